Source: an optimization exercise on an open RTL-to-GDS flow (aim: small area, a short achievable clock period and few clock cycles per item). Production flows keep margins and buffers that such runs may drop. In this exercise RTL edits were held to simulation tests only and were not proved equivalent to the original. The runs stand in the order in which they began. Some may have run side by side, so a run need not build on the results above it, and the first need not be the original design. Some runs may be left out. An edit can pass the tests and still lose a function that they never use.

===== flow/config.mk =====
export PLATFORM = sky130hd
export DESIGN_NAME = cpu
export DESIGN_NICKNAME = cpu
export VERILOG_FILES = /design/flow/design.v
export SDC_FILE = /design/flow/constraint.sdc
export NUM_CORES = 4
export LEC_CHECK = 0
export CAP_MARGIN = 20
export CORE_MARGIN = 2
export CORE_UTILIZATION = 40
export SLEW_MARGIN = 20

===== flow/constraint.sdc =====
create_clock -name core_clock -period 18.0 [get_ports {clk}]
set_input_delay 3.6000 -clock core_clock [delete_from_list [all_inputs] [get_ports {clk}]]
set_output_delay 3.6000 -clock core_clock [all_outputs]
set_load 0.01 [all_outputs]

===== flow/design.v =====
module addr_gen(
    input addr_gen_sel,
    input [31:0] pc,
    input [31:0] reg1,
    input [31:0] imm,
    output [31:0] next_pc
);
assign next_pc = (addr_gen_sel) ? (reg1 + imm) : (pc + imm);
endmodule
module alu(
    input [3:0] alu_op,
    input [31:0] operand1,
    input [31:0] operand2,
    output reg [31:0] result
);
wire [63:0] mult_output;
reg [63:0] mult_operand1;
reg [63:0] mult_operand2;
reg [31:0] selected_mult_output;
always@(*) begin
    case(alu_op)
        4'b0000:
            result = (operand1 + operand2);
        4'b0001:
            result = (operand1 - operand2);
        4'b0010:
            result = operand1 << (operand2[4:0]);
        4'b0011:
            result = (($signed(operand1)) < ($signed(operand2)));
        4'b0100:
            result = (operand1 < operand2);
        4'b0101:
            result = (operand1 ^ operand2);
        4'b0110:
            result = operand1 >> (operand2[4:0]);
        4'b0111:
            result = $signed(operand1) >>> (operand2[4:0]);
        4'b1000:
            result = (operand1 | operand2);
        4'b1001:
            result = (operand1 & operand2);
        4'b1010,
        4'b1011,
        4'b1100,
        4'b1101:
            result = selected_mult_output;
        default:
            result = 32'd0;
    endcase
end
always@(*) begin
    mult_operand1[31:0] = operand1;
    mult_operand2[31:0] = operand2;
    case(alu_op)
        4'b1010,
        4'b1011: begin
            mult_operand1[63:32] = {32{operand1[31]}};
            mult_operand2[63:32] = {32{operand2[31]}};
        end
        4'b1100: begin
            mult_operand1[63:32] = {32{operand1[31]}};
            mult_operand2[63:32] = {32'd0};
        end
        4'b1101: begin
            mult_operand1[63:32] = {32'd0};
            mult_operand2[63:32] = {32'd0};
        end
        default: begin
            mult_operand1[63:32] = {32{operand1[31]}};
            mult_operand2[63:32] = {32{operand2[31]}};
        end
    endcase
end
assign mult_output = mult_operand1 * mult_operand2;
always@(*) begin
    case(alu_op)
        4'b1010:
            selected_mult_output = mult_output[31:0];
        4'b1011,
        4'b1100,
        4'b1101:
            selected_mult_output = mult_output[63:32];
        default:
            selected_mult_output = mult_output[31:0];
    endcase
end
endmodule
module branch_comparator(
    input is_branch,
    input [2:0] branch_type,
    input [31:0] operand1,
    input [31:0] operand2,
    output branch_take
);
reg compare_result;
always@(*) begin
    case(branch_type)
        3'b000:
            compare_result = (operand1 == operand2);
        3'b001:
            compare_result = (operand1 != operand2);
        3'b100:
            compare_result = (($signed(operand1)) < ($signed(operand2)));
        3'b101:
            compare_result = (($signed(operand1)) >= ($signed(operand2)));
        3'b110:
            compare_result = (operand1 < operand2);
        3'b111:
            compare_result = (operand1 >= operand2);
        default:
            compare_result = 1'b0;
    endcase
end
assign branch_take = is_branch & compare_result;
endmodule
module csr_alu(
    input [31:0] operand1,
    input [31:0] operand2,
    input [31:0] csr_in,
    input [2:0] csr_calc_op,
    output reg [31:0] csr_result
);
reg [31:0] selected_operand;
always@(*) begin
    selected_operand = (csr_calc_op[2] == 1'b1) ? operand2 : operand1;
    case(csr_calc_op[1:0])
        2'b00:
            csr_result = selected_operand;
        2'b01:
            csr_result = csr_in | selected_operand;
        2'b10:
            csr_result = csr_in & (~selected_operand);
        default:
            csr_result = selected_operand;
    endcase
end
endmodule
module csr_reg_bank(
    input clk,
    input nrst,
    input [11:0] raddr,
    output [31:0] rdata,
    input wen,
    input [11:0] waddr,
    input [31:0] wdata,
    input wb_is_a_inst
);
reg [31:0] registers[0:3];
reg [1:0] decoded_waddr;
reg [1:0] decoded_raddr;
always@(*) begin
    case(waddr)
        12'b1100_0000_0000:
            decoded_waddr = 2'd0;
        12'b1100_1000_0000:
            decoded_waddr = 2'd1;
        12'b1100_0000_0010:
            decoded_waddr = 2'd2;
        12'b1100_1000_0010:
            decoded_waddr = 2'd3;
        default:
            decoded_waddr = 2'd0;
    endcase
end
always@(posedge clk) begin
    if(~nrst) begin
        for(int i = 0; i < 4; i++)
            registers[i] <= 32'd0;
    end
    else begin
        if(wen)
            registers[decoded_waddr] <= wdata;
        else begin
            registers[0] <= registers[0] + 32'd1;
            if(registers[0] == 32'hFFFFFFFF)
                registers[1] <= registers[1] + 32'h1;
            if(wb_is_a_inst == 1'b1) begin
                registers[2] <= registers[2] + 32'h1;
            end
            if(wb_is_a_inst == 1'b1) begin
                if(registers[2] == 32'hFFFFFFFF)
                    registers[3] <= registers[3] + 32'h1;
            end
        end
    end
end
always@(*) begin
    case(raddr)
        12'b1100_0000_0000:
            decoded_raddr = 2'd0;
        12'b1100_1000_0000:
            decoded_raddr = 2'd1;
        12'b1100_0000_0010:
            decoded_raddr = 2'd2;
        12'b1100_1000_0010:
            decoded_raddr = 2'd3;
        default:
            decoded_raddr = 2'd0;
    endcase
end
assign rdata = registers[decoded_raddr];
endmodule
module d_e_ppreg(
    input clk,
    input nrst,
    input stall,
    input flush,
    input is_a_inst,
    input [31:0] pc,
    input [4:0] mem_op,
    input [3:0] alu_op,
    input [31:0] operand1,
    input [31:0] operand2,
    input [4:0] rd,
    input [2:0] wb_src,
    input [15:0] csr_op,
    input [31:0] reg2,
    output reg is_a_inst_out,
    output reg [4:0] rd_out,
    output reg [31:0] pc_out,
    output reg [31:0] operand1_out,
    output reg [31:0] operand2_out,
    output reg [4:0] mem_op_out,
    output reg [3:0] alu_op_out,
    output reg [2:0] wb_src_out,
    output reg [15:0] csr_op_out,
    output reg [31:0] reg2_out
);
always@(posedge clk) begin
    if(~nrst) begin
        is_a_inst_out <= 1'd0;
        rd_out <= 5'd0;
        pc_out <= 32'd0;
        operand1_out <= 32'd0;
        operand2_out <= 32'd0;
        mem_op_out <= 5'd0;
        alu_op_out <= 4'd0;
        wb_src_out <= 3'd0;
        csr_op_out <= 16'd0;
        reg2_out <= 32'd0;
    end
    else begin
        priority if(stall) begin
            is_a_inst_out <= is_a_inst_out;
            rd_out <= rd_out;
            pc_out <= pc_out;
            operand1_out <= operand1_out;
            operand2_out <= operand2_out;
            mem_op_out <= mem_op_out;
            alu_op_out <= alu_op_out;
            wb_src_out <= wb_src_out;
            csr_op_out <= csr_op_out;
            reg2_out <= reg2_out;
        end
        else if(flush) begin
            is_a_inst_out <= 1'd0;
            rd_out <= 5'd0;
            pc_out <= 32'd0;
            operand1_out <= 32'd0;
            operand2_out <= 32'd0;
            mem_op_out <= 5'd0;
            alu_op_out <= 4'd0;
            wb_src_out <= 3'd0;
            csr_op_out <= 16'd0;
            reg2_out <= 32'd0;
        end
        else begin
            is_a_inst_out <= is_a_inst;
            rd_out <= rd;
            pc_out <= pc;
            operand1_out <= operand1;
            operand2_out <= operand2;
            mem_op_out <= mem_op;
            alu_op_out <= alu_op;
            wb_src_out <= wb_src;
            csr_op_out <= csr_op;
            reg2_out <= reg2;
        end
    end
end
endmodule
module decoder(
    input f2_d_ppreg_is_a_inst,
    input [31:0] inst,
    output is_jump,
    output is_branch,
    output reg is_csr_op,
    output reg is_a_inst,
    output [4:0] rd,
    output [4:0] rs1,
    output [4:0] rs2,
    output reg [31:0] imm,
    output reg [1:0] operand1_sel,
    output reg [1:0] operand2_sel,
    output reg addr_gen_sel,
    output reg [2:0] wb_src,
    output reg [3:0] alu_op,
    output reg [4:0] mem_op,
    output reg [15:0] csr_op
);
assign is_jump = (inst[6:0] == 7'b1101111) | (inst[6:0] == 7'b1100111);
assign is_branch = (inst[6:0] == 7'b1100011);
assign rd = inst[11:7];
assign rs1 = inst[19:15];
assign rs2 = inst[24:20];
always@(*) begin
    if(f2_d_ppreg_is_a_inst == 1'b1) begin
        case(inst[6:0])
            7'b0110111,
            7'b0010111,
            7'b1101111,
            7'b1100111,
            7'b1100011,
            7'b0000011,
            7'b0100011,
            7'b0010011,
            7'b0110011,
            7'b1110011:
                is_a_inst = 1'b1;
            default:
                is_a_inst = 1'b0;
        endcase
    end
    else begin
        is_a_inst = 1'b0;
    end
end
always@(*) begin
    if(inst[6:0] == 7'b1110011) begin
        case(inst[14:12])
            3'b001,
            3'b010,
            3'b011,
            3'b101,
            3'b110,
            3'b111:
                is_csr_op = 1'b1;
            default:
                is_csr_op = 1'b0;
        endcase
    end
    else
        is_csr_op = 1'b0;
end
always@(*) begin
    case(inst[6:0])
        7'b0010011: begin
            if((inst[14:12] == 3'b001) | (inst[14:12] == 3'b101))  
                imm = { 27'd0 ,inst[24:20] };
            else
                imm = { {20{inst[31]}}, inst[31:20] };
        end
        7'b0000011,
        7'b1100111: begin
            imm = { {20{inst[31]}}, inst[31:20]};
        end
        7'b0100011: begin
            imm = { {20{inst[31]}}, inst[31:25], inst[11:7] };
        end
        7'b1100011: begin
            imm = { {20{inst[31]}}, inst[7], inst[30:25], inst[11:8], 1'b0 };
        end
        7'b0110111,
        7'b0010111: begin
            imm = { inst[31:12], 12'd0 };
        end
        7'b1101111: begin
            imm = { {12{inst[31]}}, inst[19:12], inst[20], inst[30:25], inst[24:21], 1'b0 };
        end
        7'b1110011: begin
            imm = { 27'd0, inst[19:15] };
        end
        default: begin
            imm = 32'd0;
        end
    endcase
end
always@(*) begin
    case(inst[6:0])
        7'b0000011,
        7'b0100011,
        7'b0010011,
        7'b0110011,
        7'b1110011:
            operand1_sel = 2'd0;
        7'b0010111,
        7'b1101111,
        7'b1100111:
            operand1_sel = 2'd1;
        7'b0110111:
            operand1_sel = 2'd2;
        default:
            operand1_sel = 2'd0;
    endcase
end
always@(*) begin
    case(inst[6:0])
        7'b0110011:
            operand2_sel = 2'd0;
       7'b0110111,
       7'b0010111,
       7'b0000011,
       7'b0100011,
       7'b0010011,
       7'b1110011:
            operand2_sel = 2'd1;
        7'b1101111,
        7'b1100111:
            operand2_sel = 2'd2;
        default:
            operand2_sel = 2'd0;
    endcase
end
always@(*) begin
    case(inst[6:0])
        7'b1101111,
        7'b1100011: begin
            addr_gen_sel = 1'b0;
        end
        7'b1100111: begin
            addr_gen_sel = 1'b1;
        end
        default: begin
            addr_gen_sel = 1'b0;
        end
    endcase
end
always@(*) begin
    case(inst[6:0])
        7'b0110111,
        7'b0010111,
        7'b1101111,
        7'b1100111,
        7'b0010011,
        7'b0110011: begin
            wb_src[2] = 1'b1;
            wb_src[1:0] = 2'd1;
        end
        7'b0000011: begin
            wb_src[2] = 1'b1;
            wb_src[1:0] = 2'd0;
        end
        7'b1110011: begin
            wb_src[2] = 1'b1;
            wb_src[1:0] = 2'd2;
        end
        default: begin
            wb_src[2] = 1'b0;
            wb_src[1:0] = 2'b0;
        end
    endcase
end
always@(*) begin
    case(inst[6:0])
        7'b0110111,
        7'b0010111,
        7'b1101111,
        7'b1100111,
        7'b0000011,
        7'b0100011:
            alu_op = 4'b0000;
        7'b0010011: begin
            unique case(inst[14:12])
                3'b000:
                    alu_op = 4'b0000;
                3'b010:
                    alu_op = 4'b0011;
                3'b011:
                    alu_op = 4'b0100;
                3'b100:
                    alu_op = 4'b0101;
                3'b110:
                    alu_op = 4'b1000;
                3'b111:
                    alu_op = 4'b1001;
                3'b001: begin
                    unique if(inst[31:25] == 7'b0000000)
                        alu_op = 4'b0010;
                    else
                        alu_op = 4'b0000;
                end
                3'b101: begin
                    unique if(inst[31:25] == 7'b0000000)
                        alu_op = 4'b0110;
                    else if(inst[31:25] == 7'b0100000)
                        alu_op = 4'b0111;
                    else
                        alu_op = 4'b0000;
                end
                default:
                    alu_op = 4'b0000;
            endcase
        end
        7'b0110011: begin
            unique case(inst[14:12])
                3'b000: begin
                    unique if(inst[31:25] == 7'b0000000)
                        alu_op = 4'b0000;
                    else if(inst[31:25] == 7'b0100000)
                        alu_op = 4'b0001;
                    else if(inst[31:25] == 7'b0000001)
                        alu_op = 4'b1010;
                    else
                        alu_op = 4'b0000;
                end
                3'b001: begin
                    unique if(inst[31:25] == 7'b0000000)
                        alu_op = 4'b0010;
                    else if(inst[31:25] == 7'b0000001)
                        alu_op = 4'b1011;
                    else
                        alu_op = 4'b0000;
                end
                3'b010: begin
                    unique if(inst[31:25] == 7'b0000000)
                        alu_op = 4'b0011;
                    else if(inst[31:25] == 7'b0000001)
                        alu_op = 4'b1100;
                    else
                        alu_op = 4'b0000;
                end
                3'b011: begin
                    unique if(inst[31:25] == 7'b0000000)
                        alu_op = 4'b0100;
                    else if(inst[31:25] == 7'b0000001)
                        alu_op = 4'b1101;
                    else
                        alu_op = 4'b0000;
                end
                3'b100:
                    alu_op = 4'b0101;
                3'b101: begin
                    unique if(inst[31:25] == 7'b0000000)
                        alu_op = 4'b0110;
                    else if(inst[31:25] == 7'b0100000)
                        alu_op = 4'b0111;
                    else
                        alu_op = 4'b0000;
                end
                3'b110:
                    alu_op = 4'b1000;
                3'b111:
                    alu_op = 4'b1001;
                default:
                    alu_op = 4'b0000;
            endcase
        end
        default:
            alu_op = 4'b0000;
    endcase
end
always@(*) begin
    unique if(inst[6:0] == 7'b0000011) begin
        case(inst[14:12])
            3'b000: begin
                mem_op[4:3] = 2'b10;
                mem_op[2] = 1'b1;
                mem_op[1:0] = 2'b00;
            end
            3'b001: begin
                mem_op[4:3] = 2'b10;
                mem_op[2] = 1'b1;
                mem_op[1:0] = 2'b01;
            end
            3'b010: begin
                mem_op[4:3] = 2'b10;
                mem_op[2] = 1'b1;
                mem_op[1:0] = 2'b10;
            end
            3'b100: begin
                mem_op[4:3] = 2'b10;
                mem_op[2] = 1'b0;
                mem_op[1:0] = 2'b00;
            end
            3'b101: begin
                mem_op[4:3] = 2'b10;
                mem_op[2] = 1'b0;
                mem_op[1:0] = 2'b01;
            end
            default: begin
                mem_op[4:3] = 2'b00;
                mem_op[2] = 1'b0;
                mem_op[1:0] = 2'b10;
            end
        endcase
    end
    else if(inst[6:0] == 7'b0100011) begin
        case(inst[14:12])
            3'b000: begin
                mem_op[4:3] = 2'b11;
                mem_op[2] = 1'b0;
                mem_op[1:0] = 2'b00;
            end
            3'b001: begin
                mem_op[4:3] = 2'b11;
                mem_op[2] = 1'b0;
                mem_op[1:0] = 2'b01;
            end
            3'b010: begin
                mem_op[4:3] = 2'b11;
                mem_op[2] = 1'b0;
                mem_op[1:0] = 2'b10;
            end
            default: begin
                mem_op[4:3] = 2'b00;
                mem_op[2] = 1'b0;
                mem_op[1:0] = 2'b10;
            end
        endcase
    end
    else begin
        mem_op[4:3] = 2'b00;
        mem_op[2] = 1'b0;
        mem_op[1:0] = 2'b10;
    end
end
always@(*) begin
    csr_op[11:0] = inst[31:20];
    if(inst[6:0] == 7'b1110011) begin
        case(inst[14:12])
            3'b001: begin
                csr_op[15] = (inst[11:7] == 5'd0) ? 1'b0 : 1'b1;
                csr_op[14] = 1'b0;
                csr_op[13:12] = 2'b00;
            end
            3'b101: begin
                csr_op[15] = (inst[11:7] == 5'd0) ? 1'b0 : 1'b1;
                csr_op[14] = 1'b1;
                csr_op[13:12] = 2'b00;
            end
            3'b010: begin
                csr_op[15] = (inst[11:7] == 5'd0) ? 1'b0 : 1'b1;
                csr_op[14] = 1'b0;
                csr_op[13:12] = 2'b01;
            end
            3'b110: begin
                csr_op[15] = (inst[11:7] == 5'd0) ? 1'b0 : 1'b1;
                csr_op[14] = 1'b1;
                csr_op[13:12] = 2'b01;
            end
            3'b011: begin
                csr_op[15] = (inst[11:7] == 5'd0) ? 1'b0 : 1'b1;
                csr_op[14] = 1'b0;
                csr_op[13:12] = 2'b10;
            end
            3'b111: begin
                csr_op[15] = (inst[11:7] == 5'd0) ? 1'b0 : 1'b1;
                csr_op[14] = 1'b1;
                csr_op[13:12] = 2'b10;
            end
            default: begin
                csr_op[15] = 1'b0;
                csr_op[14] = 1'b0;
                csr_op[13:12] = 2'b00;
            end
        endcase
    end
    else begin
        csr_op[15] = 1'b0;
        csr_op[14] = 1'b0;
        csr_op[13:12] = 2'b00;
    end
end
endmodule
module e_m1_ppreg(
    input clk,
    input nrst,
    input flush,
    input is_a_inst,
    input [31:0] pc,
    input [4:0] rd,
    input [4:0] mem_op,
    input [31:0] result,
    input [2:0] wb_src,
    input [15:0] csr_op,
    input [31:0] csr_dataout,
    input [31:0] csr_result,
    input [31:0] operand2,
    output reg is_a_inst_out,
    output reg [31:0] pc_out,
    output reg [4:0] rd_out,
    output reg [4:0] mem_op_out,
    output reg [31:0] result_out,
    output reg [2:0] wb_src_out,
    output reg [15:0] csr_op_out,
    output reg [31:0] csr_dataout_out,
    output reg [31:0] csr_result_out,
    output reg [31:0] operand2_out
);
always@(posedge clk) begin
    if(~nrst) begin
        is_a_inst_out <= 1'd0;
        pc_out <= 32'd0;
        rd_out <= 5'd0;
        mem_op_out <= 5'd0;
        result_out <= 32'd0;
        wb_src_out <= 3'd0;
        csr_op_out <= 16'd0;
        csr_dataout_out <= 32'd0;
        csr_result_out <= 32'd0;
        operand2_out <= 32'd0;
    end
    else begin
        priority if(flush) begin
            is_a_inst_out <= 1'd0;
            pc_out <= 32'd0;
            rd_out <= 5'd0;
            mem_op_out <= 5'd0;
            result_out <= 32'd0;
            wb_src_out <= 3'd0;
            csr_op_out <= 16'd0;
            csr_dataout_out <= 32'd0;
            csr_result_out <= 32'd0;
            operand2_out <= 32'd0;
        end
        else begin
            is_a_inst_out <= is_a_inst;
            pc_out <= pc;
            rd_out <= rd;
            mem_op_out <= mem_op;
            result_out <= result;
            wb_src_out <= wb_src;
            csr_op_out <= csr_op;
            csr_dataout_out <= csr_dataout;
            csr_result_out <= csr_result;
            operand2_out <= operand2;
        end
    end
end
endmodule
module f1_f2_ppreg(
    input clk,
    input nrst,
    input stall,
    input flush,
    input [31:0] pc,
    output reg is_a_inst_out,
    output reg flushed_out,
    output reg [31:0] pc_out
);
always@(posedge clk) begin
    if(~nrst) begin
        is_a_inst_out <= 1'b0;
        flushed_out <= 1'b1;
        pc_out <= 32'd0;
    end
    else begin
        priority if(stall) begin
            is_a_inst_out <= is_a_inst_out;
            flushed_out <= flushed_out;
            pc_out <= pc_out;
        end
        else if(flush) begin
            is_a_inst_out <= 1'b0;
            flushed_out <= 1'b1;
            pc_out <= 32'd0;
        end
        else begin
            is_a_inst_out <= 1'b1;
            flushed_out <= 1'b0;
            pc_out <= pc;
        end
    end
end
endmodule
module f2_d_ppreg(
    input clk,
    input nrst,
    input stall,
    input flush,
    input is_a_inst,
    input [31:0] inst,
    input [31:0] pc,
    output reg is_a_inst_out,
    output reg [31:0] inst_out,
    output reg [31:0] pc_out
);
always@(posedge clk) begin
    if(~nrst) begin
        is_a_inst_out <= 1'b0;
        inst_out <= 32'd0;
        pc_out <= 32'd0;
    end
    else begin
        priority if(stall) begin
            is_a_inst_out <= is_a_inst_out;
            inst_out <= inst_out;
            pc_out <= pc_out;
        end
        else if(flush) begin
            is_a_inst_out <= 1'b0;
            inst_out <= 32'h00000013;
            pc_out <= 32'd0;
        end
        else begin
            is_a_inst_out <= is_a_inst;
            inst_out <= inst;
            pc_out <= pc;
        end
    end
end
endmodule
module forwarding_unit(
    input [4:0] decoded_rs1,
    input [4:0] decoded_rs2,
    input [4:0] ex_rd,
    input [31:0] ex_result,
    input [31:0] ex_csr_dataout,
    input [2:0] ex_wb_src,
    input [4:0] ex_mem_op,
    input [4:0] m1_rd,
    input [31:0] m1_result,
    input [31:0] m1_csr_dataout,
    input [4:0] m1_mem_op,
    input [2:0] m1_wb_src,
    input [4:0] m2_rd,
    input [31:0] m2_result,
    input [31:0] m2_csr_dataout,
    input [31:0] m2_dmem_dataout,
    input [2:0] m2_wb_src,
    input [4:0] wb_rd,
    input [31:0] wb_result,
    input [31:0] wb_dmem_dataout,
    input [31:0] wb_csr_dataout,
    input [2:0] wb_wb_src,
    output reg de_operand1_sel,
    output reg de_operand2_sel,
    output reg [31:0] to_de_operand1,
    output reg [31:0] to_de_operand2
);
always@(*) begin
    priority if((ex_wb_src[2] == 1'b1) && (decoded_rs1 == ex_rd) && (decoded_rs1 != 5'd0)) begin
        if(ex_mem_op[4:3] == 2'b10) begin
            de_operand1_sel = 1'b0;
            to_de_operand1 = 32'd0;
        end
        else begin
            de_operand1_sel = 1'b1;
            case(ex_wb_src[1:0])
                2'd0:
                    to_de_operand1 = 32'd0;
                2'd1:
                    to_de_operand1 = ex_result;
                2'd2:
                    to_de_operand1 = ex_csr_dataout;
                default:
                    to_de_operand1 = 32'd0;
            endcase
        end
    end
    else if((m1_wb_src[2] == 1'b1) && (decoded_rs1 == m1_rd) && (decoded_rs1 != 5'd0)) begin
        if(m1_mem_op[4:3] == 2'b10) begin
            de_operand1_sel = 1'b0;
            to_de_operand1 = 32'd0;
        end
        else begin
            de_operand1_sel = 1'b1;
            case(m1_wb_src[1:0])
                2'd0:
                    to_de_operand1 = 32'd0;
                2'd1:
                    to_de_operand1 = m1_result;
                2'd2:
                    to_de_operand1 = m1_csr_dataout;
                default:
                    to_de_operand1 = 32'd0;
            endcase
        end
    end
    else if((m2_wb_src[2] == 1'b1) && (decoded_rs1 == m2_rd) && (decoded_rs1 != 5'd0)) begin
        de_operand1_sel = 1'b1;
        case(m2_wb_src[1:0])
            2'd0:
                to_de_operand1 = m2_dmem_dataout;
            2'd1:
                to_de_operand1 = m2_result;
            2'd2:
                to_de_operand1 = m2_csr_dataout;
            default:
                to_de_operand1 = 32'd0;
        endcase
    end
    else if((wb_wb_src[2] == 1'b1) && (decoded_rs1 == wb_rd) && (decoded_rs1 != 5'd0)) begin
        de_operand1_sel = 1'b1;
        case(wb_wb_src[1:0])
            2'd0:
                to_de_operand1 = wb_dmem_dataout;
            2'd1:
                to_de_operand1 = wb_result;
            2'd2:
                to_de_operand1 = wb_csr_dataout;
            default:
                to_de_operand1 = 32'd0;
        endcase
    end
    else begin
        de_operand1_sel = 1'b0;
        to_de_operand1 = 32'd0;
    end
end
always@(*) begin
    priority if((ex_wb_src[2] == 1'b1) && (decoded_rs2 == ex_rd) && (decoded_rs2 != 5'd0)) begin
        if(ex_mem_op[4:3] == 2'b10) begin
            de_operand2_sel = 1'b0;
            to_de_operand2 = 32'd0;
        end
        else begin
            de_operand2_sel = 1'b1;
            case(ex_wb_src[1:0])
                2'd0:
                    to_de_operand2 = 32'd0;
                2'd1:
                    to_de_operand2 = ex_result;
                2'd2:
                    to_de_operand2 = ex_csr_dataout;
                default:
                    to_de_operand2 = 32'd0;
            endcase
        end
    end
    else if((m1_wb_src[2] == 1'b1) && (decoded_rs2 == m1_rd) && (decoded_rs2 != 5'd0)) begin
        if(m1_mem_op[4:3] == 2'b10) begin
            de_operand2_sel = 1'b0;
            to_de_operand2 = 32'd0;
        end
        else begin
            de_operand2_sel = 1'b1;
            case(m1_wb_src[1:0])
                2'd0:
                    to_de_operand2 = 32'd0;
                2'd1:
                    to_de_operand2 = m1_result;
                2'd2:
                    to_de_operand2 = m1_csr_dataout;
                default:
                    to_de_operand2 = 32'd0;
            endcase
        end
    end
    else if((m2_wb_src[2] == 1'b1) && (decoded_rs2 == m2_rd) && (decoded_rs2 != 5'd0)) begin
        de_operand2_sel = 1'b1;
        case(m2_wb_src[1:0])
            2'd0:
                to_de_operand2 = m2_dmem_dataout;
            2'd1:
                to_de_operand2 = m2_result;
            2'd2:
                to_de_operand2 = m2_csr_dataout;
            default:
                to_de_operand2 = 32'd0;
        endcase
    end
    else if((wb_wb_src[2] == 1'b1) && (decoded_rs2 == wb_rd) && (decoded_rs2 != 5'd0)) begin
        de_operand2_sel = 1'b1;
        case(wb_wb_src[1:0])
            2'd0:
                to_de_operand2 = wb_dmem_dataout;
            2'd1:
                to_de_operand2 = wb_result;
            2'd2:
                to_de_operand2 = wb_csr_dataout;
            default:
                to_de_operand2 = 32'd0;
        endcase
    end
    else begin
        de_operand2_sel = 1'b0;
        to_de_operand2 = 32'd0;
    end
end
endmodule
module hazard_eliminator(
    input de_is_csr_op,
    input [4:0] decoded_rs1,
    input [4:0] decoded_rs2,
    input ex_is_a_inst,
    input [4:0] ex_rd,
    input [4:0] ex_mem_op,
    input m1_is_a_inst,
    input [4:0] m1_rd,
    input [4:0] m1_mem_op,
    input m2_is_a_inst,
    input wb_is_a_inst,
    output reg stall_pc,
    output reg stall_f2,
    output reg stall_de,
    output reg stall_ex,
    output reg flush_ex,
    output reg flush_m1
);
reg load_use_in_de;
always@(*) begin
    if((decoded_rs1 == ex_rd) && (ex_mem_op[4:3] == 2'b10))
        load_use_in_de = 1'b1;
    else if((decoded_rs2 == ex_rd) && (ex_mem_op[4:3] == 2'b10))
        load_use_in_de = 1'b1;
    else if((decoded_rs1 == m1_rd) && (m1_mem_op[4:3] == 2'b10))
        load_use_in_de = 1'b1;
    else if((decoded_rs2 == m1_rd) && (m1_mem_op[4:3] == 2'b10))
        load_use_in_de = 1'b1;
    else
        load_use_in_de = 1'b0;
end
always@(*) begin
    priority if((load_use_in_de == 1'b1) && ((ex_is_a_inst == 1'b1) || (m1_is_a_inst == 1'b1))) begin
        stall_pc = 1'b1;
        stall_f2 = 1'b1;
        stall_de = 1'b1;
        stall_ex = 1'b0;
        flush_ex = 1'b1;
        flush_m1 = 1'b0;
    end
    else if((de_is_csr_op == 1'b1) && ((ex_is_a_inst == 1'b1) || (m1_is_a_inst == 1'b1) || (m2_is_a_inst == 1'b1) || (wb_is_a_inst == 1'b1))) begin
        stall_pc = 1'b1;
        stall_f2 = 1'b1;
        stall_de = 1'b1;
        stall_ex = 1'b0;
        flush_ex = 1'b1;
        flush_m1 = 1'b0;
    end
    else begin
        stall_pc = 1'b0;
        stall_f2 = 1'b0;
        stall_de = 1'b0;
        stall_ex = 1'b0;
        flush_ex = 1'b0;
        flush_m1 = 1'b0;
    end
end
endmodule
module m1_m2_ppreg(
    input clk,
    input nrst,
    input is_a_inst,
    input [31:0] result,
    input [4:0] rd,
    input [2:0] wb_src,
    input [31:0] pc,
    input [4:0] mem_op,
    input [15:0] csr_op,
    input [31:0] csr_dataout,
    input [31:0] csr_result,
    output reg is_a_inst_out,
    output reg [31:0] result_out,
    output reg [4:0] rd_out,
    output reg [2:0] wb_src_out,
    output reg [31:0] pc_out,
    output reg [4:0] mem_op_out,
    output reg [15:0] csr_op_out,
    output reg [31:0] csr_dataout_out,
    output reg [31:0] csr_result_out
);
always@(posedge clk) begin
    if(~nrst) begin
        is_a_inst_out <= 1'd0;
        result_out <= 32'd0;
        rd_out <= 5'd0;
        wb_src_out <= 3'd0;
        pc_out <= 32'd0;
        mem_op_out <= 5'd0;
        csr_op_out <= 16'd0;
        csr_dataout_out <= 32'd0;
        csr_result_out <= 32'd0;
    end 
    else begin
        is_a_inst_out <= is_a_inst;
        result_out <= result;
        rd_out <= rd;
        wb_src_out <= wb_src;
        pc_out <= pc;
        mem_op_out <= mem_op;
        csr_op_out <= csr_op;
        csr_dataout_out <= csr_dataout;
        csr_result_out <= csr_result;
    end
end
endmodule
module m2_wb_ppreg(
    input clk,
    input nrst,
    input is_a_inst,
    input [31:0] dmem_dataout,
    input [31:0] result,
    input [4:0] rd,
    input [2:0] wb_src,
    input [31:0] pc,
    input [15:0] csr_op,
    input [31:0] csr_dataout,
    input [31:0] csr_result,
    output reg is_a_inst_out,
    output reg [31:0] dmem_dataout_out,
    output reg [31:0] result_out,
    output reg [4:0] rd_out,
    output reg [2:0] wb_src_out,
    output reg [31:0] pc_out,
    output reg [15:0] csr_op_out,
    output reg [31:0] csr_dataout_out,
    output reg [31:0] csr_result_out
);
always@(posedge clk) begin
    if(~nrst) begin
        is_a_inst_out <= 1'd0;
        dmem_dataout_out <= 32'd0;
        result_out <= 32'd0;
        rd_out <= 5'd0;
        wb_src_out <= 3'd0;
        pc_out <= 32'd0;
        csr_op_out <= 16'd0;
        csr_dataout_out <= 32'd0;
        csr_result_out <= 32'd0;
    end
    else begin
        is_a_inst_out <= is_a_inst;
        dmem_dataout_out <= dmem_dataout;
        result_out <= result;
        rd_out <= rd;
        wb_src_out <= wb_src;
        pc_out <= pc;
        csr_op_out <= csr_op;
        csr_dataout_out <= csr_dataout;
        csr_result_out <= csr_result;
    end
end
endmodule
module mmu(
    input [4:0] mem_op,
    input [31:0] store_data,
    input [31:0] addr,
    output [15:0] addrin,
    output [31:0] datain,
    output reg [3:0] wen
);
reg [31:0] store_aligned;
assign addrin = addr[15:0];
assign datain = store_aligned;
always@(*) begin
    if(mem_op[4:3] == 2'b11) begin
        unique case(mem_op[1:0])
            2'b00: begin
                unique case(addr[1:0])
                    2'b00:
                        wen = 4'b1110;
                    2'b01:
                        wen = 4'b1101;
                    2'b10:
                        wen = 4'b1011;
                    2'b11:
                        wen = 4'b0111;
                endcase
            end
            2'b01: begin
                unique case(addr[1:0])
                    2'b00:
                        wen = 4'b1100;
                    2'b01:
                        wen = 4'b1001;
                    2'b10:
                        wen = 4'b0011;
                    default:
                        wen = 4'b1111;
                endcase
            end
            2'b10:
                wen = 4'b0000;
            default:
                wen = 4'b1111;
        endcase
    end
    else
        wen = 4'b1111;
end
always@(*) begin
    unique case(mem_op[1:0])
        2'b00: begin
            unique case(addr[1:0])
                2'b00:
                    store_aligned = { 24'd0, store_data[7:0] };
                2'b01:
                    store_aligned = { 16'd0, store_data[7:0], 8'd0 };
                2'b10:
                    store_aligned = { 8'd0, store_data[7:0], 16'd0 };
                2'b11:
                    store_aligned = { store_data[7:0], 24'd0 };
            endcase
        end
        2'b01: begin
            unique case(addr[1:0])
                2'b00:
                    store_aligned = { 16'd0, store_data[15:0] };
                2'b01:
                    store_aligned = { 8'd0, store_data[15:0], 8'd0 };
                2'b10:
                    store_aligned = { store_data[15:0], 16'd0 };
                default:
                    store_aligned = 32'd0;
            endcase
        end
        2'b10: begin
            store_aligned = store_data;
        end
        default:
            store_aligned = 32'd0;
    endcase
end
endmodule
module pc(
    input clk,
    input nrst,
    input stall,
    input is_branch,
    input is_jump,
    input [31:0] new_pc,
    output reg [31:0] pc_out
);
always@(posedge clk) begin
    if(~nrst)
        pc_out <= 32'd0;
    else begin
        if(stall)
            pc_out <= pc_out;
        else if(is_branch | is_jump)
            pc_out <= new_pc;
        else
            pc_out <= pc_out + 32'd4;
    end
end
endmodule
module read_aligner(
    input [4:0] mem_op,
    input [31:0] dataout,
    input [31:0] addr,
    output reg [31:0] aligned_dataout
);
reg [7:0] read_part_byte;
reg [15:0] read_part_half;
always@(*) begin
    unique case(addr[1:0])
        2'b00:
            read_part_byte = dataout[7:0];
        2'b01:
            read_part_byte = dataout[15:8];
        2'b10:
            read_part_byte = dataout[23:16];
        2'b11:
            read_part_byte = dataout[31:24];
        default:
            read_part_byte = 8'd0;
    endcase
end
always@(*) begin
    unique case(addr[1:0])
        2'b00:
            read_part_half= dataout[15:0];
        2'b01:
            read_part_half = dataout[23:8];
        2'b10:
            read_part_half = dataout[31:16];
        default:
            read_part_half = 16'd0;
    endcase
end
always@(*) begin
    case(mem_op[1:0])
        2'b00:
            aligned_dataout = (mem_op[2] == 1'b1) ? { {24{read_part_byte[7]}}, read_part_byte[7:0] } : { 24'd0, read_part_byte[7:0] };
        2'b01:
            aligned_dataout = (mem_op[2] == 1'b1) ? { {16{read_part_half[15]}}, read_part_half[15:0] } : { 16'd0, read_part_half[15:0] };
        2'b10:
            aligned_dataout = dataout;
        default:
            aligned_dataout = 32'd0;
    endcase
end
endmodule
module regfile(
    input clk,
    input nrst,
    input [4:0] raddr1,
    input [4:0] raddr2,
    output [31:0] rdata1,
    output [31:0] rdata2,
    input wen,
    input [4:0] waddr,
    input [31:0] wdata
);
reg [31:0] register_bank [0:31];
always@(posedge clk) begin
    if(~nrst) begin
        for(int i = 1; i < 32; i++) begin
            register_bank[i] <= 32'd0;
        end
    end
    else begin
        if(wen) begin
            register_bank[waddr] <= wdata;
        end
    end
end
assign rdata1 = (raddr1 == 5'd0) ? 32'd0 : register_bank[raddr1];
assign rdata2 = (raddr2 == 5'd0) ? 32'd0 : register_bank[raddr2];
endmodule
module wb_unit(
    input [2:0] wb_src,
    input [4:0] rd,
    input [31:0] dmem_dataout,
    input [31:0] result,
    input [31:0] csr_dataout,
    output wen,
    output [4:0] waddr,
    output reg [31:0] wdata
);
assign waddr = rd;
assign wen = wb_src[2];
always@(*) begin
    case(wb_src[1:0])
        2'd0: begin
            wdata = dmem_dataout;
        end
        2'd1: begin
            wdata = result;
        end
        2'd2: begin
            wdata = csr_dataout;
        end
        default: begin
            wdata = result;
        end
    endcase
end
endmodule
module cpu(
    input clk,
    input nrst,
    input [31:0] isram_dataout,
    output isram_cs,
    output [15:0] isram_addr,
    input [31:0] dsram_dataout,
    output [3:0] dsram_wen,
    output [15:0] dsram_addr,
    output [31:0] dsram_datain
);
wire [31:0] _from_pc_pc_out;
wire _from_f1_f2_ppreg_is_a_inst_out;
wire _from_f1_f2_ppreg_flushed_out;
wire [31:0] _from_f1_f2_ppreg_pc_out;
wire branch_take_or_is_jump;
wire _from_f2_d_ppreg_is_a_inst_out;
wire [31:0] _from_f2_d_ppreg_inst_out;
wire [31:0] _from_f2_d_ppreg_pc_out;
wire [31:0] isram_dataout_or_nop;
wire _from_decoder_is_jump;
wire _from_decoder_is_branch;
wire _from_decoder_is_csr_op;
wire _from_decoder_is_a_inst;
wire [4:0] _from_decoder_rd;
wire [4:0] _from_decoder_rs1;
wire [4:0] _from_decoder_rs2;
wire [31:0] _from_decoder_imm;
wire [1:0] _from_decoder_operand1_sel;
wire [1:0] _from_decoder_operand2_sel;
wire _from_decoder_addr_gen_sel;
wire [2:0] _from_decoder_wb_src;
wire [3:0] _from_decoder_alu_op;
wire [4:0] _from_decoder_mem_op;
wire [15:0] _from_decoder_csr_op;
wire [31:0] _from_addr_gen_next_pc;
wire [31:0] _from_regfile_rdata1;
wire [31:0] _from_regfile_rdata2;
wire _from_branch_comparator_branch_take;
wire [31:0] de_operand1;
wire [31:0] de_operand2;
wire _from_d_e_ppreg_is_a_inst_out;
wire [4:0] _from_d_e_ppreg_rd_out;
wire [31:0] _from_d_e_ppreg_pc_out;
wire [31:0] _from_d_e_ppreg_operand1_out;
wire [31:0] _from_d_e_ppreg_operand2_out;
wire [4:0] _from_d_e_ppreg_mem_op_out;
wire [3:0] _from_d_e_ppreg_alu_op_out;
wire [2:0] _from_d_e_ppreg_wb_src_out;
wire [15:0] _from_d_e_ppreg_csr_op_out;
wire [31:0] _from_d_e_ppreg_reg2_out;
reg [31:0] d_e_ppreg_operand1;
reg [31:0] d_e_ppreg_operand2;
wire [31:0] _from_alu_result;
wire [31:0] _from_csr_alu_csr_result;
wire _from_e_m1_ppreg_is_a_inst_out;
wire [31:0] _from_e_m1_ppreg_pc_out;
wire [4:0] _from_e_m1_ppreg_rd_out;
wire [4:0] _from_e_m1_ppreg_mem_op_out;
wire [31:0] _from_e_m1_ppreg_result_out;
wire [2:0] _from_e_m1_ppreg_wb_src_out;
wire [15:0] _from_e_m1_ppreg_csr_op_out;
wire [31:0] _from_e_m1_ppreg_csr_dataout_out;
wire [31:0] _from_e_m1_ppreg_csr_result_out;
wire [31:0] _from_e_m1_ppreg_operand2_out;
wire _from_m1_m2_ppreg_is_a_inst_out;
wire [31:0] _from_m1_m2_ppreg_result_out;
wire [4:0] _from_m1_m2_ppreg_rd_out;
wire [2:0] _from_m1_m2_ppreg_wb_src_out;
wire [31:0] _from_m1_m2_ppreg_pc_out;
wire [4:0] _from_m1_m2_ppreg_mem_op_out;
wire [15:0] _from_m1_m2_ppreg_csr_op_out;
wire [31:0] _from_m1_m2_ppreg_csr_dataout_out;
wire [31:0] _from_m1_m2_ppreg_csr_result_out;
wire [31:0] _from_read_aligner_aligned_dataout;
wire _from_m2_wb_ppreg_is_a_inst_out;
wire [31:0] _from_m2_wb_ppreg_dmem_dataout_out;
wire [31:0] _from_m2_wb_ppreg_result_out;
wire [4:0] _from_m2_wb_ppreg_rd_out;
wire [2:0] _from_m2_wb_ppreg_wb_src_out;
wire [31:0] _from_m2_wb_ppreg_pc_out;
wire [15:0] _from_m2_wb_ppreg_csr_op_out;
wire [31:0] _from_m2_wb_ppreg_csr_dataout_out;
wire [31:0] _from_m2_wb_ppreg_csr_result_out;
wire _from_wb_unit_wen;
wire [4:0] _from_wb_unit_waddr;
wire [31:0] _from_wb_unit_wdata;
wire _from_forwarding_unit_de_operand1_sel;
wire _from_forwarding_unit_de_operand2_sel;
wire [31:0] _from_forwarding_unit_to_de_operand1;
wire [31:0] _from_forwarding_unit_to_de_operand2;
wire _from_hazard_eliminator_stall_pc;
wire _from_hazard_eliminator_stall_f2;
wire _from_hazard_eliminator_stall_de;
wire _from_hazard_eliminator_stall_ex;
wire _from_hazard_eliminator_flush_ex;
wire _from_hazard_eliminator_flush_m1;
wire [31:0] _from_csr_reg_bank_rdata;
assign isram_cs = ~_from_hazard_eliminator_stall_pc;
pc _pc(
    .clk(clk),
    .nrst(nrst),
    .stall(_from_hazard_eliminator_stall_pc),
    .is_branch(_from_branch_comparator_branch_take),
    .is_jump(_from_decoder_is_jump),
    .new_pc(_from_addr_gen_next_pc),
    .pc_out(_from_pc_pc_out)
);
assign isram_addr = _from_pc_pc_out[15:0];
assign branch_take_or_is_jump = _from_branch_comparator_branch_take | _from_decoder_is_jump;
f1_f2_ppreg f1_f2_ppreg(
    .clk(clk),
    .nrst(nrst),
    .stall(_from_hazard_eliminator_stall_f2),
    .flush(branch_take_or_is_jump),
    .pc(_from_pc_pc_out),
    .is_a_inst_out(_from_f1_f2_ppreg_is_a_inst_out),
    .flushed_out(_from_f1_f2_ppreg_flushed_out),
    .pc_out(_from_f1_f2_ppreg_pc_out)
);
assign isram_dataout_or_nop = (_from_f1_f2_ppreg_flushed_out == 1'b1) ? 32'h00000013 : isram_dataout;
f2_d_ppreg f2_d_ppreg(
    .clk(clk),
    .nrst(nrst),
    .stall(_from_hazard_eliminator_stall_de),
    .flush(branch_take_or_is_jump),
    .is_a_inst(_from_f1_f2_ppreg_is_a_inst_out),
    .inst(isram_dataout_or_nop),
    .pc(_from_f1_f2_ppreg_pc_out),
    .is_a_inst_out(_from_f2_d_ppreg_is_a_inst_out),
    .inst_out(_from_f2_d_ppreg_inst_out),
    .pc_out(_from_f2_d_ppreg_pc_out)
);
decoder _decoder(
    .inst(_from_f2_d_ppreg_inst_out),
    .f2_d_ppreg_is_a_inst(_from_f2_d_ppreg_is_a_inst_out),
    .is_jump(_from_decoder_is_jump),
    .is_branch(_from_decoder_is_branch),
    .is_csr_op(_from_decoder_is_csr_op),
    .is_a_inst(_from_decoder_is_a_inst),
    .rd(_from_decoder_rd),
    .rs1(_from_decoder_rs1),
    .rs2(_from_decoder_rs2),
    .imm(_from_decoder_imm),
    .operand1_sel(_from_decoder_operand1_sel),
    .operand2_sel(_from_decoder_operand2_sel),
    .addr_gen_sel(_from_decoder_addr_gen_sel),
    .wb_src(_from_decoder_wb_src),
    .alu_op(_from_decoder_alu_op),
    .mem_op(_from_decoder_mem_op),
    .csr_op(_from_decoder_csr_op)
);
addr_gen _addr_gen(
    .addr_gen_sel(_from_decoder_addr_gen_sel),
    .pc(_from_f2_d_ppreg_pc_out),
    .reg1(de_operand1),
    .imm(_from_decoder_imm),
    .next_pc(_from_addr_gen_next_pc)
);
regfile _regfile(
    .clk(clk),
    .nrst(nrst),
    .raddr1(_from_decoder_rs1),
    .raddr2(_from_decoder_rs2),
    .rdata1(_from_regfile_rdata1),
    .rdata2(_from_regfile_rdata2),
    .wen(_from_wb_unit_wen),
    .waddr(_from_wb_unit_waddr),
    .wdata(_from_wb_unit_wdata)
);
assign de_operand1 = (_from_forwarding_unit_de_operand1_sel == 1'b1) ? _from_forwarding_unit_to_de_operand1 : _from_regfile_rdata1;
assign de_operand2 = (_from_forwarding_unit_de_operand2_sel == 1'b1) ? _from_forwarding_unit_to_de_operand2 : _from_regfile_rdata2;
branch_comparator _branch_comparator(
    .is_branch(_from_decoder_is_branch),
    .branch_type(_from_f2_d_ppreg_inst_out[14:12]),
    .operand1(de_operand1),
    .operand2(de_operand2),
    .branch_take(_from_branch_comparator_branch_take)
);
always@(*) begin
    case(_from_decoder_operand1_sel)
        2'd0:
            d_e_ppreg_operand1 = de_operand1;
        2'd1:
            d_e_ppreg_operand1 = _from_f2_d_ppreg_pc_out;
        2'd2:
            d_e_ppreg_operand1 = 32'd0;
        default:
            d_e_ppreg_operand1 = 32'd0;
    endcase
end
always@(*) begin
    case(_from_decoder_operand2_sel)
        2'd0:
            d_e_ppreg_operand2 = de_operand2;
        2'd1:
            d_e_ppreg_operand2 = _from_decoder_imm;
        2'd2:
            d_e_ppreg_operand2 = 32'd4;
        default:
            d_e_ppreg_operand2 = 32'd0;
    endcase
end
d_e_ppreg d_e_ppreg(
    .clk(clk),
    .nrst(nrst),
    .stall(_from_hazard_eliminator_stall_ex),
    .flush(_from_hazard_eliminator_flush_ex),
    .is_a_inst(_from_decoder_is_a_inst),
    .pc(_from_f2_d_ppreg_pc_out),
    .mem_op(_from_decoder_mem_op),
    .alu_op(_from_decoder_alu_op),
    .operand1(d_e_ppreg_operand1),
    .operand2(d_e_ppreg_operand2),
    .rd(_from_decoder_rd),
    .wb_src(_from_decoder_wb_src),
    .csr_op(_from_decoder_csr_op),
    .reg2(de_operand2),
    .is_a_inst_out(_from_d_e_ppreg_is_a_inst_out),
    .rd_out(_from_d_e_ppreg_rd_out),
    .pc_out(_from_d_e_ppreg_pc_out),
    .operand1_out(_from_d_e_ppreg_operand1_out),
    .operand2_out(_from_d_e_ppreg_operand2_out),
    .mem_op_out(_from_d_e_ppreg_mem_op_out),
    .alu_op_out(_from_d_e_ppreg_alu_op_out),
    .wb_src_out(_from_d_e_ppreg_wb_src_out),
    .csr_op_out(_from_d_e_ppreg_csr_op_out),
    .reg2_out(_from_d_e_ppreg_reg2_out)
);
alu _alu(
    .alu_op(_from_d_e_ppreg_alu_op_out),
    .operand1(_from_d_e_ppreg_operand1_out),
    .operand2(_from_d_e_ppreg_operand2_out),
    .result(_from_alu_result)
);
csr_alu _csr_alu(
    .operand1(_from_d_e_ppreg_operand1_out),
    .operand2(_from_d_e_ppreg_operand2_out),
    .csr_in(_from_csr_reg_bank_rdata),
    .csr_calc_op(_from_d_e_ppreg_csr_op_out[14:12]),
    .csr_result(_from_csr_alu_csr_result)
);
e_m1_ppreg _e_m1_ppreg(
    .clk(clk),
    .nrst(nrst),
    .flush(_from_hazard_eliminator_flush_m1),
    .is_a_inst(_from_d_e_ppreg_is_a_inst_out),
    .pc(_from_d_e_ppreg_pc_out),
    .rd(_from_d_e_ppreg_rd_out),
    .mem_op(_from_d_e_ppreg_mem_op_out),
    .result(_from_alu_result),
    .wb_src(_from_d_e_ppreg_wb_src_out),
    .csr_op(_from_d_e_ppreg_csr_op_out),
    .csr_dataout(_from_csr_reg_bank_rdata),
    .csr_result(_from_csr_alu_csr_result),
    .operand2(_from_d_e_ppreg_reg2_out),
    .is_a_inst_out(_from_e_m1_ppreg_is_a_inst_out),
    .pc_out(_from_e_m1_ppreg_pc_out),
    .rd_out(_from_e_m1_ppreg_rd_out),
    .mem_op_out(_from_e_m1_ppreg_mem_op_out),
    .result_out(_from_e_m1_ppreg_result_out),
    .wb_src_out(_from_e_m1_ppreg_wb_src_out),
    .csr_op_out(_from_e_m1_ppreg_csr_op_out),
    .csr_dataout_out(_from_e_m1_ppreg_csr_dataout_out),
    .csr_result_out(_from_e_m1_ppreg_csr_result_out),
    .operand2_out(_from_e_m1_ppreg_operand2_out)
);
mmu _mmu(
    .mem_op(_from_e_m1_ppreg_mem_op_out),
    .store_data(_from_e_m1_ppreg_operand2_out),
    .addr(_from_e_m1_ppreg_result_out),
    .addrin(dsram_addr),
    .datain(dsram_datain),
    .wen(dsram_wen)
);
m1_m2_ppreg _m1_m2_ppreg(
    .clk(clk),
    .nrst(nrst),
    .is_a_inst(_from_e_m1_ppreg_is_a_inst_out),
    .result(_from_e_m1_ppreg_result_out),
    .rd(_from_e_m1_ppreg_rd_out),
    .wb_src(_from_e_m1_ppreg_wb_src_out),
    .pc(_from_e_m1_ppreg_pc_out),
    .mem_op(_from_e_m1_ppreg_mem_op_out),
    .csr_op(_from_e_m1_ppreg_csr_op_out),
    .csr_dataout(_from_e_m1_ppreg_csr_dataout_out),
    .csr_result(_from_e_m1_ppreg_csr_result_out),
    .is_a_inst_out(_from_m1_m2_ppreg_is_a_inst_out),
    .result_out(_from_m1_m2_ppreg_result_out),
    .rd_out(_from_m1_m2_ppreg_rd_out),
    .wb_src_out(_from_m1_m2_ppreg_wb_src_out),
    .pc_out(_from_m1_m2_ppreg_pc_out),
    .mem_op_out(_from_m1_m2_ppreg_mem_op_out),
    .csr_op_out(_from_m1_m2_ppreg_csr_op_out),
    .csr_dataout_out(_from_m1_m2_ppreg_csr_dataout_out),
    .csr_result_out(_from_m1_m2_ppreg_csr_result_out)
);
read_aligner _read_aligner(
    .mem_op(_from_m1_m2_ppreg_mem_op_out),
    .dataout(dsram_dataout),
    .addr(_from_m1_m2_ppreg_result_out),
    .aligned_dataout(_from_read_aligner_aligned_dataout)
);
m2_wb_ppreg _m2_wb_ppreg(
    .clk(clk),
    .nrst(nrst),
    .is_a_inst(_from_m1_m2_ppreg_is_a_inst_out),
    .dmem_dataout(_from_read_aligner_aligned_dataout),
    .result(_from_m1_m2_ppreg_result_out),
    .rd(_from_m1_m2_ppreg_rd_out),
    .wb_src(_from_m1_m2_ppreg_wb_src_out),
    .pc(_from_m1_m2_ppreg_pc_out),
    .csr_op(_from_m1_m2_ppreg_csr_op_out),
    .csr_dataout(_from_m1_m2_ppreg_csr_dataout_out),
    .csr_result(_from_m1_m2_ppreg_csr_result_out),
    .is_a_inst_out(_from_m2_wb_ppreg_is_a_inst_out),
    .dmem_dataout_out(_from_m2_wb_ppreg_dmem_dataout_out),
    .result_out(_from_m2_wb_ppreg_result_out),
    .rd_out(_from_m2_wb_ppreg_rd_out),
    .wb_src_out(_from_m2_wb_ppreg_wb_src_out),
    .pc_out(_from_m2_wb_ppreg_pc_out),
    .csr_op_out(_from_m2_wb_ppreg_csr_op_out),
    .csr_dataout_out(_from_m2_wb_ppreg_csr_dataout_out),
    .csr_result_out(_from_m2_wb_ppreg_csr_result_out)
);
wb_unit _wb_unit(
    .wb_src(_from_m2_wb_ppreg_wb_src_out),
    .rd(_from_m2_wb_ppreg_rd_out),
    .dmem_dataout(_from_m2_wb_ppreg_dmem_dataout_out),
    .result(_from_m2_wb_ppreg_result_out),
    .csr_dataout(_from_m2_wb_ppreg_csr_dataout_out),
    .wen(_from_wb_unit_wen),
    .waddr(_from_wb_unit_waddr),
    .wdata(_from_wb_unit_wdata)
);
forwarding_unit _forwarding_unit(
    .decoded_rs1(_from_decoder_rs1),
    .decoded_rs2(_from_decoder_rs2),
    .ex_rd(_from_d_e_ppreg_rd_out),
    .ex_result(_from_alu_result),
    .ex_csr_dataout(_from_csr_reg_bank_rdata),
    .ex_wb_src(_from_d_e_ppreg_wb_src_out),
    .ex_mem_op(_from_d_e_ppreg_mem_op_out),
    .m1_rd(_from_e_m1_ppreg_rd_out),
    .m1_result(_from_e_m1_ppreg_result_out),
    .m1_csr_dataout(_from_e_m1_ppreg_csr_dataout_out),
    .m1_mem_op(_from_e_m1_ppreg_mem_op_out),
    .m1_wb_src(_from_e_m1_ppreg_wb_src_out),
    .m2_rd(_from_m1_m2_ppreg_rd_out),
    .m2_result(_from_m1_m2_ppreg_result_out),
    .m2_csr_dataout(_from_m1_m2_ppreg_csr_dataout_out),
    .m2_dmem_dataout(_from_read_aligner_aligned_dataout),
    .m2_wb_src(_from_m1_m2_ppreg_wb_src_out),
    .wb_rd(_from_m2_wb_ppreg_rd_out),
    .wb_result(_from_m2_wb_ppreg_result_out),
    .wb_dmem_dataout(_from_m2_wb_ppreg_dmem_dataout_out),
    .wb_csr_dataout(_from_m2_wb_ppreg_csr_dataout_out),
    .wb_wb_src(_from_m2_wb_ppreg_wb_src_out),
    .de_operand1_sel(_from_forwarding_unit_de_operand1_sel),
    .de_operand2_sel(_from_forwarding_unit_de_operand2_sel),
    .to_de_operand1(_from_forwarding_unit_to_de_operand1),
    .to_de_operand2(_from_forwarding_unit_to_de_operand2)
);
hazard_eliminator _hazard_eliminator(
    .de_is_csr_op(_from_decoder_is_csr_op),
    .decoded_rs1(_from_decoder_rs1),
    .decoded_rs2(_from_decoder_rs2),
    .ex_is_a_inst(_from_d_e_ppreg_is_a_inst_out),
    .ex_rd(_from_d_e_ppreg_rd_out),
    .ex_mem_op(_from_d_e_ppreg_mem_op_out),
    .m1_is_a_inst(_from_e_m1_ppreg_is_a_inst_out),
    .m1_rd(_from_e_m1_ppreg_rd_out),
    .m1_mem_op(_from_e_m1_ppreg_mem_op_out),
    .m2_is_a_inst(_from_m1_m2_ppreg_is_a_inst_out),
    .wb_is_a_inst(_from_m2_wb_ppreg_is_a_inst_out),
    .stall_pc(_from_hazard_eliminator_stall_pc),
    .stall_f2(_from_hazard_eliminator_stall_f2),
    .stall_de(_from_hazard_eliminator_stall_de),
    .stall_ex(_from_hazard_eliminator_stall_ex),
    .flush_ex(_from_hazard_eliminator_flush_ex),
    .flush_m1(_from_hazard_eliminator_flush_m1)
);
csr_reg_bank _csr_reg_bank(
    .clk(clk),
    .nrst(nrst),
    .raddr(_from_d_e_ppreg_csr_op_out[11:0]),
    .rdata(_from_csr_reg_bank_rdata),
    .wen(_from_m2_wb_ppreg_csr_op_out[15]),
    .waddr(_from_m2_wb_ppreg_csr_op_out[11:0]),
    .wdata(_from_m2_wb_ppreg_csr_result_out),
    .wb_is_a_inst(_from_m2_wb_ppreg_is_a_inst_out)
);
endmodule

===== flow/run.sh =====
#!/bin/bash
# synth_recipe.tcl (not shown) runs the flow's synth.tcl, then flattens the netlist and writes it again
# the make line also repeats each setting of config.mk as NAME=value (left out here)
make -C /OpenROAD-flow-scripts/flow DESIGN_CONFIG=/design/flow/config.mk WORK_HOME=/design/flow/orfs CLKGATE_MAP_FILE= SYNTH_SCRIPT=/design/flow/synth_recipe.tcl finish

==> notes.md, run 1 <==
root buffer selected by CTS = sky130_fd_sc_hd__clkbuf_16
detailed placement HPWL = 450000 microns
final setup violation count = 0
starting density of the core = 40.2%
detailed router's first-iteration violation count = 15000
H-tree levels = 4
total grt overflow = 0
commonest non-fill, non-tap cell in the layout = sky130_fd_sc_hd__nor2_1
Synth Area in Compound Gates = 8.60%
Layout Utilization = 44.1%
fraction of layout instances using a drive strength above 1 = 12.2%
total nets after synthesis = 16300
number of iterations in the first detailed-routing pass = 7
share of the cycle needed by the critical path after routing = 86.7%
clock-pin slew of the registers on the worst-case setup and hold paths = 0.06 ns
distinct cell type count after synthesis = 98
Cells after Synth = 14400
top register by number of flip-flops = _regfile.register_bank
number of cells on the worst hold path = 1
sequential-to-total area share from yosys stat = 33.0%
routed via count divided by cell count = 6.05
endpoint kind of the worst setup timing path = flip-flop
global-route wire length before repair = 863000 microns
die extent in y = 611 microns
Min-Delay Endpoint = _m1_m2_ppreg.csr_op_out[1]
total of buffers placed on input and output ports = 134
highest-count cells in the layout ignoring fill and taps = 1980 x sky130_fd_sc_hd__nor2_1, 1772 x sky130_fd_sc_hd__inv_1, 1423 x sky130_fd_sc_hd__fa_1, 1301 x sky130_fd_sc_hd__nand2_1, 1152 x sky130_fd_sc_hd__edfxtp_1
core area = 366000 sq um
worst min-delay path startpoint = _e_m1_ppreg.csr_op_out[1]
count of max-cap constraint violations = 0
mux cell area share after synthesis = 12.5%
initial antenna violation count = 55
Crit path required time = 18.74 ns
full die area = 373000 sq um
post-CTS repair timing setup buffer count = 0
kind of start point of the critical path = flip-flop
Worst Hold Class = reg -> reg
status = no timing/DRC/antenna violations
maximum operating frequency = 64.0 MHz
number of standard-cell rows in the floorplan = 222
number of I/O pins = 135
largest family of logic cells by synthesized area = adder cells
longest individual stage delay on the worst path = 0.97 ns
max-slew violation count = 0
synthesized-area fraction occupied by adder cells = 23.4%
global-route total usage across every layer = 32.5%
worst clock skew = 0.141 ns
cell with the biggest individual delay on the critical path = sky130_fd_sc_hd__dfxtp_1
clock network latency to the later pin of the worst-skew pair = 0.94 ns
DRC Markers = 0
number of nets in the layout = 16100
clock sinks = 1849
register bit total from synthesis = 1849
R2R cell count = 45
filler-free cell count of the finished design = 19100
crit path kind = reg -> reg
placed standard-cell area = 155000 sq um
Syn Area/Cell = 10.3 sq um
Critical Path Fanout Max = 44
number of routed nets with antenna violations = 0
routed wire length = 610000 microns
total clock buffers created by CTS = 201
final critical-path required period = 15.61 ns
placer's final routability congestion estimate = 1.11
max FFs per register = 1024
final std cell area, no fill = 161000 sq um
number of hold violations in the final report = 0
basic-gate share of the synthesized area counting and, or, nand and nor cells = 13.2%
aggregate negative setup slack = 0 ns
Worst Tran Pin Value = 1.41 ns
die boundary width = 611 microns
area growth from synthesis to layout = 9.61%
post-synth design cell area = 147000 sq um
vias in the first global route = 115000
via total after detailed routing = 115000
yosys synthesis warning count = 19
worst slew slack as a fraction of its limit = 6.26%
FILL cells = 34800
Reg2Reg Setup Slack = 2.39 ns
Critical Path AT = 16.36 ns
Worst path most repeated cell = sky130_fd_sc_hd__fa_1
unrepaired setup endpoints after global routing = no
number of hold buffers added after cts = 0
fraction of synthesis flops using an asynchronous set or reset pin = 0%
worst r2r src = d_e_ppreg.alu_op_out[0]
flip-flop cell with the highest count after synthesis = sky130_fd_sc_hd__edfxtp_1
Post-Place Cells = 18700
TritonCTS clock tree = built
pin count of the biggest net entering global routing = 115
cts repair resizes = 0
deepest clock path buffer count = 4
EDFF count, synth = 1152
average routed wire per standard cell = 32.0 microns
Top Registers = _regfile.register_bank x1024, _csr_reg_bank.registers x128
xor-xnor portion of the synthesized cell area = 1.83%
per-stage QoR:
stage	setup slack, ns	hold WS, ns
finish	2.39	0.392
detailed placement	2.76	0.417
floorplan	5.16	0.405
global placement	2.95	0.414
CTS	2.65	0.398
global route	1.62	0.411
layout make-up:
| cell class | count | area, sq um | share of cell area [%] |
|---|---|---|---|
| Tap cell | 4816 | 6030 | 3.73 |
| Clock inverter | 100 | 965 | 0.597 |
| Multi-Input combinational cell | 9645 | 88500 | 54.8 |
| Inverter | 1803 | 6770 | 4.20 |
| Clock buffer | 267 | 5610 | 3.48 |
| Antenna cell | 23 | 57.6 | 0.0356 |
| Timing Repair Buffer | 586 | 4920 | 3.05 |
| Sequential cell | 1849 | 48600 | 30.1 |
critical path: cells and delay by family, from the launching register on:
kind / cells / cell delay [ns]
compound gates: 9 / 2.40
fa+ha+maj: 12 / 6.72
buf+inv: 11 / 2.07
simple gates: 13 / 3.20
flops: 1 / 0.97
logic make-up (layout without fill, tap and decap cells):
kind of cell | count (synthesis) | count (layout)
adder cells (fa/ha/maj) | 1905 | 1905
multiplexers | 966 | 966
flip-flops | 1849 | 1849
AO/OA/AOI/OAI | 1969 | 1969
XOR/XNOR | 307 | 307
buffers and inverters | 2868 | 2756
other | 0 | 23
AND/OR/NAND/NOR | 4498 | 4498
synthesized netlist by cell type, types with 49 or more instances:
| cell type | n | area, sq um |
|---|---|---|
| sky130_fd_sc_hd__a211oi_1 | 72 | 541 |
| sky130_fd_sc_hd__a21o_1 | 99 | 743 |
| sky130_fd_sc_hd__a21oi_1 | 533 | 2670 |
| sky130_fd_sc_hd__a22o_1 | 69 | 604 |
| sky130_fd_sc_hd__a22oi_1 | 62 | 465 |
| sky130_fd_sc_hd__and2_1 | 379 | 2370 |
| sky130_fd_sc_hd__and3_1 | 94 | 588 |
| sky130_fd_sc_hd__buf_1 | 147 | 552 |
| sky130_fd_sc_hd__buf_2 | 79 | 395 |
| sky130_fd_sc_hd__clkbuf_1 | 795 | 2980 |
| sky130_fd_sc_hd__dfxtp_1 | 697 | 14000 |
| sky130_fd_sc_hd__edfxtp_1 | 1152 | 34600 |
| sky130_fd_sc_hd__fa_1 | 1423 | 28500 |
| sky130_fd_sc_hd__ha_1 | 482 | 6030 |
| sky130_fd_sc_hd__inv_1 | 1775 | 6660 |
| sky130_fd_sc_hd__mux2i_1 | 245 | 2450 |
| sky130_fd_sc_hd__mux4_2 | 691 | 15600 |
| sky130_fd_sc_hd__nand2_1 | 1360 | 5100 |
| sky130_fd_sc_hd__nand3_1 | 213 | 1070 |
| sky130_fd_sc_hd__nand4_1 | 61 | 382 |
| sky130_fd_sc_hd__nor2_1 | 1987 | 7460 |
| sky130_fd_sc_hd__nor2b_1 | 58 | 363 |
| sky130_fd_sc_hd__nor3_1 | 143 | 716 |
| sky130_fd_sc_hd__o211ai_1 | 53 | 398 |
| sky130_fd_sc_hd__o21a_1 | 49 | 368 |
| sky130_fd_sc_hd__o21ai_0 | 497 | 2490 |
| sky130_fd_sc_hd__o22ai_1 | 85 | 532 |
| sky130_fd_sc_hd__xnor2_1 | 179 | 1570 |
| sky130_fd_sc_hd__xor2_1 | 128 | 1120 |
layer usage:
metal / GRT usage (%) / vias to the layer above / share of wire [%]
met5: 0 / - / 0.038
met4: 24.1 / 36 / 9.2
met2: 49.5 / 7086 / 44
met1: 40.0 / 58700 / 36
met3: 7.88 / 1788 / 11
li1: - / 47800 / -
how the worst max path moves through the flow:
stage                     slack [ns]             end                      start  cells after the start
final                           2.39       flip-flop    d_e_ppreg.alu_op_out[0]                     45
after global routing            1.62       flip-flop    d_e_ppreg.alu_op_out[1]                     46
after CTS                       2.65       flip-flop    d_e_ppreg.alu_op_out[1]                     46
after detailed placement        2.76       flip-flop    d_e_ppreg.alu_op_out[1]                     46
after global placement          2.95  _pc.pc_out[11]    d_e_ppreg.alu_op_out[1]                     46
after floorplan                 5.16       flip-flop  d_e_ppreg.operand2_out[1]                     49
Testbench counts, summed over its fixed seeds: cycles 85,390, instrs 61,413.
Power of run 1 is not shown: the default activity estimate is doubtful for this run.
--- run 2: outline of the changes from run 1 ---
flow/design.v: 1723 -> 2020 lines; modules unchanged: 0
  mul_tree: new, 1692 lines, shown in part
  cpu: edited, 393 -> 328 lines
  removed: addr_gen, alu, branch_comparator, csr_alu, csr_reg_bank, d_e_ppreg, decoder, e_m1_ppreg, f1_f2_ppreg, f2_d_ppreg, forwarding_unit, hazard_eliminator, m1_m2_ppreg, m2_wb_ppreg, mmu, pc, read_aligner, regfile, wb_unit
==> module mul_tree as of run 2, first 37 of 1692 lines <==
module mul_tree(
    input  [32:0] a,
    input  [32:0] b,
    output [63:0] sum,
    output [63:0] carry
);
wire neg0 = b[1];
wire one0 = b[0] ^ 1'b0;
wire two0 = (b[1] & ~b[0] & ~1'b0) | (~b[1] & b[0] & 1'b0);
wire pp0_0 = ((one0 & a[0]) | (two0 & 1'b0)) ^ neg0;
wire pp0_1 = ((one0 & a[1]) | (two0 & a[0])) ^ neg0;
wire pp0_2 = ((one0 & a[2]) | (two0 & a[1])) ^ neg0;
wire pp0_3 = ((one0 & a[3]) | (two0 & a[2])) ^ neg0;
wire pp0_4 = ((one0 & a[4]) | (two0 & a[3])) ^ neg0;
wire pp0_5 = ((one0 & a[5]) | (two0 & a[4])) ^ neg0;
wire pp0_6 = ((one0 & a[6]) | (two0 & a[5])) ^ neg0;
wire pp0_7 = ((one0 & a[7]) | (two0 & a[6])) ^ neg0;
wire pp0_8 = ((one0 & a[8]) | (two0 & a[7])) ^ neg0;
wire pp0_9 = ((one0 & a[9]) | (two0 & a[8])) ^ neg0;
wire pp0_10 = ((one0 & a[10]) | (two0 & a[9])) ^ neg0;
wire pp0_11 = ((one0 & a[11]) | (two0 & a[10])) ^ neg0;
wire pp0_12 = ((one0 & a[12]) | (two0 & a[11])) ^ neg0;
wire pp0_13 = ((one0 & a[13]) | (two0 & a[12])) ^ neg0;
wire pp0_14 = ((one0 & a[14]) | (two0 & a[13])) ^ neg0;
wire pp0_15 = ((one0 & a[15]) | (two0 & a[14])) ^ neg0;
wire pp0_16 = ((one0 & a[16]) | (two0 & a[15])) ^ neg0;
wire pp0_17 = ((one0 & a[17]) | (two0 & a[16])) ^ neg0;
wire pp0_18 = ((one0 & a[18]) | (two0 & a[17])) ^ neg0;
wire pp0_19 = ((one0 & a[19]) | (two0 & a[18])) ^ neg0;
wire pp0_20 = ((one0 & a[20]) | (two0 & a[19])) ^ neg0;
wire pp0_21 = ((one0 & a[21]) | (two0 & a[20])) ^ neg0;
wire pp0_22 = ((one0 & a[22]) | (two0 & a[21])) ^ neg0;
wire pp0_23 = ((one0 & a[23]) | (two0 & a[22])) ^ neg0;
wire pp0_24 = ((one0 & a[24]) | (two0 & a[23])) ^ neg0;
wire pp0_25 = ((one0 & a[25]) | (two0 & a[24])) ^ neg0;
wire pp0_26 = ((one0 & a[26]) | (two0 & a[25])) ^ neg0;
wire pp0_27 = ((one0 & a[27]) | (two0 & a[26])) ^ neg0;
==> module cpu as of run 2 <==
module cpu(
    input clk,
    input nrst,
    input [31:0] isram_dataout,
    output isram_cs,
    output [15:0] isram_addr,
    input [31:0] dsram_dataout,
    output [3:0] dsram_wen,
    output [15:0] dsram_addr,
    output [31:0] dsram_datain
);
localparam [6:0] OP_LUI = 7'b0110111, OP_AUIPC = 7'b0010111, OP_JAL = 7'b1101111,
                 OP_JALR = 7'b1100111, OP_BR = 7'b1100011, OP_LD = 7'b0000011,
                 OP_ST = 7'b0100011, OP_IMM = 7'b0010011, OP_OP = 7'b0110011,
                 OP_SYS = 7'b1110011;
reg  [31:0] pcF;         
reg         vF;          
reg  [15:0] seqF;        
reg         redir_q;     
reg  [31:0] redir_pc;
reg  [31:0] irD;
reg  [31:0] pcD;
reg         vD;
reg         predD;       
reg  [15:0] tgtD;        
reg         vE;
reg  [4:0]  rdE;
reg         wenE, brE, jalrE, ldE, stE, mulE, csrE, linkE, csrwE, predE;
reg  [2:0]  f3E;
reg  [2:0]  aluE;        
reg         subE, sraE;
reg  [1:0]  csrsE;       
reg  [31:0] aE, bE, cE;  
reg         fa1, fa2, fb1, fb2, fc1, fc2;
reg         vM1, wenM1, ldM1, mulM1;
reg  [4:0]  rdM1;
reg  [2:0]  f3M1;
reg  [31:0] resM1;
reg  [3:0]  wenq;
reg  [31:0] sdM1;
reg  [31:0] maM1, mbM1;  
reg  [63:0] mps, mpc;
reg         vM2, wenM2, ldM2, mulM2;
reg  [4:0]  rdM2;
reg  [2:0]  f3M2;
reg  [31:0] resM2;
reg  [31:0] instret, instreth, cycle, cycleh;
reg  [31:0] rf [1:31];
wire [31:0] iw = isram_dataout;
wire        pd_jal = (iw[6:0] == OP_JAL);
wire        pd_br  = (iw[6:0] == OP_BR);
wire        pd_take = pd_jal | (pd_br & (iw[31] | iw[12]));
wire [15:0] pd_imm = iw[2] ? {iw[15:12], iw[20], iw[30:21], 1'b0}
                           : {{4{iw[31]}}, iw[7], iw[30:25], iw[11:8], 1'b0};
wire [15:0] pd_tgt = pcF[15:0] + pd_imm;
wire [6:0] opD  = irD[6:0];
wire [4:0] rdD  = irD[11:7];
wire [2:0] f3D  = irD[14:12];
wire [4:0] rs1D = irD[19:15];
wire [4:0] rs2D = irD[24:20];
wire d_lui  = (opD == OP_LUI);
wire d_aui  = (opD == OP_AUIPC);
wire d_jal  = (opD == OP_JAL);
wire d_jalr = (opD == OP_JALR);
wire d_br   = (opD == OP_BR);
wire d_ld   = (opD == OP_LD);
wire d_st   = (opD == OP_ST);
wire d_imm  = (opD == OP_IMM);
wire d_op   = (opD == OP_OP);
wire d_sys  = (opD == OP_SYS);
wire d_mul  = d_op & irD[25];
wire d_csr  = d_sys & (f3D[1:0] != 2'b00);
wire d_known = d_lui | d_aui | d_jal | d_jalr | d_br | d_ld | d_st | d_imm | d_op | d_sys;
wire d_use1 = d_jalr | d_br | d_ld | d_st | d_imm | d_op | (d_csr & ~f3D[2]);
wire d_use2 = d_br | d_st | d_op;
wire d_wen  = (d_lui | d_aui | d_jal | d_jalr | d_ld | d_imm | d_op | d_sys) & (rdD != 5'd0);
wire [31:0] immI = {{20{irD[31]}}, irD[31:20]};
wire [31:0] immS = {{20{irD[31]}}, irD[31:25], irD[11:7]};
wire [31:0] immB = {{20{irD[31]}}, irD[7], irD[30:25], irD[11:8], 1'b0};
wire [31:0] immU = {irD[31:12], 12'd0};
wire [31:0] immJ = {{12{irD[31]}}, irD[19:12], irD[20], irD[30:21], 1'b0};
wire        wbE_ = vM2 & wenM2;
wire [31:0] wb_data;
wire [31:0] rf1 = (rs1D == 5'd0) ? 32'd0 : rf[rs1D];
wire [31:0] rf2 = (rs2D == 5'd0) ? 32'd0 : rf[rs2D];
wire [31:0] r1D = (wbE_ && rdM2 == rs1D) ? wb_data : rf1;
wire [31:0] r2D = (wbE_ && rdM2 == rs2D) ? wb_data : rf2;
wire [31:0] pc4D  = pcD + 32'd4;
wire [31:0] tgt32 = pcD + (d_jal ? immJ : immB);
wire m1E = rdE == rs1D, m2E = rdE == rs2D;
wire m1M = rdM1 == rs1D, m2M = rdM1 == rs2D;
wire hzE = vE & wenE & (ldE | mulE);
wire hzM = vM1 & wenM1 & (ldM1 | mulM1);
wire stallD_c = vD & ((d_use1 & ((hzE & m1E) | (hzM & m1M))) |
                      (d_use2 & ((hzE & m2E) | (hzM & m2M))));
reg  stallD;
wire [6:0] fop = iw[6:0];
wire f_use1 = (fop == OP_JALR) | (fop == OP_BR) | (fop == OP_LD) | (fop == OP_ST) |
              (fop == OP_IMM) | (fop == OP_OP) | ((fop == OP_SYS) & ~iw[14] & (iw[13:12] != 2'b00));
wire f_use2 = (fop == OP_BR) | (fop == OP_ST) | (fop == OP_OP);
wire hzD = vD & d_known & d_wen & (d_ld | d_mul);
wire hzE1 = vE & wenE & (ldE | mulE);
wire [4:0] frs1 = iw[19:15], frs2 = iw[24:20];
wire hzA = (f_use1 & ((hzD & rdD == frs1) | (hzE1 & rdE == frs1))) |
           (f_use2 & ((hzD & rdD == frs2) | (hzE1 & rdE == frs2)));
wire hzB = (d_use1 & hzE1 & m1E) | (d_use2 & hzE1 & m2E);
wire [31:0] resM2fwd = resM2;
wire [31:0] A = fa1 ? resM1 : fa2 ? resM2fwd : aE;
wire [31:0] B = fb1 ? resM1 : fb2 ? resM2fwd : bE;
wire [31:0] C = fc1 ? resM1 : fc2 ? resM2fwd : cE;
wire [32:0] sumx = {1'b0, A} + {1'b0, subE ? ~B : B} + {32'd0, subE};
wire [31:0] sum = sumx[31:0];
wire        eq  = (A == B);
wire        ltu = ~sumx[32];
wire        lts = (A[31] ^ B[31]) ? A[31] : sum[31];
wire        shl = (aluE == 3'b001);
wire [31:0] shin;
wire [31:0] shout;
genvar gi;
generate for (gi = 0; gi < 32; gi = gi + 1) begin : g_rev
    assign shin[gi] = shl ? A[31 - gi] : A[gi];
end endgenerate
wire [32:0] shx = {sraE & A[31], shin};
wire [32:0] shr = $signed(shx) >>> B[4:0];
wire [31:0] shres;
generate for (gi = 0; gi < 32; gi = gi + 1) begin : g_rev2
    assign shres[gi] = shl ? shr[31 - gi] : shr[gi];
end endgenerate
reg [31:0] alu;
always @(*) begin
    case (aluE)
        3'b000: alu = sum;
        3'b001: alu = shres;
        3'b010: alu = {31'd0, lts};
        3'b011: alu = {31'd0, ltu};
        3'b100: alu = A ^ B;
        3'b101: alu = shres;
        3'b110: alu = A | B;
        default: alu = A & B;
    endcase
end
wire [31:0] csr_old = csrsE[0] ? (csrsE[1] ? instreth : instret)
                               : (csrsE[1] ? cycleh : cycle);
reg  [31:0] csr_new;
always @(*) begin
    case (f3E[1:0])
        2'b01:   csr_new = A;
        2'b10:   csr_new = csr_old | A;
        default: csr_new = csr_old & ~A;
    endcase
end
wire [31:0] resE = linkE ? cE : csrE ? csr_old : alu;
reg btaken;
always @(*) begin
    case (f3E)
        3'b000: btaken = eq;
        3'b001: btaken = ~eq;
        3'b100: btaken = lts;
        3'b101: btaken = ~lts;
        3'b110: btaken = ltu;
        3'b111: btaken = ~ltu;
        default: btaken = 1'b0;
    endcase
end
wire mispE = vE & (jalrE | (brE & (btaken != predE)));
wire [1:0]  ea = sum[1:0];
reg  [3:0]  st_wen;
reg  [31:0] st_data;
always @(*) begin
    case (f3E[1:0])
        2'b00:   begin st_wen = ~(4'b0001 << ea); st_data = {4{C[7:0]}}; end
        2'b01:   begin st_wen = ea[1] ? 4'b0011 : 4'b1100; st_data = {2{C[15:0]}}; end
        default: begin st_wen = 4'b0000; st_data = C; end
    endcase
end
wire [32:0] ma = {(f3M1[1:0] != 2'b11) & maM1[31], maM1};
wire [32:0] mb = {~f3M1[1] & mbM1[31], mbM1};
wire [63:0] tsum, tcar;
mul_tree u_mul(.a(ma), .b(mb), .sum(tsum), .carry(tcar));
wire [63:0] prod = mps + mpc;
wire [31:0] mulres = (f3M2 == 3'b000) ? prod[31:0] : prod[63:32];
reg [31:0] ld_al;
always @(*) begin
    case (f3M2[1:0])
        2'b00: begin
            case (resM2[1:0])
                2'b00: ld_al = {{24{~f3M2[2] & dsram_dataout[7]}},  dsram_dataout[7:0]};
                2'b01: ld_al = {{24{~f3M2[2] & dsram_dataout[15]}}, dsram_dataout[15:8]};
                2'b10: ld_al = {{24{~f3M2[2] & dsram_dataout[23]}}, dsram_dataout[23:16]};
                default: ld_al = {{24{~f3M2[2] & dsram_dataout[31]}}, dsram_dataout[31:24]};
            endcase
        end
        2'b01: ld_al = resM2[1] ? {{16{~f3M2[2] & dsram_dataout[31]}}, dsram_dataout[31:16]}
                                : {{16{~f3M2[2] & dsram_dataout[15]}}, dsram_dataout[15:0]};
        default: ld_al = dsram_dataout;
    endcase
end
assign wb_data = ldM2 ? ld_al : mulM2 ? mulres : resM2;
assign dsram_addr   = resM1[15:0];
assign dsram_wen    = wenq;
assign dsram_datain = sdM1;
wire        pred_go = vD & predD;
assign isram_cs   = redir_q | ~stallD;
assign isram_addr = redir_q ? redir_pc[15:0] : pred_go ? tgtD : seqF;
wire [31:0] next_pc = redir_q ? redir_pc : pred_go ? tgt32 : pcF + 32'd4;
wire advD = ~stallD;
always @(posedge clk) begin
    if (~nrst) begin
        vF <= 1'b0;
        vD <= 1'b0;
        stallD <= 1'b0;
        vE <= 1'b0;
        vM1 <= 1'b0;
        vM2 <= 1'b0;
        wenq <= 4'hF;
        redir_q <= 1'b1;
        redir_pc <= 32'd0;
        pcF <= 32'd0;
        seqF <= 16'd4;
    end else begin
        redir_q <= mispE;
        redir_pc <= jalrE ? {sum[31:1], 1'b0} : C;
        if (isram_cs) begin
            pcF <= next_pc;
            seqF <= next_pc[15:0] + 16'd4;
        end
        vF <= ~mispE & (isram_cs | vF);
        stallD <= ~mispE & (stallD ? hzB : (vF & ~pred_go & hzA));
        if (mispE)
            vD <= 1'b0;
        else if (advD)
            vD <= vF & ~pred_go;
        vE <= ~mispE & advD & vD & d_known;
        vM1 <= vE;
        wenq <= (vE & stE) ? st_wen : 4'hF;
        vM2 <= vM1;
    end
end
always @(posedge clk) begin
    if (advD) begin
        irD   <= iw;
        pcD   <= pcF;
        predD <= pd_take;
        tgtD  <= pd_tgt;
    end
end
always @(posedge clk) begin
    if (advD) begin
        rdE   <= rdD;
        wenE  <= d_wen;
        brE   <= d_br;
        jalrE <= d_jalr;
        ldE   <= d_ld;
        stE   <= d_st;
        mulE  <= d_mul;
        csrE  <= d_csr;
        csrwE <= d_csr & (rdD != 5'd0);
        linkE <= d_jal | d_jalr;
        predE <= predD;
        f3E   <= f3D;
        csrsE <= {irD[27], irD[21]};
        if (d_op | d_imm) begin
            aluE <= f3D;
            subE <= (d_op & irD[30] & (f3D == 3'b000)) | (f3D[2:1] == 2'b01);
            sraE <= irD[30];
        end else begin
            aluE <= 3'b000;
            subE <= 1'b0;
            sraE <= 1'b0;
        end
        if (d_br) subE <= 1'b1;
        aE <= d_lui ? 32'd0 : (d_aui | d_jal) ? pcD : (d_csr & f3D[2]) ? {27'd0, rs1D} : r1D;
        bE <= (d_op | d_br) ? r2D :
              d_st ? immS :
              (d_lui | d_aui) ? immU :
              d_jal ? 32'd4 : immI;
        cE <= d_st ? r2D : (d_jal | d_jalr) ? pc4D : (predD ? pc4D : tgt32);
        fa1 <= d_use1 & vE & wenE & m1E;
        fa2 <= d_use1 & vM1 & wenM1 & m1M & ~(vE & wenE & m1E);
        fb1 <= (d_op | d_br) & vE & wenE & m2E;
        fb2 <= (d_op | d_br) & vM1 & wenM1 & m2M & ~(vE & wenE & m2E);
        fc1 <= d_st & vE & wenE & m2E;
        fc2 <= d_st & vM1 & wenM1 & m2M & ~(vE & wenE & m2E);
    end
end
always @(posedge clk) begin
    rdM1  <= rdE;
    wenM1 <= wenE;
    ldM1  <= ldE;
    mulM1 <= mulE;
    f3M1  <= f3E;
    resM1 <= resE;
    sdM1  <= st_data;
    maM1  <= A;
    mbM1  <= B;
end
always @(posedge clk) begin
    rdM2  <= rdM1;
    wenM2 <= wenM1;
    ldM2  <= ldM1;
    mulM2 <= mulM1;
    mps   <= tsum;
    mpc   <= tcar;
    f3M2  <= f3M1;
    resM2 <= resM1;
end
always @(posedge clk) begin
    if (wbE_)
        rf[rdM2] <= wb_data;
end
wire csr_wr = vE & csrwE;
always @(posedge clk) begin
    if (~nrst) begin
        instret  <= 32'd0;
        instreth <= 32'd0;
        cycle    <= 32'd0;
        cycleh   <= 32'd0;
    end else begin
        {cycleh, cycle} <= {cycleh, cycle} + 64'd1;
        if (csr_wr) begin
            if (csrsE == 2'b01) instret <= csr_new;
            if (csrsE == 2'b11) instreth <= csr_new;
        end else if (vE) begin
            {instreth, instret} <= {instreth, instret} + 64'd1;
        end
    end
end
endmodule
removed: flow/run.sh
==> flow/flow/run.sh (new file) <==
#!/bin/bash
set -euo pipefail
export SETUP_SLACK_MARGIN=11
bash standard.sh > standard.log 2>&1
==> flow/standard.sh (new file) <==
#!/bin/bash
# synth_recipe.tcl (not shown) runs the flow's synth.tcl, then flattens the netlist and writes it again
# the make line also repeats each setting of config.mk as NAME=value (left out here)
make -C /OpenROAD-flow-scripts/flow DESIGN_CONFIG=/design/flow/config.mk WORK_HOME=/design/flow/orfs CLKGATE_MAP_FILE= SYNTH_SCRIPT=/design/flow/synth_recipe.tcl "${@:-finish}"
==> run 2 against run 1 <==
  * Fmax increased by 130%
  * Area after synthesis decreased by 15%
  * First-iteration DRC count increased by 2.0%
  * Cell area decreased by 15%
  * Critical path type is now reg -> out
  * Largest cell class unchanged
==> notes.md, run 2 <==
full die area = 319000 sq um (was 373000 sq um)
routed via count divided by cell count = 6.43 (was 6.05)
post-synth design cell area = 126000 sq um (was 147000 sq um)
pin count of the biggest net entering global routing = 168 (was 115)
number of hold buffers added after cts = 0 (unchanged)
total grt overflow = 0 (unchanged)
cell type with the largest total area after synthesis = sky130_fd_sc_hd__edfxtp_1 (unchanged)
endpoint kind of the worst setup timing path = output pin (was flip-flop)
starting density of the core = 40.2% (about the same)
max-slew violation count = 0 (unchanged)
yosys synthesis warning count = 1 (was 19)
global-route total usage across every layer = 31.4% (was 32.5%)
Worst Setup Slack, final = 11.09 ns (was 2.39 ns)
wire length on met1 = 201000 microns (was 219000 microns)
Crit path required time = 14.40 ns (was 18.74 ns)
clock-pin slew of the registers on the worst-case setup and hold paths = 0.06 ns (about the same)
share of the cycle needed by the critical path after routing = 38.4% (was 86.7%)
initial antenna violation count = 31 (was 55)
register bit total from synthesis = 1735 (was 1849)
average routed wire per standard cell = 31.2 microns (was 32.0 microns)
area growth from synthesis to layout = 8.76% (was 9.61%)
most frequent cells after synthesis = 1289 x sky130_fd_sc_hd__nor2_1, 1199 x sky130_fd_sc_hd__edfxtp_1, 1064 x sky130_fd_sc_hd__a21oi_1, 1001 x sky130_fd_sc_hd__nand2_1, 974 x sky130_fd_sc_hd__o21ai_0 (was 1987 x sky130_fd_sc_hd__nor2_1, 1775 x sky130_fd_sc_hd__inv_1, 1423 x sky130_fd_sc_hd__fa_1, 1360 x sky130_fd_sc_hd__nand2_1, 1152 x sky130_fd_sc_hd__edfxtp_1)
fraction of layout instances using a drive strength above 1 = 12.3% (was 12.2%)
final setup violation count = 0 (unchanged)
Critical Path Fanout Max = 22 (was 44)
leading cell type by number of instances after synthesis = sky130_fd_sc_hd__nor2_1 (unchanged)
EDFF count, synth = 1199 (was 1152)
final critical-path required period = 6.91 ns (was 15.61 ns)
fraction of synthesis flops using an asynchronous set or reset pin = 0% (unchanged)
highest metal used = met5 (unchanged)
distinct cell type count after synthesis = 116 (was 98)
total of buffers placed on input and output ports = 134 (unchanged)
Top Registers = rf x992, mps x64, mpc x63 (was _regfile.register_bank x1024, _csr_reg_bank.registers x128)
number of I/O pins = 135 (unchanged)
global-route wire length before repair = 723000 microns (was 863000 microns)
via total after detailed routing = 106000 (was 115000)
number of standard-cell rows in the floorplan = 205 (was 222)
met2 wire len = 223000 microns (was 270000 microns)
post-placement setup slack = 10.14 ns (was 2.76 ns)
H-tree levels = 4 (unchanged)
vias in the first global route = 96300 (was 115000)
number of hold violations in the final report = 0 (unchanged)
worst clock skew = 0.0977 ns (was 0.141 ns)
Cells after Synth = 12700 (was 14400)
number of iterations in the first detailed-routing pass = 10 (was 7)
top register by number of flip-flops = rf (was _regfile.register_bank)
detailed router's first-iteration violation count = 15300 (was 15000)
placer's final routability congestion estimate = 1.04 (was 1.11)
max FFs per register = 992 (was 1024)
Worst Tran Pin Value = 1.35 ns (was 1.41 ns)
number of routed nets with antenna violations = 0 (unchanged)
unrepaired setup endpoints after global routing = no (unchanged)
status = no timing/DRC/antenna violations (unchanged)
Hold Slack = 0.330 ns (was 0.392 ns)
count of max-cap constraint violations = 0 (unchanged)
detailed-routed wire length on met3 = 55000 microns (was 65300 microns)
DRC Markers = 0 (unchanged)
sequential-to-total area share from yosys stat = 37.2% (was 33.0%)
clock network latency to the later pin of the worst-skew pair = 0.93 ns (was 0.94 ns)
number of nets in the layout = 12900 (was 16100)
worst slew slack as a fraction of its limit = 9.10% (was 6.26%)
FILL cells = 29600 (was 34800)
total nets after synthesis = 13500 (was 16300)
root buffer selected by CTS = sky130_fd_sc_hd__clkbuf_16 (unchanged)
Critical Path AT = 3.31 ns (was 16.36 ns)
Syn Area/Cell = 9.90 sq um (was 10.3 sq um)
crit path kind = reg -> out (was reg -> reg)
top-area cell type share of the netlist area = 28.7% (was 23.5%)
TritonCTS clock tree = built (unchanged)
die extent in y = 564 microns (was 611 microns)
dominant cells by area after synthesis = sky130_fd_sc_hd__edfxtp_1 29%, sky130_fd_sc_hd__mux4_2 11%, sky130_fd_sc_hd__dfxtp_1 8.5%, sky130_fd_sc_hd__fa_1 7.3%, sky130_fd_sc_hd__a21oi_1 4.2% (was sky130_fd_sc_hd__edfxtp_1 23%, sky130_fd_sc_hd__fa_1 19%, sky130_fd_sc_hd__mux4_2 11%, sky130_fd_sc_hd__dfxtp_1 9.5%, sky130_fd_sc_hd__nor2_1 5.1%)
maximum operating frequency = 145 MHz (was 64.0 MHz)
routed wire length = 513000 microns (was 610000 microns)
total clock buffers created by CTS = 196 (was 201)
Worst Hold Class = reg -> reg (unchanged)
clock sinks = 1735 (was 1849)
detailed placement HPWL = 356000 microns (was 450000 microns)
commonest non-fill, non-tap cell in the layout = sky130_fd_sc_hd__nor2_1 (unchanged)
deepest clock path buffer count = 4 (unchanged)
die boundary width = 564 microns (was 611 microns)
aggregate negative setup slack = 0 ns (unchanged)
highest-count cells in the layout ignoring fill and taps = 1247 x sky130_fd_sc_hd__nor2_1, 1199 x sky130_fd_sc_hd__edfxtp_1, 1061 x sky130_fd_sc_hd__a21oi_1, 1000 x sky130_fd_sc_hd__nand2_1, 962 x sky130_fd_sc_hd__o21ai_0 (was 1980 x sky130_fd_sc_hd__nor2_1, 1772 x sky130_fd_sc_hd__inv_1, 1423 x sky130_fd_sc_hd__fa_1, 1301 x sky130_fd_sc_hd__nand2_1, 1152 x sky130_fd_sc_hd__edfxtp_1)
core area = 312000 sq um (was 366000 sq um)
kind of start point of the critical path = flip-flop (unchanged)
flip-flop cell with the highest count after synthesis = sky130_fd_sc_hd__edfxtp_1 (unchanged)
Reg2Reg Setup Slack = 11.86 ns (was 2.39 ns)
[run 2: per-layer routing]
layer / track usage [%] / vias up
met3: 6.50 / 1209
met1: 42.4 / 52200
met2: 46.9 / 6488
met4: 17.5 / 28
li1: - / 45700
met5: 0 / -
[run 2: cell type report]
class	instances	area [sq um]	area share, %
Multi-Input combinational cell	9077	72000	52.7
Sequential cell	1735	46900	34.3
Clock buffer	251	5310	3.89
Tap cell	4140	5180	3.79
Timing Repair Buffer	455	3820	2.79
Inverter	654	2470	1.81
Clock inverter	100	918	0.672
Timing Repair inverter	3	17.5	0.0128
Antenna cell	4	10.0	0.00733
[run 2: worst max-delay path: stages (launching register included)]
cell	delay, ns
sky130_fd_sc_hd__edfxtp_1	0.44
sky130_fd_sc_hd__and2_2	0.49
sky130_fd_sc_hd__buf_4	0.41
sky130_fd_sc_hd__mux2i_1	0.11
sky130_fd_sc_hd__o21ai_0	0.34
sky130_fd_sc_hd__clkdlybuf4s50_1	0.61
[run 2: final timing paths]
| check | from | to | cells past startpoint |
|---|---|---|---|
| hold reg to reg | mulM1 | mulM2 | 0 |
| setup reg to reg | irD[5] | cE[29] | 20 |
| hold / removal | mulM1 | mulM2 | 0 |
| setup / recovery | predD | isram_addr[8] | 5 |
[run 2: cell families after synthesis]
group           Yosys count  synth area share, %
mux                    1034                 14.4
compound gates         3628                 17.9
buf+inv                1877                 5.83
fa+ha+maj               868                 11.1
flops                  1735                 37.2
xor+xnor                345                 2.41
simple gates           3202                 11.2
[run 2: through the flow]
stage	instances	utilization [%]	instance area (sq um)
after floorplan	12700	-	126000
after global placement	16100	41.8	130000
after detailed placement	16100	41.8	130000
after CTS	16400	43.8	137000
after global routing	16400	43.8	137000
final	16400	43.8	137000
[run 2: what timing repair did]
action | CTS | global route
endpoints found under the setup margin | 3 | 2
setup buffers | 1 | 0
gates cloned | 3 | 0
gates resized for setup | 2 | 3
Testbench counts for the RTL of run 2, summed over its fixed seeds: cycles 82,926, instrs 61,413.
Power of run 2 is not shown: the default activity estimate is doubtful for this run.
==> run 3: changes to the inputs <==
==> flow/design.v (replaced) <==
module mul_pass(
    input  [32:0] a,
    input  [12:0] w,
    input  [35:0] acc,
    output [46:0] t
);
wire neg0 = w[2];
wire one0 = w[1] ^ w[0];
wire two0 = (w[2] & ~w[1] & ~w[0]) | (~w[2] & w[1] & w[0]);
wire pp0_0 = ((one0 & a[0]) | (two0 & 1'b0)) ^ neg0;
wire pp0_1 = ((one0 & a[1]) | (two0 & a[0])) ^ neg0;
wire pp0_2 = ((one0 & a[2]) | (two0 & a[1])) ^ neg0;
wire pp0_3 = ((one0 & a[3]) | (two0 & a[2])) ^ neg0;
wire pp0_4 = ((one0 & a[4]) | (two0 & a[3])) ^ neg0;
wire pp0_5 = ((one0 & a[5]) | (two0 & a[4])) ^ neg0;
wire pp0_6 = ((one0 & a[6]) | (two0 & a[5])) ^ neg0;
wire pp0_7 = ((one0 & a[7]) | (two0 & a[6])) ^ neg0;
wire pp0_8 = ((one0 & a[8]) | (two0 & a[7])) ^ neg0;
wire pp0_9 = ((one0 & a[9]) | (two0 & a[8])) ^ neg0;
wire pp0_10 = ((one0 & a[10]) | (two0 & a[9])) ^ neg0;
wire pp0_11 = ((one0 & a[11]) | (two0 & a[10])) ^ neg0;
wire pp0_12 = ((one0 & a[12]) | (two0 & a[11])) ^ neg0;
wire pp0_13 = ((one0 & a[13]) | (two0 & a[12])) ^ neg0;
wire pp0_14 = ((one0 & a[14]) | (two0 & a[13])) ^ neg0;
wire pp0_15 = ((one0 & a[15]) | (two0 & a[14])) ^ neg0;
wire pp0_16 = ((one0 & a[16]) | (two0 & a[15])) ^ neg0;
wire pp0_17 = ((one0 & a[17]) | (two0 & a[16])) ^ neg0;
wire pp0_18 = ((one0 & a[18]) | (two0 & a[17])) ^ neg0;
wire pp0_19 = ((one0 & a[19]) | (two0 & a[18])) ^ neg0;
wire pp0_20 = ((one0 & a[20]) | (two0 & a[19])) ^ neg0;
wire pp0_21 = ((one0 & a[21]) | (two0 & a[20])) ^ neg0;
wire pp0_22 = ((one0 & a[22]) | (two0 & a[21])) ^ neg0;
wire pp0_23 = ((one0 & a[23]) | (two0 & a[22])) ^ neg0;
wire pp0_24 = ((one0 & a[24]) | (two0 & a[23])) ^ neg0;
wire pp0_25 = ((one0 & a[25]) | (two0 & a[24])) ^ neg0;
wire pp0_26 = ((one0 & a[26]) | (two0 & a[25])) ^ neg0;
wire pp0_27 = ((one0 & a[27]) | (two0 & a[26])) ^ neg0;
wire pp0_28 = ((one0 & a[28]) | (two0 & a[27])) ^ neg0;
wire pp0_29 = ((one0 & a[29]) | (two0 & a[28])) ^ neg0;
wire pp0_30 = ((one0 & a[30]) | (two0 & a[29])) ^ neg0;
wire pp0_31 = ((one0 & a[31]) | (two0 & a[30])) ^ neg0;
wire pp0_32 = ((one0 & a[32]) | (two0 & a[31])) ^ neg0;
wire pp0_33 = ((one0 & a[32]) | (two0 & a[32])) ^ neg0;
wire neg1 = w[4];
wire one1 = w[3] ^ w[2];
wire two1 = (w[4] & ~w[3] & ~w[2]) | (~w[4] & w[3] & w[2]);
wire pp1_0 = ((one1 & a[0]) | (two1 & 1'b0)) ^ neg1;
wire pp1_1 = ((one1 & a[1]) | (two1 & a[0])) ^ neg1;
wire pp1_2 = ((one1 & a[2]) | (two1 & a[1])) ^ neg1;
wire pp1_3 = ((one1 & a[3]) | (two1 & a[2])) ^ neg1;
wire pp1_4 = ((one1 & a[4]) | (two1 & a[3])) ^ neg1;
wire pp1_5 = ((one1 & a[5]) | (two1 & a[4])) ^ neg1;
wire pp1_6 = ((one1 & a[6]) | (two1 & a[5])) ^ neg1;
wire pp1_7 = ((one1 & a[7]) | (two1 & a[6])) ^ neg1;
wire pp1_8 = ((one1 & a[8]) | (two1 & a[7])) ^ neg1;
wire pp1_9 = ((one1 & a[9]) | (two1 & a[8])) ^ neg1;
wire pp1_10 = ((one1 & a[10]) | (two1 & a[9])) ^ neg1;
wire pp1_11 = ((one1 & a[11]) | (two1 & a[10])) ^ neg1;
wire pp1_12 = ((one1 & a[12]) | (two1 & a[11])) ^ neg1;
wire pp1_13 = ((one1 & a[13]) | (two1 & a[12])) ^ neg1;
wire pp1_14 = ((one1 & a[14]) | (two1 & a[13])) ^ neg1;
wire pp1_15 = ((one1 & a[15]) | (two1 & a[14])) ^ neg1;
wire pp1_16 = ((one1 & a[16]) | (two1 & a[15])) ^ neg1;
wire pp1_17 = ((one1 & a[17]) | (two1 & a[16])) ^ neg1;
wire pp1_18 = ((one1 & a[18]) | (two1 & a[17])) ^ neg1;
wire pp1_19 = ((one1 & a[19]) | (two1 & a[18])) ^ neg1;
wire pp1_20 = ((one1 & a[20]) | (two1 & a[19])) ^ neg1;
wire pp1_21 = ((one1 & a[21]) | (two1 & a[20])) ^ neg1;
wire pp1_22 = ((one1 & a[22]) | (two1 & a[21])) ^ neg1;
wire pp1_23 = ((one1 & a[23]) | (two1 & a[22])) ^ neg1;
wire pp1_24 = ((one1 & a[24]) | (two1 & a[23])) ^ neg1;
wire pp1_25 = ((one1 & a[25]) | (two1 & a[24])) ^ neg1;
wire pp1_26 = ((one1 & a[26]) | (two1 & a[25])) ^ neg1;
wire pp1_27 = ((one1 & a[27]) | (two1 & a[26])) ^ neg1;
wire pp1_28 = ((one1 & a[28]) | (two1 & a[27])) ^ neg1;
wire pp1_29 = ((one1 & a[29]) | (two1 & a[28])) ^ neg1;
wire pp1_30 = ((one1 & a[30]) | (two1 & a[29])) ^ neg1;
wire pp1_31 = ((one1 & a[31]) | (two1 & a[30])) ^ neg1;
wire pp1_32 = ((one1 & a[32]) | (two1 & a[31])) ^ neg1;
wire pp1_33 = ((one1 & a[32]) | (two1 & a[32])) ^ neg1;
wire neg2 = w[6];
wire one2 = w[5] ^ w[4];
wire two2 = (w[6] & ~w[5] & ~w[4]) | (~w[6] & w[5] & w[4]);
wire pp2_0 = ((one2 & a[0]) | (two2 & 1'b0)) ^ neg2;
wire pp2_1 = ((one2 & a[1]) | (two2 & a[0])) ^ neg2;
wire pp2_2 = ((one2 & a[2]) | (two2 & a[1])) ^ neg2;
wire pp2_3 = ((one2 & a[3]) | (two2 & a[2])) ^ neg2;
wire pp2_4 = ((one2 & a[4]) | (two2 & a[3])) ^ neg2;
wire pp2_5 = ((one2 & a[5]) | (two2 & a[4])) ^ neg2;
wire pp2_6 = ((one2 & a[6]) | (two2 & a[5])) ^ neg2;
wire pp2_7 = ((one2 & a[7]) | (two2 & a[6])) ^ neg2;
wire pp2_8 = ((one2 & a[8]) | (two2 & a[7])) ^ neg2;
wire pp2_9 = ((one2 & a[9]) | (two2 & a[8])) ^ neg2;
wire pp2_10 = ((one2 & a[10]) | (two2 & a[9])) ^ neg2;
wire pp2_11 = ((one2 & a[11]) | (two2 & a[10])) ^ neg2;
wire pp2_12 = ((one2 & a[12]) | (two2 & a[11])) ^ neg2;
wire pp2_13 = ((one2 & a[13]) | (two2 & a[12])) ^ neg2;
wire pp2_14 = ((one2 & a[14]) | (two2 & a[13])) ^ neg2;
wire pp2_15 = ((one2 & a[15]) | (two2 & a[14])) ^ neg2;
wire pp2_16 = ((one2 & a[16]) | (two2 & a[15])) ^ neg2;
wire pp2_17 = ((one2 & a[17]) | (two2 & a[16])) ^ neg2;
wire pp2_18 = ((one2 & a[18]) | (two2 & a[17])) ^ neg2;
wire pp2_19 = ((one2 & a[19]) | (two2 & a[18])) ^ neg2;
wire pp2_20 = ((one2 & a[20]) | (two2 & a[19])) ^ neg2;
wire pp2_21 = ((one2 & a[21]) | (two2 & a[20])) ^ neg2;
wire pp2_22 = ((one2 & a[22]) | (two2 & a[21])) ^ neg2;
wire pp2_23 = ((one2 & a[23]) | (two2 & a[22])) ^ neg2;
wire pp2_24 = ((one2 & a[24]) | (two2 & a[23])) ^ neg2;
wire pp2_25 = ((one2 & a[25]) | (two2 & a[24])) ^ neg2;
wire pp2_26 = ((one2 & a[26]) | (two2 & a[25])) ^ neg2;
wire pp2_27 = ((one2 & a[27]) | (two2 & a[26])) ^ neg2;
wire pp2_28 = ((one2 & a[28]) | (two2 & a[27])) ^ neg2;
wire pp2_29 = ((one2 & a[29]) | (two2 & a[28])) ^ neg2;
wire pp2_30 = ((one2 & a[30]) | (two2 & a[29])) ^ neg2;
wire pp2_31 = ((one2 & a[31]) | (two2 & a[30])) ^ neg2;
wire pp2_32 = ((one2 & a[32]) | (two2 & a[31])) ^ neg2;
wire pp2_33 = ((one2 & a[32]) | (two2 & a[32])) ^ neg2;
wire neg3 = w[8];
wire one3 = w[7] ^ w[6];
wire two3 = (w[8] & ~w[7] & ~w[6]) | (~w[8] & w[7] & w[6]);
wire pp3_0 = ((one3 & a[0]) | (two3 & 1'b0)) ^ neg3;
wire pp3_1 = ((one3 & a[1]) | (two3 & a[0])) ^ neg3;
wire pp3_2 = ((one3 & a[2]) | (two3 & a[1])) ^ neg3;
wire pp3_3 = ((one3 & a[3]) | (two3 & a[2])) ^ neg3;
wire pp3_4 = ((one3 & a[4]) | (two3 & a[3])) ^ neg3;
wire pp3_5 = ((one3 & a[5]) | (two3 & a[4])) ^ neg3;
wire pp3_6 = ((one3 & a[6]) | (two3 & a[5])) ^ neg3;
wire pp3_7 = ((one3 & a[7]) | (two3 & a[6])) ^ neg3;
wire pp3_8 = ((one3 & a[8]) | (two3 & a[7])) ^ neg3;
wire pp3_9 = ((one3 & a[9]) | (two3 & a[8])) ^ neg3;
wire pp3_10 = ((one3 & a[10]) | (two3 & a[9])) ^ neg3;
wire pp3_11 = ((one3 & a[11]) | (two3 & a[10])) ^ neg3;
wire pp3_12 = ((one3 & a[12]) | (two3 & a[11])) ^ neg3;
wire pp3_13 = ((one3 & a[13]) | (two3 & a[12])) ^ neg3;
wire pp3_14 = ((one3 & a[14]) | (two3 & a[13])) ^ neg3;
wire pp3_15 = ((one3 & a[15]) | (two3 & a[14])) ^ neg3;
wire pp3_16 = ((one3 & a[16]) | (two3 & a[15])) ^ neg3;
wire pp3_17 = ((one3 & a[17]) | (two3 & a[16])) ^ neg3;
wire pp3_18 = ((one3 & a[18]) | (two3 & a[17])) ^ neg3;
wire pp3_19 = ((one3 & a[19]) | (two3 & a[18])) ^ neg3;
wire pp3_20 = ((one3 & a[20]) | (two3 & a[19])) ^ neg3;
wire pp3_21 = ((one3 & a[21]) | (two3 & a[20])) ^ neg3;
wire pp3_22 = ((one3 & a[22]) | (two3 & a[21])) ^ neg3;
wire pp3_23 = ((one3 & a[23]) | (two3 & a[22])) ^ neg3;
wire pp3_24 = ((one3 & a[24]) | (two3 & a[23])) ^ neg3;
wire pp3_25 = ((one3 & a[25]) | (two3 & a[24])) ^ neg3;
wire pp3_26 = ((one3 & a[26]) | (two3 & a[25])) ^ neg3;
wire pp3_27 = ((one3 & a[27]) | (two3 & a[26])) ^ neg3;
wire pp3_28 = ((one3 & a[28]) | (two3 & a[27])) ^ neg3;
wire pp3_29 = ((one3 & a[29]) | (two3 & a[28])) ^ neg3;
wire pp3_30 = ((one3 & a[30]) | (two3 & a[29])) ^ neg3;
wire pp3_31 = ((one3 & a[31]) | (two3 & a[30])) ^ neg3;
wire pp3_32 = ((one3 & a[32]) | (two3 & a[31])) ^ neg3;
wire pp3_33 = ((one3 & a[32]) | (two3 & a[32])) ^ neg3;
wire neg4 = w[10];
wire one4 = w[9] ^ w[8];
wire two4 = (w[10] & ~w[9] & ~w[8]) | (~w[10] & w[9] & w[8]);
wire pp4_0 = ((one4 & a[0]) | (two4 & 1'b0)) ^ neg4;
wire pp4_1 = ((one4 & a[1]) | (two4 & a[0])) ^ neg4;
wire pp4_2 = ((one4 & a[2]) | (two4 & a[1])) ^ neg4;
wire pp4_3 = ((one4 & a[3]) | (two4 & a[2])) ^ neg4;
wire pp4_4 = ((one4 & a[4]) | (two4 & a[3])) ^ neg4;
wire pp4_5 = ((one4 & a[5]) | (two4 & a[4])) ^ neg4;
wire pp4_6 = ((one4 & a[6]) | (two4 & a[5])) ^ neg4;
wire pp4_7 = ((one4 & a[7]) | (two4 & a[6])) ^ neg4;
wire pp4_8 = ((one4 & a[8]) | (two4 & a[7])) ^ neg4;
wire pp4_9 = ((one4 & a[9]) | (two4 & a[8])) ^ neg4;
wire pp4_10 = ((one4 & a[10]) | (two4 & a[9])) ^ neg4;
wire pp4_11 = ((one4 & a[11]) | (two4 & a[10])) ^ neg4;
wire pp4_12 = ((one4 & a[12]) | (two4 & a[11])) ^ neg4;
wire pp4_13 = ((one4 & a[13]) | (two4 & a[12])) ^ neg4;
wire pp4_14 = ((one4 & a[14]) | (two4 & a[13])) ^ neg4;
wire pp4_15 = ((one4 & a[15]) | (two4 & a[14])) ^ neg4;
wire pp4_16 = ((one4 & a[16]) | (two4 & a[15])) ^ neg4;
wire pp4_17 = ((one4 & a[17]) | (two4 & a[16])) ^ neg4;
wire pp4_18 = ((one4 & a[18]) | (two4 & a[17])) ^ neg4;
wire pp4_19 = ((one4 & a[19]) | (two4 & a[18])) ^ neg4;
wire pp4_20 = ((one4 & a[20]) | (two4 & a[19])) ^ neg4;
wire pp4_21 = ((one4 & a[21]) | (two4 & a[20])) ^ neg4;
wire pp4_22 = ((one4 & a[22]) | (two4 & a[21])) ^ neg4;
wire pp4_23 = ((one4 & a[23]) | (two4 & a[22])) ^ neg4;
wire pp4_24 = ((one4 & a[24]) | (two4 & a[23])) ^ neg4;
wire pp4_25 = ((one4 & a[25]) | (two4 & a[24])) ^ neg4;
wire pp4_26 = ((one4 & a[26]) | (two4 & a[25])) ^ neg4;
wire pp4_27 = ((one4 & a[27]) | (two4 & a[26])) ^ neg4;
wire pp4_28 = ((one4 & a[28]) | (two4 & a[27])) ^ neg4;
wire pp4_29 = ((one4 & a[29]) | (two4 & a[28])) ^ neg4;
wire pp4_30 = ((one4 & a[30]) | (two4 & a[29])) ^ neg4;
wire pp4_31 = ((one4 & a[31]) | (two4 & a[30])) ^ neg4;
wire pp4_32 = ((one4 & a[32]) | (two4 & a[31])) ^ neg4;
wire pp4_33 = ((one4 & a[32]) | (two4 & a[32])) ^ neg4;
wire neg5 = w[12];
wire one5 = w[11] ^ w[10];
wire two5 = (w[12] & ~w[11] & ~w[10]) | (~w[12] & w[11] & w[10]);
wire pp5_0 = ((one5 & a[0]) | (two5 & 1'b0)) ^ neg5;
wire pp5_1 = ((one5 & a[1]) | (two5 & a[0])) ^ neg5;
wire pp5_2 = ((one5 & a[2]) | (two5 & a[1])) ^ neg5;
wire pp5_3 = ((one5 & a[3]) | (two5 & a[2])) ^ neg5;
wire pp5_4 = ((one5 & a[4]) | (two5 & a[3])) ^ neg5;
wire pp5_5 = ((one5 & a[5]) | (two5 & a[4])) ^ neg5;
wire pp5_6 = ((one5 & a[6]) | (two5 & a[5])) ^ neg5;
wire pp5_7 = ((one5 & a[7]) | (two5 & a[6])) ^ neg5;
wire pp5_8 = ((one5 & a[8]) | (two5 & a[7])) ^ neg5;
wire pp5_9 = ((one5 & a[9]) | (two5 & a[8])) ^ neg5;
wire pp5_10 = ((one5 & a[10]) | (two5 & a[9])) ^ neg5;
wire pp5_11 = ((one5 & a[11]) | (two5 & a[10])) ^ neg5;
wire pp5_12 = ((one5 & a[12]) | (two5 & a[11])) ^ neg5;
wire pp5_13 = ((one5 & a[13]) | (two5 & a[12])) ^ neg5;
wire pp5_14 = ((one5 & a[14]) | (two5 & a[13])) ^ neg5;
wire pp5_15 = ((one5 & a[15]) | (two5 & a[14])) ^ neg5;
wire pp5_16 = ((one5 & a[16]) | (two5 & a[15])) ^ neg5;
wire pp5_17 = ((one5 & a[17]) | (two5 & a[16])) ^ neg5;
wire pp5_18 = ((one5 & a[18]) | (two5 & a[17])) ^ neg5;
wire pp5_19 = ((one5 & a[19]) | (two5 & a[18])) ^ neg5;
wire pp5_20 = ((one5 & a[20]) | (two5 & a[19])) ^ neg5;
wire pp5_21 = ((one5 & a[21]) | (two5 & a[20])) ^ neg5;
wire pp5_22 = ((one5 & a[22]) | (two5 & a[21])) ^ neg5;
wire pp5_23 = ((one5 & a[23]) | (two5 & a[22])) ^ neg5;
wire pp5_24 = ((one5 & a[24]) | (two5 & a[23])) ^ neg5;
wire pp5_25 = ((one5 & a[25]) | (two5 & a[24])) ^ neg5;
wire pp5_26 = ((one5 & a[26]) | (two5 & a[25])) ^ neg5;
wire pp5_27 = ((one5 & a[27]) | (two5 & a[26])) ^ neg5;
wire pp5_28 = ((one5 & a[28]) | (two5 & a[27])) ^ neg5;
wire pp5_29 = ((one5 & a[29]) | (two5 & a[28])) ^ neg5;
wire pp5_30 = ((one5 & a[30]) | (two5 & a[29])) ^ neg5;
wire pp5_31 = ((one5 & a[31]) | (two5 & a[30])) ^ neg5;
wire pp5_32 = ((one5 & a[32]) | (two5 & a[31])) ^ neg5;
wire pp5_33 = ((one5 & a[32]) | (two5 & a[32])) ^ neg5;
wire s1 = pp0_8 ^ pp1_6;
wire c2 = pp0_8 & pp1_6;
wire s3 = pp0_9 ^ pp1_7;
wire c4 = pp0_9 & pp1_7;
wire s5 = pp0_10 ^ pp1_8 ^ pp2_6;
wire c6 = (pp0_10 & pp1_8) | (pp0_10 & pp2_6) | (pp1_8 & pp2_6);
wire s7 = pp3_4 ^ pp4_2;
wire c8 = pp3_4 & pp4_2;
wire s9 = pp0_11 ^ pp1_9 ^ pp2_7;
wire c10 = (pp0_11 & pp1_9) | (pp0_11 & pp2_7) | (pp1_9 & pp2_7);
wire s11 = pp3_5 ^ pp4_3;
wire c12 = pp3_5 & pp4_3;
wire s13 = pp0_12 ^ pp1_10 ^ pp2_8;
wire c14 = (pp0_12 & pp1_10) | (pp0_12 & pp2_8) | (pp1_10 & pp2_8);
wire s15 = pp3_6 ^ pp4_4;
wire c16 = pp3_6 & pp4_4;
wire s17 = pp0_13 ^ pp1_11 ^ pp2_9;
wire c18 = (pp0_13 & pp1_11) | (pp0_13 & pp2_9) | (pp1_11 & pp2_9);
wire s19 = pp3_7 ^ pp4_5;
wire c20 = pp3_7 & pp4_5;
wire s21 = pp0_14 ^ pp1_12 ^ pp2_10;
wire c22 = (pp0_14 & pp1_12) | (pp0_14 & pp2_10) | (pp1_12 & pp2_10);
wire s23 = pp3_8 ^ pp4_6;
wire c24 = pp3_8 & pp4_6;
wire s25 = pp0_15 ^ pp1_13 ^ pp2_11;
wire c26 = (pp0_15 & pp1_13) | (pp0_15 & pp2_11) | (pp1_13 & pp2_11);
wire s27 = pp3_9 ^ pp4_7;
wire c28 = pp3_9 & pp4_7;
wire s29 = pp0_16 ^ pp1_14 ^ pp2_12;
wire c30 = (pp0_16 & pp1_14) | (pp0_16 & pp2_12) | (pp1_14 & pp2_12);
wire s31 = pp3_10 ^ pp4_8;
wire c32 = pp3_10 & pp4_8;
wire s33 = pp0_17 ^ pp1_15 ^ pp2_13;
wire c34 = (pp0_17 & pp1_15) | (pp0_17 & pp2_13) | (pp1_15 & pp2_13);
wire s35 = pp3_11 ^ pp4_9;
wire c36 = pp3_11 & pp4_9;
wire s37 = pp0_18 ^ pp1_16 ^ pp2_14;
wire c38 = (pp0_18 & pp1_16) | (pp0_18 & pp2_14) | (pp1_16 & pp2_14);
wire s39 = pp3_12 ^ pp4_10;
wire c40 = pp3_12 & pp4_10;
wire s41 = pp0_19 ^ pp1_17 ^ pp2_15;
wire c42 = (pp0_19 & pp1_17) | (pp0_19 & pp2_15) | (pp1_17 & pp2_15);
wire s43 = pp3_13 ^ pp4_11;
wire c44 = pp3_13 & pp4_11;
wire s45 = pp0_20 ^ pp1_18 ^ pp2_16;
wire c46 = (pp0_20 & pp1_18) | (pp0_20 & pp2_16) | (pp1_18 & pp2_16);
wire s47 = pp3_14 ^ pp4_12;
wire c48 = pp3_14 & pp4_12;
wire s49 = pp0_21 ^ pp1_19 ^ pp2_17;
wire c50 = (pp0_21 & pp1_19) | (pp0_21 & pp2_17) | (pp1_19 & pp2_17);
wire s51 = pp3_15 ^ pp4_13;
wire c52 = pp3_15 & pp4_13;
wire s53 = pp0_22 ^ pp1_20 ^ pp2_18;
wire c54 = (pp0_22 & pp1_20) | (pp0_22 & pp2_18) | (pp1_20 & pp2_18);
wire s55 = pp3_16 ^ pp4_14;
wire c56 = pp3_16 & pp4_14;
wire s57 = pp0_23 ^ pp1_21 ^ pp2_19;
wire c58 = (pp0_23 & pp1_21) | (pp0_23 & pp2_19) | (pp1_21 & pp2_19);
wire s59 = pp3_17 ^ pp4_15;
wire c60 = pp3_17 & pp4_15;
wire s61 = pp0_24 ^ pp1_22 ^ pp2_20;
wire c62 = (pp0_24 & pp1_22) | (pp0_24 & pp2_20) | (pp1_22 & pp2_20);
wire s63 = pp3_18 ^ pp4_16;
wire c64 = pp3_18 & pp4_16;
wire s65 = pp0_25 ^ pp1_23 ^ pp2_21;
wire c66 = (pp0_25 & pp1_23) | (pp0_25 & pp2_21) | (pp1_23 & pp2_21);
wire s67 = pp3_19 ^ pp4_17;
wire c68 = pp3_19 & pp4_17;
wire s69 = pp0_26 ^ pp1_24 ^ pp2_22;
wire c70 = (pp0_26 & pp1_24) | (pp0_26 & pp2_22) | (pp1_24 & pp2_22);
wire s71 = pp3_20 ^ pp4_18;
wire c72 = pp3_20 & pp4_18;
wire s73 = pp0_27 ^ pp1_25 ^ pp2_23;
wire c74 = (pp0_27 & pp1_25) | (pp0_27 & pp2_23) | (pp1_25 & pp2_23);
wire s75 = pp3_21 ^ pp4_19;
wire c76 = pp3_21 & pp4_19;
wire s77 = pp0_28 ^ pp1_26 ^ pp2_24;
wire c78 = (pp0_28 & pp1_26) | (pp0_28 & pp2_24) | (pp1_26 & pp2_24);
wire s79 = pp3_22 ^ pp4_20;
wire c80 = pp3_22 & pp4_20;
wire s81 = pp0_29 ^ pp1_27 ^ pp2_25;
wire c82 = (pp0_29 & pp1_27) | (pp0_29 & pp2_25) | (pp1_27 & pp2_25);
wire s83 = pp3_23 ^ pp4_21;
wire c84 = pp3_23 & pp4_21;
wire s85 = pp0_30 ^ pp1_28 ^ pp2_26;
wire c86 = (pp0_30 & pp1_28) | (pp0_30 & pp2_26) | (pp1_28 & pp2_26);
wire s87 = pp3_24 ^ pp4_22;
wire c88 = pp3_24 & pp4_22;
wire s89 = pp0_31 ^ pp1_29 ^ pp2_27;
wire c90 = (pp0_31 & pp1_29) | (pp0_31 & pp2_27) | (pp1_29 & pp2_27);
wire s91 = pp3_25 ^ pp4_23;
wire c92 = pp3_25 & pp4_23;
wire s93 = pp0_32 ^ pp1_30 ^ pp2_28;
wire c94 = (pp0_32 & pp1_30) | (pp0_32 & pp2_28) | (pp1_30 & pp2_28);
wire s95 = pp3_26 ^ pp4_24;
wire c96 = pp3_26 & pp4_24;
wire s97 = ~pp0_33 ^ pp1_31 ^ pp2_29;
wire c98 = (~pp0_33 & pp1_31) | (~pp0_33 & pp2_29) | (pp1_31 & pp2_29);
wire s99 = pp3_27 ^ pp4_25 ^ pp5_23;
wire c100 = (pp3_27 & pp4_25) | (pp3_27 & pp5_23) | (pp4_25 & pp5_23);
wire s101 = pp1_32 ^ pp2_30 ^ pp3_28;
wire c102 = (pp1_32 & pp2_30) | (pp1_32 & pp3_28) | (pp2_30 & pp3_28);
wire s103 = pp4_26 ^ pp5_24;
wire c104 = pp4_26 & pp5_24;
wire s105 = ~pp1_33 ^ pp2_31 ^ pp3_29;
wire c106 = (~pp1_33 & pp2_31) | (~pp1_33 & pp3_29) | (pp2_31 & pp3_29);
wire s107 = pp4_27 ^ pp5_25;
wire c108 = pp4_27 & pp5_25;
wire s109 = pp0_4 ^ pp1_2;
wire c110 = pp0_4 & pp1_2;
wire s111 = pp0_5 ^ pp1_3;
wire c112 = pp0_5 & pp1_3;
wire s113 = pp0_6 ^ pp1_4 ^ pp2_2;
wire c114 = (pp0_6 & pp1_4) | (pp0_6 & pp2_2) | (pp1_4 & pp2_2);
wire s115 = pp3_0 ^ neg3;
wire c116 = pp3_0 & neg3;
wire s117 = pp0_7 ^ pp1_5 ^ pp2_3;
wire c118 = (pp0_7 & pp1_5) | (pp0_7 & pp2_3) | (pp1_5 & pp2_3);
wire s119 = pp3_1 ^ acc[7];
wire c120 = pp3_1 & acc[7];
wire s121 = pp2_4 ^ pp3_2 ^ pp4_0;
wire c122 = (pp2_4 & pp3_2) | (pp2_4 & pp4_0) | (pp3_2 & pp4_0);
wire s123 = neg4 ^ acc[8] ^ s1;
wire c124 = (neg4 & acc[8]) | (neg4 & s1) | (acc[8] & s1);
wire s125 = pp2_5 ^ pp3_3 ^ pp4_1;
wire c126 = (pp2_5 & pp3_3) | (pp2_5 & pp4_1) | (pp3_3 & pp4_1);
wire s127 = acc[9] ^ c2 ^ s3;
wire c128 = (acc[9] & c2) | (acc[9] & s3) | (c2 & s3);
wire s129 = pp5_0 ^ neg5 ^ acc[10];
wire c130 = (pp5_0 & neg5) | (pp5_0 & acc[10]) | (neg5 & acc[10]);
wire s131 = c4 ^ s5 ^ s7;
wire c132 = (c4 & s5) | (c4 & s7) | (s5 & s7);
wire s133 = pp5_1 ^ acc[11] ^ c6;
wire c134 = (pp5_1 & acc[11]) | (pp5_1 & c6) | (acc[11] & c6);
wire s135 = c8 ^ s9 ^ s11;
wire c136 = (c8 & s9) | (c8 & s11) | (s9 & s11);
wire s137 = pp5_2 ^ acc[12] ^ c10;
wire c138 = (pp5_2 & acc[12]) | (pp5_2 & c10) | (acc[12] & c10);
wire s139 = c12 ^ s13 ^ s15;
wire c140 = (c12 & s13) | (c12 & s15) | (s13 & s15);
wire s141 = pp5_3 ^ acc[13] ^ c14;
wire c142 = (pp5_3 & acc[13]) | (pp5_3 & c14) | (acc[13] & c14);
wire s143 = c16 ^ s17 ^ s19;
wire c144 = (c16 & s17) | (c16 & s19) | (s17 & s19);
wire s145 = pp5_4 ^ acc[14] ^ c18;
wire c146 = (pp5_4 & acc[14]) | (pp5_4 & c18) | (acc[14] & c18);
wire s147 = c20 ^ s21 ^ s23;
wire c148 = (c20 & s21) | (c20 & s23) | (s21 & s23);
wire s149 = pp5_5 ^ acc[15] ^ c22;
wire c150 = (pp5_5 & acc[15]) | (pp5_5 & c22) | (acc[15] & c22);
wire s151 = c24 ^ s25 ^ s27;
wire c152 = (c24 & s25) | (c24 & s27) | (s25 & s27);
wire s153 = pp5_6 ^ acc[16] ^ c26;
wire c154 = (pp5_6 & acc[16]) | (pp5_6 & c26) | (acc[16] & c26);
wire s155 = c28 ^ s29 ^ s31;
wire c156 = (c28 & s29) | (c28 & s31) | (s29 & s31);
wire s157 = pp5_7 ^ acc[17] ^ c30;
wire c158 = (pp5_7 & acc[17]) | (pp5_7 & c30) | (acc[17] & c30);
wire s159 = c32 ^ s33 ^ s35;
wire c160 = (c32 & s33) | (c32 & s35) | (s33 & s35);
wire s161 = pp5_8 ^ acc[18] ^ c34;
wire c162 = (pp5_8 & acc[18]) | (pp5_8 & c34) | (acc[18] & c34);
wire s163 = c36 ^ s37 ^ s39;
wire c164 = (c36 & s37) | (c36 & s39) | (s37 & s39);
wire s165 = pp5_9 ^ acc[19] ^ c38;
wire c166 = (pp5_9 & acc[19]) | (pp5_9 & c38) | (acc[19] & c38);
wire s167 = c40 ^ s41 ^ s43;
wire c168 = (c40 & s41) | (c40 & s43) | (s41 & s43);
wire s169 = pp5_10 ^ acc[20] ^ c42;
wire c170 = (pp5_10 & acc[20]) | (pp5_10 & c42) | (acc[20] & c42);
wire s171 = c44 ^ s45 ^ s47;
wire c172 = (c44 & s45) | (c44 & s47) | (s45 & s47);
wire s173 = pp5_11 ^ acc[21] ^ c46;
wire c174 = (pp5_11 & acc[21]) | (pp5_11 & c46) | (acc[21] & c46);
wire s175 = c48 ^ s49 ^ s51;
wire c176 = (c48 & s49) | (c48 & s51) | (s49 & s51);
wire s177 = pp5_12 ^ acc[22] ^ c50;
wire c178 = (pp5_12 & acc[22]) | (pp5_12 & c50) | (acc[22] & c50);
wire s179 = c52 ^ s53 ^ s55;
wire c180 = (c52 & s53) | (c52 & s55) | (s53 & s55);
wire s181 = pp5_13 ^ acc[23] ^ c54;
wire c182 = (pp5_13 & acc[23]) | (pp5_13 & c54) | (acc[23] & c54);
wire s183 = c56 ^ s57 ^ s59;
wire c184 = (c56 & s57) | (c56 & s59) | (s57 & s59);
wire s185 = pp5_14 ^ acc[24] ^ c58;
wire c186 = (pp5_14 & acc[24]) | (pp5_14 & c58) | (acc[24] & c58);
wire s187 = c60 ^ s61 ^ s63;
wire c188 = (c60 & s61) | (c60 & s63) | (s61 & s63);
wire s189 = pp5_15 ^ acc[25] ^ c62;
wire c190 = (pp5_15 & acc[25]) | (pp5_15 & c62) | (acc[25] & c62);
wire s191 = c64 ^ s65 ^ s67;
wire c192 = (c64 & s65) | (c64 & s67) | (s65 & s67);
wire s193 = pp5_16 ^ acc[26] ^ c66;
wire c194 = (pp5_16 & acc[26]) | (pp5_16 & c66) | (acc[26] & c66);
wire s195 = c68 ^ s69 ^ s71;
wire c196 = (c68 & s69) | (c68 & s71) | (s69 & s71);
wire s197 = pp5_17 ^ acc[27] ^ c70;
wire c198 = (pp5_17 & acc[27]) | (pp5_17 & c70) | (acc[27] & c70);
wire s199 = c72 ^ s73 ^ s75;
wire c200 = (c72 & s73) | (c72 & s75) | (s73 & s75);
wire s201 = pp5_18 ^ acc[28] ^ c74;
wire c202 = (pp5_18 & acc[28]) | (pp5_18 & c74) | (acc[28] & c74);
wire s203 = c76 ^ s77 ^ s79;
wire c204 = (c76 & s77) | (c76 & s79) | (s77 & s79);
wire s205 = pp5_19 ^ acc[29] ^ c78;
wire c206 = (pp5_19 & acc[29]) | (pp5_19 & c78) | (acc[29] & c78);
wire s207 = c80 ^ s81 ^ s83;
wire c208 = (c80 & s81) | (c80 & s83) | (s81 & s83);
wire s209 = pp5_20 ^ acc[30] ^ c82;
wire c210 = (pp5_20 & acc[30]) | (pp5_20 & c82) | (acc[30] & c82);
wire s211 = c84 ^ s85 ^ s87;
wire c212 = (c84 & s85) | (c84 & s87) | (s85 & s87);
wire s213 = pp5_21 ^ acc[31] ^ c86;
wire c214 = (pp5_21 & acc[31]) | (pp5_21 & c86) | (acc[31] & c86);
wire s215 = c88 ^ s89 ^ s91;
wire c216 = (c88 & s89) | (c88 & s91) | (s89 & s91);
wire s217 = pp5_22 ^ acc[32] ^ c90;
wire c218 = (pp5_22 & acc[32]) | (pp5_22 & c90) | (acc[32] & c90);
wire s219 = c92 ^ s93 ^ s95;
wire c220 = (c92 & s93) | (c92 & s95) | (s93 & s95);
wire s221 = acc[33] ^ 1'b1 ^ c94;
wire c222 = (acc[33] & 1'b1) | (acc[33] & c94) | (1'b1 & c94);
wire s223 = c96 ^ s97 ^ s99;
wire c224 = (c96 & s97) | (c96 & s99) | (s97 & s99);
wire s225 = acc[34] ^ 1'b1 ^ c98;
wire c226 = (acc[34] & 1'b1) | (acc[34] & c98) | (1'b1 & c98);
wire s227 = c100 ^ s101 ^ s103;
wire c228 = (c100 & s101) | (c100 & s103) | (s101 & s103);
wire s229 = ~acc[35] ^ 1'b1 ^ c102;
wire c230 = (~acc[35] & 1'b1) | (~acc[35] & c102) | (1'b1 & c102);
wire s231 = c104 ^ s105 ^ s107;
wire c232 = (c104 & s105) | (c104 & s107) | (s105 & s107);
wire s233 = pp2_32 ^ pp3_30 ^ pp4_28;
wire c234 = (pp2_32 & pp3_30) | (pp2_32 & pp4_28) | (pp3_30 & pp4_28);
wire s235 = pp5_26 ^ c106 ^ c108;
wire c236 = (pp5_26 & c106) | (pp5_26 & c108) | (c106 & c108);
wire s237 = ~pp2_33 ^ pp3_31 ^ pp4_29;
wire c238 = (~pp2_33 & pp3_31) | (~pp2_33 & pp4_29) | (pp3_31 & pp4_29);
wire s239 = pp3_32 ^ pp4_30;
wire c240 = pp3_32 & pp4_30;
wire s241 = pp0_2 ^ pp1_0;
wire c242 = pp0_2 & pp1_0;
wire s243 = pp0_3 ^ pp1_1;
wire c244 = pp0_3 & pp1_1;
wire s245 = pp2_0 ^ neg2 ^ acc[4];
wire c246 = (pp2_0 & neg2) | (pp2_0 & acc[4]) | (neg2 & acc[4]);
wire s247 = pp2_1 ^ acc[5] ^ c110;
wire c248 = (pp2_1 & acc[5]) | (pp2_1 & c110) | (acc[5] & c110);
wire s249 = acc[6] ^ c112 ^ s113;
wire c250 = (acc[6] & c112) | (acc[6] & s113) | (c112 & s113);
wire s251 = c114 ^ c116 ^ s117;
wire c252 = (c114 & c116) | (c114 & s117) | (c116 & s117);
wire s253 = c118 ^ c120 ^ s121;
wire c254 = (c118 & c120) | (c118 & s121) | (c120 & s121);
wire s255 = c122 ^ c124 ^ s125;
wire c256 = (c122 & c124) | (c122 & s125) | (c124 & s125);
wire s257 = c126 ^ c128 ^ s129;
wire c258 = (c126 & c128) | (c126 & s129) | (c128 & s129);
wire s259 = c130 ^ c132 ^ s133;
wire c260 = (c130 & c132) | (c130 & s133) | (c132 & s133);
wire s261 = c134 ^ c136 ^ s137;
wire c262 = (c134 & c136) | (c134 & s137) | (c136 & s137);
wire s263 = c138 ^ c140 ^ s141;
wire c264 = (c138 & c140) | (c138 & s141) | (c140 & s141);
wire s265 = c142 ^ c144 ^ s145;
wire c266 = (c142 & c144) | (c142 & s145) | (c144 & s145);
wire s267 = c146 ^ c148 ^ s149;
wire c268 = (c146 & c148) | (c146 & s149) | (c148 & s149);
wire s269 = c150 ^ c152 ^ s153;
wire c270 = (c150 & c152) | (c150 & s153) | (c152 & s153);
wire s271 = c154 ^ c156 ^ s157;
wire c272 = (c154 & c156) | (c154 & s157) | (c156 & s157);
wire s273 = c158 ^ c160 ^ s161;
wire c274 = (c158 & c160) | (c158 & s161) | (c160 & s161);
wire s275 = c162 ^ c164 ^ s165;
wire c276 = (c162 & c164) | (c162 & s165) | (c164 & s165);
wire s277 = c166 ^ c168 ^ s169;
wire c278 = (c166 & c168) | (c166 & s169) | (c168 & s169);
wire s279 = c170 ^ c172 ^ s173;
wire c280 = (c170 & c172) | (c170 & s173) | (c172 & s173);
wire s281 = c174 ^ c176 ^ s177;
wire c282 = (c174 & c176) | (c174 & s177) | (c176 & s177);
wire s283 = c178 ^ c180 ^ s181;
wire c284 = (c178 & c180) | (c178 & s181) | (c180 & s181);
wire s285 = c182 ^ c184 ^ s185;
wire c286 = (c182 & c184) | (c182 & s185) | (c184 & s185);
wire s287 = c186 ^ c188 ^ s189;
wire c288 = (c186 & c188) | (c186 & s189) | (c188 & s189);
wire s289 = c190 ^ c192 ^ s193;
wire c290 = (c190 & c192) | (c190 & s193) | (c192 & s193);
wire s291 = c194 ^ c196 ^ s197;
wire c292 = (c194 & c196) | (c194 & s197) | (c196 & s197);
wire s293 = c198 ^ c200 ^ s201;
wire c294 = (c198 & c200) | (c198 & s201) | (c200 & s201);
wire s295 = c202 ^ c204 ^ s205;
wire c296 = (c202 & c204) | (c202 & s205) | (c204 & s205);
wire s297 = c206 ^ c208 ^ s209;
wire c298 = (c206 & c208) | (c206 & s209) | (c208 & s209);
wire s299 = c210 ^ c212 ^ s213;
wire c300 = (c210 & c212) | (c210 & s213) | (c212 & s213);
wire s301 = c214 ^ c216 ^ s217;
wire c302 = (c214 & c216) | (c214 & s217) | (c216 & s217);
wire s303 = c218 ^ c220 ^ s221;
wire c304 = (c218 & c220) | (c218 & s221) | (c220 & s221);
wire s305 = c222 ^ c224 ^ s225;
wire c306 = (c222 & c224) | (c222 & s225) | (c224 & s225);
wire s307 = c226 ^ c228 ^ s229;
wire c308 = (c226 & c228) | (c226 & s229) | (c228 & s229);
wire s309 = c230 ^ c232 ^ s233;
wire c310 = (c230 & c232) | (c230 & s233) | (c232 & s233);
wire s311 = pp5_27 ^ c234 ^ c236;
wire c312 = (pp5_27 & c234) | (pp5_27 & c236) | (c234 & c236);
wire s313 = pp5_28 ^ 1'b1 ^ c238;
wire c314 = (pp5_28 & 1'b1) | (pp5_28 & c238) | (1'b1 & c238);
wire s315 = ~pp3_33 ^ pp4_31 ^ pp5_29;
wire c316 = (~pp3_33 & pp4_31) | (~pp3_33 & pp5_29) | (pp4_31 & pp5_29);
wire s317 = pp4_32 ^ pp5_30;
wire c318 = pp4_32 & pp5_30;
wire s319 = pp0_0 ^ neg0;
wire c320 = pp0_0 & neg0;
wire s321 = pp0_1 ^ acc[1];
wire c322 = pp0_1 & acc[1];
wire s323 = neg1 ^ acc[2] ^ s241;
wire c324 = (neg1 & acc[2]) | (neg1 & s241) | (acc[2] & s241);
wire s325 = acc[3] ^ c242 ^ s243;
wire c326 = (acc[3] & c242) | (acc[3] & s243) | (c242 & s243);
wire s327 = s109 ^ c244 ^ s245;
wire c328 = (s109 & c244) | (s109 & s245) | (c244 & s245);
wire s329 = s111 ^ c246 ^ s247;
wire c330 = (s111 & c246) | (s111 & s247) | (c246 & s247);
wire s331 = s115 ^ c248 ^ s249;
wire c332 = (s115 & c248) | (s115 & s249) | (c248 & s249);
wire s333 = s119 ^ c250 ^ s251;
wire c334 = (s119 & c250) | (s119 & s251) | (c250 & s251);
wire s335 = s123 ^ c252 ^ s253;
wire c336 = (s123 & c252) | (s123 & s253) | (c252 & s253);
wire s337 = s127 ^ c254 ^ s255;
wire c338 = (s127 & c254) | (s127 & s255) | (c254 & s255);
wire s339 = s131 ^ c256 ^ s257;
wire c340 = (s131 & c256) | (s131 & s257) | (c256 & s257);
wire s341 = s135 ^ c258 ^ s259;
wire c342 = (s135 & c258) | (s135 & s259) | (c258 & s259);
wire s343 = s139 ^ c260 ^ s261;
wire c344 = (s139 & c260) | (s139 & s261) | (c260 & s261);
wire s345 = s143 ^ c262 ^ s263;
wire c346 = (s143 & c262) | (s143 & s263) | (c262 & s263);
wire s347 = s147 ^ c264 ^ s265;
wire c348 = (s147 & c264) | (s147 & s265) | (c264 & s265);
wire s349 = s151 ^ c266 ^ s267;
wire c350 = (s151 & c266) | (s151 & s267) | (c266 & s267);
wire s351 = s155 ^ c268 ^ s269;
wire c352 = (s155 & c268) | (s155 & s269) | (c268 & s269);
wire s353 = s159 ^ c270 ^ s271;
wire c354 = (s159 & c270) | (s159 & s271) | (c270 & s271);
wire s355 = s163 ^ c272 ^ s273;
wire c356 = (s163 & c272) | (s163 & s273) | (c272 & s273);
wire s357 = s167 ^ c274 ^ s275;
wire c358 = (s167 & c274) | (s167 & s275) | (c274 & s275);
wire s359 = s171 ^ c276 ^ s277;
wire c360 = (s171 & c276) | (s171 & s277) | (c276 & s277);
wire s361 = s175 ^ c278 ^ s279;
wire c362 = (s175 & c278) | (s175 & s279) | (c278 & s279);
wire s363 = s179 ^ c280 ^ s281;
wire c364 = (s179 & c280) | (s179 & s281) | (c280 & s281);
wire s365 = s183 ^ c282 ^ s283;
wire c366 = (s183 & c282) | (s183 & s283) | (c282 & s283);
wire s367 = s187 ^ c284 ^ s285;
wire c368 = (s187 & c284) | (s187 & s285) | (c284 & s285);
wire s369 = s191 ^ c286 ^ s287;
wire c370 = (s191 & c286) | (s191 & s287) | (c286 & s287);
wire s371 = s195 ^ c288 ^ s289;
wire c372 = (s195 & c288) | (s195 & s289) | (c288 & s289);
wire s373 = s199 ^ c290 ^ s291;
wire c374 = (s199 & c290) | (s199 & s291) | (c290 & s291);
wire s375 = s203 ^ c292 ^ s293;
wire c376 = (s203 & c292) | (s203 & s293) | (c292 & s293);
wire s377 = s207 ^ c294 ^ s295;
wire c378 = (s207 & c294) | (s207 & s295) | (c294 & s295);
wire s379 = s211 ^ c296 ^ s297;
wire c380 = (s211 & c296) | (s211 & s297) | (c296 & s297);
wire s381 = s215 ^ c298 ^ s299;
wire c382 = (s215 & c298) | (s215 & s299) | (c298 & s299);
wire s383 = s219 ^ c300 ^ s301;
wire c384 = (s219 & c300) | (s219 & s301) | (c300 & s301);
wire s385 = s223 ^ c302 ^ s303;
wire c386 = (s223 & c302) | (s223 & s303) | (c302 & s303);
wire s387 = s227 ^ c304 ^ s305;
wire c388 = (s227 & c304) | (s227 & s305) | (c304 & s305);
wire s389 = s231 ^ c306 ^ s307;
wire c390 = (s231 & c306) | (s231 & s307) | (c306 & s307);
wire s391 = s235 ^ c308 ^ s309;
wire c392 = (s235 & c308) | (s235 & s309) | (c308 & s309);
wire s393 = s237 ^ c310 ^ s311;
wire c394 = (s237 & c310) | (s237 & s311) | (c310 & s311);
wire s395 = s239 ^ c312 ^ s313;
wire c396 = (s239 & c312) | (s239 & s313) | (c312 & s313);
wire s397 = c240 ^ c314 ^ s315;
wire c398 = (c240 & c314) | (c240 & s315) | (c314 & s315);
wire s399 = 1'b1 ^ c316 ^ s317;
wire c400 = (1'b1 & c316) | (1'b1 & s317) | (c316 & s317);
wire s401 = ~pp4_33 ^ pp5_31 ^ c318;
wire c402 = (~pp4_33 & pp5_31) | (~pp4_33 & c318) | (pp5_31 & c318);
wire s403 = pp5_32 ^ 1'b1;
wire c404 = pp5_32 & 1'b1;
wire [46:0] r0 = {1'b1, 1'b1, 1'b1, ~pp5_33, c402, c400, c398, c396, c394, c392, c390, c388, c386, c384, c382, c380, c378, c376, c374, c372, c370, c368, c366, c364, c362, c360, c358, c356, c354, c352, c350, c348, c346, c344, c342, c340, c338, c336, c334, c332, c330, c328, c326, c324, c322, c320, acc[0]};
wire [46:0] r1 = {1'b0, 1'b0, 1'b0, c404, s403, s401, s399, s397, s395, s393, s391, s389, s387, s385, s383, s381, s379, s377, s375, s373, s371, s369, s367, s365, s363, s361, s359, s357, s355, s353, s351, s349, s347, s345, s343, s341, s339, s337, s335, s333, s331, s329, s327, s325, s323, s321, s319};
assign t = r0 + r1;
endmodule
module cpu(
    input clk,
    input nrst,
    input [31:0] isram_dataout,
    output isram_cs,
    output [15:0] isram_addr,
    input [31:0] dsram_dataout,
    output [3:0] dsram_wen,
    output [15:0] dsram_addr,
    output [31:0] dsram_datain
);
localparam [6:0] OP_LUI = 7'b0110111, OP_AUIPC = 7'b0010111, OP_JAL = 7'b1101111,
                 OP_JALR = 7'b1100111, OP_BR = 7'b1100011, OP_LD = 7'b0000011,
                 OP_ST = 7'b0100011, OP_IMM = 7'b0010011, OP_OP = 7'b0110011,
                 OP_SYS = 7'b1110011;
reg  [31:0] pcF;         
reg         vF;          
reg  [15:0] seqF;        
reg         redir_q;     
reg  [31:0] redir_pc;
reg  [31:0] irD;
reg  [31:0] pcD;
reg         vD;
reg         predD;       
reg  [15:0] tgtD;        
reg         stallD;      
reg         vE;
reg  [4:0]  rdE;
reg         wenE, brE, jalrE, ldE, stE, mulE, csrE, linkE, csrwE, predE;
reg  [2:0]  f3E;
reg  [2:0]  aluE;        
reg         subE, sraE;
reg  [1:0]  csrsE;       
reg  [31:0] aE, bE, cE;  
reg         fa1, fa2, fb1, fb2, fc1, fc2;
reg         vM1, wenM1, ldM1;
reg  [4:0]  rdM1;
reg  [2:0]  f3M1;
reg  [31:0] resM1;
reg  [3:0]  wenq;
reg  [31:0] sdM1;
reg         vM2, wenM2, ldM2;
reg  [4:0]  rdM2;
reg  [2:0]  f3M2;
reg  [31:0] resM2;
reg         mbusy;       
reg         mdone;       
reg         mkill;       
reg  [1:0]  mcnt;
reg  [4:0]  mrd;
reg         mhi;
reg  [32:0] ma;
reg  [36:0] mwin;        
reg  [35:0] macc;
reg  [35:0] mlow;
reg  [31:0] instret, instreth, cycle, cycleh;
reg  [31:0] rf [1:31];
function automatic [2:0] uses(input [31:0] w);    
    reg [6:0] op;
    begin
        op = w[6:0];
        uses[2] = (op == OP_JALR) | (op == OP_BR) | (op == OP_LD) | (op == OP_ST) |
                  (op == OP_IMM) | (op == OP_OP) |
                  ((op == OP_SYS) & ~w[14] & (w[13:12] != 2'b00));
        uses[1] = (op == OP_BR) | (op == OP_ST) | (op == OP_OP);
        uses[0] = (op == OP_OP) & w[25];
    end
endfunction
function automatic hazard(
    input v, input u1, input u2, input m, input [4:0] rs1, input [4:0] rs2,
    input ve, input wene, input lde, input mule, input [4:0] rde,
    input vm1, input wenm1, input ldm1, input [4:0] rdm1,
    input busy, input pend, input [4:0] mr);
    reg l1, l2, p1, p2;
    begin
        l1 = (ve & wene & lde & rde == rs1) | (vm1 & wenm1 & ldm1 & rdm1 == rs1);
        l2 = (ve & wene & lde & rde == rs2) | (vm1 & wenm1 & ldm1 & rdm1 == rs2);
        p1 = (ve & mule & rde == rs1 & rs1 != 5'd0) | (pend & mr == rs1);
        p2 = (ve & mule & rde == rs2 & rs2 != 5'd0) | (pend & mr == rs2);
        hazard = v & ((u1 & (l1 | p1)) | (u2 & (l2 | p2)) | (m & ((ve & mule) | busy)));
    end
endfunction
wire [31:0] iw = isram_dataout;
wire        pd_jal = (iw[6:0] == OP_JAL);
wire        pd_br  = (iw[6:0] == OP_BR);
wire        pd_take = pd_jal | (pd_br & (iw[31] | iw[12]));
wire [15:0] pd_imm = iw[2] ? {iw[15:12], iw[20], iw[30:21], 1'b0}
                           : {{4{iw[31]}}, iw[7], iw[30:25], iw[11:8], 1'b0};
wire [15:0] pd_tgt = pcF[15:0] + pd_imm;
wire [2:0]  f_uses = uses(iw);
wire [6:0] opD  = irD[6:0];
wire [4:0] rdD  = irD[11:7];
wire [2:0] f3D  = irD[14:12];
wire [4:0] rs1D = irD[19:15];
wire [4:0] rs2D = irD[24:20];
wire d_lui  = (opD == OP_LUI);
wire d_aui  = (opD == OP_AUIPC);
wire d_jal  = (opD == OP_JAL);
wire d_jalr = (opD == OP_JALR);
wire d_br   = (opD == OP_BR);
wire d_ld   = (opD == OP_LD);
wire d_st   = (opD == OP_ST);
wire d_imm  = (opD == OP_IMM);
wire d_op   = (opD == OP_OP);
wire d_sys  = (opD == OP_SYS);
wire d_mul  = d_op & irD[25];
wire d_csr  = d_sys & (f3D[1:0] != 2'b00);
wire d_known = d_lui | d_aui | d_jal | d_jalr | d_br | d_ld | d_st | d_imm | d_op | d_sys;
wire [2:0] d_uses = uses(irD);
wire d_use1 = d_uses[2];
wire d_use2 = d_uses[1];
wire d_wen  = (d_lui | d_aui | d_jal | d_jalr | d_ld | d_imm | (d_op & ~d_mul) | d_sys) &
              (rdD != 5'd0);
wire [31:0] immI = {{20{irD[31]}}, irD[31:20]};
wire [31:0] immS = {{20{irD[31]}}, irD[31:25], irD[11:7]};
wire [31:0] immB = {{20{irD[31]}}, irD[7], irD[30:25], irD[11:8], 1'b0};
wire [31:0] immU = {irD[31:12], 12'd0};
wire [31:0] immJ = {{12{irD[31]}}, irD[19:12], irD[20], irD[30:21], 1'b0};
wire        m2w   = vM2 & wenM2;
wire        mwb   = mbusy & mdone & ~mkill & ~m2w;
wire        rf_we = m2w | mwb;
wire [4:0]  rf_wa = m2w ? rdM2 : mrd;
wire [31:0] rf_wd;
wire [31:0] rf1 = (rs1D == 5'd0) ? 32'd0 : rf[rs1D];
wire [31:0] rf2 = (rs2D == 5'd0) ? 32'd0 : rf[rs2D];
wire [31:0] r1D = (rf_we && rf_wa == rs1D) ? rf_wd : rf1;
wire [31:0] r2D = (rf_we && rf_wa == rs2D) ? rf_wd : rf2;
wire [31:0] pc4D  = pcD + 32'd4;
wire [31:0] tgt32 = pcD + (d_jal ? immJ : immB);
wire m1E = rdE == rs1D, m2E = rdE == rs2D;
wire m1M = rdM1 == rs1D, m2M = rdM1 == rs2D;
wire [31:0] A = fa1 ? resM1 : fa2 ? resM2 : aE;
wire [31:0] B = fb1 ? resM1 : fb2 ? resM2 : bE;
wire [31:0] C = fc1 ? resM1 : fc2 ? resM2 : cE;
wire [32:0] sumx = {1'b0, A} + {1'b0, subE ? ~B : B} + {32'd0, subE};
wire [31:0] sum = sumx[31:0];
wire        eq  = (A == B);
wire        ltu = ~sumx[32];
wire        lts = (A[31] ^ B[31]) ? A[31] : sum[31];
wire        shl = (aluE == 3'b001);
wire [31:0] shin;
genvar gi;
generate for (gi = 0; gi < 32; gi = gi + 1) begin : g_rev
    assign shin[gi] = shl ? A[31 - gi] : A[gi];
end endgenerate
wire [32:0] shx = {sraE & A[31], shin};
wire [32:0] shr = $signed(shx) >>> B[4:0];
wire [31:0] shres;
generate for (gi = 0; gi < 32; gi = gi + 1) begin : g_rev2
    assign shres[gi] = shl ? shr[31 - gi] : shr[gi];
end endgenerate
reg [31:0] alu;
always @(*) begin
    case (aluE)
        3'b000: alu = sum;
        3'b001: alu = shres;
        3'b010: alu = {31'd0, lts};
        3'b011: alu = {31'd0, ltu};
        3'b100: alu = A ^ B;
        3'b101: alu = shres;
        3'b110: alu = A | B;
        default: alu = A & B;
    endcase
end
wire [31:0] csr_old = csrsE[0] ? (csrsE[1] ? instreth : instret)
                               : (csrsE[1] ? cycleh : cycle);
reg  [31:0] csr_new;
always @(*) begin
    case (f3E[1:0])
        2'b01:   csr_new = A;
        2'b10:   csr_new = csr_old | A;
        default: csr_new = csr_old & ~A;
    endcase
end
wire [31:0] resE = linkE ? cE : csrE ? csr_old : alu;
reg btaken;
always @(*) begin
    case (f3E)
        3'b000: btaken = eq;
        3'b001: btaken = ~eq;
        3'b100: btaken = lts;
        3'b101: btaken = ~lts;
        3'b110: btaken = ltu;
        3'b111: btaken = ~ltu;
        default: btaken = 1'b0;
    endcase
end
wire mispE = vE & (jalrE | (brE & (btaken != predE)));
wire [1:0]  ea = sum[1:0];
reg  [3:0]  st_wen;
reg  [31:0] st_data;
always @(*) begin
    case (f3E[1:0])
        2'b00:   begin st_wen = ~(4'b0001 << ea); st_data = {4{C[7:0]}}; end
        2'b01:   begin st_wen = ea[1] ? 4'b0011 : 4'b1100; st_data = {2{C[15:0]}}; end
        default: begin st_wen = 4'b0000; st_data = C; end
    endcase
end
wire        disp = vE & mulE;
wire [46:0] mt;
mul_pass u_mul(.a(ma), .w(mwin[12:0]), .acc(macc), .t(mt));
wire [31:0] mres = mhi ? {macc[27:0], mlow[35:32]} : mlow[31:0];
reg [31:0] ld_al;
always @(*) begin
    case (f3M2[1:0])
        2'b00: begin
            case (resM2[1:0])
                2'b00: ld_al = {{24{~f3M2[2] & dsram_dataout[7]}},  dsram_dataout[7:0]};
                2'b01: ld_al = {{24{~f3M2[2] & dsram_dataout[15]}}, dsram_dataout[15:8]};
                2'b10: ld_al = {{24{~f3M2[2] & dsram_dataout[23]}}, dsram_dataout[23:16]};
                default: ld_al = {{24{~f3M2[2] & dsram_dataout[31]}}, dsram_dataout[31:24]};
            endcase
        end
        2'b01: ld_al = resM2[1] ? {{16{~f3M2[2] & dsram_dataout[31]}}, dsram_dataout[31:16]}
                                : {{16{~f3M2[2] & dsram_dataout[15]}}, dsram_dataout[15:0]};
        default: ld_al = dsram_dataout;
    endcase
end
assign rf_wd = ~m2w ? mres : ldM2 ? ld_al : resM2;
assign dsram_addr   = resM1[15:0];
assign dsram_wen    = wenq;
assign dsram_datain = sdM1;
wire        pred_go = vD & predD;
assign isram_cs   = redir_q | ~stallD;
assign isram_addr = redir_q ? redir_pc[15:0] : pred_go ? tgtD : seqF;
wire [31:0] next_pc = redir_q ? redir_pc : pred_go ? tgt32 : pcF + 32'd4;
wire advD = ~stallD;
wire dadv = vD & advD & ~mispE & d_known;      
wire n_vD = mispE ? 1'b0 : stallD ? vD : (vF & ~pred_go);
wire n_vE = dadv;
wire mrel = mbusy & mdone & (mkill | ~m2w);     
wire n_mbusy = disp | (mbusy & ~mrel);
wire n_mdone = ~disp & mbusy & ~mrel & (mdone | (mcnt == 2'd2));
wire n_mkill = disp ? ((rdE == 5'd0) | (dadv & d_wen & rdD == rdE))
                    : (mkill | (mbusy & dadv & d_wen & rdD == mrd));
wire [4:0] n_mrd = disp ? rdE : mrd;
wire n_mwb = n_mbusy & n_mdone & ~n_mkill & ~(vM1 & wenM1);
wire [2:0] n_uses = stallD ? d_uses : f_uses;
wire [4:0] n_rs1  = stallD ? rs1D : iw[19:15];
wire [4:0] n_rs2  = stallD ? rs2D : iw[24:20];
wire n_stallD = hazard(n_vD, n_uses[2], n_uses[1], n_uses[0], n_rs1, n_rs2,
                       n_vE, d_wen, d_ld, d_mul, rdD,
                       vE, wenE, ldE, rdE,
                       n_mbusy, n_mbusy & ~n_mkill & ~n_mwb, n_mrd);
always @(posedge clk) begin
    if (~nrst) begin
        vF <= 1'b0;
        vD <= 1'b0;
        stallD <= 1'b0;
        vE <= 1'b0;
        vM1 <= 1'b0;
        vM2 <= 1'b0;
        wenq <= 4'hF;
        redir_q <= 1'b1;
        redir_pc <= 32'd0;
        pcF <= 32'd0;
        seqF <= 16'd4;
        mbusy <= 1'b0;
        mdone <= 1'b0;
    end else begin
        redir_q <= mispE;
        redir_pc <= jalrE ? {sum[31:1], 1'b0} : C;
        if (isram_cs) begin
            pcF <= next_pc;
            seqF <= next_pc[15:0] + 16'd4;
        end
        vF <= ~mispE & (isram_cs | vF);
        vD <= n_vD;
        stallD <= n_stallD;
        vE <= n_vE;
        vM1 <= vE;
        wenq <= (vE & stE) ? st_wen : 4'hF;
        vM2 <= vM1;
        mbusy <= n_mbusy;
        mdone <= n_mdone;
    end
end
always @(posedge clk) begin
    if (advD) begin
        irD   <= iw;
        pcD   <= pcF;
        predD <= pd_take;
        tgtD  <= pd_tgt;
    end
end
always @(posedge clk) begin
    if (advD) begin
        rdE   <= rdD;
        wenE  <= d_wen;
        brE   <= d_br;
        jalrE <= d_jalr;
        ldE   <= d_ld;
        stE   <= d_st;
        mulE  <= d_mul;
        csrE  <= d_csr;
        csrwE <= d_csr & (rdD != 5'd0);
        linkE <= d_jal | d_jalr;
        predE <= predD;
        f3E   <= f3D;
        csrsE <= {irD[27], irD[21]};
        if (d_op | d_imm) begin
            aluE <= f3D;
            subE <= (d_op & irD[30] & (f3D == 3'b000)) | (f3D[2:1] == 2'b01);
            sraE <= irD[30];
        end else begin
            aluE <= 3'b000;
            subE <= 1'b0;
            sraE <= 1'b0;
        end
        if (d_br) subE <= 1'b1;
        aE <= d_lui ? 32'd0 : d_aui ? pcD : (d_csr & f3D[2]) ? {27'd0, rs1D} : r1D;
        bE <= (d_op | d_br) ? r2D :
              d_st ? immS :
              (d_lui | d_aui) ? immU : immI;
        cE <= d_st ? r2D : (d_jal | d_jalr) ? pc4D : (predD ? pc4D : tgt32);
        fa1 <= d_use1 & vE & wenE & m1E;
        fa2 <= d_use1 & vM1 & wenM1 & m1M & ~(vE & wenE & m1E);
        fb1 <= (d_op | d_br) & vE & wenE & m2E;
        fb2 <= (d_op | d_br) & vM1 & wenM1 & m2M & ~(vE & wenE & m2E);
        fc1 <= d_st & vE & wenE & m2E;
        fc2 <= d_st & vM1 & wenM1 & m2M & ~(vE & wenE & m2E);
    end
end
always @(posedge clk) begin
    rdM1  <= rdE;
    wenM1 <= wenE;
    ldM1  <= ldE;
    f3M1  <= f3E;
    resM1 <= resE;
    sdM1  <= st_data;
end
always @(posedge clk) begin
    rdM2  <= rdM1;
    wenM2 <= wenM1;
    ldM2  <= ldM1;
    f3M2  <= f3M1;
    resM2 <= resM1;
end
always @(posedge clk) begin
    mkill <= n_mkill;
    mrd   <= n_mrd;
    if (disp) begin
        mhi  <= f3E[1:0] != 2'b00;
        ma   <= {(f3E[1:0] != 2'b11) & A[31], A};
        mwin <= {{4{~f3E[1] & B[31]}}, B, 1'b0};
        macc <= 36'd0;
        mcnt <= 2'd0;
    end else if (mbusy & ~mdone) begin
        mwin <= {12'd0, mwin[36:12]};
        macc <= {mt[46], mt[46:12]};
        mlow <= {mt[11:0], mlow[35:12]};
        mcnt <= mcnt + 2'd1;
    end
end
always @(posedge clk) begin
    if (rf_we)
        rf[rf_wa] <= rf_wd;
end
wire csr_wr = vE & csrwE;
always @(posedge clk) begin
    if (~nrst) begin
        instret  <= 32'd0;
        instreth <= 32'd0;
        cycle    <= 32'd0;
        cycleh   <= 32'd0;
    end else begin
        {cycleh, cycle} <= {cycleh, cycle} + 64'd1;
        if (csr_wr) begin
            if (csrsE == 2'b01) instret <= csr_new;
            if (csrsE == 2'b11) instreth <= csr_new;
        end else if (vE) begin
            {instreth, instret} <= {instreth, instret} + 64'd1;
        end
    end
end
endmodule
==> flow/flow/run.sh (replaced) <==
#!/bin/bash
set -euo pipefail
export SETUP_SLACK_MARGIN=13
bash standard.sh > standard.log 2>&1
==> run 3 against run 2 <==
  * Still clean on timing, DRC and antenna
  * Die area down 18%
  * Wire length fell by 14%
  * Non-clock buffer count increased by 359
  * First-iteration DRC count is 19% lower
  * Global-route usage up 1.1 points
  * Area after synthesis shrank 18%
  * Critical path depth rose by 21
  * Cell area shrank 8.9%
  * Critical path type is now reg -> reg
  * Highest routed layer unchanged
==> notes.md, run 3 <==
status = no timing/DRC/antenna violations (unchanged)
yosys synthesis warning count = 1 (unchanged)
Crit path required time = 18.70 ns (was 14.40 ns)
flip-flop cell with the highest count after synthesis = sky130_fd_sc_hd__edfxtp_1 (unchanged)
die boundary width = 511 microns (was 564 microns)
final setup violation count = 0 (unchanged)
deepest clock path buffer count = 4 (unchanged)
dominant cells by area after synthesis = sky130_fd_sc_hd__edfxtp_1 38%, sky130_fd_sc_hd__mux4_2 13%, sky130_fd_sc_hd__dfxtp_1 7.6%, sky130_fd_sc_hd__mux2i_1 4.0%, sky130_fd_sc_hd__a21oi_1 3.4% (was sky130_fd_sc_hd__edfxtp_1 29%, sky130_fd_sc_hd__mux4_2 11%, sky130_fd_sc_hd__dfxtp_1 8.5%, sky130_fd_sc_hd__fa_1 7.3%, sky130_fd_sc_hd__a21oi_1 4.2%)
starting density of the core = 40.3% (was 40.2%)
pin count of the biggest net entering global routing = 121 (was 168)
Critical Path Fanout Max = 7 (was 22)
leading cell type by number of instances after synthesis = sky130_fd_sc_hd__edfxtp_1 (was sky130_fd_sc_hd__nor2_1)
maximum operating frequency = 161 MHz (was 145 MHz)
commonest non-fill, non-tap cell in the layout = sky130_fd_sc_hd__edfxtp_1 (was sky130_fd_sc_hd__nor2_1)
clock network latency to the later pin of the worst-skew pair = 0.90 ns (was 0.93 ns)
Worst Tran Pin Value = 1.35 ns (about the same)
via total after detailed routing = 85000 (was 106000)
number of standard-cell rows in the floorplan = 185 (was 205)
EDFF count, synth = 1302 (was 1199)
root buffer selected by CTS = sky130_fd_sc_hd__clkbuf_16 (unchanged)
initial antenna violation count = 30 (was 31)
FILL cells = 22200 (was 29600)
endpoint kind of the worst setup timing path = flip-flop (was output pin)
clock-pin slew of the registers on the worst-case setup and hold paths = 0.08 ns (was 0.06 ns)
worst clock skew = 0.0942 ns (was 0.0977 ns)
Cells after Synth = 9089 (was 12700)
aggregate negative setup slack = 0 ns (unchanged)
DRC Markers = 0 (unchanged)
cell type with the largest total area after synthesis = sky130_fd_sc_hd__edfxtp_1 (unchanged)
longest individual stage delay on the worst path = 0.58 ns (was 0.61 ns)
Worst Hold Class = reg -> reg (unchanged)
most frequent cells after synthesis = 1302 x sky130_fd_sc_hd__edfxtp_1, 841 x sky130_fd_sc_hd__nor2_1, 700 x sky130_fd_sc_hd__a21oi_1, 607 x sky130_fd_sc_hd__clkbuf_1, 602 x sky130_fd_sc_hd__mux4_2 (was 1289 x sky130_fd_sc_hd__nor2_1, 1199 x sky130_fd_sc_hd__edfxtp_1, 1064 x sky130_fd_sc_hd__a21oi_1, 1001 x sky130_fd_sc_hd__nand2_1, 974 x sky130_fd_sc_hd__o21ai_0)
area growth from synthesis to layout = 21.3% (was 8.76%)
highest-count cells in the layout ignoring fill and taps = 1302 x sky130_fd_sc_hd__edfxtp_1, 786 x sky130_fd_sc_hd__nor2_1, 602 x sky130_fd_sc_hd__mux4_2, 597 x sky130_fd_sc_hd__a21oi_1, 545 x sky130_fd_sc_hd__nand2_1 (was 1247 x sky130_fd_sc_hd__nor2_1, 1199 x sky130_fd_sc_hd__edfxtp_1, 1061 x sky130_fd_sc_hd__a21oi_1, 1000 x sky130_fd_sc_hd__nand2_1, 962 x sky130_fd_sc_hd__o21ai_0)
count of buffering cells on the critical path with inverters included = 7 (was 2)
H-tree levels = 4 (unchanged)
max FFs per register = 992 (unchanged)
detailed router's first-iteration violation count = 12400 (was 15300)
final critical-path required period = 6.20 ns (was 6.91 ns)
kind of start point of the critical path = flip-flop (unchanged)
TritonCTS clock tree = built (unchanged)
register bit total from synthesis = 1690 (was 1735)
top register by number of flip-flops = rf (unchanged)
full die area = 261000 sq um (was 319000 sq um)
clock sinks = 1690 (was 1735)
CP top delay family = adder cells (was buffers and inverters)
number of hold violations in the final report = 0 (unchanged)
vias in the first global route = 79700 (was 96300)
fraction of synthesis flops using an asynchronous set or reset pin = 0% (unchanged)
sequential-to-total area share from yosys stat = 45.7% (was 37.2%)
share of the cycle needed by the critical path after routing = 34.4% (was 38.4%)
die extent in y = 511 microns (was 564 microns)
Top Registers = rf x992, mlow x36 (was rf x992, mps x64, mpc x63)
cell with the biggest individual delay on the critical path = sky130_fd_sc_hd__fa_1 (was sky130_fd_sc_hd__clkdlybuf4s50_1)
global-route wire length before repair = 605000 microns (was 723000 microns)
count of max-cap constraint violations = 0 (unchanged)
unrepaired setup endpoints after global routing = yes (was no)
core area = 255000 sq um (was 312000 sq um)
number of hold buffers added after cts = 0 (unchanged)
max-slew violation count = 0 (unchanged)
number of iterations in the first detailed-routing pass = 9 (was 10)
average routed wire per standard cell = 34.2 microns (was 31.2 microns)
total of buffers placed on input and output ports = 134 (unchanged)
global-route total usage across every layer = 32.4% (was 31.4%)
total grt overflow = 0 (unchanged)
area of the multi-input gates = 55600 sq um (was 72000 sq um)
total nets after synthesis = 9551 (was 13500)
placer's final routability congestion estimate = 1.01 (was 1.04)
worst slew slack as a fraction of its limit = 9.58% (was 9.10%)
total clock buffers created by CTS = 192 (was 196)
crit path kind = reg -> reg (was reg -> out)
Syn Area/Cell = 11.3 sq um (was 9.90 sq um)
routed wire length = 442000 microns (was 513000 microns)
number of nets in the layout = 9834 (was 12900)
number of I/O pins = 135 (unchanged)
fraction of layout instances using a drive strength above 1 = 26.0% (was 12.3%)
post-synth design cell area = 103000 sq um (was 126000 sq um)
routed via count divided by cell count = 6.58 (was 6.43)
number of routed nets with antenna violations = 0 (unchanged)
detailed placement HPWL = 280000 microns (was 356000 microns)
Critical Path AT = 6.89 ns (was 3.31 ns)
top-area cell type share of the netlist area = 38.1% (was 28.7%)
distinct cell type count after synthesis = 85 (was 116)
area taken by flip-flops and latches = 47000 sq um (was 46900 sq um)
-- run 3: cell types whose count changed after synthesis, sizes merged, moves of 108 or more --
cell and change:
nand2 -448, nor2 -448, o21ai -423, a21oi -365, clkbuf -320, fa -298, a211oi -209, inv -203
dfxtp -148, buf -124, maj3 -109, o211ai -108
-- run 3: worst register-to-register path: stages (launching register included) --
cell and delay [ns]:
sky130_fd_sc_hd__edfxtp_1 0.44, sky130_fd_sc_hd__buf_12 0.16, sky130_fd_sc_hd__buf_16 0.12, sky130_fd_sc_hd__xor2_2 0.17
sky130_fd_sc_hd__and2_4 0.18, sky130_fd_sc_hd__buf_12 0.15, sky130_fd_sc_hd__buf_8 0.14, sky130_fd_sc_hd__a22oi_2 0.11
sky130_fd_sc_hd__o21ai_1 0.10, sky130_fd_sc_hd__fa_2 0.37, sky130_fd_sc_hd__fa_1 0.54, sky130_fd_sc_hd__inv_2 0.05
sky130_fd_sc_hd__fa_1 0.58, sky130_fd_sc_hd__fa_2 0.48, sky130_fd_sc_hd__ha_4 0.27, sky130_fd_sc_hd__a211o_1 0.31
sky130_fd_sc_hd__nor4_4 0.21, sky130_fd_sc_hd__a21oi_4 0.10, sky130_fd_sc_hd__o21ai_4 0.18, sky130_fd_sc_hd__a21oi_4 0.10
sky130_fd_sc_hd__or2_4 0.27, sky130_fd_sc_hd__buf_4 0.14, sky130_fd_sc_hd__buf_6 0.12, sky130_fd_sc_hd__a21o_1 0.16
sky130_fd_sc_hd__a21oi_2 0.17, sky130_fd_sc_hd__xor2_2 0.29, sky130_fd_sc_hd__o22ai_1 0.12
-- run 3: layout make-up --
| cell class | count | area share (%) |
|---|---|---|
| timing repair buffer | 814 | 7.15 |
| multi-input combinational | 6196 | 44.7 |
| timing repair inverter | 39 | 0.347 |
| clock buffer | 240 | 4.13 |
| sequential | 1690 | 37.7 |
| tap | 3366 | 3.38 |
| clock inverter | 101 | 0.817 |
| antenna | 28 | 0.0563 |
| inverter | 439 | 1.67 |
-- run 3: what timing repair did --
action	in CTS	in global routing
buffers inserted	268	128
gates resized for setup	1179	418
setup endpoints to repair	1369	1105
gates cloned	66	25
pin swaps	167	195
-- run 3: metrics by stage --
stage                     hold WS, ns  instance area [sq um]  setup slack (ns)  util, %  cells
after floorplan                 0.310                 103000             11.57        -   9089
after global placement          0.312                 108000              9.84     42.4  12100
after detailed placement        0.313                 108000             10.12     42.4  12100
after CTS                       0.324                 121000             11.84     47.6  12700
after global routing            0.340                 124000             11.66     48.9  12900
final                           0.323                 124000             11.80     48.9  12900
-- run 3: cells by family (layout without fill, tap and decap cells) --
logic type / Yosys count / in the layout / synth area share [%]
AOI/OAI and AO/OA: 2311 / 2316 / 13.8
adders and majority gates: 427 / 427 / 6.31
buffers and inverters: 1212 / 1633 / 4.51
xor gates and xnor gates: 316 / 316 / 2.70
other: 0 / 28 / 0
muxes: 1093 / 1093 / 18.1
DFF: 1690 / 1690 / 45.7
and+or+nand+nor: 2040 / 2044 / 8.87
-- run 3: routing by layer --
metal | track usage [%] | up-vias | wire length [microns]
li1 | - | 35000 | -
met1 | 43.2 | 42700 | 166000
met2 | 49.2 | 5930 | 193000
met3 | 7.18 | 1310 | 50400
met4 | 17.8 | 18 | 31300
met5 | 0 | - | 107
-- run 3: path summary, 6_finish.rpt --
| check | from | cells after the start | endpoint | slack (ns) |
|---|---|---|---|---|
| max | mwin[2] | 26 | macc[14] | 11.80 |
| min | ldM1 | 0 | ldM2 | 0.32 |
| max reg2reg | mwin[2] | 26 | macc[14] | 11.80 |
| min reg2reg | ldM1 | 0 | ldM2 | 0.32 |
Testbench counts for the RTL of run 3, summed over its fixed seeds: cycles 84,685, instrs 61,413.
Power of run 3 is not shown: the default activity estimate is doubtful for this run.
==> run 4: changes to the inputs <==
==> flow/design.v (replaced) <==
module mul_pass(
    input  [32:0] a,
    input  [6:0] w,
    input  [35:0] acc,
    output [42:0] t
);
wire neg0 = w[2];
wire one0 = w[1] ^ w[0];
wire two0 = (w[2] & ~w[1] & ~w[0]) | (~w[2] & w[1] & w[0]);
wire pp0_0 = ((one0 & a[0]) | (two0 & 1'b0)) ^ neg0;
wire pp0_1 = ((one0 & a[1]) | (two0 & a[0])) ^ neg0;
wire pp0_2 = ((one0 & a[2]) | (two0 & a[1])) ^ neg0;
wire pp0_3 = ((one0 & a[3]) | (two0 & a[2])) ^ neg0;
wire pp0_4 = ((one0 & a[4]) | (two0 & a[3])) ^ neg0;
wire pp0_5 = ((one0 & a[5]) | (two0 & a[4])) ^ neg0;
wire pp0_6 = ((one0 & a[6]) | (two0 & a[5])) ^ neg0;
wire pp0_7 = ((one0 & a[7]) | (two0 & a[6])) ^ neg0;
wire pp0_8 = ((one0 & a[8]) | (two0 & a[7])) ^ neg0;
wire pp0_9 = ((one0 & a[9]) | (two0 & a[8])) ^ neg0;
wire pp0_10 = ((one0 & a[10]) | (two0 & a[9])) ^ neg0;
wire pp0_11 = ((one0 & a[11]) | (two0 & a[10])) ^ neg0;
wire pp0_12 = ((one0 & a[12]) | (two0 & a[11])) ^ neg0;
wire pp0_13 = ((one0 & a[13]) | (two0 & a[12])) ^ neg0;
wire pp0_14 = ((one0 & a[14]) | (two0 & a[13])) ^ neg0;
wire pp0_15 = ((one0 & a[15]) | (two0 & a[14])) ^ neg0;
wire pp0_16 = ((one0 & a[16]) | (two0 & a[15])) ^ neg0;
wire pp0_17 = ((one0 & a[17]) | (two0 & a[16])) ^ neg0;
wire pp0_18 = ((one0 & a[18]) | (two0 & a[17])) ^ neg0;
wire pp0_19 = ((one0 & a[19]) | (two0 & a[18])) ^ neg0;
wire pp0_20 = ((one0 & a[20]) | (two0 & a[19])) ^ neg0;
wire pp0_21 = ((one0 & a[21]) | (two0 & a[20])) ^ neg0;
wire pp0_22 = ((one0 & a[22]) | (two0 & a[21])) ^ neg0;
wire pp0_23 = ((one0 & a[23]) | (two0 & a[22])) ^ neg0;
wire pp0_24 = ((one0 & a[24]) | (two0 & a[23])) ^ neg0;
wire pp0_25 = ((one0 & a[25]) | (two0 & a[24])) ^ neg0;
wire pp0_26 = ((one0 & a[26]) | (two0 & a[25])) ^ neg0;
wire pp0_27 = ((one0 & a[27]) | (two0 & a[26])) ^ neg0;
wire pp0_28 = ((one0 & a[28]) | (two0 & a[27])) ^ neg0;
wire pp0_29 = ((one0 & a[29]) | (two0 & a[28])) ^ neg0;
wire pp0_30 = ((one0 & a[30]) | (two0 & a[29])) ^ neg0;
wire pp0_31 = ((one0 & a[31]) | (two0 & a[30])) ^ neg0;
wire pp0_32 = ((one0 & a[32]) | (two0 & a[31])) ^ neg0;
wire pp0_33 = ((one0 & a[32]) | (two0 & a[32])) ^ neg0;
wire neg1 = w[4];
wire one1 = w[3] ^ w[2];
wire two1 = (w[4] & ~w[3] & ~w[2]) | (~w[4] & w[3] & w[2]);
wire pp1_0 = ((one1 & a[0]) | (two1 & 1'b0)) ^ neg1;
wire pp1_1 = ((one1 & a[1]) | (two1 & a[0])) ^ neg1;
wire pp1_2 = ((one1 & a[2]) | (two1 & a[1])) ^ neg1;
wire pp1_3 = ((one1 & a[3]) | (two1 & a[2])) ^ neg1;
wire pp1_4 = ((one1 & a[4]) | (two1 & a[3])) ^ neg1;
wire pp1_5 = ((one1 & a[5]) | (two1 & a[4])) ^ neg1;
wire pp1_6 = ((one1 & a[6]) | (two1 & a[5])) ^ neg1;
wire pp1_7 = ((one1 & a[7]) | (two1 & a[6])) ^ neg1;
wire pp1_8 = ((one1 & a[8]) | (two1 & a[7])) ^ neg1;
wire pp1_9 = ((one1 & a[9]) | (two1 & a[8])) ^ neg1;
wire pp1_10 = ((one1 & a[10]) | (two1 & a[9])) ^ neg1;
wire pp1_11 = ((one1 & a[11]) | (two1 & a[10])) ^ neg1;
wire pp1_12 = ((one1 & a[12]) | (two1 & a[11])) ^ neg1;
wire pp1_13 = ((one1 & a[13]) | (two1 & a[12])) ^ neg1;
wire pp1_14 = ((one1 & a[14]) | (two1 & a[13])) ^ neg1;
wire pp1_15 = ((one1 & a[15]) | (two1 & a[14])) ^ neg1;
wire pp1_16 = ((one1 & a[16]) | (two1 & a[15])) ^ neg1;
wire pp1_17 = ((one1 & a[17]) | (two1 & a[16])) ^ neg1;
wire pp1_18 = ((one1 & a[18]) | (two1 & a[17])) ^ neg1;
wire pp1_19 = ((one1 & a[19]) | (two1 & a[18])) ^ neg1;
wire pp1_20 = ((one1 & a[20]) | (two1 & a[19])) ^ neg1;
wire pp1_21 = ((one1 & a[21]) | (two1 & a[20])) ^ neg1;
wire pp1_22 = ((one1 & a[22]) | (two1 & a[21])) ^ neg1;
wire pp1_23 = ((one1 & a[23]) | (two1 & a[22])) ^ neg1;
wire pp1_24 = ((one1 & a[24]) | (two1 & a[23])) ^ neg1;
wire pp1_25 = ((one1 & a[25]) | (two1 & a[24])) ^ neg1;
wire pp1_26 = ((one1 & a[26]) | (two1 & a[25])) ^ neg1;
wire pp1_27 = ((one1 & a[27]) | (two1 & a[26])) ^ neg1;
wire pp1_28 = ((one1 & a[28]) | (two1 & a[27])) ^ neg1;
wire pp1_29 = ((one1 & a[29]) | (two1 & a[28])) ^ neg1;
wire pp1_30 = ((one1 & a[30]) | (two1 & a[29])) ^ neg1;
wire pp1_31 = ((one1 & a[31]) | (two1 & a[30])) ^ neg1;
wire pp1_32 = ((one1 & a[32]) | (two1 & a[31])) ^ neg1;
wire pp1_33 = ((one1 & a[32]) | (two1 & a[32])) ^ neg1;
wire neg2 = w[6];
wire one2 = w[5] ^ w[4];
wire two2 = (w[6] & ~w[5] & ~w[4]) | (~w[6] & w[5] & w[4]);
wire pp2_0 = ((one2 & a[0]) | (two2 & 1'b0)) ^ neg2;
wire pp2_1 = ((one2 & a[1]) | (two2 & a[0])) ^ neg2;
wire pp2_2 = ((one2 & a[2]) | (two2 & a[1])) ^ neg2;
wire pp2_3 = ((one2 & a[3]) | (two2 & a[2])) ^ neg2;
wire pp2_4 = ((one2 & a[4]) | (two2 & a[3])) ^ neg2;
wire pp2_5 = ((one2 & a[5]) | (two2 & a[4])) ^ neg2;
wire pp2_6 = ((one2 & a[6]) | (two2 & a[5])) ^ neg2;
wire pp2_7 = ((one2 & a[7]) | (two2 & a[6])) ^ neg2;
wire pp2_8 = ((one2 & a[8]) | (two2 & a[7])) ^ neg2;
wire pp2_9 = ((one2 & a[9]) | (two2 & a[8])) ^ neg2;
wire pp2_10 = ((one2 & a[10]) | (two2 & a[9])) ^ neg2;
wire pp2_11 = ((one2 & a[11]) | (two2 & a[10])) ^ neg2;
wire pp2_12 = ((one2 & a[12]) | (two2 & a[11])) ^ neg2;
wire pp2_13 = ((one2 & a[13]) | (two2 & a[12])) ^ neg2;
wire pp2_14 = ((one2 & a[14]) | (two2 & a[13])) ^ neg2;
wire pp2_15 = ((one2 & a[15]) | (two2 & a[14])) ^ neg2;
wire pp2_16 = ((one2 & a[16]) | (two2 & a[15])) ^ neg2;
wire pp2_17 = ((one2 & a[17]) | (two2 & a[16])) ^ neg2;
wire pp2_18 = ((one2 & a[18]) | (two2 & a[17])) ^ neg2;
wire pp2_19 = ((one2 & a[19]) | (two2 & a[18])) ^ neg2;
wire pp2_20 = ((one2 & a[20]) | (two2 & a[19])) ^ neg2;
wire pp2_21 = ((one2 & a[21]) | (two2 & a[20])) ^ neg2;
wire pp2_22 = ((one2 & a[22]) | (two2 & a[21])) ^ neg2;
wire pp2_23 = ((one2 & a[23]) | (two2 & a[22])) ^ neg2;
wire pp2_24 = ((one2 & a[24]) | (two2 & a[23])) ^ neg2;
wire pp2_25 = ((one2 & a[25]) | (two2 & a[24])) ^ neg2;
wire pp2_26 = ((one2 & a[26]) | (two2 & a[25])) ^ neg2;
wire pp2_27 = ((one2 & a[27]) | (two2 & a[26])) ^ neg2;
wire pp2_28 = ((one2 & a[28]) | (two2 & a[27])) ^ neg2;
wire pp2_29 = ((one2 & a[29]) | (two2 & a[28])) ^ neg2;
wire pp2_30 = ((one2 & a[30]) | (two2 & a[29])) ^ neg2;
wire pp2_31 = ((one2 & a[31]) | (two2 & a[30])) ^ neg2;
wire pp2_32 = ((one2 & a[32]) | (two2 & a[31])) ^ neg2;
wire pp2_33 = ((one2 & a[32]) | (two2 & a[32])) ^ neg2;
wire s1 = pp0_4 ^ pp1_2;
wire c2 = pp0_4 & pp1_2;
wire s3 = pp0_5 ^ pp1_3;
wire c4 = pp0_5 & pp1_3;
wire s5 = pp0_6 ^ pp1_4;
wire c6 = pp0_6 & pp1_4;
wire s7 = pp0_7 ^ pp1_5;
wire c8 = pp0_7 & pp1_5;
wire s9 = pp0_8 ^ pp1_6;
wire c10 = pp0_8 & pp1_6;
wire s11 = pp0_9 ^ pp1_7;
wire c12 = pp0_9 & pp1_7;
wire s13 = pp0_10 ^ pp1_8;
wire c14 = pp0_10 & pp1_8;
wire s15 = pp0_11 ^ pp1_9;
wire c16 = pp0_11 & pp1_9;
wire s17 = pp0_12 ^ pp1_10;
wire c18 = pp0_12 & pp1_10;
wire s19 = pp0_13 ^ pp1_11;
wire c20 = pp0_13 & pp1_11;
wire s21 = pp0_14 ^ pp1_12;
wire c22 = pp0_14 & pp1_12;
wire s23 = pp0_15 ^ pp1_13;
wire c24 = pp0_15 & pp1_13;
wire s25 = pp0_16 ^ pp1_14;
wire c26 = pp0_16 & pp1_14;
wire s27 = pp0_17 ^ pp1_15;
wire c28 = pp0_17 & pp1_15;
wire s29 = pp0_18 ^ pp1_16;
wire c30 = pp0_18 & pp1_16;
wire s31 = pp0_19 ^ pp1_17;
wire c32 = pp0_19 & pp1_17;
wire s33 = pp0_20 ^ pp1_18;
wire c34 = pp0_20 & pp1_18;
wire s35 = pp0_21 ^ pp1_19;
wire c36 = pp0_21 & pp1_19;
wire s37 = pp0_22 ^ pp1_20;
wire c38 = pp0_22 & pp1_20;
wire s39 = pp0_23 ^ pp1_21;
wire c40 = pp0_23 & pp1_21;
wire s41 = pp0_24 ^ pp1_22;
wire c42 = pp0_24 & pp1_22;
wire s43 = pp0_25 ^ pp1_23;
wire c44 = pp0_25 & pp1_23;
wire s45 = pp0_26 ^ pp1_24;
wire c46 = pp0_26 & pp1_24;
wire s47 = pp0_27 ^ pp1_25;
wire c48 = pp0_27 & pp1_25;
wire s49 = pp0_28 ^ pp1_26;
wire c50 = pp0_28 & pp1_26;
wire s51 = pp0_29 ^ pp1_27;
wire c52 = pp0_29 & pp1_27;
wire s53 = pp0_30 ^ pp1_28;
wire c54 = pp0_30 & pp1_28;
wire s55 = pp0_31 ^ pp1_29;
wire c56 = pp0_31 & pp1_29;
wire s57 = pp0_32 ^ pp1_30;
wire c58 = pp0_32 & pp1_30;
wire s59 = ~pp0_33 ^ pp1_31 ^ pp2_29;
wire c60 = (~pp0_33 & pp1_31) | (~pp0_33 & pp2_29) | (pp1_31 & pp2_29);
wire s61 = pp1_32 ^ pp2_30;
wire c62 = pp1_32 & pp2_30;
wire s63 = ~pp1_33 ^ pp2_31;
wire c64 = ~pp1_33 & pp2_31;
wire s65 = pp0_2 ^ pp1_0;
wire c66 = pp0_2 & pp1_0;
wire s67 = pp0_3 ^ pp1_1;
wire c68 = pp0_3 & pp1_1;
wire s69 = pp2_0 ^ neg2 ^ acc[4];
wire c70 = (pp2_0 & neg2) | (pp2_0 & acc[4]) | (neg2 & acc[4]);
wire s71 = pp2_1 ^ acc[5] ^ c2;
wire c72 = (pp2_1 & acc[5]) | (pp2_1 & c2) | (acc[5] & c2);
wire s73 = pp2_2 ^ acc[6] ^ c4;
wire c74 = (pp2_2 & acc[6]) | (pp2_2 & c4) | (acc[6] & c4);
wire s75 = pp2_3 ^ acc[7] ^ c6;
wire c76 = (pp2_3 & acc[7]) | (pp2_3 & c6) | (acc[7] & c6);
wire s77 = pp2_4 ^ acc[8] ^ c8;
wire c78 = (pp2_4 & acc[8]) | (pp2_4 & c8) | (acc[8] & c8);
wire s79 = pp2_5 ^ acc[9] ^ c10;
wire c80 = (pp2_5 & acc[9]) | (pp2_5 & c10) | (acc[9] & c10);
wire s81 = pp2_6 ^ acc[10] ^ c12;
wire c82 = (pp2_6 & acc[10]) | (pp2_6 & c12) | (acc[10] & c12);
wire s83 = pp2_7 ^ acc[11] ^ c14;
wire c84 = (pp2_7 & acc[11]) | (pp2_7 & c14) | (acc[11] & c14);
wire s85 = pp2_8 ^ acc[12] ^ c16;
wire c86 = (pp2_8 & acc[12]) | (pp2_8 & c16) | (acc[12] & c16);
wire s87 = pp2_9 ^ acc[13] ^ c18;
wire c88 = (pp2_9 & acc[13]) | (pp2_9 & c18) | (acc[13] & c18);
wire s89 = pp2_10 ^ acc[14] ^ c20;
wire c90 = (pp2_10 & acc[14]) | (pp2_10 & c20) | (acc[14] & c20);
wire s91 = pp2_11 ^ acc[15] ^ c22;
wire c92 = (pp2_11 & acc[15]) | (pp2_11 & c22) | (acc[15] & c22);
wire s93 = pp2_12 ^ acc[16] ^ c24;
wire c94 = (pp2_12 & acc[16]) | (pp2_12 & c24) | (acc[16] & c24);
wire s95 = pp2_13 ^ acc[17] ^ c26;
wire c96 = (pp2_13 & acc[17]) | (pp2_13 & c26) | (acc[17] & c26);
wire s97 = pp2_14 ^ acc[18] ^ c28;
wire c98 = (pp2_14 & acc[18]) | (pp2_14 & c28) | (acc[18] & c28);
wire s99 = pp2_15 ^ acc[19] ^ c30;
wire c100 = (pp2_15 & acc[19]) | (pp2_15 & c30) | (acc[19] & c30);
wire s101 = pp2_16 ^ acc[20] ^ c32;
wire c102 = (pp2_16 & acc[20]) | (pp2_16 & c32) | (acc[20] & c32);
wire s103 = pp2_17 ^ acc[21] ^ c34;
wire c104 = (pp2_17 & acc[21]) | (pp2_17 & c34) | (acc[21] & c34);
wire s105 = pp2_18 ^ acc[22] ^ c36;
wire c106 = (pp2_18 & acc[22]) | (pp2_18 & c36) | (acc[22] & c36);
wire s107 = pp2_19 ^ acc[23] ^ c38;
wire c108 = (pp2_19 & acc[23]) | (pp2_19 & c38) | (acc[23] & c38);
wire s109 = pp2_20 ^ acc[24] ^ c40;
wire c110 = (pp2_20 & acc[24]) | (pp2_20 & c40) | (acc[24] & c40);
wire s111 = pp2_21 ^ acc[25] ^ c42;
wire c112 = (pp2_21 & acc[25]) | (pp2_21 & c42) | (acc[25] & c42);
wire s113 = pp2_22 ^ acc[26] ^ c44;
wire c114 = (pp2_22 & acc[26]) | (pp2_22 & c44) | (acc[26] & c44);
wire s115 = pp2_23 ^ acc[27] ^ c46;
wire c116 = (pp2_23 & acc[27]) | (pp2_23 & c46) | (acc[27] & c46);
wire s117 = pp2_24 ^ acc[28] ^ c48;
wire c118 = (pp2_24 & acc[28]) | (pp2_24 & c48) | (acc[28] & c48);
wire s119 = pp2_25 ^ acc[29] ^ c50;
wire c120 = (pp2_25 & acc[29]) | (pp2_25 & c50) | (acc[29] & c50);
wire s121 = pp2_26 ^ acc[30] ^ c52;
wire c122 = (pp2_26 & acc[30]) | (pp2_26 & c52) | (acc[30] & c52);
wire s123 = pp2_27 ^ acc[31] ^ c54;
wire c124 = (pp2_27 & acc[31]) | (pp2_27 & c54) | (acc[31] & c54);
wire s125 = pp2_28 ^ acc[32] ^ c56;
wire c126 = (pp2_28 & acc[32]) | (pp2_28 & c56) | (acc[32] & c56);
wire s127 = acc[33] ^ 1'b1 ^ c58;
wire c128 = (acc[33] & 1'b1) | (acc[33] & c58) | (1'b1 & c58);
wire s129 = acc[34] ^ 1'b1 ^ c60;
wire c130 = (acc[34] & 1'b1) | (acc[34] & c60) | (1'b1 & c60);
wire s131 = ~acc[35] ^ 1'b1 ^ c62;
wire c132 = (~acc[35] & 1'b1) | (~acc[35] & c62) | (1'b1 & c62);
wire s133 = pp0_0 ^ neg0;
wire c134 = pp0_0 & neg0;
wire s135 = pp0_1 ^ acc[1];
wire c136 = pp0_1 & acc[1];
wire s137 = neg1 ^ acc[2] ^ s65;
wire c138 = (neg1 & acc[2]) | (neg1 & s65) | (acc[2] & s65);
wire s139 = acc[3] ^ c66 ^ s67;
wire c140 = (acc[3] & c66) | (acc[3] & s67) | (c66 & s67);
wire s141 = s1 ^ c68 ^ s69;
wire c142 = (s1 & c68) | (s1 & s69) | (c68 & s69);
wire s143 = s3 ^ c70 ^ s71;
wire c144 = (s3 & c70) | (s3 & s71) | (c70 & s71);
wire s145 = s5 ^ c72 ^ s73;
wire c146 = (s5 & c72) | (s5 & s73) | (c72 & s73);
wire s147 = s7 ^ c74 ^ s75;
wire c148 = (s7 & c74) | (s7 & s75) | (c74 & s75);
wire s149 = s9 ^ c76 ^ s77;
wire c150 = (s9 & c76) | (s9 & s77) | (c76 & s77);
wire s151 = s11 ^ c78 ^ s79;
wire c152 = (s11 & c78) | (s11 & s79) | (c78 & s79);
wire s153 = s13 ^ c80 ^ s81;
wire c154 = (s13 & c80) | (s13 & s81) | (c80 & s81);
wire s155 = s15 ^ c82 ^ s83;
wire c156 = (s15 & c82) | (s15 & s83) | (c82 & s83);
wire s157 = s17 ^ c84 ^ s85;
wire c158 = (s17 & c84) | (s17 & s85) | (c84 & s85);
wire s159 = s19 ^ c86 ^ s87;
wire c160 = (s19 & c86) | (s19 & s87) | (c86 & s87);
wire s161 = s21 ^ c88 ^ s89;
wire c162 = (s21 & c88) | (s21 & s89) | (c88 & s89);
wire s163 = s23 ^ c90 ^ s91;
wire c164 = (s23 & c90) | (s23 & s91) | (c90 & s91);
wire s165 = s25 ^ c92 ^ s93;
wire c166 = (s25 & c92) | (s25 & s93) | (c92 & s93);
wire s167 = s27 ^ c94 ^ s95;
wire c168 = (s27 & c94) | (s27 & s95) | (c94 & s95);
wire s169 = s29 ^ c96 ^ s97;
wire c170 = (s29 & c96) | (s29 & s97) | (c96 & s97);
wire s171 = s31 ^ c98 ^ s99;
wire c172 = (s31 & c98) | (s31 & s99) | (c98 & s99);
wire s173 = s33 ^ c100 ^ s101;
wire c174 = (s33 & c100) | (s33 & s101) | (c100 & s101);
wire s175 = s35 ^ c102 ^ s103;
wire c176 = (s35 & c102) | (s35 & s103) | (c102 & s103);
wire s177 = s37 ^ c104 ^ s105;
wire c178 = (s37 & c104) | (s37 & s105) | (c104 & s105);
wire s179 = s39 ^ c106 ^ s107;
wire c180 = (s39 & c106) | (s39 & s107) | (c106 & s107);
wire s181 = s41 ^ c108 ^ s109;
wire c182 = (s41 & c108) | (s41 & s109) | (c108 & s109);
wire s183 = s43 ^ c110 ^ s111;
wire c184 = (s43 & c110) | (s43 & s111) | (c110 & s111);
wire s185 = s45 ^ c112 ^ s113;
wire c186 = (s45 & c112) | (s45 & s113) | (c112 & s113);
wire s187 = s47 ^ c114 ^ s115;
wire c188 = (s47 & c114) | (s47 & s115) | (c114 & s115);
wire s189 = s49 ^ c116 ^ s117;
wire c190 = (s49 & c116) | (s49 & s117) | (c116 & s117);
wire s191 = s51 ^ c118 ^ s119;
wire c192 = (s51 & c118) | (s51 & s119) | (c118 & s119);
wire s193 = s53 ^ c120 ^ s121;
wire c194 = (s53 & c120) | (s53 & s121) | (c120 & s121);
wire s195 = s55 ^ c122 ^ s123;
wire c196 = (s55 & c122) | (s55 & s123) | (c122 & s123);
wire s197 = s57 ^ c124 ^ s125;
wire c198 = (s57 & c124) | (s57 & s125) | (c124 & s125);
wire s199 = s59 ^ c126 ^ s127;
wire c200 = (s59 & c126) | (s59 & s127) | (c126 & s127);
wire s201 = s61 ^ c128 ^ s129;
wire c202 = (s61 & c128) | (s61 & s129) | (c128 & s129);
wire s203 = s63 ^ c130 ^ s131;
wire c204 = (s63 & c130) | (s63 & s131) | (c130 & s131);
wire s205 = pp2_32 ^ c64 ^ c132;
wire c206 = (pp2_32 & c64) | (pp2_32 & c132) | (c64 & c132);
wire [42:0] r0 = {1'b1, 1'b1, 1'b1, 1'b1, 1'b1, ~pp2_33, c204, c202, c200, c198, c196, c194, c192, c190, c188, c186, c184, c182, c180, c178, c176, c174, c172, c170, c168, c166, c164, c162, c160, c158, c156, c154, c152, c150, c148, c146, c144, c142, c140, c138, c136, c134, acc[0]};
wire [42:0] r1 = {1'b0, 1'b0, 1'b0, 1'b0, 1'b0, c206, s205, s203, s201, s199, s197, s195, s193, s191, s189, s187, s185, s183, s181, s179, s177, s175, s173, s171, s169, s167, s165, s163, s161, s159, s157, s155, s153, s151, s149, s147, s145, s143, s141, s139, s137, s135, s133};
assign t = r0 + r1;
endmodule
module cpu(
    input clk,
    input nrst,
    input [31:0] isram_dataout,
    output isram_cs,
    output [15:0] isram_addr,
    input [31:0] dsram_dataout,
    output [3:0] dsram_wen,
    output [15:0] dsram_addr,
    output [31:0] dsram_datain
);
localparam [6:0] OP_LUI = 7'b0110111, OP_AUIPC = 7'b0010111, OP_JAL = 7'b1101111,
                 OP_JALR = 7'b1100111, OP_BR = 7'b1100011, OP_LD = 7'b0000011,
                 OP_ST = 7'b0100011, OP_IMM = 7'b0010011, OP_OP = 7'b0110011,
                 OP_SYS = 7'b1110011;
reg  [31:0] pcF;         
reg         vF;          
reg  [15:0] faddr;       
reg  [15:0] seqF;        
reg         csq;         
reg         redir_q;     
reg  [31:0] redir_pc;
reg  [31:0] irD;
reg  [31:0] pcD;
reg         vD;
reg         predD;       
reg  [15:0] tgtD;        
reg         stallD;      
reg         vE;
reg  [4:0]  rdE;
reg         wenE, brE, jalrE, ldE, stE, mulE, csrE, linkE, csrwE, predE;
reg  [2:0]  f3E;
reg  [2:0]  aluE;        
reg         subE, sraE;
reg  [1:0]  csrsE;       
reg  [31:0] aE, bE, cE;  
reg         fa1, fa2, fb1, fb2, fc1, fc2;
reg         vM1, wenM1, ldM1;
reg  [4:0]  rdM1;
reg  [2:0]  f3M1;
reg  [31:0] resM1;
reg  [3:0]  wenq;
reg  [31:0] sdM1;
reg         vM2, wenM2, ldM2;
reg  [4:0]  rdM2;
reg  [2:0]  f3M2;
reg  [31:0] resM2;
reg         mbusy;       
reg         mdone;       
reg         mkill;       
localparam ND = 3;           
localparam NP = 6;           
localparam NB = 2 * ND * NP;   
localparam TW = 36 + 2 * ND + (ND == 6 ? -1 : 1);
reg  [2:0]  mcnt;
reg  [4:0]  mrd;
reg         mhi;
reg  [32:0] ma;
reg  [NB:0] mq;
reg  [35:0] macc;
reg  [31:0] instret, instreth, cycle, cycleh;
reg  [31:0] rf [1:31];
function automatic [63:0] inc64(input [63:0] x);
    reg [7:0] ones;
    reg       c;
    integer g, i;
    begin
        for (g = 0; g < 8; g = g + 1)
            ones[g] = &x[8*g +: 8];
        for (g = 0; g < 8; g = g + 1) begin
            c = 1'b1;
            for (i = 0; i < g; i = i + 1)
                c = c & ones[i];
            for (i = 0; i < 8; i = i + 1) begin
                inc64[8*g + i] = x[8*g + i] ^ c;
                c = c & x[8*g + i];
            end
        end
    end
endfunction
function automatic [31:0] pcinc(input [31:0] p);
    reg [63:0] t;
    begin
        t = inc64({34'd0, p[31:2]});
        pcinc = {t[29:0], p[1:0]};
    end
endfunction
function automatic [2:0] uses(input [31:0] w);    
    reg [6:0] op;
    begin
        op = w[6:0];
        uses[2] = (op == OP_JALR) | (op == OP_BR) | (op == OP_LD) | (op == OP_ST) |
                  (op == OP_IMM) | (op == OP_OP) |
                  ((op == OP_SYS) & ~w[14] & (w[13:12] != 2'b00));
        uses[1] = (op == OP_BR) | (op == OP_ST) | (op == OP_OP);
        uses[0] = (op == OP_OP) & w[25];
    end
endfunction
function automatic hazard(
    input v, input u1, input u2, input m, input [4:0] rs1, input [4:0] rs2,
    input ve, input wene, input lde, input mule, input [4:0] rde,
    input vm1, input wenm1, input ldm1, input [4:0] rdm1,
    input busy, input pend, input [4:0] mr);
    reg l1, l2, p1, p2;
    begin
        l1 = (ve & wene & lde & rde == rs1) | (vm1 & wenm1 & ldm1 & rdm1 == rs1);
        l2 = (ve & wene & lde & rde == rs2) | (vm1 & wenm1 & ldm1 & rdm1 == rs2);
        p1 = (ve & mule & rde == rs1 & rs1 != 5'd0) | (pend & mr == rs1);
        p2 = (ve & mule & rde == rs2 & rs2 != 5'd0) | (pend & mr == rs2);
        hazard = v & ((u1 & (l1 | p1)) | (u2 & (l2 | p2)) | (m & ((ve & mule) | busy)));
    end
endfunction
wire [31:0] iw = isram_dataout;
wire        pd_jal = (iw[6:0] == OP_JAL);
wire        pd_br  = (iw[6:0] == OP_BR);
wire        pd_take = pd_jal | (pd_br & (iw[31] | iw[12]));
wire [15:0] pd_tgt;
pd_add u_pd(.pc(pcF[15:0]), .iw(iw), .tgt(pd_tgt));
wire [2:0]  f_uses = uses(iw);
wire [6:0] opD  = irD[6:0];
wire [4:0] rdD  = irD[11:7];
wire [2:0] f3D  = irD[14:12];
wire [4:0] rs1D = irD[19:15];
wire [4:0] rs2D = irD[24:20];
wire d_lui  = (opD == OP_LUI);
wire d_aui  = (opD == OP_AUIPC);
wire d_jal  = (opD == OP_JAL);
wire d_jalr = (opD == OP_JALR);
wire d_br   = (opD == OP_BR);
wire d_ld   = (opD == OP_LD);
wire d_st   = (opD == OP_ST);
wire d_imm  = (opD == OP_IMM);
wire d_op   = (opD == OP_OP);
wire d_sys  = (opD == OP_SYS);
wire d_mul  = d_op & irD[25];
wire d_csr  = d_sys & (f3D[1:0] != 2'b00);
wire d_known = d_lui | d_aui | d_jal | d_jalr | d_br | d_ld | d_st | d_imm | d_op | d_sys;
wire [2:0] d_uses = uses(irD);
wire d_use1 = d_uses[2];
wire d_use2 = d_uses[1];
wire d_wen  = (d_lui | d_aui | d_jal | d_jalr | d_ld | d_imm | (d_op & ~d_mul) | d_sys) &
              (rdD != 5'd0);
wire [31:0] immI = {{20{irD[31]}}, irD[31:20]};
wire [31:0] immS = {{20{irD[31]}}, irD[31:25], irD[11:7]};
wire [31:0] immB = {{20{irD[31]}}, irD[7], irD[30:25], irD[11:8], 1'b0};
wire [31:0] immU = {irD[31:12], 12'd0};
wire [31:0] immJ = {{12{irD[31]}}, irD[19:12], irD[20], irD[30:21], 1'b0};
wire        m2w   = vM2 & wenM2;
wire        mwb   = mbusy & mdone & ~mkill & ~m2w;
wire        rf_we = m2w | mwb;
wire [4:0]  rf_wa = m2w ? rdM2 : mrd;
wire [31:0] rf_wd;
wire [31:0] sel1 = 32'd1 << rs1D;
wire [31:0] sel2 = 32'd1 << rs2D;
reg  [31:0] rf1, rf2;
integer ri;
always @(*) begin
    rf1 = 32'd0;
    rf2 = 32'd0;
    for (ri = 1; ri < 32; ri = ri + 1) begin
        rf1 = rf1 | ({32{sel1[ri]}} & rf[ri]);
        rf2 = rf2 | ({32{sel2[ri]}} & rf[ri]);
    end
end
wire [31:0] r1D = (rf_we && rf_wa == rs1D) ? rf_wd : rf1;
wire [31:0] r2D = (rf_we && rf_wa == rs2D) ? rf_wd : rf2;
wire [31:0] pc4D  = pcinc(pcD);
wire [31:0] tgt32 = pcD + (d_jal ? immJ : immB);
wire m1E = rdE == rs1D, m2E = rdE == rs2D;
wire m1M = rdM1 == rs1D, m2M = rdM1 == rs2D;
wire [31:0] A = fa1 ? resM1 : fa2 ? resM2 : aE;
wire [31:0] B = fb1 ? resM1 : fb2 ? resM2 : bE;
wire [31:0] C = fc1 ? resM1 : fc2 ? resM2 : cE;
wire [32:0] sumx = {1'b0, A} + {1'b0, subE ? ~B : B} + {32'd0, subE};
wire [31:0] sum = sumx[31:0];
wire        eq  = (A == B);
wire        ltu = ~sumx[32];
wire        lts = (A[31] ^ B[31]) ? A[31] : sum[31];
wire        shl = (aluE == 3'b001);
wire [31:0] shin;
genvar gi;
generate for (gi = 0; gi < 32; gi = gi + 1) begin : g_rev
    assign shin[gi] = shl ? A[31 - gi] : A[gi];
end endgenerate
wire [32:0] shx = {sraE & A[31], shin};
wire [32:0] shr = $signed(shx) >>> B[4:0];
wire [31:0] shres;
generate for (gi = 0; gi < 32; gi = gi + 1) begin : g_rev2
    assign shres[gi] = shl ? shr[31 - gi] : shr[gi];
end endgenerate
reg [31:0] alu;
always @(*) begin
    case (aluE)
        3'b000: alu = sum;
        3'b001: alu = shres;
        3'b010: alu = {31'd0, lts};
        3'b011: alu = {31'd0, ltu};
        3'b100: alu = A ^ B;
        3'b101: alu = shres;
        3'b110: alu = A | B;
        default: alu = A & B;
    endcase
end
wire [31:0] csr_old = csrsE[0] ? (csrsE[1] ? instreth : instret)
                               : (csrsE[1] ? cycleh : cycle);
reg  [31:0] csr_new;
always @(*) begin
    case (f3E[1:0])
        2'b01:   csr_new = A;
        2'b10:   csr_new = csr_old | A;
        default: csr_new = csr_old & ~A;
    endcase
end
wire [31:0] resE = linkE ? cE : csrE ? csr_old : alu;
reg btaken;
always @(*) begin
    case (f3E)
        3'b000: btaken = eq;
        3'b001: btaken = ~eq;
        3'b100: btaken = lts;
        3'b101: btaken = ~lts;
        3'b110: btaken = ltu;
        3'b111: btaken = ~ltu;
        default: btaken = 1'b0;
    endcase
end
wire mispE = vE & (jalrE | (brE & (btaken != predE)));
wire [1:0]  ea = sum[1:0];
reg  [3:0]  st_wen;
reg  [31:0] st_data;
always @(*) begin
    case (f3E[1:0])
        2'b00:   begin st_wen = ~(4'b0001 << ea); st_data = {4{C[7:0]}}; end
        2'b01:   begin st_wen = ea[1] ? 4'b0011 : 4'b1100; st_data = {2{C[15:0]}}; end
        default: begin st_wen = 4'b0000; st_data = C; end
    endcase
end
wire        disp = vE & mulE;
wire [TW-1:0] mt;
mul_pass u_mul(.a(ma), .w(mq[2*ND:0]), .acc(macc), .t(mt));
wire [63:0] mprod = {macc, mq[NB:1]};
wire [31:0] mres = mhi ? mprod[63:32] : mprod[31:0];
reg [31:0] ld_al;
always @(*) begin
    case (f3M2[1:0])
        2'b00: begin
            case (resM2[1:0])
                2'b00: ld_al = {{24{~f3M2[2] & dsram_dataout[7]}},  dsram_dataout[7:0]};
                2'b01: ld_al = {{24{~f3M2[2] & dsram_dataout[15]}}, dsram_dataout[15:8]};
                2'b10: ld_al = {{24{~f3M2[2] & dsram_dataout[23]}}, dsram_dataout[23:16]};
                default: ld_al = {{24{~f3M2[2] & dsram_dataout[31]}}, dsram_dataout[31:24]};
            endcase
        end
        2'b01: ld_al = resM2[1] ? {{16{~f3M2[2] & dsram_dataout[31]}}, dsram_dataout[31:16]}
                                : {{16{~f3M2[2] & dsram_dataout[15]}}, dsram_dataout[15:0]};
        default: ld_al = dsram_dataout;
    endcase
end
assign rf_wd = ~m2w ? mres : ldM2 ? ld_al : resM2;
assign dsram_addr   = resM1[15:0];
assign dsram_wen    = wenq;
assign dsram_datain = sdM1;
wire        pred_go = vD & predD;
assign isram_cs   = csq;
assign isram_addr = faddr;
wire [31:0] next_pc = redir_q ? redir_pc : pred_go ? tgt32 : pcinc(pcF);
wire [31:0] n_pcF = isram_cs ? next_pc : pcF;
wire advD = ~stallD;
wire dadv = vD & advD & ~mispE & d_known;      
wire n_vD = mispE ? 1'b0 : stallD ? vD : (vF & ~pred_go);
wire n_vE = dadv;
wire        n_predD = advD ? pd_take : predD;
wire [15:0] n_tgtD  = advD ? pd_tgt : tgtD;
wire [15:0] n_redir = jalrE ? {sum[15:1], 1'b0} : C[15:0];
wire [31:0] n_seq4  = pcinc({16'd0, redir_q ? redir_pc[15:0] : pred_go ? tgtD : seqF});
wire [15:0] n_seq   = isram_cs ? n_seq4[15:0] : seqF;
wire [15:0] n_faddr = mispE ? n_redir : (n_vD & n_predD) ? n_tgtD : n_seq;
wire mrel = mbusy & mdone & (mkill | ~m2w);     
wire n_mbusy = disp | (mbusy & ~mrel);
wire n_mdone = ~disp & mbusy & ~mrel & (mdone | (mcnt == NP - 1));
wire n_mkill = disp ? ((rdE == 5'd0) | (dadv & d_wen & rdD == rdE))
                    : (mkill | (mbusy & dadv & d_wen & rdD == mrd));
wire [4:0] n_mrd = disp ? rdE : mrd;
wire n_mwb = n_mbusy & n_mdone & ~n_mkill & ~(vM1 & wenM1);
wire [2:0] n_uses = stallD ? d_uses : f_uses;
wire [4:0] n_rs1  = stallD ? rs1D : iw[19:15];
wire [4:0] n_rs2  = stallD ? rs2D : iw[24:20];
wire n_stallD = hazard(n_vD, n_uses[2], n_uses[1], n_uses[0], n_rs1, n_rs2,
                       n_vE, d_wen, d_ld, d_mul, rdD,
                       vE, wenE, ldE, rdE,
                       n_mbusy, n_mbusy & ~n_mkill & ~n_mwb, n_mrd);
always @(posedge clk) begin
    if (~nrst) begin
        vF <= 1'b0;
        vD <= 1'b0;
        stallD <= 1'b0;
        vE <= 1'b0;
        vM1 <= 1'b0;
        vM2 <= 1'b0;
        wenq <= 4'hF;
        redir_q <= 1'b1;
        redir_pc <= 32'd0;
        pcF <= 32'd0;
        faddr <= 16'd0;
        seqF <= 16'd4;
        csq <= 1'b1;
        mbusy <= 1'b0;
        mdone <= 1'b0;
    end else begin
        redir_q <= mispE;
        redir_pc <= jalrE ? {sum[31:1], 1'b0} : C;
        pcF <= n_pcF;
        faddr <= n_faddr;
        seqF <= n_seq;
        csq <= mispE | ~n_stallD;
        vF <= ~mispE & (isram_cs | vF);
        vD <= n_vD;
        stallD <= n_stallD;
        vE <= n_vE;
        vM1 <= vE;
        wenq <= (vE & stE) ? st_wen : 4'hF;
        vM2 <= vM1;
        mbusy <= n_mbusy;
        mdone <= n_mdone;
    end
end
always @(posedge clk) begin
    if (advD) begin
        irD   <= iw;
        pcD   <= pcF;
        predD <= pd_take;
        tgtD  <= pd_tgt;
    end
end
always @(posedge clk) begin
    if (advD) begin
        rdE   <= rdD;
        wenE  <= d_wen;
        brE   <= d_br;
        jalrE <= d_jalr;
        ldE   <= d_ld;
        stE   <= d_st;
        mulE  <= d_mul;
        csrE  <= d_csr;
        csrwE <= d_csr & (rdD != 5'd0);
        linkE <= d_jal | d_jalr;
        predE <= predD;
        f3E   <= f3D;
        csrsE <= {irD[27], irD[21]};
        if (d_op | d_imm) begin
            aluE <= f3D;
            subE <= (d_op & irD[30] & (f3D == 3'b000)) | (f3D[2:1] == 2'b01);
            sraE <= irD[30];
        end else begin
            aluE <= 3'b000;
            subE <= 1'b0;
            sraE <= 1'b0;
        end
        if (d_br) subE <= 1'b1;
        aE <= d_lui ? 32'd0 : d_aui ? pcD : (d_csr & f3D[2]) ? {27'd0, rs1D} : r1D;
        bE <= (d_op | d_br) ? r2D :
              d_st ? immS :
              (d_lui | d_aui) ? immU : immI;
        cE <= d_st ? r2D : (d_jal | d_jalr) ? pc4D : (predD ? pc4D : tgt32);
        fa1 <= d_use1 & vE & wenE & m1E;
        fa2 <= d_use1 & vM1 & wenM1 & m1M & ~(vE & wenE & m1E);
        fb1 <= (d_op | d_br) & vE & wenE & m2E;
        fb2 <= (d_op | d_br) & vM1 & wenM1 & m2M & ~(vE & wenE & m2E);
        fc1 <= d_st & vE & wenE & m2E;
        fc2 <= d_st & vM1 & wenM1 & m2M & ~(vE & wenE & m2E);
    end
end
always @(posedge clk) begin
    rdM1  <= rdE;
    wenM1 <= wenE;
    ldM1  <= ldE;
    f3M1  <= f3E;
    resM1 <= resE;
    sdM1  <= st_data;
end
always @(posedge clk) begin
    rdM2  <= rdM1;
    wenM2 <= wenM1;
    ldM2  <= ldM1;
    f3M2  <= f3M1;
    resM2 <= resM1;
end
always @(posedge clk) begin
    mkill <= n_mkill;
    mrd   <= n_mrd;
    if (disp) begin
        mhi  <= f3E[1:0] != 2'b00;
        ma   <= {(f3E[1:0] != 2'b11) & A[31], A};
        mq   <= {{(NB-31){~f3E[1] & B[31]}}, B, 1'b0};
        macc <= 36'd0;
        mcnt <= 3'd0;
    end else if (mbusy & ~mdone) begin
        mq   <= {mt[2*ND-1:0], mq[NB:2*ND]};
        macc <= $signed(mt[TW-1:2*ND]);
        mcnt <= mcnt + 3'd1;
    end
end
always @(posedge clk) begin
    if (rf_we)
        rf[rf_wa] <= rf_wd;
end
wire csr_wr = vE & csrwE;
always @(posedge clk) begin
    if (~nrst) begin
        instret  <= 32'd0;
        instreth <= 32'd0;
        cycle    <= 32'd0;
        cycleh   <= 32'd0;
    end else begin
        {cycleh, cycle} <= inc64({cycleh, cycle});
        if (csr_wr) begin
            if (csrsE == 2'b01) instret <= csr_new;
            if (csrsE == 2'b11) instreth <= csr_new;
        end else if (vE) begin
            {instreth, instret} <= inc64({instreth, instret});
        end
    end
end
endmodule
module pd_add(
    input  [15:0] pc,
    input  [31:0] iw,
    output [15:0] tgt
);
wire [15:0] imm = iw[2] ? {iw[15:12], iw[20], iw[30:21], 1'b0}
                        : {{4{iw[31]}}, iw[7], iw[30:25], iw[11:8], 1'b0};
assign tgt = pc + imm;
endmodule
--- a/flow/config.mk
+++ b/flow/config.mk
@@ -9,3 +9,4 @@
 export CORE_MARGIN = 2
 export CORE_UTILIZATION = 40
 export SLEW_MARGIN = 20
+export SYNTH_HIERARCHICAL = 1
==> run 4 against run 3 <==
  * Utilization down 0.12 points
  * Final cell count down 6.5%
  * Synthesized cell count down 5.6%
  * Non-clock buffer count down 63
  * Flip-flop and latch count down 20
  * Critical path depth down 12
  * Clock skew up 0.040 ns
  * Clock-buffer cell count down 11
  * Critical endpoint is now aE[10]
  * Highest routed layer unchanged
==> notes.md, run 4 <==
DRC Markers = 0 (unchanged)
top register by number of flip-flops = rf (unchanged)
deepest clock path buffer count = 3 (was 4)
max-slew violation count = 0 (unchanged)
post-placement setup slack = 10.69 ns (was 10.12 ns)
Worst Tran Pin Value = 1.35 ns (about the same)
Critical Path AT = 5.90 ns (was 6.89 ns)
Cells after Synth = 8577 (was 9089)
max FFs per register = 992 (unchanged)
Reg2Reg Setup Slack = 12.94 ns (was 11.80 ns)
die extent in y = 484 microns (was 511 microns)
number of iterations in the first detailed-routing pass = 16 (was 9)
detailed router's first-iteration violation count = 17500 (was 12400)
Top Registers = rf x992, mq x37, macc x36 (was rf x992, mlow x36)
clock sinks = 1670 (was 1690)
number of hold violations in the final report = 0 (unchanged)
unrepaired setup endpoints after global routing = yes (unchanged)
TritonCTS clock tree = built (unchanged)
worst clock skew = 0.134 ns (was 0.0942 ns)
number of standard-cell rows in the floorplan = 176 (was 185)
vias in the first global route = 80500 (was 79700)
GR Layer Usage met2 = 54.8% (was 49.2%)
commonest non-fill, non-tap cell in the layout = sky130_fd_sc_hd__edfxtp_1 (unchanged)
Worst Hold Class = reg -> reg (unchanged)
Critical Path Fanout Max = 5 (was 7)
Crit path required time = 18.62 ns (was 18.70 ns)
global-route wire length before repair = 653000 microns (was 605000 microns)
initial antenna violation count = 40 (was 30)
total of buffers placed on input and output ports = 134 (unchanged)
fraction of layout instances using a drive strength above 1 = 19.5% (was 26.0%)
Worst Setup Slack, final = 12.71 ns (was 11.80 ns)
final setup violation count = 0 (unchanged)
total clock buffers created by CTS = 182 (was 192)
worst min-delay path startpoint = f3M1[0] (was ldM1)
R2R cell count = 20 (was 26)
status = no timing/DRC/antenna violations (unchanged)
clock-pin slew of the registers on the worst-case setup and hold paths = 0.07 ns (was 0.08 ns)
number of cells on the worst hold path = 0 (unchanged)
share of the cycle needed by the critical path after routing = 29.4% (was 34.4%)
cell with the biggest individual delay on the critical path = sky130_fd_sc_hd__o21ai_2 (was sky130_fd_sc_hd__fa_1)
worst reg2reg path endpoint = faddr[15] (was macc[14])
worst slew slack as a fraction of its limit = 7.35% (was 9.58%)
placer's final routability congestion estimate = 1.08 (was 1.01)
average routed wire per standard cell = 40.4 microns (was 34.2 microns)
number of I/O pins = 135 (unchanged)
kind of start point of the critical path = input port (was flip-flop)
post-synth design cell area = 92200 sq um (was 103000 sq um)
ordered cell list for the critical path = buf_8 > mux2i_4 > nor2_2 > a21oi_4 > nor4_4 > buf_12 > buf_12 > a21oi_4 > a2bb2oi_4 > a21oi_2 > o21ai_2 > bufinv_8 > o32a_1 > a22o_1
clock network latency to the later pin of the worst-skew pair = 0.93 ns (was 0.90 ns)
routed wire length = 488000 microns (was 442000 microns)
worst r2r src = fb2 (was mwin[2])
area growth from synthesis to layout = 21.4% (was 21.3%)
core area = 230000 sq um (was 255000 sq um)
yosys synthesis warning count = 7 (was 1)
total grt overflow = 0 (unchanged)
longest individual stage delay on the worst path = 0.28 ns (was 0.58 ns)
Min-Delay Endpoint = f3M2[0] (was ldM2)
detailed placement HPWL = 299000 microns (was 280000 microns)
aggregate negative setup slack = 0 ns (unchanged)
die boundary width = 484 microns (was 511 microns)
H-tree levels = 4 (unchanged)
met1 Resource Use GR = 48.9% (was 43.2%)
busiest layer in global routing = met2 (unchanged)
crit path kind = in -> reg (was reg -> reg)
total nets after synthesis = 9103 (was 9551)
maximum operating frequency = 189 MHz (was 161 MHz)
global-route total usage across every layer = 39.8% (was 32.4%)
pin count of the biggest net entering global routing = 160 (was 121)
full die area = 234000 sq um (was 261000 sq um)
routing usage on met3 = 18.4% (was 7.18%)
routed via count divided by cell count = 7.25 (was 6.58)
count of max-cap constraint violations = 0 (unchanged)
final critical-path required period = 5.29 ns (was 6.20 ns)
root buffer selected by CTS = sky130_fd_sc_hd__clkbuf_16 (unchanged)
number of nets in the layout = 9384 (was 9834)
Syn Area/Cell = 10.8 sq um (was 11.3 sq um)
via total after detailed routing = 87500 (was 85000)
number of hold buffers added after cts = 0 (unchanged)
highest-count cells in the layout ignoring fill and taps = 1253 x sky130_fd_sc_hd__edfxtp_1, 567 x sky130_fd_sc_hd__nand2_1, 502 x sky130_fd_sc_hd__a21oi_1, 457 x sky130_fd_sc_hd__buf_4, 416 x sky130_fd_sc_hd__nor2_1 (was 1302 x sky130_fd_sc_hd__edfxtp_1, 786 x sky130_fd_sc_hd__nor2_1, 602 x sky130_fd_sc_hd__mux4_2, 597 x sky130_fd_sc_hd__a21oi_1, 545 x sky130_fd_sc_hd__nand2_1)
starting density of the core = 40.2% (was 40.3%)
number of routed nets with antenna violations = 0 (unchanged)
endpoint kind of the worst setup timing path = flip-flop (unchanged)
[run 4: how the worst max path moves through the flow]
| stage | from | end | slack, ns | cells after the start |
|---|---|---|---|---|
| after detailed placement | dsram_dataout[23] | cE[12] | 10.69 | 12 |
| final | dsram_dataout[7] | aE[10] | 12.71 | 14 |
| after floorplan | isram_dataout[2] | faddr[13] | 12.10 | 11 |
| after global routing | isram_dataout[2] | faddr[7] | 12.72 | 13 |
| after global placement | dsram_dataout[23] | cE[12] | 10.70 | 12 |
| after CTS | dsram_dataout[7] | aE[10] | 12.73 | 14 |
[run 4: layout make-up]
type                            count  area [sq um]
Antenna cell                       30          75.1
Fill cell                       20400        118000
Timing Repair Buffer              751          7410
Tap cell                         3026          3790
Clock buffer                      229          4850
Multi-Input combinational cell   5978         47200
Timing Repair inverter              5          31.3
Clock inverter                    112          1360
Inverter                          270          1150
Sequential cell                  1670         46100
[run 4: metrics by stage]
stage | instance area, sq um | instances | utilization [%] | hold WS (ns)
after floorplan | 93000 | 8577 | - | 0.310
after global placement | 98300 | 11300 | 42.8 | 0.314
after detailed placement | 98300 | 11300 | 42.8 | 0.317
after CTS | 109000 | 11900 | 47.3 | 0.301
after global routing | 112000 | 12000 | 48.7 | 0.310
final | 112000 | 12100 | 48.7 | 0.288
[run 4: repair_timing]
action / 4_1_cts / 5_1_grt
pin swaps: 121 / 179
setup buffers: 178 / 129
resized for setup: 771 / 361
setup endpoints to repair: 1041 / 676
cloned: 46 / 16
[run 4: worst max-delay path: cells and delay by family]
kind                   cells  cell delay, ns
buffers and inverters      4            0.69
AO/OA/AOI/OAI              7            1.17
AND/OR/NAND/NOR            2            0.15
multiplexers               1            0.26
[run 4: per-layer routing]
metal,share of wire (%),vias to the layer above
met5,0.18,-
met4,9.3,34
met3,16,2388
met2,39,8629
met1,35,42600
li1,-,33800
Testbench counts for the RTL of run 4, summed over its fixed seeds: cycles 86,802, instrs 61,413.
Power of run 4 is not shown: the default activity estimate is doubtful for this run.
==> run 5: changes to the inputs <==
--- a/flow/design.v
+++ b/flow/design.v
@@ -358,6 +358,7 @@
 reg         wenE, brE, jalrE, ldE, stE, mulE, csrE, linkE, csrwE, predE;
 reg  [2:0]  f3E;
 reg  [2:0]  aluE;        
+reg         kEq, kNe, kLt, kGe, kLtu, kGeu, kJ;
 reg         subE, sraE;
 reg  [1:0]  csrsE;       
 reg  [31:0] aE, bE, cE;  
@@ -438,11 +439,17 @@
     end
 endfunction
 wire [31:0] iw = isram_dataout;
-wire        pd_jal = (iw[6:0] == OP_JAL);
-wire        pd_br  = (iw[6:0] == OP_BR);
-wire        pd_take = pd_jal | (pd_br & (iw[31] | iw[12]));
-wire [15:0] pd_tgt;
-pd_add u_pd(.pc(pcF[15:0]), .iw(iw), .tgt(pd_tgt));
+wire        pd_jal  = (iw[6:0] == OP_JAL);
+wire        pd_br   = (iw[6:0] == OP_BR);
+wire        pd_jalr = (iw[6:0] == OP_JALR);
+wire        pd_fuse = pd_jalr & vD & (irD[6:0] == OP_AUIPC) & (irD[11:7] != 5'd0) &
+                      (iw[19:15] == irD[11:7]);
+wire        pd_take = pd_jal | pd_fuse | (pd_br & (iw[31] | iw[12]));
+wire [15:0] aui16 = {pcD[15:12] + irD[15:12], pcD[11:0]};    
+wire [15:0] pd_tjb, pd_tj;      
+pd_add u_pd(.pc(pcF[15:0]), .auipc(aui16), .iw(iw), .tjb(pd_tjb), .tj(pd_tj));
+wire        pd_isj = (iw[3:2] == 2'b01);
+wire [15:0] pd_tgt = pd_isj ? pd_tj : pd_tjb;
 wire [2:0]  f_uses = uses(iw);
 wire [6:0] opD  = irD[6:0];
 wire [4:0] rdD  = irD[11:7];
@@ -489,10 +496,12 @@
         rf2 = rf2 | ({32{sel2[ri]}} & rf[ri]);
     end
 end
-wire [31:0] r1D = (rf_we && rf_wa == rs1D) ? rf_wd : rf1;
-wire [31:0] r2D = (rf_we && rf_wa == rs2D) ? rf_wd : rf2;
+wire [31:0] r1D = rf1;
+wire [31:0] r2D = rf2;
+wire        w1D = rf_we & (rf_wa == rs1D) & (rs1D != 5'd0);
+wire        w2D = rf_we & (rf_wa == rs2D) & (rs2D != 5'd0);
 wire [31:0] pc4D  = pcinc(pcD);
-wire [31:0] tgt32 = pcD + (d_jal ? immJ : immB);
+wire [31:0] tgt32;
 wire m1E = rdE == rs1D, m2E = rdE == rs2D;
 wire m1M = rdM1 == rs1D, m2M = rdM1 == rs2D;
 wire [31:0] A = fa1 ? resM1 : fa2 ? resM2 : aE;
@@ -539,6 +548,9 @@
     endcase
 end
 wire [31:0] resE = linkE ? cE : csrE ? csr_old : alu;
+wire [31:0] tgt_jb = pcD + (d_jal ? immJ : immB);
+wire [31:0] jtgt = aE + bE + immI;
+assign tgt32 = d_jalr ? {jtgt[31:1], 1'b0} : tgt_jb;
 reg btaken;
 always @(*) begin
     case (f3E)
@@ -551,7 +563,8 @@
         default: btaken = 1'b0;
     endcase
 end
-wire mispE = vE & (jalrE | (brE & (btaken != predE)));
+wire mispE = vE & (kJ | (eq & kEq) | (~eq & kNe) | (lts & kLt) | (~lts & kGe) |
+                   (ltu & kLtu) | (~ltu & kGeu));
 wire [1:0]  ea = sum[1:0];
 reg  [3:0]  st_wen;
 reg  [31:0] st_data;
@@ -601,7 +614,12 @@
 wire [15:0] n_redir = jalrE ? {sum[15:1], 1'b0} : C[15:0];
 wire [31:0] n_seq4  = pcinc({16'd0, redir_q ? redir_pc[15:0] : pred_go ? tgtD : seqF});
 wire [15:0] n_seq   = isram_cs ? n_seq4[15:0] : seqF;
-wire [15:0] n_faddr = mispE ? n_redir : (n_vD & n_predD) ? n_tgtD : n_seq;
+wire        sel_pd  = ~mispE & advD & vF & ~pred_go & pd_take;
+wire [15:0] n_frest = mispE ? n_redir : (stallD & vD & predD) ? tgtD : n_seq;
+wire        sel_tj  = sel_pd & pd_isj;
+wire        sel_tjb = sel_pd & ~pd_isj;
+wire [15:0] n_faddr = ({16{sel_tj}} & pd_tj) | ({16{sel_tjb}} & pd_tjb) |
+                      ({16{~sel_pd}} & n_frest);
 wire mrel = mbusy & mdone & (mkill | ~m2w);     
 wire n_mbusy = disp | (mbusy & ~mrel);
 wire n_mdone = ~disp & mbusy & ~mrel & (mdone | (mcnt == NP - 1));
@@ -609,13 +627,17 @@
                     : (mkill | (mbusy & dadv & d_wen & rdD == mrd));
 wire [4:0] n_mrd = disp ? rdE : mrd;
 wire n_mwb = n_mbusy & n_mdone & ~n_mkill & ~(vM1 & wenM1);
+wire [2:0] n_mcnt = disp ? 3'd0 : (mbusy & ~mdone) ? mcnt + 3'd1 : mcnt;
+wire n_mrel  = n_mbusy & n_mdone & (n_mkill | ~(vM1 & wenM1));
+wire t1_done = n_mbusy & ~n_mrel & (n_mdone | (n_mcnt == NP - 1));
+wire n_mheld = n_mbusy & ~n_mrel & ~(t1_done & (n_mkill | ~(vE & wenE)));
 wire [2:0] n_uses = stallD ? d_uses : f_uses;
 wire [4:0] n_rs1  = stallD ? rs1D : iw[19:15];
 wire [4:0] n_rs2  = stallD ? rs2D : iw[24:20];
 wire n_stallD = hazard(n_vD, n_uses[2], n_uses[1], n_uses[0], n_rs1, n_rs2,
                        n_vE, d_wen, d_ld, d_mul, rdD,
                        vE, wenE, ldE, rdE,
-                       n_mbusy, n_mbusy & ~n_mkill & ~n_mwb, n_mrd);
+                       n_mheld, n_mbusy & ~n_mkill & ~n_mwb, n_mrd);
 always @(posedge clk) begin
     if (~nrst) begin
         vF <= 1'b0;
@@ -672,6 +694,13 @@
         csrwE <= d_csr & (rdD != 5'd0);
         linkE <= d_jal | d_jalr;
         predE <= predD;
+        kEq  <= d_br & (f3D[2:1] == 2'b00) & (f3D[0] == predD);
+        kNe  <= d_br & (f3D[2:1] == 2'b00) & (f3D[0] != predD);
+        kLt  <= d_br & (f3D[2:1] == 2'b10) & (f3D[0] == predD);
+        kGe  <= d_br & (f3D[2:1] == 2'b10) & (f3D[0] != predD);
+        kLtu <= d_br & (f3D[2:1] == 2'b11) & (f3D[0] == predD);
+        kGeu <= d_br & (f3D[2:1] == 2'b11) & (f3D[0] != predD);
+        kJ   <= d_jalr & ~predD;
         f3E   <= f3D;
         csrsE <= {irD[27], irD[21]};
         if (d_op | d_imm) begin
@@ -684,11 +713,14 @@
             sraE <= 1'b0;
         end
         if (d_br) subE <= 1'b1;
-        aE <= d_lui ? 32'd0 : d_aui ? pcD : (d_csr & f3D[2]) ? {27'd0, rs1D} : r1D;
-        bE <= (d_op | d_br) ? r2D :
+        aE <= (d_use1 & w1D) ? rf_wd :
+              d_lui ? 32'd0 : d_aui ? pcD : (d_csr & f3D[2]) ? {27'd0, rs1D} : r1D;
+        bE <= ((d_op | d_br) & w2D) ? rf_wd :
+              (d_op | d_br) ? r2D :
               d_st ? immS :
               (d_lui | d_aui) ? immU : immI;
-        cE <= d_st ? r2D : (d_jal | d_jalr) ? pc4D : (predD ? pc4D : tgt32);
+        cE <= (d_st & w2D) ? rf_wd :
+              d_st ? r2D : (d_jal | d_jalr) ? pc4D : (predD ? pc4D : tgt_jb);
         fa1 <= d_use1 & vE & wenE & m1E;
         fa2 <= d_use1 & vM1 & wenM1 & m1M & ~(vE & wenE & m1E);
         fb1 <= (d_op | d_br) & vE & wenE & m2E;
@@ -751,10 +783,14 @@
 endmodule
 module pd_add(
     input  [15:0] pc,
+    input  [15:0] auipc,
     input  [31:0] iw,
-    output [15:0] tgt
+    output [15:0] tjb,       
+    output [15:0] tj         
 );
-wire [15:0] imm = iw[2] ? {iw[15:12], iw[20], iw[30:21], 1'b0}
+wire [15:0] imm = iw[3] ? {iw[15:12], iw[20], iw[30:21], 1'b0}
                         : {{4{iw[31]}}, iw[7], iw[30:25], iw[11:8], 1'b0};
-assign tgt = pc + imm;
+assign tjb = pc + imm;
+wire [15:0] t = auipc + {{4{iw[31]}}, iw[31:20]};
+assign tj = {t[15:1], 1'b0};
 endmodule
--- a/flow/config.mk
+++ b/flow/config.mk
@@ -10,3 +10,4 @@
 export CORE_UTILIZATION = 40
 export SLEW_MARGIN = 20
 export SYNTH_HIERARCHICAL = 1
+export TNS_END_PERCENT = 0
==> run 5 against run 4 <==
  * Still clean
  * Area after synthesis increased by 4.2%
  * Wire length decreased by 0.12%
  * Utilization decreased by 2.3 points
  * Clock skew decreased by 0.054 ns
  * Clock-buffer cell count rose by 5
  * Cell area is 1.2% lower
  * Flip-flop and latch count increased by 5
  * Critical path depth decreased by 4
  * Critical path type unchanged
==> notes.md, run 5 <==
number of routed nets with antenna violations = 0 (unchanged)
unrepaired setup endpoints after global routing = yes (unchanged)
highest-count cells in the layout ignoring fill and taps = 1275 x sky130_fd_sc_hd__edfxtp_1, 622 x sky130_fd_sc_hd__nand2_1, 588 x sky130_fd_sc_hd__a21oi_1, 553 x sky130_fd_sc_hd__nor2_1, 475 x sky130_fd_sc_hd__a22oi_1 (was 1253 x sky130_fd_sc_hd__edfxtp_1, 567 x sky130_fd_sc_hd__nand2_1, 502 x sky130_fd_sc_hd__a21oi_1, 457 x sky130_fd_sc_hd__buf_4, 416 x sky130_fd_sc_hd__nor2_1)
average routed wire per standard cell = 39.0 microns (was 40.4 microns)
DRC Markers = 0 (unchanged)
core area = 238000 sq um (was 230000 sq um)
clock-pin slew of the registers on the worst-case setup and hold paths = 0.06 ns (was 0.07 ns)
full die area = 244000 sq um (was 234000 sq um)
top register by number of flip-flops = rf (unchanged)
vias in the first global route = 82200 (was 80500)
final setup violation count = 0 (unchanged)
total clock buffers created by CTS = 183 (was 182)
starting density of the core = 40.3% (was 40.2%)
global-route wire length before repair = 662000 microns (was 653000 microns)
die boundary width = 494 microns (was 484 microns)
detailed placement HPWL = 315000 microns (was 299000 microns)
routed via count divided by cell count = 7.04 (was 7.25)
number of nets in the layout = 9762 (was 9384)
highest metal used = met5 (unchanged)
post-synth design cell area = 96100 sq um (was 92200 sq um)
FILL cells = 21800 (was 20400)
die extent in y = 494 microns (was 484 microns)
number of iterations in the first detailed-routing pass = 13 (was 16)
wire length on met1 = 171000 microns (was 170000 microns)
Top Registers = rf x992, mq x37, macc x36 (unchanged)
commonest non-fill, non-tap cell in the layout = sky130_fd_sc_hd__edfxtp_1 (unchanged)
kind of start point of the critical path = input port (unchanged)
root buffer selected by CTS = sky130_fd_sc_hd__clkbuf_16 (unchanged)
fraction of layout instances using a drive strength above 1 = 12.8% (was 19.5%)
area growth from synthesis to layout = 15.1% (was 21.4%)
pin count of the biggest net entering global routing = 146 (was 160)
Worst Tran Pin Value = 1.35 ns (about the same)
routed wire length = 487000 microns (was 488000 microns)
initial antenna violation count = 29 (was 40)
total grt overflow = 0 (unchanged)
met2 wire len = 205000 microns (was 192000 microns)
R2R cell count = 18 (was 20)
status = no timing/DRC/antenna violations (unchanged)
number of cells on the worst hold path = 0 (unchanged)
detailed router's first-iteration violation count = 16700 (was 17500)
placer's final routability congestion estimate = 1.07 (was 1.08)
maximum operating frequency = 183 MHz (was 189 MHz)
max FFs per register = 992 (unchanged)
aggregate negative setup slack = 0 ns (unchanged)
Crit path required time = 18.73 ns (was 18.62 ns)
count of max-cap constraint violations = 0 (unchanged)
final std cell area, no fill = 111000 sq um (was 112000 sq um)
H-tree levels = 4 (unchanged)
detailed-routed wire length on met3 = 65100 microns (was 79800 microns)
deepest clock path buffer count = 3 (unchanged)
worst slew slack as a fraction of its limit = 9.15% (was 7.35%)
placed standard-cell area = 102000 sq um (was 98300 sq um)
clock network latency to the later pin of the worst-skew pair = 0.90 ns (was 0.93 ns)
final critical-path required period = 5.47 ns (was 5.29 ns)
Critical Path Fanout Max = 33 (was 5)
Worst Hold Class = reg -> reg (unchanged)
Syn Area/Cell = 10.5 sq um (was 10.8 sq um)
share of the cycle needed by the critical path after routing = 30.4% (was 29.4%)
number of standard-cell rows in the floorplan = 179 (was 176)
total nets after synthesis = 9736 (was 9103)
number of hold violations in the final report = 0 (unchanged)
endpoint kind of the worst setup timing path = flip-flop (unchanged)
total of buffers placed on input and output ports = 134 (unchanged)
yosys synthesis warning count = 7 (unchanged)
number of I/O pins = 135 (unchanged)
TritonCTS clock tree = built (unchanged)
Cells after Synth = 9129 (was 8577)
worst clock skew = 0.0806 ns (was 0.134 ns)
crit path kind = in -> reg (unchanged)
global-route total usage across every layer = 38.5% (was 39.8%)
Critical Path AT = 6.20 ns (was 5.90 ns)
via total after detailed routing = 87900 (was 87500)
clock sinks = 1675 (was 1670)
max-slew violation count = 0 (unchanged)
run 5: layout make-up:
type                       count  area, sq um  share of cell area, %
tap                         3167         3960                   3.58
timing repair buffer         524         4800                   4.34
inverter                     288         1140                   1.03
sequential                  1675        46400                   41.9
multi-input combinational   6470        47900                   43.3
clock inverter               110         1360                   1.23
antenna                       13         32.5                 0.0294
clock buffer                 234         5000                   4.52
timing repair inverter        13         97.6                 0.0882
run 5: metal layers:
layer | vias to the layer above | global-route usage [%]
met5 | - | 0.489
met4 | 20 | 27.7
met3 | 2245 | 13.0
met2 | 7579 | 57.1
met1 | 42900 | 46.7
li1 | 35200 | -
run 5: repair_timing:
action	in CTS	in global routing
pin swaps	40	15
cloned	25	3
hold buffers	0	0
endpoints found under the hold margin	0	0
gates resized for setup	356	51
endpoints found under the setup margin	1155	1019
buffers inserted	75	6
run 5: path summary, 6_finish.rpt:
kind,startpoint,to,slack [ns]
max,dsram_dataout[12],bE[4],12.53
min,f3M1[0],f3M2[0],0.30
max reg2reg,fa2,faddr[1],12.54
min reg2reg,f3M1[0],f3M2[0],0.30
run 5: worst max-delay path: stages:
cell                              delay (ns)
sky130_fd_sc_hd__clkdlybuf4s50_1        0.53
sky130_fd_sc_hd__inv_1                  0.07
sky130_fd_sc_hd__nor3_1                 0.18
sky130_fd_sc_hd__a21oi_1                0.07
sky130_fd_sc_hd__o211ai_1               0.48
sky130_fd_sc_hd__o211ai_1               0.19
sky130_fd_sc_hd__o21ai_2                0.13
sky130_fd_sc_hd__buf_6                  0.31
sky130_fd_sc_hd__o22ai_2                0.32
sky130_fd_sc_hd__a21oi_1                0.23
run 5: stage by stage:
step                      hold slack [ns]  setup slack (ns)  utilization, %  instances
final                               0.305             12.53            46.4      12500
after global placement              0.316             10.22            42.7      12000
after global routing                0.299             12.49            46.4      12500
after CTS                           0.293             12.69            46.2      12500
after floorplan                     0.310             11.93               -       9129
after detailed placement            0.313             10.20            42.8      12000
Testbench counts for the RTL of run 5, summed over its fixed seeds: cycles 83,320, instrs 61,413.
Power of run 5 is not shown: the default activity estimate is doubtful for this run.
==> run 6: changes to the inputs <==
--- a/flow/config.mk
+++ b/flow/config.mk
@@ -10,4 +10,3 @@
 export CORE_UTILIZATION = 40
 export SLEW_MARGIN = 20
 export SYNTH_HIERARCHICAL = 1
-export TNS_END_PERCENT = 0
==> run 6 against run 5 <==
  * The layout now fails its checks (capacitance limit, slew limit)
  * Via count grew 0.64%
  * Synthesized cell count is the same
  * Worst hold slack gained 0.022 ns
  * Final cell count grew 0.91%
  * Utilization grew 1.0 points
  * Clock-buffer cell count shrank 14
==> notes.md, run 6 <==
ordered cell list for the critical path = buf_12 > mux2_4 > ha_4 > fa_2 > a211o_1 > a21oi_2 > a22oi_2 > a31oi_2 > nand2_1 > xor2_1 > mux2_4 > mux2i_1 > nor2_1 (was clkdlybuf4s50_1 > inv_1 > nor3_1 > a21oi_1 > o211ai_1 > o211ai_1 > o21ai_2 > buf_6 > o22ai_2 > a21oi_1)
Critical Path AT = 6.13 ns (was 6.20 ns)
number of standard-cell rows in the floorplan = 179 (unchanged)
post-synth design cell area = 96100 sq um (unchanged)
via total after detailed routing = 88500 (was 87900)
top register by number of flip-flops = rf (unchanged)
FILL cells = 21700 (was 21800)
total of buffers placed on input and output ports = 134 (unchanged)
reasons for failing layout checks = capacitance limit, slew limit
kind of start point of the critical path = input port (unchanged)
number of nets in the layout = 9874 (was 9762)
TritonCTS clock tree = built (unchanged)
aggregate negative setup slack = 0 ns (unchanged)
total clock buffers created by CTS = 184 (was 183)
core area = 238000 sq um (unchanged)
initial antenna violation count = 35 (was 29)
Crit path required time = 18.73 ns (about the same)
CP top delay family = compound AO/OA/AOI/OAI gates (unchanged)
starting density of the core = 40.3% (unchanged)
clock-pin slew of the registers on the worst-case setup and hold paths = 0.06 ns (about the same)
share of the cycle needed by the critical path after routing = 30.0% (was 30.4%)
endpoint kind of the worst setup timing path = flip-flop (unchanged)
final setup violation count = 0 (unchanged)
Syn Area/Cell = 10.5 sq um (unchanged)
die extent in y = 494 microns (unchanged)
deepest clock path buffer count = 3 (unchanged)
DRC Markers = 0 (unchanged)
count of buffering cells on the critical path with inverters included = 1 (was 3)
full die area = 244000 sq um (unchanged)
detailed router's first-iteration violation count = 16900 (was 16700)
vias in the first global route = 81900 (was 82200)
clock sinks = 1675 (unchanged)
worst reg2reg path endpoint = faddr[11] (was faddr[1])
global-route wire length before repair = 669000 microns (was 662000 microns)
H-tree levels = 4 (unchanged)
cell with the biggest individual delay on the critical path = sky130_fd_sc_hd__fa_2 (was sky130_fd_sc_hd__clkdlybuf4s50_1)
crit path launch = isram_dataout[3] (was dsram_dataout[12])
Worst Tran Pin Value = 2.42 ns (was 1.35 ns)
status = complete, but fails checks (was no timing/DRC/antenna violations)
fraction of layout instances using a drive strength above 1 = 16.7% (was 12.8%)
worst r2r src = fa2 (unchanged)
worst min-delay path startpoint = f3M1[2] (was f3M1[0])
total grt overflow = 0 (unchanged)
total nets after synthesis = 9736 (unchanged)
longest individual stage delay on the worst path = 0.34 ns (was 0.53 ns)
number of hold violations in the final report = 0 (unchanged)
Worst Hold Class = reg -> reg (unchanged)
number of routed nets with antenna violations = 0 (unchanged)
count of max-cap constraint violations = 1 (was 0)
Cells after Synth = 9129 (unchanged)
number of iterations in the first detailed-routing pass = 12 (was 13)
Worst path most repeated cell = sky130_fd_sc_hd__mux2_4
placer's final routability congestion estimate = 1.06 (was 1.07)
yosys synthesis warning count = 7 (unchanged)
routed via count divided by cell count = 7.02 (was 7.04)
maximum operating frequency = 185 MHz (was 183 MHz)
crit path kind = in -> reg (unchanged)
Critical Path Fanout Max = 3 (was 33)
die boundary width = 494 microns (unchanged)
Reg2Reg Setup Slack = 12.84 ns (was 12.54 ns)
max FFs per register = 992 (unchanged)
detailed placement HPWL = 312000 microns (was 315000 microns)
number of hold buffers added after cts = 0 (unchanged)
number of I/O pins = 135 (unchanged)
area growth from synthesis to layout = 17.6% (was 15.1%)
clock network latency to the later pin of the worst-skew pair = 0.91 ns (was 0.90 ns)
unrepaired setup endpoints after global routing = yes (unchanged)
pin count of the biggest net entering global routing = 97 (was 146)
R2R cell count = 17 (was 18)
final critical-path required period = 5.40 ns (was 5.47 ns)
cell count along the critical path = 13 (was 10)
worst clock skew = 0.107 ns (was 0.0806 ns)
max-slew violation count = 3 (was 0)
routed wire length = 497000 microns (was 487000 microns)
global-route total usage across every layer = 39.0% (was 38.5%)
Critical path destination = faddr[13] (was bE[4])
average routed wire per standard cell = 39.4 microns (was 39.0 microns)
root buffer selected by CTS = sky130_fd_sc_hd__clkbuf_16 (unchanged)
highest-count cells in the layout ignoring fill and taps = 1275 x sky130_fd_sc_hd__edfxtp_1, 609 x sky130_fd_sc_hd__nand2_1, 548 x sky130_fd_sc_hd__nor2_1, 548 x sky130_fd_sc_hd__a21oi_1, 471 x sky130_fd_sc_hd__a22oi_1 (was 1275 x sky130_fd_sc_hd__edfxtp_1, 622 x sky130_fd_sc_hd__nand2_1, 588 x sky130_fd_sc_hd__a21oi_1, 553 x sky130_fd_sc_hd__nor2_1, 475 x sky130_fd_sc_hd__a22oi_1)
worst slew slack as a fraction of its limit = -62.4% (was 9.15%)
Top Registers = rf x992, mq x37, macc x36 (unchanged)
commonest non-fill, non-tap cell in the layout = sky130_fd_sc_hd__edfxtp_1 (unchanged)
==> run 6: what timing repair did <==
action	4_1_cts	5_1_grt
setup buffers	138	56
setup endpoints to repair	1244	439
hold endpoints to repair	0	0
gates cloned	37	2
pin swaps	104	110
resized for setup	730	214
==> run 6: per-stage QoR <==
| step | utilization [%] | instances | setup WS [ns] | cell area, sq um | hold WS (ns) |
|---|---|---|---|---|---|
| global route | 47.4 | 12600 | 12.52 | 113000 | 0.341 |
| global placement | 42.8 | 12000 | 10.68 | 102000 | 0.314 |
| CTS | 46.7 | 12500 | 12.60 | 111000 | 0.328 |
| finish | 47.4 | 12600 | 12.60 | 113000 | 0.326 |
| floorplan | - | 9129 | 11.93 | 96600 | 0.310 |
| detailed placement | 42.8 | 12000 | 10.79 | 102000 | 0.314 |
==> run 6: worst reg2reg max path, delay by kind of cell, from the launching register on <==
kind	cells	cell delay, ns
xor+xnor	1	0.85
flops	1	0.37
mux	4	0.95
compound gates	4	0.85
buf+inv	4	0.99
simple gates	3	0.65
fa+ha+maj	1	0.46
==> run 6: layout make-up <==
class	count	area (sq um)	share of cell area (%)
well taps	3167	3960	3.51
multi-input cells	6486	49600	43.8
repair inverters	1	7.51	0.00664
inverters	288	1130	1.00
flip-flops and latches	1675	46400	41.0
clock inverters	122	1370	1.21
clock buffers	220	4820	4.26
diodes	18	45.0	0.0398
repair buffers	631	5780	5.11
==> run 6: worst min-delay path by stage <==
stage,endpoint,slack [ns],cells past startpoint
finish,f3M2[2],0.33,0
global route,f3M2[2],0.34,0
CTS,f3M2[2],0.33,0
detailed placement,f3M2[2],0.31,0
global placement,f3M2[1],0.31,0
floorplan,f3M2[0],0.31,0
==> run 6: metal layers <==
layer,track usage (%),vias to the layer above,share of wire [%]
met4,27.3,34,9.1
li1,-,35400,-
met1,47.2,42900,35
met2,57.2,7788,42
met5,0.705,-,0.080
met3,14.7,2263,14
Power of run 6 is not shown: the default activity estimate is doubtful for this run.

[what the ideal ports hide]
No port has a modelled driver above. Below, the same layouts with a new extraction and two added sets of constraints. Step 1, drivers: a clkbuf_16 drives clk and a buf_2 each remaining input, both assumed. Step 2 moves the port delays by t, midway between the first and last clock arrival at a register: inputs arrive t later, outputs are due t later. That takes back most of the time a late clock gives input paths. Slacks: ideal / step 1 / step 2; pairs: ideal / step 1.
run	t (ns)	slack for setup (ns)	worst setup path after step 2	worst register clock-pin slew, ns	pins driven straight from the clock port
run 1	0.948	2.386 / 2.386 / 2.386	register to register	0.08 / 0.08	1
run 2	0.967	11.091 / 11.001 / 10.229	input to register	0.07 / 0.07	1
run 3	0.967	11.804 / 11.804 / 11.430	input to register	0.08 / 0.08	1
run 4	0.961	12.713 / 12.773 / 11.812	input to register	0.07 / 0.07	1
run 5	0.959	12.528 / 12.535 / 11.638	input to register	0.07 / 0.07	1
run 6	0.952	12.600 / 12.651 / 11.699	input to register	0.08 / 0.08	1
